Source: an optimization exercise on an open RTL-to-GDS flow (aim: small area, a short achievable clock period and few clock cycles). Production flows keep margins and buffers that such runs may drop. Where RTL was checked, it was by simulation tests only, not by an equivalence proof against the original. Runs are listed by start time; runs that overlapped did not see each other's results, and the first one shown may already differ from the original design. Not every run is shown, and edits may drop behaviour that the tests do not exercise. Only the layout flow was run in runs 3 to 11; the RTL was not checked for function there. Power figures rest on the tool's default switching activity, not on a simulated workload.

File: flow/design.v
`timescale 1ns / 1ps
module filtering(
    output reg [7:0] out,
    output reg out_valid,
	 output reg [15:0] addr_edge,
	 output reg finished,
    output reg [15:0] addr_im,
    input  [7:0] dout_im,
    input start,
    input rst,
    input clk
    );
	reg [7:0] matrix [0:2][0:2];
	reg [1:0] row_matrix;
	reg [1:0] row_matrix1;
	reg [1:0] row_matrix2;
	reg [7:0] col1, col2;
	reg rd1, rd2;
	reg [7:0] row,col;
	reg start_flag;
	reg win_valid, ax_valid, abs_valid, a_valid;
	reg signed [10:0] Ax;
	reg signed [10:0] Ay;
	reg [9:0] abs_Ax;
	reg [9:0] abs_Ay;
	reg [10:0] A;
   always @(posedge clk) begin
     if ( rst ) begin
        start_flag<=0;
        addr_im<=0;
        finished<=0;
        rd1<=0;
        rd2<=0;
        win_valid<=0;
        ax_valid<=0;
        abs_valid<=0;
        a_valid<=0;
        out_valid<=0;
     end
     else begin
       if ( start && !start_flag ) begin
          start_flag<=1;
          finished<=0;
          row<=0;
          col<=0;
          row_matrix<=0;
          addr_edge<=16'hFFFF;
       end
       rd1<=0;
       if( start_flag==1 ) begin
	    row_matrix<=row_matrix+1;
		 row_matrix1<=row_matrix;
		 col1<=col;
		 rd1<=1;
		 addr_im<=224*(row+row_matrix)+col;
		 if( row_matrix==2 ) begin 
		     row_matrix<=0;
		     col<=col+1;
			  if ( col==223) begin 
		     row<=row+1;
			  col<=0;
			  if ( row==221 ) start_flag<=0;
		     end
		 end
       end
       rd2<=rd1;
       row_matrix2<=row_matrix1;
       col2<=col1;
       if ( rd2 ) begin
	    matrix[row_matrix2][2]<=dout_im;
		 matrix[row_matrix2][1]<=matrix[row_matrix2][2];
	    matrix[row_matrix2][0]<=matrix[row_matrix2][1];
       end
       win_valid<= rd2 && row_matrix2==2 && col2>=2;
       ax_valid<=win_valid;
	   if ( win_valid ) begin 
	      Ax<=matrix[0][0]+2*matrix[1][0]+matrix[2][0]-matrix[0][2]-2*matrix[1][2]-matrix[2][2];
         Ay<=matrix[0][0]+2*matrix[0][1]+matrix[0][2]-matrix[2][0]-2*matrix[2][1]-matrix[2][2];
       end
       abs_valid<=ax_valid;
       if ( ax_valid ) begin
         if ( Ax<0 )  abs_Ax<=-Ax;
         else 		abs_Ax<=Ax;	
         if ( Ay<0 )  abs_Ay<=-Ay;
         else 		abs_Ay<=Ay;	  
       end
       a_valid<=abs_valid;
       if ( abs_valid ) A<=abs_Ax+abs_Ay;
       out_valid<=a_valid;
       if ( a_valid ) begin
			if ( A>=200 ) out<=0;
			else out<=255;
			addr_edge<=addr_edge+1;
       end
       if ( out_valid && addr_edge==16'd49283 ) finished<=1;
     end
   end
endmodule
File: flow/run.sh
#!/bin/bash
# synth_recipe.tcl (not shown) runs the flow's synth.tcl, then flattens the netlist and writes it again
# the make line also repeats each setting of config.mk as NAME=value (left out here)
make -C /OpenROAD-flow-scripts/flow DESIGN_CONFIG=/design/flow/config.mk WORK_HOME=/design/flow/orfs CLKGATE_MAP_FILE= SYNTH_SCRIPT=/design/flow/synth_recipe.tcl finish
File: flow/config.mk
export PLATFORM = sky130hd
export DESIGN_NAME = filtering
export DESIGN_NICKNAME = filtering
export VERILOG_FILES = /design/flow/design.v
export SDC_FILE = /design/flow/constraint.sdc
export NUM_CORES = 4
export LEC_CHECK = 0
export CAP_MARGIN = 20
export CORE_MARGIN = 2
export CORE_UTILIZATION = 40
export SLEW_MARGIN = 20
File: flow/constraint.sdc
create_clock -name core_clock -period 4.5 [get_ports {clk}]
set_input_delay 0.9000 -clock core_clock [delete_from_list [all_inputs] [get_ports {clk}]]
set_output_delay 0.9000 -clock core_clock [all_outputs]
set_load 0.01 [all_outputs]
==> results.yml, run 1 <==
layout:
  diodes: 0
  area_delta_synth_final_pct: 11.70
  drive_gt1_share_pct: 11.34
  fin_nets: 1687
  final_core_util_pct: 45.11
sta:
  hold_viol: 0
  fmax_mhz: 245.9
  max_slew.worst_pin.slew_ns: 1.004
  setup_tns_ns: 0
  final_max_slew_viol_count: 0
  finalWorstSetupSlack_ns: 0.4330
  relSlewSlack_pct: 32.99
  fin_crit_ns: 4.067
  final-setup-viol-count: 0
  period_share_pct: 90.38
  grt_setup_unrepaired: "no"
  fin_skew_ns: 0.02535
detailed_routing:
  ant_nets: 0
  drt_iter0_markers: 933
  drt-pass1-iter-count: 7
  wl_mm: 40.12
  wl_per_cell_um: 19.10
  via_count: 11708
  drcViolationCount: 0
  viasPerCell: 5.575
worst_hold_path:
  min_from: "col1[6]"
  holdPathEnd: "col2[6]"
  min_path_type: "reg2reg"
  min_path_cells: 0
clock_network:
  htree_num_levels: 1
  cts_setup_buffers: 0
  cts.sinks: 256
  path_clk_slew_ns: 0.06
  clock_path_buffers: 3
  cts_buffers: 30
  ctsResizeCount: 0
  cts-root-buf: "clkbuf_16"
  tritoncts: "yes"
  hold_buffers: 0
  clock_latency_ns: 0.57
critical_path:
  start_kind: "flip-flop"
  end_kind: "flip-flop"
  cp_slowest_cell: "fa_1"
  rr_startpoint: "row[0]"
  rr_endpoint: "addr_im[14]"
  required_ns: 4.95
  r2r_slack_ns: 0.43
  crit_arrival_ns: 4.52
  crit_chain: "ha_1 > fa_1 > xor2_2 > fa_1 > ha_1 > inv_1 > fa_1 > nand2b_1 > a21oi_1 > xor2_1 > nand3_1 > or3_1 > a31o_2"
  slowest_delay_ns: 0.54
  worst-setup-path-type: "reg2reg"
  cp_max_fo: 6
  r2r_cells: 13
  cpMostUsedCell: "fa_1"
yosys:
  ys_seq_elements: 256
  netlist_instances: 1518
  synth_top_area_share_pct: 41.13
  ys_warn_count: 1
  async_reset_ff_share_pct: 0
  synth_top_cells_by_area: "edfxtp_1, fa_1, mux4_2"
  syn_avg_cell_area_um2: 11.11
  ys_seq_area_share_pct: 44.09
  syn_nets: 1668
  ys_types: 59
  synth-edff-count: 231
  synthFlopType: "edfxtp_1"
  yosysTopAreaCell: "edfxtp_1"
  synth_area_um2: 16870
power:
  max-vdd-ir-drop_mv: 0.2988
  powerDensity_nw_per_um2: 330.7
  leakagePower_nw: 7.215
placed_design:
  gp_congestion: 0.8560
  dpl_worst_slack_ns: 0.3243
  port-buffer-count: 52
  hpwl_mm: 29.07
floorplan:
  std_cell_rows: 75
  io_pins: 53
  start_util_pct: 40.39
  core_area_um2: 41760
  die_area_um2: 43820
  die_h_um: 209.3
  die_x_um: 209.3
global_route:
  grt_pass1_vias: 11734
  grt_use_total_pct: 18.66
  overflow: 0
  antenna_found_initial: 0
  grt_pass1_wl_mm: 64.78
  grt_max_degree: 48
run_status:
  status: "no timing/DRC/antenna violations"
run:
  maxCapViolations: 0
==> per-stage QoR <==
step | area, um^2 | total power [mW] | hold WS, ns | cells
3_5_place_dp | 17830 | 3.805 | 0.4045 | 2043
5_1_grt | 18840 | 6.508 | 0.4233 | 2100
2_1_floorplan | 16870 | 3.551 | 0.4003 | 1518
3_3_place_gp | 17830 | 3.794 | 0.4030 | 2043
6_report | 18840 | 6.229 | 0.4159 | 2100
4_1_cts | 18820 | 6.277 | 0.4153 | 2099
==> layout by cell type (no fill, tap or decap), types with 4 or more instances in the layout <==
cell,Yosys,layout
or3_1,7,7
and3_1,5,5
a22o_1,9,9
a21oi_1,91,91
fa_1,70,70
nand2_1,194,194
o21bai_1,6,6
xor2_1,27,26
dfxtp_1,25,25
clkinvlp_4,0,4
edfxtp_1,231,231
nor3_1,8,8
mux2_2,16,16
clkbuf_16,0,31
nand4_1,11,11
nand2b_1,12,12
mux4_2,55,55
bufinv_16,0,4
o21ai_0,117,117
clkinv_1,1,8
a21o_1,12,12
a211oi_1,9,9
nor2_1,112,112
nor2b_1,17,16
mux2i_1,43,43
ha_1,69,67
o221ai_1,14,14
clkbuf_1,52,6
nand3_1,30,30
a211oi_2,7,7
o31ai_1,9,9
buf_4,18,36
o21ai_1,14,14
clkdlybuf4s50_1,0,52
and4_1,4,4
clkinv_2,0,4
xnor2_1,48,48
inv_1,99,99
and2_1,4,4
a21oi_2,9,9
==> power by group <==
| group | switching (mW) | internal (mW) | total [mW] |
|---|---|---|---|
| logic | 0.604 | 0.459 | 1.06 |
| registers | 0.0476 | 2.65 | 2.70 |
| clock network | 0.985 | 1.48 | 2.47 |
| total | 1.64 | 4.59 | 6.23 |
==> layout make-up <==
type                            instances  area, um^2
Clock buffer                           37       798.3
Sequential cell                       256        7437
Clock inverter                         19       196.4
Inverter                              100       375.4
Fill cell                            3783       22920
Tap cell                              539       674.4
Timing Repair Buffer                   90       822.0
Multi-Input combinational cell       1059        8536
==> per-layer routing <==
| layer | up-vias | GRT usage, % | part of all wire (%) |
|---|---|---|---|
| li1 | 5479 | - | - |
| met4 | 0 | 6.453 | 2.8 |
| met3 | 79 | 2.289 | 5.9 |
| met2 | 386 | 31.24 | 48 |
| met5 | - | 0 | 0 |
| met1 | 5764 | 25.21 | 43 |
==> worst max path at each step <==
stage	from	endpoint	slack, ns	cells after the start
6_report	row[0]	addr_im[14]	0.43	13
5_1_grt	row[1]	addr_im[15]	0.02	14
4_1_cts	row[0]	addr_im[15]	0.28	13
3_5_place_dp	row[0]	addr_im[15]	0.32	13
3_3_place_gp	row[0]	addr_im[14]	0.43	12
2_1_floorplan	row[0]	addr_im[14]	0.69	13
==> kinds of logic after synthesis <==
group,count (synthesis),share of synthesized area (%)
buffers and inverters,203,5.386
AOI/OAI and AO/OA,315,11.31
DFF,256,44.09
and+or+nand+nor,415,10.76
xor gates and xnor gates,75,3.895
adders and majority gates,139,13.43
muxes,115,11.12
==> registers in the layout, indices dropped and copies added, names as in the netlist, 2 cells and up <==
signal	flops
addr_im	16
row	8
Ay	11
abs_Ay	10
col	8
abs_Ax	10
col1	7
row_matrix2	2
col2	7
addr_edge	16
matrix	128
row_matrix1	2
row_matrix	2
Ax	11
A	8
==> Yosys cell counts, drive strengths merged (2+ instances only) <==
master / number
o21a: 2
o221ai: 15
nor4: 2
xor2: 27
inv: 99
a21boi: 2
o21bai: 6
and3: 5
a21oi: 100
nor3: 8
nor2b: 17
a31o: 2
mux2i: 43
nor2: 112
or3: 7
and4: 4
o31ai: 10
buf: 51
clkbuf: 52
nand2: 194
and2: 4
nand3: 30
nand4: 11
a22o: 9
dfxtp: 25
o41ai: 3
fa: 70
a211oi: 16
mux2: 16
ha: 69
nor4b: 3
mux4: 56
nor3b: 2
nand2b: 12
a21o: 12
o21ai: 131
o211ai: 2
xnor2: 48
edfxtp: 231
==> critical path: cells and delay by family, from the launching register on <==
kind	cells	cell delay, ns
flip-flops	1	0.46
buffers and inverters	1	0.05
AND/OR/NAND/NOR	3	0.69
AO/OA/AOI/OAI	2	0.38
XOR/XNOR	2	0.57
adder cells (fa/ha/maj)	5	1.81
Testbench counts, summed over its fixed seeds: cycles 1,790,304.
==> run 2, diff against run 1 <==
==> flow/design.v (replaced) <==
`timescale 1ns / 1ps
module filtering(
    output reg [7:0] out,
    output reg out_valid,
    output reg [15:0] addr_edge,
    output reg finished,
    output reg [15:0] addr_im,
    input  [7:0] dout_im,
    input start,
    input rst,
    input clk
    );
   localparam M = 8;
   reg [7:0] px [0:2*M];
   integer i;
   reg       active;       
   reg       run;          
   reg [2:0] j;            
   reg [7:0] x;            
   reg f1v, f1j, f1x, f1l;
   reg f2v, f2j, f2x, f2l;
   reg [8:0] up1, vp1;     
   reg [9:0] up2, vp2;     
   wire [7:0] pa = px[2*M];
   wire [7:0] pb = px[M];
   wire [7:0] pc = px[0];
   wire [8:0] l  = pa + pb;           
   wire [8:0] r  = pb + pc;           
   wire [7:0] npc = ~pc;
   wire [8:0] eo = pa + npc;          
   wire [10:0] u = up2 + {2'b00, ~r};    
   wire [10:0] v = vp2 + l;              
   wire edge_hit = (u >= 11'd866) || (u <= 11'd666) || (v >= 11'd866) || (v <= 11'd666);
   always @(posedge clk) begin
      px[0] <= dout_im;
      for (i = 1; i <= 2*M; i = i + 1) px[i] <= px[i-1];
      up1 <= l;
      up2 <= up1 + eo;
      vp1 <= r;
      vp2 <= eo + {1'b0, ~vp1};
   end
   always @(posedge clk) begin
      if (rst) begin
         active <= 0;
         run <= 0;
         f1v <= 0; f2v <= 0;
         f1l <= 0; f2l <= 0;
         out_valid <= 0;
         finished <= 0;
      end else begin
         if (start && !active) begin
            active <= 1;
            run <= 1;
            finished <= 0;
            addr_im <= 0;
            j <= 0;
            x <= 0;
            addr_edge <= 16'hFFFF;
         end else if (run) begin
            j <= j + 1;
            if (j == 7) begin
               if (x == 223) begin
                  x <= 0;
                  addr_im <= addr_im - 16'd447;
               end else begin
                  x <= x + 1;
                  addr_im <= addr_im - 16'd1567;
               end
            end else
               addr_im <= addr_im + 16'd224;
            if (addr_im == 16'd50175) run <= 0;
         end
         f1v <= run && j >= 2 && x >= 2;
         f1j <= j == 2;
         f1x <= x == 2;
         f1l <= run && addr_im == 16'd50175;
         f2v <= f1v; f2j <= f1j; f2x <= f1x; f2l <= f1l;
         out_valid <= f2v;
         out <= edge_hit ? 8'd0 : 8'd255;
         if (f2v)
            addr_edge <= addr_edge + (f2j ? (f2x ? 16'd1 : -16'd1109) : 16'd222);
         if (f2l) begin
            finished <= 1;
            active <= 0;
         end
      end
   end
endmodule
==> results.yml, run 2 <==
power:
  intPower_mw: 4.328
  powerDensity_nw_per_um2: 549.4
  power_frac_seq_pct: 40.0
  p_sw_share_pct: 28.76
  p_clk_share_pct: 33.4
  leakagePower_nw: 4.588
  max-vdd-ir-drop_mv: 0.3443
  power_switching_mw: 1.747
  comb_power_share_pct: 26.6
detailed_routing:
  drt-pass1-iter-count: 4
  wl_per_cell_um: 12.94
  viasPerCell: 4.746
  via_count: 5895
  ant_nets: 0
  drt_iter0_markers: 197
  drcViolationCount: 0
  wl_mm: 16.07
sta:
  period_share_pct: 85.50
  final-setup-viol-count: 0
  setup_tns_ns: 0
  relSlewSlack_pct: 45.66
  grt_setup_unrepaired: "no"
  final_max_slew_viol_count: 0
  fin_crit_ns: 3.847
  hold_viol: 0
  fin_skew_ns: 0.007477
  fmax_mhz: 259.9
  max_slew.worst_pin.slew_ns: 0.8151
critical_path:
  start_kind: "flip-flop"
  path_buf_inv: 1
  required_ns: 4.80
  crit_start: "px[8][0]"
  crit_family: "compound AO/OA/AOI/OAI gates"
  end_kind: "flip-flop"
  crit_chain: "ha_1 > inv_1 > fa_1 > nor2b_1 > o21ai_0 > a21boi_0 > o21ai_0 > a21boi_0 > o21ai_0 > nor2b_1 > ha_1 > or3_1 > a32oi_1 > mux2i_1 > a2111oi_2"
  slowest_delay_ns: 0.41
  cpMostUsedCell: "o21ai_0"
  worst-setup-path-type: "reg2reg"
  cp_max_fo: 5
  rr_startpoint: "px[8][0]"
  crit_arrival_ns: 4.15
  cp_slowest_cell: "or3_1"
yosys:
  ys_top_cells_by_count: "dfxtp_1, ha_1, inv_1, nor2_1, nand2_1"
  netlist_instances: 846
  synth_area_um2: 9364
  async_reset_ff_share_pct: 0
  ys_types: 60
  ys_seq_area_share_pct: 54.30
  ys_seq_elements: 230
  ys_warn_count: 2
  yosysTopAreaCell: "dfxtp_1"
  syn_nets: 951
  syn_avg_cell_area_um2: 11.07
  synthFlopType: "dfxtp_1"
  synth_top_cells_by_area: "dfxtp_1, edfxtp_1, ha_1"
  synth_top_area_share_pct: 38.91
  synth-edff-count: 48
  post-synth-top-count-cell: "dfxtp_1"
layout:
  top_regs: "px x136, addr_edge x16, addr_im x16"
  largest_reg_flops: 136
  diodes: 0
  nFillCells: 2052
  final_cell_mix: "dfxtp_1, ha_1, inv_1"
  largest_register: "px"
  ff_latch_area_um2: 5085
  post-route-cell-area_um2: 11060
  drive_gt1_share_pct: 6.243
  layout_commonest_cell: "dfxtp_1"
  area_delta_synth_final_pct: 18.11
  multiInputGateArea_um2: 3949
  fin_cells: 1242
  fin_nets: 1018
placed_design:
  placed_cells: 1200
  place_area_um2: 10220
  gp_congestion: 0.7847
  port-buffer-count: 52
  hpwl_mm: 11.79
global_route:
  grt_pass1_vias: 5877
  grt_pass1_wl_mm: 27.59
  grt_max_degree: 23
  grt_use_total_pct: 13.81
  overflow: 0
  antenna_found_initial: 0
clock_network:
  cts_buffers: 24
  ctsResizeCount: 0
  hold_buffers: 0
  clock_latency_ns: 0.50
  clock_path_buffers: 3
  cts.sinks: 230
  cts_setup_buffers: 0
  htree_num_levels: 1
  tritoncts: "yes"
  cts-root-buf: "clkbuf_16"
  path_clk_slew_ns: 0.06
floorplan:
  core_area_um2: 22780
  io_pins: 53
  start_util_pct: 41.11
  die_x_um: 157.0
  die_h_um: 157.0
  die_area_um2: 24650
  std_cell_rows: 55
worst_hold_path:
  min_path_type: "reg2reg"
  min_from: "px[15][4]"
run_status:
  status: "no timing/DRC/antenna violations"
run:
  maxCapViolations: 0
==> run 2: cell count changes after synthesis, moves of 16 or more <==
cell      before  now
mux4_2        55    0
fa_1          70    8
ha_1          69   86
mux2i_1       43    5
clkbuf_1      52    6
a21oi_1       91   46
nor2_1       112   64
dfxtp_1       25  182
o21ai_0      117   34
buf_2         20    0
edfxtp_1     231   48
nand2_1      194   52
inv_1         99   67
mux2_2        16    0
==> run 2: per-layer routing <==
| metal | routed length [um] | GRT usage (%) | share of wire, % | up-vias |
|---|---|---|---|---|
| li1 | - | - | - | 3080 |
| met1 | 8154 | 19.20 | 51 | 2721 |
| met2 | 7082 | 22.20 | 44 | 81 |
| met3 | 655 | 2.450 | 4.1 | 13 |
| met4 | 179 | 3.713 | 1.1 | 0 |
| met5 | 0 | 0 | 0 | - |
==> run 2: final timing paths <==
kind,to,slack [ns],cells past startpoint
setup / recovery,out[6],0.65,15
hold / removal,px[16][4],0.32,0
setup reg to reg,out[6],0.65,15
hold reg to reg,px[16][4],0.32,0
==> run 2: logic make-up after synthesis <==
family | Yosys count | share of synthesized area [%]
AO/OA/AOI/OAI | 156 | 11.10
XOR/XNOR | 73 | 6.828
AND/OR/NAND/NOR | 207 | 10.50
adder cells (fa/ha/maj) | 94 | 13.20
multiplexers | 5 | 0.5345
flip-flops | 230 | 54.30
buffers and inverters | 81 | 3.527
==> run 2: cell type report <==
cell class,instances,area share (%)
Clock buffer,35,6.732
Clock inverter,7,0.8598
Inverter,67,2.274
Multi-Input combinational cell,535,35.71
Sequential cell,230,45.98
Tap cell,313,3.541
Timing Repair Buffer,55,4.910
==> run 2: power groups by stage <==
stage               combinational [mW]  sequential (mW)  clock [mW]
floorplan                         1.28             2.45           0
global placement                  1.59             2.47           0
detailed placement                1.61             2.48           0
CTS                               1.62             2.43        2.08
global route                      1.85             2.46        2.18
finish                            1.62             2.43        2.03
==> run 2: per-stage QoR <==
stage          power (mW)  setup slack, ns  hold slack [ns]  util [%]
6_report            6.076           0.6525           0.3234     48.55
5_1_grt             6.481           0.2828           0.3268     48.55
4_1_cts             6.142           0.6440           0.3233     48.55
3_5_place_dp        4.089           0.6615           0.3121     44.87
3_3_place_gp        4.060           0.7228           0.3098     44.87
2_1_floorplan       3.728            1.067           0.3096         -
Testbench counts for the RTL of run 2, summed over its fixed seeds: cycles 795,684.
==> run 3, diff against run 2 <==
==> flow/design.v (replaced) <==
`timescale 1ns / 1ps
module filtering(
    output reg [7:0] out,
    output reg out_valid,
    output reg [15:0] addr_edge,
    output reg finished,
    output reg [15:0] addr_im,
    input  [7:0] dout_im,
    input start,
    input rst,
    input clk
    );
   localparam M = 8;
   reg [7:0] px [0:2*M];
   integer i;
   wire [7:0] pa = px[2*M];
   wire [7:0] pb = px[M];
   wire [7:0] pc = px[0];
   wire [7:0] npc = ~pc;
   reg [8:0] lr, rr, er;      
   reg [8:0] lr1, rr1;        
   reg [9:0] xs, ys;          
   reg [10:0] us, vs;         
   wire [8:0] nrr1 = ~rr1;
   wire [8:0] nrr  = ~rr;
   always @(posedge clk) begin
      px[0] <= dout_im;
      for (i = 1; i <= 2*M; i = i + 1) px[i] <= px[i-1];
      lr  <= pa + pb;
      rr  <= pb + pc;
      er  <= pa + npc;
      lr1 <= lr;
      rr1 <= rr;
      xs  <= lr1 + er;
      ys  <= er + nrr1;
      us  <= xs + nrr;
      vs  <= ys + lr;
   end
   wire edge_hit = (us >= 11'd866) || (us <= 11'd666) || (vs >= 11'd866) || (vs <= 11'd666);
   reg       pend;           
   reg       run;
   reg [2:0] j;
   reg [7:0] x;
   reg       j7;             
   reg       xe;             
   reg       s0;             
   reg       fv, fj, fx, fl;  
   wire [15:0] de = fj ? (fx ? 16'd1 : -16'd1109) : 16'd222;
   wire [8:0]  ae_lo  = {1'b0, addr_edge[7:0]} + {1'b0, de[7:0]};
   wire [7:0]  ae_hi0 = addr_edge[15:8] + de[15:8];
   wire [7:0]  ae_hi1 = addr_edge[15:8] + de[15:8] + 8'd1;
   always @(posedge clk) begin
      if (rst) begin
         pend <= 0;
         run <= 0;
         fv <= 0;
         fl <= 0;
         out_valid <= 0;
         finished <= 0;
      end else begin
         pend <= start && !run && !pend;
         if (start && !run && !pend) finished <= 0;
         if (pend) run <= 1;
         fv <= run && ((j >= 5 && x >= 2) || (j <= 2 && (x >= 3 || (x == 0 && !s0))));
         fl <= run && addr_im == 16'd50176;
         out_valid <= fv;
         if (fl) begin
            finished <= 1;
            run <= 0;
         end
      end
   end
   always @(posedge clk) begin
      if (pend) begin
         addr_im <= 0;
         j <= 0;
         j7 <= 0;
         x <= 0;
         xe <= 0;
         s0 <= 1;
         addr_edge <= 16'hFFFF;
      end else begin
         if (run) begin
            j <= j + 1;
            j7 <= j == 6;
            xe <= x == 223;
            if (j7) begin
               x <= x + 1;
               if (xe) begin
                  x <= 0;
                  s0 <= 0;
                  addr_im <= addr_im - 16'd447;
               end else
                  addr_im <= addr_im - 16'd1567;
            end else
               addr_im <= addr_im + 16'd224;
         end
         if (fv)
            addr_edge <= {ae_lo[8] ? ae_hi1 : ae_hi0, ae_lo[7:0]};
      end
      fj <= j == 5;
      fx <= x == 2;
      out <= edge_hit ? 8'd0 : 8'd255;
   end
endmodule
==> results.yml, run 3 <==
run_status:
  status: "no timing/DRC/antenna violations"
critical_path:
  slowest_delay_ns: 0.47
  path_buf_inv: 1
  cpMostUsedCell: "ha_1"
  r2r_cells: 11
  cp_max_fo: 11
  required_ns: 4.89
  crit_cells: 11
  crit_arrival_ns: 3.58
  cp_slowest_cell: "or4_4"
  crit_chain: "nand2b_4 > clkinv_2 > ha_1 > ha_1 > and2_1 > a221oi_1 > nand3_1 > or4_4 > a211o_1 > a311oi_1 > a41oi_1"
  worst-setup-path-type: "reg2reg"
  crit_family: "simple AND/OR/NAND/NOR gates"
  end_kind: "flip-flop"
  start_kind: "flip-flop"
yosys:
  async_reset_ff_share_pct: 0
  ys_warn_count: 2
  syn_nets: 1095
  netlist_instances: 991
  ys_seq_elements: 278
  synth-edff-count: 0
  post-synth-top-count-cell: "dfxtp_1"
  ys_seq_area_share_pct: 53.47
  ys_types: 67
  synth_area_um2: 10410
  synthFlopType: "dfxtp_1"
  syn_avg_cell_area_um2: 10.50
  synth_top_area_share_pct: 53.47
  ys_top_cells_by_count: "dfxtp_1, ha_1, inv_1, a21oi_1, nor2_1"
  yosysTopAreaCell: "dfxtp_1"
  synth_top_cells_by_area: "dfxtp_1, ha_1, a21oi_1"
layout:
  largest_register: "px"
  drive_gt1_share_pct: 5.784
  largest_reg_flops: 136
  diodes: 0
  final_core_util_pct: 47.27
  fin_nets: 1155
  top_regs: "px x136, addr_edge x16, addr_im x16"
  layout_commonest_cell: "dfxtp_1"
  area_delta_synth_final_pct: 17.36
  final_cell_mix: "dfxtp_1, ha_1, inv_1"
floorplan:
  die_area_um2: 27330
  std_cell_rows: 59
  die_x_um: 165.3
  die_h_um: 165.3
  io_pins: 53
  core_area_um2: 25840
  start_util_pct: 40.28
sta:
  fin_skew_ns: 0.01200
  grt_setup_unrepaired: "no"
  relSlewSlack_pct: 57.41
  setup_tns_ns: 0
  final-setup-viol-count: 0
  fmax_mhz: 313.0
  fin_crit_ns: 3.195
  final_max_slew_viol_count: 0
  period_share_pct: 71.00
  max_slew.worst_pin.slew_ns: 0.6380
  hold_viol: 0
global_route:
  grt_pass1_wl_mm: 29.66
  grt_max_degree: 31
  grt_use_total_pct: 13.09
  antenna_found_initial: 0
  grt_pass1_vias: 6478
  overflow: 0
clock_network:
  path_clk_slew_ns: 0.07
  clock_latency_ns: 0.55
  hold_buffers: 0
  cts.sinks: 278
  cts_setup_buffers: 0
  cts_buffers: 29
  cts-root-buf: "clkbuf_16"
  clock_path_buffers: 3
  ctsResizeCount: 0
  tritoncts: "yes"
  htree_num_levels: 1
detailed_routing:
  drt-pass1-iter-count: 4
  viasPerCell: 4.814
  drt_iter0_markers: 323
  ant_nets: 0
  drcViolationCount: 0
  via_count: 6774
  wl_mm: 17.50
  wl_per_cell_um: 12.44
worst_hold_path:
  min_path_cells: 0
  min_path_type: "reg2reg"
placed_design:
  port-buffer-count: 52
  gp_congestion: 0.7982
  hpwl_mm: 12.39
power:
  finalPower_mw: 7.028
  leakagePower_nw: 5.298
  powerDensity_nw_per_um2: 575.4
  max-vdd-ir-drop_mv: 0.3878
run:
  maxCapViolations: 0
run 3: logic make-up after synthesis:
logic type                 count (synthesis)  synth area share, %
AOI/OAI and AO/OA                        203                11.90
xor gates and xnor gates                  74                6.227
adders and majority gates                 93                11.76
buffers and inverters                    104                4.532
DFF                                      278                53.47
muxes                                     11                1.058
and+or+nand+nor                          228                11.05
run 3: worst paths after layout:
| check | from | end | slack, ns |
|---|---|---|---|
| max | fx | addr_edge[13] | 1.31 |
| max reg2reg | fx | addr_edge[13] | 1.31 |
| min reg2reg | px[9][0] | px[10][0] | 0.32 |
| min | px[9][0] | px[10][0] | 0.32 |
run 3: metal layers:
layer / vias to the layer above / wire length (um) / track usage, %
met4: 0 / 336 / 3.683
met1: 3137 / 8579 / 18.12
met5: - / 0 / 0
met2: 111 / 7808 / 21.14
met3: 30 / 780 / 2.173
li1: 3496 / - / -
run 3: final cells by class:
class | instances | area, um^2
fillers | 2401 | 13620
flip-flops and latches | 278 | 5565
clock buffers | 38 | 799.5
well taps | 335 | 419.2
repair buffers | 54 | 535.5
clock inverters | 14 | 226.5
multi-input cells | 609 | 4370
inverters | 79 | 297.8
run 3: where the power goes:
part	internal, mW	total [mW]	switching, mW
combinational	0.711	1.46	0.753
sequential	2.84	3.05	0.212
clock	1.55	2.51	0.968
total	5.10	7.03	1.93
run 3: through the flow:
step	std cells	cell area [um^2]	worst slack, ns	hold WS, ns
CTS	1407	12210	1.329	0.3232
global route	1407	12210	1.040	0.3279
detailed placement	1355	11190	1.359	0.3121
finish	1407	12210	1.305	0.3233
global placement	1355	11190	1.434	0.3102
floorplan	991	10410	1.683	0.3096
==> run 4, diff against run 3 <==
--- a/flow/config.mk
+++ b/flow/config.mk
@@ -8,4 +8,5 @@
 export CAP_MARGIN = 20
 export CORE_MARGIN = 2
 export CORE_UTILIZATION = 40
+export SETUP_SLACK_MARGIN = 2.3
 export SLEW_MARGIN = 20
==> results.yml, run 4 <==
sta:
  period_share_pct: 61.55
  fin_crit_ns: 2.770
  final-setup-viol-count: 0
  setup_tns_ns: 0
  relSlewSlack_pct: 60.35
  final_max_slew_viol_count: 0
  fin_skew_ns: 0.01833
  grt_setup_unrepaired: "yes"
  hold_viol: 0
  fmax_mhz: 361.1
  finalWorstSetupSlack_ns: 1.730
  max_slew.worst_pin.slew_ns: 0.5940
detailed_routing:
  via_count: 6839
  drcViolationCount: 0
  ant_nets: 0
  drt-pass1-iter-count: 4
  wl_mm: 18.19
  wl_per_cell_um: 12.66
  viasPerCell: 4.759
  drt_iter0_markers: 227
yosys:
  ys_seq_area_share_pct: 53.47
  synth-edff-count: 0
  ys_seq_elements: 278
  synth_top_area_share_pct: 53.47
  synth_area_um2: 10410
  ys_top_cells_by_count: "dfxtp_1, ha_1, inv_1, a21oi_1, nor2_1"
  syn_nets: 1095
  ys_warn_count: 2
  ys_types: 67
  synth_top_cells_by_area: "dfxtp_1, ha_1, a21oi_1"
  yosysTopAreaCell: "dfxtp_1"
  async_reset_ff_share_pct: 0
  syn_avg_cell_area_um2: 10.50
  netlist_instances: 991
  synthFlopType: "dfxtp_1"
  post-synth-top-count-cell: "dfxtp_1"
critical_path:
  end_kind: "flip-flop"
  worst-setup-path-type: "reg2reg"
  required_ns: 4.88
  start_kind: "flip-flop"
  cp_max_fo: 5
  crit_arrival_ns: 3.15
floorplan:
  die_x_um: 165.3
  start_util_pct: 40.28
  io_pins: 53
  die_h_um: 165.3
  die_area_um2: 27330
  std_cell_rows: 59
  core_area_um2: 25840
placed_design:
  gp_congestion: 0.8490
  place_area_um2: 11290
  dpl_worst_slack_ns: 1.661
  port-buffer-count: 52
  hpwl_mm: 12.48
global_route:
  grt_max_degree: 32
  grt_pass1_wl_mm: 30.26
  overflow: 0
  grt_pass1_vias: 6480
  antenna_found_initial: 0
  grt_use_total_pct: 13.43
clock_network:
  cts_buffers: 29
  tritoncts: "yes"
  path_clk_slew_ns: 0.06
  htree_num_levels: 1
  clock_latency_ns: 0.55
  hold_buffers: 0
  cts.sinks: 278
  cts-root-buf: "clkbuf_16"
  clock_path_buffers: 3
layout:
  largest_reg_flops: 136
  nFillCells: 2380
  multiInputGateArea_um2: 4627
  area_delta_synth_final_pct: 22.30
  post-route-cell-area_um2: 12730
  fin_nets: 1183
  layout_commonest_cell: "dfxtp_1"
  final_cell_mix: "dfxtp_1, ha_1, inv_1"
  largest_register: "px"
  drive_gt1_share_pct: 14.97
  top_regs: "px x136, addr_edge x16, addr_im x16"
  diodes: 0
  ff_latch_area_um2: 5624
power:
  powerDensity_nw_per_um2: 561.3
  max-vdd-ir-drop_mv: 0.3235
  leakagePower_nw: 5.628
  finalPower_mw: 7.145
run:
  maxCapViolations: 0
worst_hold_path:
  min_path_type: "reg2reg"
run_status:
  status: "no timing/DRC/antenna violations"
## run 4: layout make-up
class | count | share of cell area [%]
Multi-Input combinational cell | 609 | 36.35
Timing Repair Buffer | 82 | 5.583
Tap cell | 335 | 3.293
Clock buffer | 40 | 6.822
Inverter | 79 | 2.369
Clock inverter | 14 | 1.396
Sequential cell | 278 | 44.19
## run 4: per-stage QoR
step / cells / util, % / hold WS, ns
2_1_floorplan: 991 / - / 0.3096
3_3_place_gp: 1355 / 43.71 / 0.3103
3_5_place_dp: 1355 / 43.71 / 0.3121
4_1_cts: 1431 / 48.64 / 0.3179
5_1_grt: 1437 / 49.26 / 0.3245
6_report: 1437 / 49.26 / 0.3190
## run 4: report_power, final
group | switching (mW) | leakage, nW | internal (mW) | total (mW)
Combinational | 0.820 | 2.77 | 0.762 | 1.58
Sequential | 0.210 | 2.33 | 2.84 | 3.05
Clock | 0.976 | 0.524 | 1.53 | 2.51
Total | 2.01 | 5.63 | 5.14 | 7.14
## run 4: critical path, stage by stage, from the launching register on
cell	delay, ns
dfxtp_2	0.32
nand2b_4	0.17
buf_6	0.14
xnor2_4	0.14
ha_4	0.16
nor2_1	0.06
a221oi_4	0.32
nand3_2	0.15
or4_4	0.58
a211o_1	0.27
a311oi_1	0.23
a41oi_1	0.07
## run 4: kinds of logic (layout without fill, tap and decap cells)
| family | count (synthesis) | after routing | synth area share (%) |
|---|---|---|---|
| AO/OA/AOI/OAI | 203 | 203 | 11.90 |
| XOR/XNOR | 74 | 74 | 6.227 |
| adder cells (fa/ha/maj) | 93 | 93 | 11.76 |
| buffers and inverters | 104 | 215 | 4.532 |
| flip-flops | 278 | 278 | 53.47 |
| multiplexers | 11 | 11 | 1.058 |
| AND/OR/NAND/NOR | 228 | 228 | 11.05 |
## run 4: worst paths after layout
| check | cells past startpoint | slack, ns | startpoint | end |
|---|---|---|---|---|
| max | 11 | 1.73 | fx | addr_edge[13] |
| min | 0 | 0.32 | px[11][1] | px[12][1] |
| min reg2reg | 0 | 0.32 | px[11][1] | px[12][1] |
| max reg2reg | 11 | 1.73 | fx | addr_edge[13] |
## run 4: layer usage
layer / global-route usage (%) / up-vias / wire length (um)
met3: 2.647 / 44 / 743
li1: - / 3557 / -
met5: 0 / - / 0
met1: 17.96 / 3119 / 8766
met4: 3.879 / 0 / 470
met2: 22.10 / 119 / 8209
## run 4: timing repair
action                                  in CTS  in global routing
cloned                                       0                  0
buffers inserted                            22                  6
endpoints found under the setup margin      59                 37
endpoints found under the hold margin        0                  0
pin swaps                                   15                 23
resized for setup                           85                 37
==> run 5, diff against run 4 <==
--- a/flow/design.v
+++ b/flow/design.v
@@ -44,11 +44,12 @@
    reg       j7;             
    reg       xe;             
    reg       s0;             
-   reg       fv, fj, fx, fl;  
-   wire [15:0] de = fj ? (fx ? 16'd1 : -16'd1109) : 16'd222;
-   wire [8:0]  ae_lo  = {1'b0, addr_edge[7:0]} + {1'b0, de[7:0]};
-   wire [7:0]  ae_hi0 = addr_edge[15:8] + de[15:8];
-   wire [7:0]  ae_hi1 = addr_edge[15:8] + de[15:8] + 8'd1;
+   reg       fv, fl;         
+   reg       fj1, fj2, fs;   
+   wire [7:0] klo = fv ? 8'd222 : (fj1 ? (fs ? 8'd35 : 8'd205) : 8'd0);
+   wire [8:0] ae_lo = {1'b0, addr_edge[7:0]} + {1'b0, klo};
+   wire [7:0] ae_hi_inc = addr_edge[15:8] + 8'd1;
+   wire [7:0] ae_hi_jmp = addr_edge[15:8] + (fs ? 8'd255 : 8'd250);
    always @(posedge clk) begin
       if (rst) begin
          pend <= 0;
@@ -95,11 +96,15 @@
             end else
                addr_im <= addr_im + 16'd224;
          end
-         if (fv)
-            addr_edge <= {ae_lo[8] ? ae_hi1 : ae_hi0, ae_lo[7:0]};
+         addr_edge[7:0] <= ae_lo[7:0];
+         if (fj2)
+            addr_edge[15:8] <= ae_hi_jmp;
+         else if (ae_lo[8])
+            addr_edge[15:8] <= ae_hi_inc;
       end
-      fj <= j == 5;
-      fx <= x == 2;
+      fj1 <= run && j == 3 && x >= 2;
+      fj2 <= run && j == 4 && x >= 2;
+      fs <= x == 2;
       out <= edge_hit ? 8'd0 : 8'd255;
    end
 endmodule
==> results.yml, run 5 <==
run_status:
  status: "no timing/DRC/antenna violations"
layout:
  drive_gt1_share_pct: 10.99
  final_core_util_pct: 49.01
  top_regs: "px x136, addr_edge x16, addr_im x16"
  area_delta_synth_final_pct: 20.00
  diodes: 0
  final_cell_mix: "dfxtp_1, ha_1, nor2_1"
  largest_register: "px"
  layout_commonest_cell: "dfxtp_1"
  fin_nets: 1138
  post-route-cell-area_um2: 12340
  fin_cells: 1376
  largest_reg_flops: 136
critical_path:
  crit_chain: "inv_2 > a21o_4 > ha_1 > a211oi_2 > o211ai_1 > nand2_2 > buf_6 > nor4_2 > or3_1"
  required_ns: 4.92
  crit_cells: 9
  rr_startpoint: "fs"
  r2r_cells: 9
  r2r_slack_ns: 2.31
  start_kind: "flip-flop"
  crit_family: "compound AO/OA/AOI/OAI gates"
  endpoint: "addr_edge[15]"
  crit_start: "fs"
  cp_slowest_cell: "dfxtp_2"
  path_buf_inv: 2
  end_kind: "flip-flop"
  rr_endpoint: "addr_edge[15]"
  slowest_delay_ns: 0.34
  crit_arrival_ns: 2.61
  cp_max_fo: 5
  worst-setup-path-type: "reg2reg"
detailed_routing:
  via_count: 6679
  ant_nets: 0
  top_layer_used: "met4"
  wl_mm: 18.17
  wl_per_cell_um: 13.21
  met3_length_um: 659
  drcViolationCount: 0
  wl_met2_mm: 8.254
  viasPerCell: 4.854
  drt_iter0_markers: 318
  drt-pass1-iter-count: 4
  met1_length_mm: 8.822
sta:
  relSlewSlack_pct: 37.15
  period_share_pct: 48.76
  max_slew.worst_pin.slew_ns: 0.9356
  fin_skew_ns: 0.01029
  setup_tns_ns: 0
  hold_ws_ns: 0.3206
  final-setup-viol-count: 0
  grt_setup_unrepaired: "yes"
  fmax_mhz: 455.7
  fin_crit_ns: 2.194
  final_max_slew_viol_count: 0
  hold_viol: 0
power:
  leakagePower_nw: 5.340
  powerDensity_nw_per_um2: 615.3
  max-vdd-ir-drop_mv: 0.3325
yosys:
  ys_types: 68
  synth-edff-count: 0
  yosysTopAreaCell: "dfxtp_1"
  ys_seq_area_share_pct: 54.31
  synth_top_cells_by_area: "dfxtp_1, ha_1, xnor2_1"
  syn_avg_cell_area_um2: 10.85
  post-synth-top-count-cell: "dfxtp_1"
  async_reset_ff_share_pct: 0
  syn_nets: 1059
  synth_top_area_share_pct: 54.31
  ys_top_cells_by_count: "dfxtp_1, ha_1, nor2_1, inv_1, a21oi_1"
  netlist_instances: 948
  synthFlopType: "dfxtp_1"
  synth_area_um2: 10280
  ys_seq_elements: 279
  ys_warn_count: 2
placed_design:
  port-buffer-count: 52
  place_area_um2: 11140
  hpwl_mm: 12.65
  placed_cells: 1313
  gp_congestion: 0.8694
floorplan:
  die_x_um: 164.4
  start_util_pct: 40.84
  std_cell_rows: 58
  die_h_um: 164.4
  core_area_um2: 25180
  io_pins: 53
  die_area_um2: 27010
clock_network:
  path_clk_slew_ns: 0.06
  cts_buffers: 27
  tritoncts: "yes"
  htree_num_levels: 1
  cts-root-buf: "clkbuf_16"
  clock_latency_ns: 0.54
  clock_path_buffers: 3
  cts.sinks: 279
global_route:
  grt_max_degree: 42
  overflow: 0
  grt_use_total_pct: 13.53
  grt_pass1_vias: 6463
  antenna_found_initial: 0
  grt_pass1_wl_mm: 29.90
worst_hold_path:
  min_path_type: "reg2reg"
run:
  maxCapViolations: 0
==> run 5: changes by cell type after synthesis, moves of 5 or more <==
cell	delta
nand2_1	-28
a21oi_1	-13
xor2_1	-11
ha_1	+6
a211oi_1	+12
nor4_1	+9
o21bai_1	+5
mux2i_1	-8
nand2b_1	+5
nand3_1	-9
a21o_1	+8
inv_1	-12
o21ai_0	-11
==> run 5: logic make-up after synthesis <==
logic type               synth area share [%]
adder cells (fa/ha/maj)                 12.82
buffers and inverters                   3.443
AND/OR/NAND/NOR                         10.10
XOR/XNOR                                5.706
AO/OA/AOI/OAI                           13.22
flip-flops                              54.31
multiplexers                           0.4015
==> run 5: repair_timing <==
| item | in CTS | in global routing |
|---|---|---|
| setup buffers | 7 | 8 |
| pin swaps | 5 | 12 |
| setup endpoints to repair | 52 | 18 |
| hold buffers | 0 | 0 |
| resized for setup | 72 | 33 |
| gates cloned | 0 | 0 |
==> run 5: final cells by class <==
type | count | area (um^2)
Timing Repair Buffer | 69 | 635.6
Clock inverter | 9 | 165.2
Clock buffer | 39 | 750.7
Multi-Input combinational cell | 583 | 4502
Sequential cell | 279 | 5624
Fill cell | 2252 | 12840
Tap cell | 330 | 412.9
Inverter | 67 | 251.5
==> run 5: per-stage QoR <==
stage	setup WS, ns	power, mW
6_report	2.306	7.593
2_1_floorplan	2.292	4.666
3_5_place_dp	1.959	5.208
5_1_grt	2.207	8.088
3_3_place_gp	2.034	5.190
4_1_cts	2.037	7.586
==> run 5: routing by layer <==
layer	vias to the layer above	track usage [%]
li1	3462	-
met1	3097	17.81
met2	88	22.40
met3	32	2.247
met4	0	4.864
met5	-	0
==> run 5: worst min-delay path by stage <==
| stage | to | cells past startpoint | slack (ns) | start |
|---|---|---|---|---|
| after CTS | px[12][6] | 0 | 0.32 | px[11][6] |
| after global placement | px[6][7] | 0 | 0.31 | px[5][7] |
| final | px[12][6] | 0 | 0.32 | px[11][6] |
| after global routing | px[5][6] | 0 | 0.33 | px[4][6] |
| after detailed placement | px[11][4] | 0 | 0.31 | px[10][4] |
| after floorplan | px[10][0] | 0 | 0.31 | px[9][0] |
==> run 5: power breakdown <==
| part | switching [mW] | total (mW) | leakage (nW) | internal [mW] |
|---|---|---|---|---|
| sequential | 0.263 | 3.18 | 2.35 | 2.92 |
| clock | 0.914 | 2.31 | 0.439 | 1.39 |
| combinational | 1.09 | 2.11 | 2.55 | 1.01 |
==> run 6, diff against run 5 <==
--- a/flow/config.mk
+++ b/flow/config.mk
@@ -8,5 +8,7 @@
 export CAP_MARGIN = 20
 export CORE_MARGIN = 2
 export CORE_UTILIZATION = 40
+export CTS_BUF_LIST = sky130_fd_sc_hd__clkbuf_4 sky130_fd_sc_hd__clkbuf_8
+export CTS_CLUSTER_SIZE = 30
 export SETUP_SLACK_MARGIN = 2.3
 export SLEW_MARGIN = 20
==> results.yml, run 6 <==
sta:
  fmax_mhz: 458.2
  grt_setup_unrepaired: "yes"
  final-setup-viol-count: 0
  hold_viol: 0
  fin_skew_ns: 0.03462
  fin_crit_ns: 2.183
  max_slew.worst_pin.slew_ns: 0.9526
  setup_tns_ns: 0
  period_share_pct: 48.50
  relSlewSlack_pct: 36.00
  final_max_slew_viol_count: 0
global_route:
  grt_pass1_vias: 6528
  grt_max_degree: 42
  overflow: 0
  grt_pass1_wl_mm: 30.22
  antenna_found_initial: 0
  grt_use_total_pct: 13.75
floorplan:
  die_area_um2: 27010
  die_h_um: 164.4
  die_x_um: 164.4
  core_area_um2: 25180
  start_util_pct: 40.84
  std_cell_rows: 58
  io_pins: 53
detailed_routing:
  wl_mm: 18.24
  drt-pass1-iter-count: 4
  wl_per_cell_um: 13.05
  ant_nets: 0
  via_count: 6725
  viasPerCell: 4.814
  drcViolationCount: 0
  drt_iter0_markers: 303
yosys:
  async_reset_ff_share_pct: 0
  synth_fa_ha_area_share_pct: 12.82
  synth_top_family_by_area: "compound AO/OA/AOI/OAI gates"
  muxShareOfSynthArea_pct: 0.4015
  yosysTopAreaCell: "dfxtp_1"
  ys_seq_area_share_pct: 54.31
  synth-edff-count: 0
  synthFlopType: "dfxtp_1"
  post-synth-top-count-cell: "dfxtp_1"
  yosys.area_share.simple_pct: 10.10
  netlist_instances: 948
  synth_compound_area_share_pct: 13.22
  syn_avg_cell_area_um2: 10.85
  ys_types: 68
  synth_area_um2: 10280
  synth_xor_area_share_pct: 5.706
  synth_top_cells_by_area: "dfxtp_1, ha_1, xnor2_1"
  syn_nets: 1059
  ys_top_cells_by_count: "dfxtp_1, ha_1, nor2_1, inv_1, a21oi_1"
  ys_warn_count: 2
  synth_top_area_share_pct: 54.31
  ys_seq_elements: 279
power:
  powerDensity_nw_per_um2: 606.3
  leakagePower_nw: 5.354
  max-vdd-ir-drop_mv: 0.3450
  finalPower_mw: 7.435
clock_network:
  hold_buffers: 0
  cts-root-buf: "clkbuf_8"
  path_clk_slew_ns: 0.06
  clock_latency_ns: 0.56
  clock_path_buffers: 3
  htree_num_levels: 2
  tritoncts: "yes"
  cts_buffers: 44
  cts.sinks: 279
placed_design:
  port-buffer-count: 52
  hpwl_mm: 12.65
  gp_congestion: 0.8694
  placed_cells: 1313
layout:
  top_regs: "px x136, addr_edge x16, addr_im x16"
  fin_cells: 1397
  nFillCells: 2260
  layout_commonest_cell: "dfxtp_1"
  fin_nets: 1149
  diodes: 0
  area_delta_synth_final_pct: 19.23
  drive_gt1_share_pct: 13.59
  largest_register: "px"
  final_cell_mix: "dfxtp_1, ha_1, nor2_1"
  largest_reg_flops: 136
worst_hold_path:
  min_path_type: "reg2reg"
  min_from: "px[11][1]"
critical_path:
  start_kind: "flip-flop"
  worst-setup-path-type: "reg2reg"
  required_ns: 4.91
  end_kind: "flip-flop"
  cp_max_fo: 6
  cp_slowest_cell: "dfxtp_2"
  crit_chain: "nor2b_4 > ha_4 > fa_2 > a211oi_2 > o211ai_1 > nand2_2 > buf_4 > nor4_1 > or3_1"
  rr_startpoint: "fv"
  slowest_delay_ns: 0.41
  crit_arrival_ns: 2.59
  crit_start: "fv"
run:
  maxCapViolations: 0
run_status:
  status: "no timing/DRC/antenna violations"
==> run 6: cell count changes in the layout (fill, tap and decap cells not counted), sizes merged <==
cell	change
clkbuf	+23
clkinv	+8
buf	-6
bufinv	-2
clkinvlp	-2
==> run 6: worst max-delay path, delay by kind of cell (launching register included) <==
kind                       cells  cell delay, ns
DFF                            1            0.41
AOI/OAI and AO/OA              2            0.43
and+or+nand+nor                4            0.56
buffers and inverters          1            0.13
adders and majority gates      2            0.54
==> run 6: cell type report <==
cell class | count | area (um^2) | area share [%]
tap | 330 | 412.9 | 3.367
multi-input combinational | 583 | 4492 | 36.63
sequential | 279 | 5623 | 45.85
inverter | 67 | 251.5 | 2.051
clock buffer | 62 | 784.5 | 6.397
timing repair buffer | 63 | 566.8 | 4.622
clock inverter | 13 | 132.6 | 1.082
==> run 6: metrics by stage <==
stage	area (um^2)	worst slack (ns)	hold WS [ns]	util (%)
after global routing	12260	2.230	0.3173	48.70
after detailed placement	11140	1.959	0.3121	44.23
after CTS	12130	2.066	0.3070	48.16
final	12260	2.317	0.3031	48.70
after floorplan	10290	2.292	0.3096	-
after global placement	11140	2.034	0.3097	44.23
==> run 6: final timing paths <==
path                   end  slack [ns]  depth (start not counted)
max reg2reg  addr_edge[15]        2.32                          9
min              px[12][1]        0.30                          0
min reg2reg      px[12][1]        0.30                          0
max          addr_edge[15]        2.32                          9
==> run 6: cell families (layout without fill, tap and decap cells) <==
group / Yosys count / after routing
mux: 4 / 4
xor+xnor: 67 / 67
simple gates: 205 / 205
flops: 279 / 279
compound gates: 207 / 207
buf+inv: 86 / 205
fa+ha+maj: 100 / 100
==> run 6: power by group <==
part	switching [mW]	internal (mW)	leakage [nW]	total, mW
registers	0.261	2.92	2.35	3.18
clock network	0.941	1.25	0.494	2.19
logic	1.08	0.988	2.51	2.07
total	2.28	5.15	5.35	7.43
==> run 6: timing repair <==
| item | CTS | global route |
|---|---|---|
| gates cloned | 0 | 0 |
| gates resized for setup | 68 | 31 |
| buffers inserted | 6 | 3 |
| endpoints found under the hold margin | 0 | 0 |
| pin swaps | 3 | 7 |
| endpoints found under the setup margin | 52 | 24 |
==> run 6: per-layer routing <==
layer / track usage (%) / vias up / share of wire, %
met5: 0 / - / 0
met4: 4.944 / 0 / 2.5
met3: 3.131 / 37 / 3.9
met2: 22.48 / 116 / 45
met1: 17.80 / 3092 / 49
li1: - / 3480 / -
==> run 7, diff against run 6 <==
--- a/flow/config.mk
+++ b/flow/config.mk
@@ -8,7 +8,5 @@
 export CAP_MARGIN = 20
 export CORE_MARGIN = 2
 export CORE_UTILIZATION = 40
-export CTS_BUF_LIST = sky130_fd_sc_hd__clkbuf_4 sky130_fd_sc_hd__clkbuf_8
-export CTS_CLUSTER_SIZE = 30
-export SETUP_SLACK_MARGIN = 2.3
+export SETUP_SLACK_MARGIN = 2.6
 export SLEW_MARGIN = 20
==> results.yml, run 7 <==
run_status:
  status: "no timing/DRC/antenna violations"
yosys:
  ys_types: 68
  syn_avg_cell_area_um2: 10.85
  ys_top_cells_by_count: "dfxtp_1, ha_1, nor2_1, inv_1, a21oi_1"
  post-synth-top-count-cell: "dfxtp_1"
  ys_warn_count: 2
  ys_seq_area_share_pct: 54.31
  synth_area_um2: 10280
  yosysTopAreaCell: "dfxtp_1"
  synth_top_area_share_pct: 54.31
  synthFlopType: "dfxtp_1"
  syn_nets: 1059
  synth_top_cells_by_area: "dfxtp_1, ha_1, xnor2_1"
  netlist_instances: 948
  synth-edff-count: 0
  async_reset_ff_share_pct: 0
  ys_seq_elements: 279
layout:
  area_delta_synth_final_pct: 30.44
  layout_commonest_cell: "dfxtp_1"
  diodes: 0
  post-route-cell-area_um2: 13420
  final_core_util_pct: 53.27
  largest_register: "px"
  drive_gt1_share_pct: 27.11
  top_regs: "px x136, addr_edge x16, addr_im x16"
  final_cell_mix: "dfxtp_1, ha_1, nor2_1"
  largest_reg_flops: 136
  fin_nets: 1180
detailed_routing:
  viasPerCell: 4.870
  via_count: 6925
  drt_iter0_markers: 315
  wl_per_cell_um: 13.92
  drcViolationCount: 0
  ant_nets: 0
  drt-pass1-iter-count: 4
  wl_mm: 19.79
global_route:
  antenna_found_initial: 0
  overflow: 0
  grt_use_total_pct: 14.31
  grt_pass1_vias: 6754
  grt_pass1_wl_mm: 31.63
  grt_max_degree: 42
sta:
  final_max_slew_viol_count: 0
  final-setup-viol-count: 0
  relSlewSlack_pct: 44.90
  fin_crit_ns: 2.089
  finalWorstSetupSlack_ns: 2.411
  grt_setup_unrepaired: "yes"
  hold_viol: 0
  period_share_pct: 46.42
  fin_skew_ns: 0.008584
  setup_tns_ns: 0
  fmax_mhz: 478.7
  max_slew.worst_pin.slew_ns: 0.8265
floorplan:
  std_cell_rows: 58
  core_area_um2: 25180
  die_x_um: 164.4
  io_pins: 53
  start_util_pct: 40.84
  die_h_um: 164.4
  die_area_um2: 27010
critical_path:
  required_ns: 4.94
  cp_slowest_cell: "fa_2"
  cp_max_fo: 4
  start_kind: "flip-flop"
  crit_chain: "nor2b_4 > ha_4 > fa_2 > a211oi_4 > o211ai_1 > nand2_2 > buf_4 > nor2_1 > a211o_1"
  crit_arrival_ns: 2.53
  worst-setup-path-type: "reg2reg"
  slowest_delay_ns: 0.42
  end_kind: "flip-flop"
clock_network:
  path_clk_slew_ns: 0.06
  cts_buffers: 29
  cts.sinks: 279
  cts-root-buf: "clkbuf_16"
  tritoncts: "yes"
  hold_buffers: 0
  htree_num_levels: 1
  clock_path_buffers: 3
  clock_latency_ns: 0.55
worst_hold_path:
  min_path_type: "reg2reg"
run:
  maxCapViolations: 0
power:
  max-vdd-ir-drop_mv: 0.3626
  leakagePower_nw: 5.705
  powerDensity_nw_per_um2: 634.0
placed_design:
  dpl_worst_slack_ns: 2.010
  hpwl_mm: 12.90
  port-buffer-count: 52
  gp_congestion: 0.7997
  place_area_um2: 11230
## run 7: cell types whose count changed in the layout (fill, tap and decap cells not counted), moves of 11 or more
| cell | change |
|---|---|
| clkbuf_8 | -49 |
| buf_6 | +47 |
| dlygate4sd2_1 | -41 |
| buf_4 | +39 |
| clkbuf_16 | +29 |
| dfxtp_1 | -26 |
| dfxtp_4 | +19 |
| ha_1 | -12 |
| clkbuf_4 | -11 |
## run 7: logic make-up after synthesis
logic type / count (synthesis) / synth area share, %
compound gates: 207 / 13.22
fa+ha+maj: 100 / 12.82
xor+xnor: 67 / 5.706
flops: 279 / 54.31
simple gates: 205 / 10.10
mux: 4 / 0.4015
buf+inv: 86 / 3.443
## run 7: power breakdown
group          total (mW)  internal, mW  switching, mW
Combinational        2.56          1.30           1.26
Sequential           3.20          2.93          0.266
Clock                2.75          1.75           1.00
Total                8.51          5.98           2.53
## run 7: worst max-delay path: cells and delay by family, from the launching register on
family | cells | cell delay, ns
AO/OA/AOI/OAI | 3 | 0.59
adder cells (fa/ha/maj) | 2 | 0.58
flip-flops | 1 | 0.33
AND/OR/NAND/NOR | 3 | 0.33
buffers and inverters | 1 | 0.15
## run 7: cell type report
cell class | count | area, um^2
Tap cell | 330 | 412.9
Clock buffer | 32 | 757.0
Sequential cell | 279 | 5703
Inverter | 67 | 256.5
Clock inverter | 22 | 375.4
Timing Repair Buffer | 109 | 1033
Multi-Input combinational cell | 583 | 4877
Fill cell | 2152 | 11770
## run 7: metrics by stage
step | std cells | power (mW) | hold slack, ns
floorplan | 948 | 4.722 | 0.3096
global placement | 1311 | 5.249 | 0.3096
detailed placement | 1311 | 5.277 | 0.3121
CTS | 1406 | 8.313 | 0.3243
global route | 1422 | 9.025 | 0.3273
finish | 1422 | 8.505 | 0.3223
## run 7: path summary, 6_finish.rpt
path,start,cells past startpoint,to,slack [ns]
max,fj1,9,addr_edge[13],2.41
min reg2reg,px[4][7],0,px[5][7],0.32
min,px[4][7],0,px[5][7],0.32
max reg2reg,fj1,9,addr_edge[13],2.41
## run 7: timing repair
item                                    4_1_cts  5_1_grt
endpoints found under the setup margin       87       77
pin swaps                                    32       52
cloned                                        0        0
buffers inserted                             41       16
resized for setup                           297       85
## run 7: metal layers
metal	track usage [%]	part of all wire, %
met3	2.652	4.4
met4	4.226	1.9
met5	0	0
met1	18.90	47
met2	23.83	46
==> run 8, diff against run 7 <==
--- a/flow/design.v
+++ b/flow/design.v
@@ -20,7 +20,6 @@
    reg [8:0] lr, rr, er;      
    reg [8:0] lr1, rr1;        
    reg [9:0] xs, ys;          
-   reg [10:0] us, vs;         
    wire [8:0] nrr1 = ~rr1;
    wire [8:0] nrr  = ~rr;
    always @(posedge clk) begin
@@ -33,9 +32,9 @@
       rr1 <= rr;
       xs  <= lr1 + er;
       ys  <= er + nrr1;
-      us  <= xs + nrr;
-      vs  <= ys + lr;
    end
+   wire [10:0] us = xs + nrr;   
+   wire [10:0] vs = ys + lr;    
    wire edge_hit = (us >= 11'd866) || (us <= 11'd666) || (vs >= 11'd866) || (vs <= 11'd666);
    reg       pend;           
    reg       run;
@@ -62,8 +61,8 @@
          pend <= start && !run && !pend;
          if (start && !run && !pend) finished <= 0;
          if (pend) run <= 1;
-         fv <= run && ((j >= 5 && x >= 2) || (j <= 2 && (x >= 3 || (x == 0 && !s0))));
-         fl <= run && addr_im == 16'd50176;
+         fv <= run && ((j >= 4 && x >= 2) || (j <= 1 && (x >= 3 || (x == 0 && !s0))));
+         fl <= run && j == 1 && addr_im == 16'd49952;
          out_valid <= fv;
          if (fl) begin
             finished <= 1;
@@ -102,8 +101,8 @@
          else if (ae_lo[8])
             addr_edge[15:8] <= ae_hi_inc;
       end
-      fj1 <= run && j == 3 && x >= 2;
-      fj2 <= run && j == 4 && x >= 2;
+      fj1 <= run && j == 2 && x >= 2;
+      fj2 <= run && j == 3 && x >= 2;
       fs <= x == 2;
       out <= edge_hit ? 8'd0 : 8'd255;
    end
--- a/flow/config.mk
+++ b/flow/config.mk
@@ -8,5 +8,5 @@
 export CAP_MARGIN = 20
 export CORE_MARGIN = 2
 export CORE_UTILIZATION = 40
-export SETUP_SLACK_MARGIN = 2.6
+export SETUP_SLACK_MARGIN = 2.3
 export SLEW_MARGIN = 20
==> results.yml, run 8 <==
clock_network:
  cts_buffers: 26
  clock_path_buffers: 3
  cts.sinks: 257
  htree_num_levels: 1
  tritoncts: "yes"
  clock_latency_ns: 0.52
  cts-root-buf: "clkbuf_16"
  path_clk_slew_ns: 0.06
layout:
  area_delta_synth_final_pct: 22.00
  top_regs: "px x136, addr_edge x16, addr_im x16"
  largest_register: "px"
  largest_reg_flops: 136
  drive_gt1_share_pct: 12.61
  final_cell_mix: "dfxtp_1, ha_1, inv_1"
  fin_nets: 1089
  post-route-cell-area_um2: 11730
  layout_commonest_cell: "dfxtp_1"
  diodes: 0
floorplan:
  die_area_um2: 25290
  die_h_um: 159.0
  std_cell_rows: 56
  die_x_um: 159.0
  start_util_pct: 40.83
  io_pins: 53
  core_area_um2: 23540
run:
  maxCapViolations: 0
critical_path:
  crit_chain: "inv_2 > ha_4 > fa_2 > a211oi_2 > nor2_1 > xor2_1 > or4b_1 > a31oi_1 > mux2i_1 > nor4_2"
  start_kind: "flip-flop"
  crit_arrival_ns: 2.79
  worst-setup-path-type: "reg2reg"
  required_ns: 4.92
  end_kind: "flip-flop"
  cp_slowest_cell: "or4b_1"
  cp_max_fo: 3
  slowest_delay_ns: 0.52
sta:
  finalWorstSetupSlack_ns: 2.133
  max_slew.worst_pin.slew_ns: 0.5215
  hold_ws_ns: 0.3223
  grt_setup_unrepaired: "yes"
  period_share_pct: 52.60
  relSlewSlack_pct: 65.23
  setup_tns_ns: 0
  final-setup-viol-count: 0
  fmax_mhz: 422.5
  final_max_slew_viol_count: 0
  fin_crit_ns: 2.367
  hold_viol: 0
  fin_skew_ns: 0.01259
yosys:
  ys_seq_area_share_pct: 53.53
  post-synth-top-count-cell: "dfxtp_1"
  synth_top_area_share_pct: 53.53
  syn_avg_cell_area_um2: 10.68
  synth_area_um2: 9612
  synth-edff-count: 0
  ys_top_cells_by_count: "dfxtp_1, ha_1, inv_1, nor2_1, nand2_1"
  syn_nets: 1010
  ys_warn_count: 2
  ys_seq_elements: 257
  yosysTopAreaCell: "dfxtp_1"
  synth_top_cells_by_area: "dfxtp_1, ha_1, xnor2_1"
  synthFlopType: "dfxtp_1"
  ys_types: 59
  async_reset_ff_share_pct: 0
  netlist_instances: 900
run_status:
  status: "no timing/DRC/antenna violations"
detailed_routing:
  wl_mm: 16.64
  met3_length_um: 615
  via_count: 6136
  drcViolationCount: 0
  top_layer_used: "met4"
  met1_length_mm: 8.283
  viasPerCell: 4.656
  drt_iter0_markers: 238
  ant_nets: 0
  drt-pass1-iter-count: 4
  wl_met2_mm: 7.426
  wl_per_cell_um: 12.62
global_route:
  antenna_found_initial: 0
  grt_pass1_wl_mm: 27.60
  overflow: 0
  grt_max_degree: 27
  grt_pass1_vias: 5883
  grt_use_total_pct: 12.91
placed_design:
  hpwl_mm: 11.69
  place_area_um2: 10480
  dpl_worst_slack_ns: 1.889
  gp_congestion: 0.8121
  port-buffer-count: 52
power:
  max-vdd-ir-drop_mv: 0.2982
  p_clk_share_pct: 31.4
  powerDensity_nw_per_um2: 639.5
  intPower_mw: 5.233
  p_sw_share_pct: 30.22
  power_switching_mw: 2.266
  power_frac_seq_pct: 37.6
  comb_power_share_pct: 31.0
  leakagePower_nw: 5.217
worst_hold_path:
  min_path_type: "reg2reg"
-- run 8: cell types whose count changed after synthesis, sizes merged, moves of 6 or more --
cell    previous run  this run
dfxtp            279       257
xor2              25        31
nand4             11         4
nor2              68        58
a211oi            14         8
nor4              13         7
nand2             34        56
-- run 8: worst paths after layout --
kind / from / endpoint / slack, ns / cells past startpoint
max: rr[0] / out[6] / 2.13 / 10
min: px[10][7] / px[11][7] / 0.32 / 0
max reg2reg: rr[0] / out[6] / 2.13 / 10
min reg2reg: px[10][7] / px[11][7] / 0.32 / 0
-- run 8: timing repair --
item,in CTS,in global routing
resized for setup,77,25
setup buffers,7,8
setup endpoints to repair,52,13
pin swaps,17,15
hold buffers,0,0
-- run 8: through the flow --
step	power (mW)	utilization, %	std cells
global placement	5.060	44.53	1255
CTS	7.435	49.06	1310
global route	7.989	49.81	1318
floorplan	4.527	-	900
detailed placement	5.078	44.53	1255
finish	7.499	49.81	1318
-- run 8: cell type report --
class,instances,area (um^2)
flip-flops and latches,257,5174
inverters,72,270.3
repair buffers,69,610.6
clock buffers,36,779.5
well taps,319,399.1
multi-input cells,553,4299
fillers,2195,11820
clock inverters,12,193.9
-- run 8: per-layer routing --
layer  up-vias  GRT usage, %
met4         0         3.760
met2        78         21.15
li1       3215             -
met3        25         2.318
met5         -             0
met1      2818         17.53
-- run 8: power by group through the flow --
stage               sequential, mW  clock [mW]  combinational (mW)
floorplan                     2.83           0                1.69
global placement              2.86           0                2.20
detailed placement            2.86           0                2.22
CTS                           2.82        2.42                2.20
global route                  2.86        2.52                2.61
finish                        2.82        2.36                2.32
-- run 8: logic make-up (layout without fill, tap and decap cells) --
| group | Yosys count | after routing | share of synthesized area, % |
|---|---|---|---|
| AND/OR/NAND/NOR | 197 | 197 | 9.763 |
| adder cells (fa/ha/maj) | 99 | 99 | 13.59 |
| multiplexers | 7 | 7 | 0.7290 |
| buffers and inverters | 90 | 189 | 3.801 |
| flip-flops | 257 | 257 | 53.53 |
| AO/OA/AOI/OAI | 178 | 178 | 12.03 |
| XOR/XNOR | 72 | 72 | 6.561 |
-- run 8: worst max-delay path, delay by kind of cell (launching register included) --
kind            cells  cell delay, ns
buf+inv             1            0.04
mux                 1            0.12
compound gates      2            0.42
flops               1            0.33
xor+xnor            1            0.16
fa+ha+maj           2            0.50
simple gates        3            0.72
==> run 9, diff against run 8 <==
--- a/flow/config.mk
+++ b/flow/config.mk
@@ -8,5 +8,7 @@
 export CAP_MARGIN = 20
 export CORE_MARGIN = 2
 export CORE_UTILIZATION = 40
+export CTS_CLUSTER_DIAMETER = 60
+export CTS_CLUSTER_SIZE = 40
 export SETUP_SLACK_MARGIN = 2.3
 export SLEW_MARGIN = 20
==> results.yml, run 9 <==
layout:
  layout_commonest_cell: "dfxtp_1"
  largest_reg_flops: 136
  final_core_util_pct: 48.43
  multiInputGateArea_um2: 4244
  nFillCells: 2234
  fin_cells: 1303
  ff_latch_area_um2: 5190
  drive_gt1_share_pct: 10.77
  largest_register: "px"
  final_cell_mix: "dfxtp_1, ha_1, inv_1"
  top_regs: "px x136, addr_edge x16, addr_im x16"
  area_delta_synth_final_pct: 18.61
  diodes: 0
  fin_nets: 1080
critical_path:
  worst-setup-path-type: "reg2reg"
  end_kind: "flip-flop"
  crit_family: "compound AO/OA/AOI/OAI gates"
  cp_slowest_cell: "or3_4"
  start_kind: "flip-flop"
  required_ns: 4.89
  cpMostUsedCell: "a21oi_2"
  cp_max_fo: 6
  slowest_delay_ns: 0.44
  path_buf_inv: 1
  crit_arrival_ns: 2.77
  crit_chain: "inv_2 > a21o_4 > ha_4 > a21o_1 > a21oi_2 > o21bai_4 > a21oi_2 > or3_4 > o31ai_2 > or3b_1"
yosys:
  netlist_instances: 900
  ys_seq_elements: 257
  synth_top_cells_by_area: "dfxtp_1, ha_1, xnor2_1"
  ys_seq_area_share_pct: 53.53
  syn_avg_cell_area_um2: 10.68
  synth_area_um2: 9612
  ys_types: 59
  syn_nets: 1010
  yosysTopAreaCell: "dfxtp_1"
  async_reset_ff_share_pct: 0
  synth_top_area_share_pct: 53.53
  synthFlopType: "dfxtp_1"
  synth-edff-count: 0
  ys_top_cells_by_count: "dfxtp_1, ha_1, inv_1, nor2_1, nand2_1"
  post-synth-top-count-cell: "dfxtp_1"
  ys_warn_count: 2
sta:
  final-setup-viol-count: 0
  max_slew.worst_pin.slew_ns: 0.5110
  relSlewSlack_pct: 65.89
  period_share_pct: 53.04
  final_max_slew_viol_count: 0
  fin_crit_ns: 2.387
  fin_skew_ns: 0.02738
  grt_setup_unrepaired: "yes"
  fmax_mhz: 419.0
  hold_viol: 0
  setup_tns_ns: 0
detailed_routing:
  via_count: 6067
  ant_nets: 0
  viasPerCell: 4.656
  wl_per_cell_um: 12.52
  wl_mm: 16.31
  drcViolationCount: 0
  drt-pass1-iter-count: 4
  drt_iter0_markers: 208
floorplan:
  std_cell_rows: 56
  die_x_um: 159.0
  core_area_um2: 23540
  die_h_um: 159.0
  die_area_um2: 25290
  io_pins: 53
  start_util_pct: 40.83
clock_network:
  htree_num_levels: 1
  cts-root-buf: "clkbuf_16"
  cts_buffers: 20
  path_clk_slew_ns: 0.07
  clock_latency_ns: 0.52
  cts.sinks: 257
  hold_buffers: 0
  tritoncts: "yes"
  clock_path_buffers: 3
power:
  max-vdd-ir-drop_mv: 0.2704
  finalPower_mw: 6.993
  powerDensity_nw_per_um2: 613.4
  leakagePower_nw: 5.068
global_route:
  grt_pass1_vias: 5797
  grt_pass1_wl_mm: 27.34
  overflow: 0
  grt_max_degree: 31
  grt_use_total_pct: 12.84
  antenna_found_initial: 0
worst_hold_path:
  min_path_type: "reg2reg"
placed_design:
  placed_cells: 1255
  hpwl_mm: 11.69
  port-buffer-count: 52
  gp_congestion: 0.8121
run_status:
  status: "no timing/DRC/antenna violations"
run:
  maxCapViolations: 0
## run 9: where the power goes
part           total, mW  internal (mW)  switching (mW)
Combinational       2.29           1.11            1.18
Sequential          2.81           2.61           0.205
Clock               1.89          0.943           0.947
Total               6.99           4.66            2.33
## run 9: worst paths after layout
path	startpoint	endpoint	slack [ns]	cells past startpoint
worst max-delay path	fs	addr_edge[15]	2.11	10
worst min register to register	px[13][6]	px[14][6]	0.32	0
worst max register to register	fs	addr_edge[15]	2.11	10
worst min-delay path	px[13][6]	px[14][6]	0.32	0
## run 9: metal layers
layer | vias to the layer above | global-route usage (%) | wire [um]
li1 | 3190 | - | -
met1 | 2780 | 17.39 | 8148
met2 | 77 | 21.15 | 7274
met3 | 20 | 2.084 | 611
met5 | - | 0 | 0
met4 | 0 | 3.926 | 274
## run 9: cell families after synthesis
| group | share of synthesized area [%] |
|---|---|
| muxes | 0.7290 |
| AOI/OAI and AO/OA | 12.03 |
| and+or+nand+nor | 9.763 |
| adders and majority gates | 13.59 |
| buffers and inverters | 3.801 |
| xor gates and xnor gates | 6.561 |
| DFF | 53.53 |
## run 9: stage by stage
step	area (um^2)	setup WS, ns	hold slack, ns
after detailed placement	10480	1.889	0.3121
final	11400	2.113	0.3151
after floorplan	9649	2.135	0.3096
after CTS	11240	2.083	0.3190
after global placement	10480	1.932	0.3096
after global routing	11400	1.970	0.3229
## run 9: final cells by class
class                           count  area share, %
Sequential cell                   257          45.52
Multi-Input combinational cell    553          37.23
Timing Repair Buffer               66          5.026
Clock buffer                       22          4.642
Tap cell                          319          3.501
Inverter                           72          2.371
Clock inverter                     14          1.712
## run 9: timing repair
action                     CTS  global route
pin swaps                    4            12
setup endpoints to repair   53            14
setup buffers                2            10
gates resized for setup     74            20
==> run 10, diff against run 9 <==
==> flow/design.v (replaced) <==
`timescale 1ns / 1ps
module filtering(
    output reg [7:0] out,
    output reg out_valid,
    output reg [15:0] addr_edge,
    output reg finished,
    output reg [15:0] addr_im,
    input  [7:0] dout_im,
    input start,
    input rst,
    input clk
    );
   localparam M = 8;
   reg [7:0] px [1:2*M];
   integer i;
   wire [7:0] pa = px[2*M];
   wire [7:0] pb = px[M];
   wire [7:0] pc = dout_im;
   wire [7:0] npc = ~pc;
   reg [8:0] lr, rr, er;      
   reg [8:0] lr1, rr1;        
   reg [9:0] xs, ys;          
   wire [8:0] nrr1 = ~rr1;
   wire [8:0] nrr  = ~rr;
   always @(posedge clk) begin
      px[1] <= dout_im;
      for (i = 2; i <= 2*M; i = i + 1) px[i] <= px[i-1];
      lr  <= pa + pb;
      rr  <= pb + pc;
      er  <= pa + npc;
      lr1 <= lr;
      rr1 <= rr;
      xs  <= lr1 + er;
      ys  <= er + nrr1;
   end
   wire [11:0] u_hi = xs + nrr + 12'd1182;    
   wire [11:0] u_lo = xs + nrr + 12'd1381;    
   wire [11:0] v_hi = ys + lr + 12'd1182;
   wire [11:0] v_lo = ys + lr + 12'd1381;
   wire edge_hit = u_hi[11] || !u_lo[11] || v_hi[11] || !v_lo[11];
   reg       pend;           
   reg       run;
   reg [2:0] j;
   reg [2:0] xh;
   wire [4:0] xl = addr_im[4:0];
   reg       j7;             
   reg       xe;             
   reg       s0;             
   reg       fv, fl;         
   wire x_ge2 = xh != 0 || xl >= 2;
   wire x_ge3 = xh != 0 || xl >= 3;
   wire x_0   = xh == 0 && xl == 0;
   wire x_2   = xh == 0 && xl == 2;
   reg       fj1, fj2, fs;   
   wire [7:0] klo = fv ? 8'd222 : (fj1 ? (fs ? 8'd35 : 8'd205) : 8'd0);
   wire [4:0] ae_n0  = {1'b0, addr_edge[3:0]} + {1'b0, klo[3:0]};
   wire [4:0] ae_n1a = {1'b0, addr_edge[7:4]} + {1'b0, klo[7:4]};
   wire [4:0] ae_n1b = {1'b0, addr_edge[7:4]} + {1'b0, klo[7:4]} + 5'd1;
   wire [8:0] ae_lo  = {ae_n0[4] ? ae_n1b : ae_n1a, ae_n0[3:0]};
   wire [7:0] ae_hi_inc = addr_edge[15:8] + 8'd1;
   wire [7:0] ae_hi_jmp = addr_edge[15:8] + (fs ? 8'd255 : 8'd250);
   always @(posedge clk) begin
      if (rst) begin
         pend <= 0;
         run <= 0;
         fv <= 0;
         fl <= 0;
         out_valid <= 0;
         finished <= 0;
      end else begin
         pend <= start && !run && !pend;
         if (start && !run && !pend) finished <= 0;
         if (pend) run <= 1;
         fv <= run && ((j >= 3 && x_ge2) || (j == 0 && (x_ge3 || (x_0 && !s0))));
         fl <= run && j == 0 && addr_im == 16'd49728;
         out_valid <= fv;
         if (fl) begin
            finished <= 1;
            run <= 0;
         end
      end
   end
   always @(posedge clk) begin
      if (pend) begin
         addr_im <= 0;
         j <= 0;
         j7 <= 0;
         xh <= 0;
         xe <= 0;
         s0 <= 1;
         addr_edge <= 16'hFFFF;
      end else begin
         if (run) begin
            j <= j + 1;
            j7 <= j == 6;
            xe <= xh == 6 && xl == 31;
            if (j7) begin
               if (xe)
                  addr_im <= addr_im - 16'd447;
               else
                  addr_im <= addr_im - 16'd1567;
            end else
               addr_im <= addr_im + 16'd224;
            if (j7) begin
               if (xe) begin
                  xh <= 0;
                  s0 <= 0;
               end else if (xl == 31)
                  xh <= xh + 1;
            end
         end
         addr_edge[7:0] <= ae_lo[7:0];
         if (fj2)
            addr_edge[15:8] <= ae_hi_jmp;
         else if (ae_lo[8])
            addr_edge[15:8] <= ae_hi_inc;
      end
      fj1 <= run && j == 1 && x_ge2;
      fj2 <= run && j == 2 && x_ge2;
      fs <= x_2;
      out <= edge_hit ? 8'd0 : 8'd255;
   end
endmodule
==> results.yml, run 10 <==
run_status:
  status: "no timing/DRC/antenna violations"
layout:
  area_delta_synth_final_pct: 20.23
  final_cell_mix: "dfxtp_1, ha_1, inv_1"
  final_core_util_pct: 49.16
  diodes: 0
  fin_cells: 1272
  largest_reg_flops: 128
  post-route-cell-area_um2: 11200
  drive_gt1_share_pct: 14.91
  layout_commonest_cell: "dfxtp_1"
  largest_register: "px"
  top_regs: "px x128, addr_edge x16, addr_im x16"
  fin_nets: 1062
  nFillCells: 2093
yosys:
  ys_top_cells_by_count: "dfxtp_1, ha_1, inv_1, a21oi_1, nor2_1"
  ys_seq_area_share_pct: 52.45
  syn_avg_cell_area_um2: 10.63
  post-synth-top-count-cell: "dfxtp_1"
  syn_nets: 991
  synth_top_cells_by_area: "dfxtp_1, ha_1, inv_1"
  synthFlopType: "dfxtp_1"
  ys_types: 60
  synth_area_um2: 9313
  ys_warn_count: 2
  synth_top_area_share_pct: 52.45
  netlist_instances: 876
  yosysTopAreaCell: "dfxtp_1"
  async_reset_ff_share_pct: 0
  synth-edff-count: 0
  ys_seq_elements: 244
sta:
  setup_tns_ns: 0
  final_max_slew_viol_count: 0
  final-setup-viol-count: 0
  grt_setup_unrepaired: "yes"
  period_share_pct: 53.85
  fin_skew_ns: 0.02642
  fin_crit_ns: 2.423
  max_slew.worst_pin.slew_ns: 0.7879
  finalWorstSetupSlack_ns: 2.077
  fmax_mhz: 412.6
  hold_ws_ns: 0.3162
  hold_viol: 0
  relSlewSlack_pct: 47.40
critical_path:
  cp_max_fo: 4
  crit_arrival_ns: 2.85
  worst-setup-path-type: "reg2reg"
  slowest_delay_ns: 0.56
  required_ns: 4.93
  cp_slowest_cell: "fa_2"
  end_kind: "flip-flop"
  crit_chain: "nor2b_4 > and2_4 > fa_2 > ha_4 > nand3_4 > or3_4 > a21oi_4 > mux2_4 > nand2_1"
  start_kind: "flip-flop"
placed_design:
  dpl_worst_slack_ns: 1.402
  gp_congestion: 0.7931
  port-buffer-count: 52
  place_area_um2: 10220
  hpwl_mm: 11.87
  placed_cells: 1225
clock_network:
  cts.sinks: 244
  cts_buffers: 18
  cts-root-buf: "clkbuf_16"
  tritoncts: "yes"
  htree_num_levels: 1
  clock_path_buffers: 3
  path_clk_slew_ns: 0.09
  clock_latency_ns: 0.50
  hold_buffers: 0
worst_hold_path:
  min_path_type: "reg2reg"
global_route:
  antenna_found_initial: 0
  grt_max_degree: 30
  overflow: 0
  grt_use_total_pct: 13.90
  grt_pass1_vias: 5730
  grt_pass1_wl_mm: 27.47
floorplan:
  start_util_pct: 40.88
  die_x_um: 156.6
  io_pins: 53
  die_h_um: 156.6
  std_cell_rows: 55
  die_area_um2: 24520
  core_area_um2: 22780
run:
  maxCapViolations: 0
power:
  powerDensity_nw_per_um2: 541.5
  leakagePower_nw: 4.959
  finalPower_mw: 6.064
  max-vdd-ir-drop_mv: 0.3816
detailed_routing:
  wl_mm: 16.41
  viasPerCell: 4.719
  drcViolationCount: 0
  drt-pass1-iter-count: 4
  drt_iter0_markers: 180
  wl_per_cell_um: 12.90
  via_count: 6003
  ant_nets: 0
## run 10: cell types whose count changed after synthesis, moves of 5 or more
cell,before,now
dfxtp_1,257,244
nand3_1,8,17
xnor2_1,41,32
inv_1,71,79
o21ai_1,12,4
nor2_1,58,52
nor4_1,6,0
o21a_1,8,2
o21ai_0,25,31
nand2_1,56,51
nor3_1,18,13
o2111ai_1,0,5
## run 10: power by group
group | internal (mW) | total, mW | switching (mW)
Combinational | 0.855 | 1.78 | 0.928
Clock | 0.816 | 1.68 | 0.862
Sequential | 2.43 | 2.60 | 0.174
Total | 4.10 | 6.06 | 1.96
## run 10: final timing paths
check / endpoint / from / slack (ns) / depth (start not counted)
worst min register to register: px[7][0] / px[6][0] / 0.32 / 0
worst max-delay path: addr_edge[9] / fj1 / 2.08 / 9
worst max register to register: addr_edge[9] / fj1 / 2.08 / 9
worst min-delay path: px[7][0] / px[6][0] / 0.32 / 0
## run 10: routing by layer
layer  routed length [um]  up-vias  track usage [%]  part of all wire [%]
met5                    0        -                0                     0
met4                  292        0            3.451                   1.8
met3                  516       21            2.326                   3.1
met2                 7472       75            22.87                    46
met1                 8130     2791            19.08                    50
li1                     -     3116                -                     -
## run 10: cells by family (layout without fill, tap and decap cells)
group           after synthesis  after routing  share of synthesized area, %
mux                           8              8                        0.8867
buf+inv                      97            180                         4.232
xor+xnor                     65             65                         6.194
compound gates              171            171                         11.69
flops                       244            244                         52.45
simple gates                187            187                         9.768
fa+ha+maj                   104            104                         14.78
## run 10: worst max-delay path: cells and delay by family (launching register included)
kind / cells / cell delay, ns
AO/OA/AOI/OAI: 1 / 0.21
AND/OR/NAND/NOR: 5 / 0.76
adder cells (fa/ha/maj): 2 / 0.71
flip-flops: 1 / 0.34
multiplexers: 1 / 0.32
## run 10: cell type report
| class | count | area, um^2 | share of cell area, % |
|---|---|---|---|
| sequential | 244 | 4938 | 44.11 |
| timing repair buffer | 69 | 593.1 | 5.297 |
| multi-input combinational | 535 | 4329 | 38.66 |
| clock inverter | 13 | 190.2 | 1.699 |
| inverter | 79 | 300.3 | 2.682 |
| clock buffer | 19 | 454.2 | 4.056 |
| tap | 313 | 391.6 | 3.498 |
## run 10: what timing repair did
| action | 4_1_cts | 5_1_grt |
|---|---|---|
| gates resized for setup | 111 | 29 |
| pin swaps | 23 | 21 |
| endpoints found under the setup margin | 68 | 25 |
| setup buffers | 10 | 5 |
==> run 11, diff against run 10 <==
--- a/flow/config.mk
+++ b/flow/config.mk
@@ -10,5 +10,5 @@
 export CORE_UTILIZATION = 40
 export CTS_CLUSTER_DIAMETER = 60
 export CTS_CLUSTER_SIZE = 40
-export SETUP_SLACK_MARGIN = 2.3
+export SETUP_SLACK_MARGIN = 2.45
 export SLEW_MARGIN = 20
==> results.yml, run 11 <==
critical_path:
  path_buf_inv: 0
  end_kind: "flip-flop"
  cp_max_fo: 5
  crit_chain: "nor2b_4 > and2_4 > ha_1 > a21o_1 > a21oi_2 > xor2_2 > or3_4 > a21oi_4 > mux2_4 > nand2_1"
  cp_slowest_cell: "or3_4"
  worst-setup-path-type: "reg2reg"
  start_kind: "flip-flop"
  crit_family: "simple AND/OR/NAND/NOR gates"
  required_ns: 4.94
  slowest_delay_ns: 0.39
  crit_arrival_ns: 2.87
detailed_routing:
  top_layer_used: "met4"
  drt-pass1-iter-count: 4
  via_count: 6068
  wl_per_cell_um: 12.99
  ant_nets: 0
  viasPerCell: 4.700
  met1_length_mm: 8.285
  drcViolationCount: 0
  wl_met2_mm: 7.625
  drt_iter0_markers: 247
  wl_mm: 16.77
  met3_length_um: 495
yosys:
  ys_seq_elements: 244
  synth_top_cells_by_area: "dfxtp_1, ha_1, inv_1"
  yosysTopAreaCell: "dfxtp_1"
  syn_nets: 991
  post-synth-top-count-cell: "dfxtp_1"
  synthFlopType: "dfxtp_1"
  synth_top_area_share_pct: 52.45
  ys_top_cells_by_count: "dfxtp_1, ha_1, inv_1, a21oi_1, nor2_1"
  netlist_instances: 876
  ys_seq_area_share_pct: 52.45
  ys_types: 60
  async_reset_ff_share_pct: 0
  synth-edff-count: 0
  ys_warn_count: 2
  syn_avg_cell_area_um2: 10.63
  synth_area_um2: 9313
floorplan:
  io_pins: 53
  std_cell_rows: 55
  core_area_um2: 22780
  start_util_pct: 40.88
  die_h_um: 156.6
  die_x_um: 156.6
  die_area_um2: 24520
clock_network:
  cts-root-buf: "clkbuf_16"
  tritoncts: "yes"
  clock_path_buffers: 3
  htree_num_levels: 1
  cts_buffers: 19
  cts.sinks: 244
  clock_latency_ns: 0.51
  hold_buffers: 0
  path_clk_slew_ns: 0.09
sta:
  fin_crit_ns: 2.430
  hold_ws_ns: 0.3222
  final_max_slew_viol_count: 0
  fmax_mhz: 411.4
  hold_viol: 0
  fin_skew_ns: 0.02248
  period_share_pct: 54.01
  grt_setup_unrepaired: "yes"
  final-setup-viol-count: 0
  setup_tns_ns: 0
  max_slew.worst_pin.slew_ns: 0.5132
  relSlewSlack_pct: 65.75
placed_design:
  gp_congestion: 0.7717
  hpwl_mm: 11.71
  port-buffer-count: 52
layout:
  diodes: 0
  layout_commonest_cell: "dfxtp_1"
  area_delta_synth_final_pct: 23.79
  top_regs: "px x128, addr_edge x16, addr_im x16"
  drive_gt1_share_pct: 22.80
  largest_register: "px"
  final_cell_mix: "dfxtp_1, ha_1, inv_1"
  nFillCells: 2046
  largest_reg_flops: 128
  fin_nets: 1080
power:
  max-vdd-ir-drop_mv: 0.2814
  leakagePower_nw: 5.016
  powerDensity_nw_per_um2: 539.6
global_route:
  grt_use_total_pct: 14.10
  grt_max_degree: 30
  overflow: 0
  grt_pass1_vias: 5770
  grt_pass1_wl_mm: 28.04
  antenna_found_initial: 0
worst_hold_path:
  min_path_type: "reg2reg"
run_status:
  status: "no timing/DRC/antenna violations"
run:
  maxCapViolations: 0
-- run 11: changes by cell type in the layout (fill, tap and decap cells not counted), moves of 9 or more --
| cell | change |
|---|---|
| dfxtp_1 | -12 |
| clkdlybuf4s15_1 | +9 |
| dlygate4sd2_1 | -36 |
| clkdlybuf4s15_2 | +15 |
| clkbuf_2 | +10 |
| dfxtp_4 | +11 |
| buf_4 | +16 |
-- run 11: cell families after synthesis --
family          synth area share [%]
xor+xnor                       6.194
simple gates                   9.768
buf+inv                        4.232
mux                           0.8867
flops                          52.45
compound gates                 11.69
fa+ha+maj                      14.78
-- run 11: per-stage QoR --
step                      instance area (um^2)  power [mW]  setup slack (ns)  utilization [%]  cells
final                                    11530       6.221             2.070            50.61   1291
after global routing                     11530       6.644             1.957            50.61   1291
after CTS                                11320       6.203             2.075            49.71   1281
after detailed placement                 10290       4.341             1.349            45.17   1225
after global placement                   10290       4.314             1.362            45.17   1225
after floorplan                           9463       3.953             2.138                -    876
-- run 11: per-layer routing --
metal / up-vias / global-route usage (%)
met5: - / 0
met4: 0 / 4.325
met3: 29 / 2.022
met2: 76 / 22.68
met1: 2817 / 19.67
li1: 3146 / -
-- run 11: repair_timing --
item | 4_1_cts | 5_1_grt
setup endpoints to repair | 73 | 60
setup buffers | 22 | 10
cloned | 0 | 0
gates resized for setup | 181 | 72
pin swaps | 23 | 41
-- run 11: layout make-up --
cell class              count  area, um^2  share of cell area (%)
flip-flops and latches    244        4981                   43.21
clock inverters            12       158.9                   1.378
repair buffers             86       730.7                   6.338
inverters                  79       310.3                   2.692
clock buffers              22       506.7                   4.395
well taps                 313       391.6                   3.397
multi-input cells         535        4449                   38.59
-- run 11: worst paths after layout --
kind	startpoint	to	slack (ns)	cells past startpoint
worst min register to register	px[3][0]	px[4][0]	0.32	0
worst max-delay path	fv	addr_edge[9]	2.07	10
worst max register to register	fv	addr_edge[9]	2.07	10
worst min-delay path	px[3][0]	px[4][0]	0.32	0
-- run 11: power by group --
part	switching, mW	total [mW]	internal, mW
combinational	0.975	1.90	0.922
clock	0.868	1.75	0.878
sequential	0.151	2.58	2.43
total	1.99	6.22	4.23
==> run 12, diff against run 11 <==
--- a/flow/design.v
+++ b/flow/design.v
@@ -52,11 +52,10 @@
    wire x_0   = xh == 0 && xl == 0;
    wire x_2   = xh == 0 && xl == 2;
    reg       fj1, fj2, fs;   
-   wire [7:0] klo = fv ? 8'd222 : (fj1 ? (fs ? 8'd35 : 8'd205) : 8'd0);
-   wire [4:0] ae_n0  = {1'b0, addr_edge[3:0]} + {1'b0, klo[3:0]};
-   wire [4:0] ae_n1a = {1'b0, addr_edge[7:4]} + {1'b0, klo[7:4]};
-   wire [4:0] ae_n1b = {1'b0, addr_edge[7:4]} + {1'b0, klo[7:4]} + 5'd1;
-   wire [8:0] ae_lo  = {ae_n0[4] ? ae_n1b : ae_n1a, ae_n0[3:0]};
+   wire [8:0] ae_222 = {1'b0, addr_edge[7:0]} + 9'd222;
+   wire [8:0] ae_35  = {1'b0, addr_edge[7:0]} + 9'd35;
+   wire [8:0] ae_205 = {1'b0, addr_edge[7:0]} + 9'd205;
+   wire [8:0] ae_lo  = fv ? ae_222 : (fj1 ? (fs ? ae_35 : ae_205) : {1'b0, addr_edge[7:0]});
    wire [7:0] ae_hi_inc = addr_edge[15:8] + 8'd1;
    wire [7:0] ae_hi_jmp = addr_edge[15:8] + (fs ? 8'd255 : 8'd250);
    always @(posedge clk) begin
--- a/flow/config.mk
+++ b/flow/config.mk
@@ -10,5 +10,5 @@
 export CORE_UTILIZATION = 40
 export CTS_CLUSTER_DIAMETER = 60
 export CTS_CLUSTER_SIZE = 40
-export SETUP_SLACK_MARGIN = 2.45
+export SETUP_SLACK_MARGIN = 2.3
 export SLEW_MARGIN = 20
==> results.yml, run 12 <==
run_status:
  status: "no timing/DRC/antenna violations"
power:
  max-vdd-ir-drop_mv: 0.2944
  comb_power_share_pct: 29.9
  intPower_mw: 4.268
  p_sw_share_pct: 32.70
  finalPower_mw: 6.341
  power_frac_seq_pct: 40.7
  power_switching_mw: 2.073
  leakagePower_nw: 5.070
  powerDensity_nw_per_um2: 544.2
  p_clk_share_pct: 29.3
global_route:
  grt_pass1_vias: 6218
  overflow: 0
  grt_use_total_pct: 14.15
  grt_pass1_wl_mm: 28.70
  grt_max_degree: 37
  antenna_found_initial: 0
detailed_routing:
  drcViolationCount: 0
  via_count: 6303
  viasPerCell: 4.764
  drt_iter0_markers: 251
  wl_per_cell_um: 13.02
  ant_nets: 0
  drt-pass1-iter-count: 4
  wl_mm: 17.22
placed_design:
  gp_congestion: 0.8268
  port-buffer-count: 52
  place_area_um2: 10430
  hpwl_mm: 12.17
  dpl_worst_slack_ns: 1.340
yosys:
  async_reset_ff_share_pct: 0
  ys_seq_elements: 244
  netlist_instances: 909
  ys_top_cells_by_count: "dfxtp_1, ha_1, inv_1, a21oi_1, nand2_1"
  post-synth-top-count-cell: "dfxtp_1"
  ys_types: 68
  synth_area_um2: 9508
  synthFlopType: "dfxtp_1"
  synth_top_cells_by_area: "dfxtp_1, ha_1, xnor2_1"
  ys_warn_count: 2
  synth_top_area_share_pct: 51.38
  syn_nets: 1021
  syn_avg_cell_area_um2: 10.46
  yosysTopAreaCell: "dfxtp_1"
  synth-edff-count: 0
  ys_seq_area_share_pct: 51.38
clock_network:
  path_clk_slew_ns: 0.12
  cts.sinks: 244
  clock_latency_ns: 0.51
  clock_path_buffers: 3
  htree_num_levels: 1
  cts_buffers: 19
  tritoncts: "yes"
  cts-root-buf: "clkbuf_16"
sta:
  relSlewSlack_pct: 55.39
  final_max_slew_viol_count: 0
  fmax_mhz: 427.6
  final-setup-viol-count: 0
  fin_crit_ns: 2.339
  period_share_pct: 51.97
  grt_setup_unrepaired: "yes"
  setup_tns_ns: 0
  max_slew.worst_pin.slew_ns: 0.6682
  fin_skew_ns: 0.03392
  hold_viol: 0
  finalWorstSetupSlack_ns: 2.162
layout:
  layout_commonest_cell: "dfxtp_1"
  final_cell_mix: "dfxtp_1, ha_1, inv_1"
  fin_nets: 1104
  largest_register: "px"
  top_regs: "px x128, addr_edge x16, addr_im x16"
  diodes: 0
  post-route-cell-area_um2: 11650
  drive_gt1_share_pct: 16.43
  area_delta_synth_final_pct: 22.56
  largest_reg_flops: 128
critical_path:
  start_kind: "flip-flop"
  cp_max_fo: 4
  crit_arrival_ns: 2.76
  r2r_slack_ns: 2.16
  required_ns: 4.93
  worst-setup-path-type: "reg2reg"
  r2r_cells: 11
  end_kind: "flip-flop"
  rr_startpoint: "rr[0]"
  rr_endpoint: "out[6]"
worst_hold_path:
  holdPathEnd: "px[5][5]"
  min_from: "px[4][5]"
  min_path_cells: 0
  min_path_type: "reg2reg"
floorplan:
  die_h_um: 158.2
  start_util_pct: 40.63
  die_x_um: 158.2
  die_area_um2: 25020
  io_pins: 53
  core_area_um2: 23400
  std_cell_rows: 56
run:
  maxCapViolations: 0
run 12: cell count changes after synthesis, sizes merged, moves of 4 or more:
cell,delta
inv,+6
xor2,-5
nor3,+4
xnor2,+5
nor2,-5
o21ai,+11
nand2b,+5
a221oi,+4
run 12: layer usage:
layer | wire [um] | part of all wire, % | up-vias | track usage, %
met3 | 616 | 3.6 | 22 | 2.245
met1 | 8221 | 48 | 2936 | 18.70
met2 | 8081 | 47 | 72 | 23.85
met5 | 0 | 0 | - | 0
met4 | 300 | 1.7 | 0 | 4.247
li1 | - | - | 3273 | -
run 12: power groups by stage:
stage	Sequential [mW]	Combinational, mW	Clock (mW)
2_1_floorplan	2.58	1.34	0
3_3_place_gp	2.62	1.65	0
3_5_place_dp	2.63	1.67	0
4_1_cts	2.58	1.76	1.91
5_1_grt	2.62	2.14	2.00
6_report	2.58	1.90	1.86
run 12: worst max-delay path by stage:
stage,from,to,slack [ns],depth (start not counted)
after CTS,rr[0],out[6],2.15,11
after global routing,rr[4],out[6],2.01,9
after detailed placement,dout_im[0],er[8],1.34,11
after floorplan,dout_im[0],er[8],2.17,10
final,rr[0],out[6],2.16,11
after global placement,dout_im[0],er[8],1.37,11
run 12: stage by stage:
step	hold slack [ns]	util, %	instances
2_1_floorplan	0.3096	-	909
3_3_place_gp	0.3098	44.55	1260
3_5_place_dp	0.3121	44.55	1260
4_1_cts	0.2995	48.64	1308
5_1_grt	0.3043	49.79	1323
6_report	0.2989	49.79	1323
run 12: layout make-up:
class                           instances  area (um^2)
Tap cell                              319        399.1
Clock buffer                           21        503.0
Timing Repair Buffer                   84        709.4
Sequential cell                       244         4942
Fill cell                            2186        11750
Inverter                               85        345.3
Clock inverter                         12        252.7
Multi-Input combinational cell        558         4501
run 12: cell families (layout without fill, tap and decap cells):
family / after synthesis / after routing / synth area share (%)
buffers and inverters: 107 / 202 / 4.830
multiplexers: 8 / 8 / 0.8554
flip-flops: 244 / 244 / 51.38
AND/OR/NAND/NOR: 192 / 192 / 9.857
adder cells (fa/ha/maj): 101 / 101 / 14.00
XOR/XNOR: 65 / 65 / 5.988
AO/OA/AOI/OAI: 192 / 192 / 13.09
run 12: repair_timing:
action                     4_1_cts  5_1_grt
gates cloned                     0        0
setup buffers                   15       15
hold endpoints to repair         0        0
setup endpoints to repair       67       23
gates resized for setup        102       46
hold buffers                     0        0
pin swaps                       11       24
run 12: critical path, stage by stage (launching register included):
cell      delay, ns
dfxtp_2        0.33
inv_2          0.06
ha_4           0.12
inv_2          0.03
fa_2           0.36
nand2b_4       0.18
a21o_1         0.17
a311oi_2       0.29
nor2_1         0.07
a21o_1         0.16
mux2_4         0.27
nor4_2         0.23
Testbench counts for the RTL of run 12, summed over its fixed seeds: cycles 795,696.
==> run 13, diff against run 12 <==
--- a/flow/config.mk
+++ b/flow/config.mk
@@ -7,7 +7,7 @@
 export LEC_CHECK = 0
 export CAP_MARGIN = 20
 export CORE_MARGIN = 2
-export CORE_UTILIZATION = 40
+export CORE_UTILIZATION = 60
 export CTS_CLUSTER_DIAMETER = 60
 export CTS_CLUSTER_SIZE = 40
 export SETUP_SLACK_MARGIN = 2.3
==> results.yml, run 13 <==
yosys:
  synthFlopType: "dfxtp_1"
  syn_avg_cell_area_um2: 10.46
  synth_top_cells_by_area: "dfxtp_1, ha_1, xnor2_1"
  ys_seq_elements: 244
  ys_warn_count: 2
  ys_top_cells_by_count: "dfxtp_1, ha_1, inv_1, a21oi_1, nand2_1"
  synth_top_area_share_pct: 51.38
  post-synth-top-count-cell: "dfxtp_1"
  syn_nets: 1021
  yosysTopAreaCell: "dfxtp_1"
  synth-edff-count: 0
  ys_types: 68
  netlist_instances: 909
  async_reset_ff_share_pct: 0
  ys_seq_area_share_pct: 51.38
  synth_area_um2: 9508
global_route:
  antenna_found_initial: 0
  grt_pass1_vias: 6451
  grt_max_degree: 37
  overflow: 0
  grt_pass1_wl_mm: 29.08
  grt_use_total_pct: 21.02
critical_path:
  rr_startpoint: "lr[0]"
  end_kind: "flip-flop"
  rr_endpoint: "out[6]"
  required_ns: 4.87
  r2r_slack_ns: 2.18
  worst-setup-path-type: "reg2reg"
  start_kind: "flip-flop"
  r2r_cells: 9
  cp_max_fo: 3
  crit_arrival_ns: 2.69
sta:
  relSlewSlack_pct: 58.02
  final_max_slew_viol_count: 0
  fmax_mhz: 430.4
  setup_tns_ns: 0
  period_share_pct: 51.63
  grt_setup_unrepaired: "yes"
  hold_ws_ns: 0.3234
  fin_crit_ns: 2.323
  max_slew.worst_pin.slew_ns: 0.6289
  finalWorstSetupSlack_ns: 2.177
  hold_viol: 0
  final-setup-viol-count: 0
  fin_skew_ns: 0.02287
layout:
  post-route-cell-area_um2: 11370
  area_delta_synth_final_pct: 19.54
  layout_commonest_cell: "dfxtp_1"
  diodes: 0
  final_core_util_pct: 72.34
  largest_reg_flops: 128
  fin_cells: 1206
  top_regs: "px x128, addr_edge x16, addr_im x16"
  final_cell_mix: "dfxtp_1, inv_1, ha_1"
  drive_gt1_share_pct: 16.06
  largest_register: "px"
  fin_nets: 1094
worst_hold_path:
  holdPathEnd: "px[16][3]"
  min_path_type: "reg2reg"
  min_from: "px[15][3]"
  min_path_cells: 0
placed_design:
  gp_congestion: 0.8840
  dpl_worst_slack_ns: 1.309
  placed_cells: 1156
  port-buffer-count: 52
  hpwl_mm: 12.03
  place_area_um2: 10290
floorplan:
  io_pins: 53
  core_area_um2: 15710
  die_x_um: 129.9
  die_h_um: 129.9
  std_cell_rows: 46
  die_area_um2: 16870
  start_util_pct: 60.51
power:
  max-vdd-ir-drop_mv: 0.4730
  leakagePower_nw: 4.942
  finalPower_mw: 6.068
  powerDensity_nw_per_um2: 533.9
clock_network:
  clock_path_buffers: 3
  path_clk_slew_ns: 0.11
  clock_latency_ns: 0.49
  cts-root-buf: "clkbuf_16"
  cts.sinks: 244
  tritoncts: "yes"
  cts_buffers: 15
  htree_num_levels: 1
detailed_routing:
  ant_nets: 0
  drt_iter0_markers: 252
  viasPerCell: 5.311
  via_count: 6405
  wl_per_cell_um: 14.42
  wl_mm: 17.39
  drcViolationCount: 0
  drt-pass1-iter-count: 4
run_status:
  status: "no timing/DRC/antenna violations"
run:
  maxCapViolations: 0
==> run 13: cell counts after synthesis <==
Identical to the previous run, type by type.
==> run 13: cells by family (layout without fill, tap and decap cells) <==
group / count (synthesis) / after routing / share of synthesized area, %
adders and majority gates: 101 / 101 / 14.00
xor gates and xnor gates: 65 / 65 / 5.988
and+or+nand+nor: 192 / 192 / 9.857
DFF: 244 / 244 / 51.38
muxes: 8 / 8 / 0.8554
buffers and inverters: 107 / 188 / 4.830
AOI/OAI and AO/OA: 192 / 192 / 13.09
==> run 13: repair_timing <==
action                                  4_1_cts  5_1_grt
hold buffers                                  0        0
setup buffers                                16        9
pin swaps                                    18       32
gates resized for setup                     122       49
endpoints found under the setup margin       68       23
==> run 13: layout make-up <==
class	instances	area, um^2
multi-input combinational	558	4594
timing repair buffer	78	664.4
clock inverter	8	151.4
inverter	85	345.3
fill	1150	4347
sequential	244	4957
tap	216	270.3
clock buffer	17	382.9
==> run 13: how the worst max path moves through the flow <==
stage	cells after the start	slack [ns]	start	to
4_1_cts	11	2.17	rr[0]	out[6]
2_1_floorplan	10	2.17	dout_im[0]	er[8]
6_report	9	2.18	lr[0]	out[6]
3_3_place_gp	11	1.34	dout_im[0]	er[8]
3_5_place_dp	11	1.31	dout_im[0]	er[8]
5_1_grt	9	2.02	lr[0]	out[6]
==> run 13: routing by layer <==
metal | share of wire (%) | track usage, % | vias up
met5 | 0 | 0 | -
met4 | 2.3 | 6.768 | 0
met3 | 3.4 | 3.157 | 33
met2 | 49 | 36.74 | 108
met1 | 45 | 26.89 | 3023
li1 | - | - | 3241
==> run 13: where the power goes <==
group | total [mW] | internal (mW) | switching [mW]
Clock | 1.50 | 0.686 | 0.812
Combinational | 1.98 | 0.952 | 1.03
Sequential | 2.59 | 2.42 | 0.164
==> run 13: worst max-delay path: stages, from the launching register on <==
cell and delay [ns]:
dfxtp_1 0.33, ha_2 0.21, fa_2 0.38, a21oi_4 0.15, o2111ai_2 0.15, a21o_1 0.22
a21oi_2 0.17, xor2_1 0.21, mux2i_2 0.31, nor4_4 0.07
==> run 14, diff against run 13 <==
--- a/flow/design.v
+++ b/flow/design.v
@@ -33,11 +33,12 @@
       xs  <= lr1 + er;
       ys  <= er + nrr1;
    end
-   wire [11:0] u_hi = xs + nrr + 12'd1182;    
-   wire [11:0] u_lo = xs + nrr + 12'd1381;    
-   wire [11:0] v_hi = ys + lr + 12'd1182;
-   wire [11:0] v_lo = ys + lr + 12'd1381;
-   wire edge_hit = u_hi[11] || !u_lo[11] || v_hi[11] || !v_lo[11];
+   reg [10:0] us, vs;         
+   always @(posedge clk) begin
+      us <= xs + nrr;
+      vs <= ys + lr;
+   end
+   wire edge_hit = (us >= 11'd866) || (us <= 11'd666) || (vs >= 11'd866) || (vs <= 11'd666);
    reg       pend;           
    reg       run;
    reg [2:0] j;
@@ -70,8 +71,8 @@
          pend <= start && !run && !pend;
          if (start && !run && !pend) finished <= 0;
          if (pend) run <= 1;
-         fv <= run && ((j >= 3 && x_ge2) || (j == 0 && (x_ge3 || (x_0 && !s0))));
-         fl <= run && j == 0 && addr_im == 16'd49728;
+         fv <= run && ((j >= 4 && x_ge2) || (j <= 1 && (x_ge3 || (x_0 && !s0))));
+         fl <= run && j == 1 && addr_im == 16'd49952;
          out_valid <= fv;
          if (fl) begin
             finished <= 1;
@@ -114,8 +115,8 @@
          else if (ae_lo[8])
             addr_edge[15:8] <= ae_hi_inc;
       end
-      fj1 <= run && j == 1 && x_ge2;
-      fj2 <= run && j == 2 && x_ge2;
+      fj1 <= run && j == 2 && x_ge2;
+      fj2 <= run && j == 3 && x_ge2;
       fs <= x_2;
       out <= edge_hit ? 8'd0 : 8'd255;
    end
==> results.yml, run 14 <==
run_status:
  status: "no timing/DRC/antenna violations"
sta:
  grt_setup_unrepaired: "yes"
  max_slew.worst_pin.slew_ns: 0.7011
  setup_tns_ns: 0
  period_share_pct: 47.26
  fin_crit_ns: 2.127
  final_max_slew_viol_count: 0
  hold_viol: 0
  fmax_mhz: 470.2
  fin_skew_ns: 0.02520
  relSlewSlack_pct: 52.97
  final-setup-viol-count: 0
critical_path:
  worst-setup-path-type: "reg2reg"
  rr_startpoint: "fj2"
  start_kind: "flip-flop"
  required_ns: 4.88
  crit_start: "fj2"
  end_kind: "flip-flop"
  cp_max_fo: 6
  crit_arrival_ns: 2.51
layout:
  final_cell_mix: "dfxtp_1, ha_1, inv_1"
  ff_latch_area_um2: 5395
  multiInputGateArea_um2: 4536
  largest_reg_flops: 128
  largest_register: "px"
  nFillCells: 1176
  drive_gt1_share_pct: 10.21
  area_delta_synth_final_pct: 15.70
  diodes: 0
  top_regs: "px x128, addr_edge x16, addr_im x16"
  layout_commonest_cell: "dfxtp_1"
  post-route-cell-area_um2: 11700
  fin_nets: 1120
yosys:
  async_reset_ff_share_pct: 0
  yosysTopAreaCell: "dfxtp_1"
  ys_top_cells_by_count: "dfxtp_1, ha_1, inv_1, nor2_1, a21oi_1"
  synth-edff-count: 0
  synth_compound_area_share_pct: 14.42
  synth_top_cells_by_area: "dfxtp_1, ha_1, xnor2_1"
  ys_seq_elements: 266
  syn_nets: 1060
  synth_fa_ha_area_share_pct: 13.04
  synthFlopType: "dfxtp_1"
  post-synth-top-count-cell: "dfxtp_1"
  ys_types: 63
  synth_top_area_share_pct: 52.67
  synth_xor_area_share_pct: 5.371
  netlist_instances: 949
  ys_warn_count: 2
  ys_seq_area_share_pct: 52.67
  syn_avg_cell_area_um2: 10.65
  synth_area_um2: 10110
  yosys.area_share.simple_pct: 9.912
  synth_top_family_by_area: "compound AO/OA/AOI/OAI gates"
  muxShareOfSynthArea_pct: 0.8044
run:
  maxCapViolations: 0
worst_hold_path:
  min_path_type: "reg2reg"
  min_from: "px[14][2]"
global_route:
  grt_max_degree: 36
  antenna_found_initial: 0
  grt_pass1_wl_mm: 32.44
  grt_pass1_vias: 6836
  grt_use_total_pct: 22.01
  overflow: 0
clock_network:
  htree_num_levels: 1
  clock_latency_ns: 0.51
  clock_path_buffers: 3
  tritoncts: "yes"
  cts_buffers: 16
  path_clk_slew_ns: 0.11
  cts.sinks: 266
  cts-root-buf: "clkbuf_16"
power:
  p_clk_share_pct: 25.1
  leakagePower_nw: 5.136
  powerDensity_nw_per_um2: 598.9
  comb_power_share_pct: 30.8
  p_sw_share_pct: 33.30
  power_frac_seq_pct: 44.1
  intPower_mw: 4.673
  max-vdd-ir-drop_mv: 0.4567
  power_switching_mw: 2.333
placed_design:
  gp_congestion: 0.9071
  hpwl_mm: 13.94
  place_area_um2: 10820
  port-buffer-count: 52
detailed_routing:
  wl_per_cell_um: 15.57
  drt-pass1-iter-count: 4
  drt_iter0_markers: 327
  ant_nets: 0
  drcViolationCount: 0
  viasPerCell: 5.534
  wl_mm: 19.29
  via_count: 6857
floorplan:
  die_area_um2: 17910
  die_x_um: 133.8
  start_util_pct: 61.19
  io_pins: 53
  core_area_um2: 16520
  die_h_um: 133.8
  std_cell_rows: 47
==> run 14: what timing repair did <==
item                                    4_1_cts  5_1_grt
setup buffers                                 4        7
gates resized for setup                      96       22
hold buffers                                  0        0
endpoints found under the setup margin       61       21
pin swaps                                     4        7
==> run 14: final cells by class <==
type / count / area share (%)
Clock inverter: 11 / 2.118
Multi-Input combinational cell: 591 / 38.77
Timing Repair Buffer: 64 / 4.738
Inverter: 70 / 2.267
Clock buffer: 17 / 3.636
Tap cell: 220 / 2.353
Sequential cell: 266 / 46.12
==> run 14: cell families (layout without fill, tap and decap cells) <==
family | Yosys count | in the layout
AND/OR/NAND/NOR | 203 | 203
XOR/XNOR | 62 | 62
AO/OA/AOI/OAI | 218 | 218
adder cells (fa/ha/maj) | 100 | 100
multiplexers | 8 | 8
buffers and inverters | 92 | 162
flip-flops | 266 | 266
==> run 14: power groups by stage <==
stage	combinational [mW]	clock (mW)	sequential (mW)
detailed placement	2.10	0	3.14
global placement	2.02	0	3.12
global route	2.42	1.89	3.14
finish	2.16	1.76	3.09
CTS	2.11	1.80	3.10
floorplan	1.59	0	3.06
==> run 14: final timing paths <==
check | cells past startpoint | slack [ns] | to
hold reg to reg | 0 | 0.33 | px[15][2]
setup reg to reg | 7 | 2.37 | addr_edge[15]
hold / removal | 0 | 0.33 | px[15][2]
setup / recovery | 7 | 2.37 | addr_edge[15]
==> run 14: worst max-delay path: stages, from the launching register on <==
cell	delay, ns
dfxtp_4	0.39
and2_1	0.16
ha_1	0.39
o211ai_1	0.13
o21ai_1	0.26
a211oi_2	0.12
o31ai_1	0.18
or3b_1	0.36
==> run 14: layer usage <==
layer,vias to the layer above,global-route usage [%],routed length [um]
met2,131,40.57,9884
met3,43,2.910,628
met4,0,7.092,528
met5,-,0,0
li1,3434,-,-
met1,3249,26.56,8249
==> run 14: metrics by stage <==
stage	hold slack [ns]	worst slack [ns]	utilization, %	std cells	total power, mW
finish	0.3314	2.373	70.80	1239	7.006
global route	0.3363	2.211	70.80	1239	7.456
CTS	0.3325	2.107	70.12	1232	7.008
detailed placement	0.3121	1.437	65.45	1200	5.237
global placement	0.3105	1.587	65.45	1200	5.146
floorplan	0.3096	2.240	-	949	4.649
Testbench counts for the RTL of run 14, summed over its fixed seeds: cycles 795,708.
==> run 15, diff against run 14 <==
--- a/flow/config.mk
+++ b/flow/config.mk
@@ -10,5 +10,5 @@
 export CORE_UTILIZATION = 60
 export CTS_CLUSTER_DIAMETER = 60
 export CTS_CLUSTER_SIZE = 40
-export SETUP_SLACK_MARGIN = 2.3
+export SETUP_SLACK_MARGIN = 2.45
 export SLEW_MARGIN = 20
==> results.yml, run 15 <==
floorplan:
  io_pins: 53
  start_util_pct: 61.19
  die_h_um: 133.8
  std_cell_rows: 47
  die_area_um2: 17910
  core_area_um2: 16520
  die_x_um: 133.8
power:
  max-vdd-ir-drop_mv: 0.5497
  powerDensity_nw_per_um2: 577.4
  leakagePower_nw: 5.141
  finalPower_mw: 6.927
clock_network:
  cts.sinks: 266
  cts_buffers: 15
  tritoncts: "yes"
  clock_latency_ns: 0.51
  htree_num_levels: 1
  clock_path_buffers: 3
  path_clk_slew_ns: 0.12
  cts-root-buf: "clkbuf_16"
  hold_buffers: 0
layout:
  diodes: 0
  fin_nets: 1140
  ff_latch_area_um2: 5424
  top_regs: "px x128, addr_edge x16, addr_im x16"
  final_cell_mix: "dfxtp_1, ha_1, inv_1"
  final_core_util_pct: 72.61
  largest_register: "px"
  area_delta_synth_final_pct: 18.66
  multiInputGateArea_um2: 4767
  layout_commonest_cell: "dfxtp_1"
  nFillCells: 1140
  largest_reg_flops: 128
  drive_gt1_share_pct: 17.63
global_route:
  overflow: 0
  grt_pass1_wl_mm: 32.53
  grt_max_degree: 39
  grt_use_total_pct: 22.03
  grt_pass1_vias: 6882
  antenna_found_initial: 0
placed_design:
  hpwl_mm: 14.06
  gp_congestion: 0.9003
  dpl_worst_slack_ns: 1.349
  port-buffer-count: 52
yosys:
  ys_top_cells_by_count: "dfxtp_1, ha_1, inv_1, nor2_1, a21oi_1"
  ys_types: 63
  syn_avg_cell_area_um2: 10.65
  post-synth-top-count-cell: "dfxtp_1"
  async_reset_ff_share_pct: 0
  synth_top_area_share_pct: 52.67
  synth_area_um2: 10110
  ys_seq_elements: 266
  netlist_instances: 949
  yosysTopAreaCell: "dfxtp_1"
  ys_seq_area_share_pct: 52.67
  syn_nets: 1060
  synth-edff-count: 0
  synthFlopType: "dfxtp_1"
  ys_warn_count: 2
  synth_top_cells_by_area: "dfxtp_1, ha_1, xnor2_1"
run:
  maxCapViolations: 0
critical_path:
  end_kind: "flip-flop"
  worst-setup-path-type: "reg2reg"
  required_ns: 4.84
  crit_arrival_ns: 2.45
  r2r_cells: 7
  rr_startpoint: "addr_edge[5]"
  r2r_slack_ns: 2.39
  rr_endpoint: "addr_edge[15]"
  start_kind: "flip-flop"
  crit_start: "addr_edge[5]"
  cp_max_fo: 7
  endpoint: "addr_edge[15]"
detailed_routing:
  drt_iter0_markers: 354
  wl_mm: 19.74
  drt-pass1-iter-count: 5
  drcViolationCount: 0
  ant_nets: 0
  viasPerCell: 5.543
  wl_per_cell_um: 15.69
  via_count: 6973
sta:
  fin_skew_ns: 0.05391
  finalWorstSetupSlack_ns: 2.392
  hold_viol: 0
  fmax_mhz: 474.3
  setup_tns_ns: 0
  final_max_slew_viol_count: 0
  max_slew.worst_pin.slew_ns: 0.6334
  grt_setup_unrepaired: "yes"
  period_share_pct: 46.85
  relSlewSlack_pct: 57.51
  fin_crit_ns: 2.108
  final-setup-viol-count: 0
run_status:
  status: "no timing/DRC/antenna violations"
worst_hold_path:
  min_path_type: "reg2reg"
[run 15: cell counts after synthesis]
Identical to the previous run, type by type.
[run 15: worst min path at each step]
stage          startpoint        end  slack (ns)  cells past startpoint
5_1_grt          px[9][7]  px[10][7]        0.33                      0
2_1_floorplan    px[9][0]  px[10][0]        0.31                      0
3_5_place_dp    px[14][3]  px[15][3]        0.31                      0
4_1_cts          px[9][7]  px[10][7]        0.33                      0
3_3_place_gp     px[7][1]   px[8][1]        0.31                      0
6_report         px[9][7]  px[10][7]        0.33                      0
[run 15: report_power, final]
part,total (mW),switching (mW),internal (mW)
clock,1.50,0.815,0.685
combinational,2.33,1.19,1.14
sequential,3.10,0.294,2.81
total,6.93,2.30,4.63
[run 15: critical path, stage by stage, from the launching register on]
cell and delay [ns]:
dfxtp_4 0.38, ha_1 0.37, nand3_2 0.14, a211oi_2 0.30
nor4_4 0.08, buf_4 0.16, o31ai_1 0.21, or3b_1 0.35
[run 15: cell type report]
class | count | area share, %
Tap cell | 220 | 2.294
Sequential cell | 266 | 45.21
Multi-Input combinational cell | 591 | 39.73
Inverter | 70 | 2.388
Clock inverter | 10 | 1.085
Clock buffer | 16 | 3.243
Timing Repair Buffer | 85 | 6.049
[run 15: through the flow]
stage	hold WS (ns)	instance area, um^2	cells
3_5_place_dp	0.3121	10860	1201
5_1_grt	0.3339	12000	1258
3_3_place_gp	0.3099	10860	1201
2_1_floorplan	0.3096	10170	949
4_1_cts	0.3343	11640	1245
6_report	0.3298	12000	1258
[run 15: kinds of logic (layout without fill, tap and decap cells)]
group           count (synthesis)  count (layout)  share of synthesized area [%]
compound gates                218             218                          14.42
xor+xnor                       62              62                          5.371
fa+ha+maj                     100             100                          13.04
buf+inv                        92             181                          3.786
flops                         266             266                          52.67
mux                             8               8                         0.8044
simple gates                  203             203                          9.912
[run 15: layer usage]
metal / vias up / GRT usage [%] / share of wire (%)
met5: - / 0 / 0
met4: 0 / 6.856 / 2.6
met2: 145 / 39.40 / 50
met3: 38 / 2.834 / 3.0
li1: 3481 / - / -
met1: 3309 / 27.80 / 44
[run 15: repair_timing]
action,CTS,global route
resized for setup,126,111
endpoints found under the setup margin,73,59
pin swaps,10,33
endpoints found under the hold margin,0,0
buffers inserted,18,13
==> run 16, diff against run 15 <==
==> flow/flow/run.sh (new file) <==
#!/bin/bash
# The standard layout (standard.sh), with the port buffers that
# global placement inserts made from buf_2 cells instead of the
# resizer's default choice. Each tool's output goes to standard.log;
# ORFS keeps its per-step logs under orfs/logs.
set -euo pipefail
bash standard.sh BUFFER_PORTS_ARGS="-buffer_cell sky130_fd_sc_hd__buf_2" finish > standard.log 2>&1
==> flow/standard.sh (new file) <==
#!/bin/bash
# synth_recipe.tcl (not shown) runs the flow's synth.tcl, then flattens the netlist and writes it again
# the make line also repeats each setting of config.mk as NAME=value (left out here)
make -C /OpenROAD-flow-scripts/flow DESIGN_CONFIG=/design/flow/config.mk WORK_HOME=/design/flow/orfs CLKGATE_MAP_FILE= SYNTH_SCRIPT=/design/flow/synth_recipe.tcl "${@:-finish}"
--- a/flow/config.mk
+++ b/flow/config.mk
@@ -10,5 +10,5 @@
 export CORE_UTILIZATION = 60
 export CTS_CLUSTER_DIAMETER = 60
 export CTS_CLUSTER_SIZE = 40
-export SETUP_SLACK_MARGIN = 2.45
+export SETUP_SLACK_MARGIN = 2.3
 export SLEW_MARGIN = 20
removed: flow/run.sh
==> results.yml, run 16 <==
sta:
  final-setup-viol-count: 0
  hold_viol: 0
  fmax_mhz: 458.8
  grt_setup_unrepaired: "yes"
  fin_skew_ns: 0.01292
  period_share_pct: 48.43
  max_slew.worst_pin.slew_ns: 0.7019
  fin_crit_ns: 2.179
  setup_tns_ns: 0
  relSlewSlack_pct: 52.91
  final_max_slew_viol_count: 0
floorplan:
  die_h_um: 133.8
  start_util_pct: 61.19
  die_area_um2: 17910
  core_area_um2: 16520
  die_x_um: 133.8
  io_pins: 53
  std_cell_rows: 47
placed_design:
  gp_congestion: 0.9004
  hpwl_mm: 13.64
  placed_cells: 1201
  port-buffer-count: 52
critical_path:
  cp_slowest_cell: "dfxtp_4"
  start_kind: "flip-flop"
  cpMostUsedCell: "buf_4"
  cp_max_fo: 7
  worst-setup-path-type: "reg2reg"
  crit_chain: "buf_4 > ha_4 > nand3_2 > a211oi_4 > nor4_4 > buf_4 > o31ai_2 > or3b_1"
  crit_arrival_ns: 2.54
  end_kind: "flip-flop"
  required_ns: 4.86
  slowest_delay_ns: 0.39
detailed_routing:
  via_count: 6811
  viasPerCell: 5.511
  wl_mm: 18.73
  wl_per_cell_um: 15.15
  drt-pass1-iter-count: 4
  drt_iter0_markers: 316
  drcViolationCount: 0
  ant_nets: 0
yosys:
  syn_nets: 1060
  ys_top_cells_by_count: "dfxtp_1, ha_1, inv_1, nor2_1, a21oi_1"
  ys_seq_area_share_pct: 52.67
  ys_warn_count: 2
  post-synth-top-count-cell: "dfxtp_1"
  ys_seq_elements: 266
  synth-edff-count: 0
  synthFlopType: "dfxtp_1"
  synth_area_um2: 10110
  syn_avg_cell_area_um2: 10.65
  synth_top_area_share_pct: 52.67
  async_reset_ff_share_pct: 0
  synth_top_cells_by_area: "dfxtp_1, ha_1, xnor2_1"
  netlist_instances: 949
  yosysTopAreaCell: "dfxtp_1"
  ys_types: 63
worst_hold_path:
  min_path_type: "reg2reg"
clock_network:
  cts_buffers: 15
  clock_latency_ns: 0.49
  path_clk_slew_ns: 0.11
  htree_num_levels: 1
  clock_path_buffers: 3
  cts.sinks: 266
  tritoncts: "yes"
  cts-root-buf: "clkbuf_16"
layout:
  top_regs: "px x128, addr_edge x16, addr_im x16"
  fin_cells: 1236
  layout_commonest_cell: "dfxtp_1"
  drive_gt1_share_pct: 13.29
  largest_reg_flops: 128
  diodes: 0
  final_cell_mix: "dfxtp_1, ha_1, inv_1"
  largest_register: "px"
  area_delta_synth_final_pct: 12.62
  fin_nets: 1119
power:
  max-vdd-ir-drop_mv: 0.5109
  leakagePower_nw: 5.003
  power_switching_mw: 2.257
  intPower_mw: 4.510
  p_clk_share_pct: 22.7
  p_sw_share_pct: 33.35
  comb_power_share_pct: 31.7
  power_frac_seq_pct: 45.6
  powerDensity_nw_per_um2: 594.2
global_route:
  grt_max_degree: 35
  grt_pass1_vias: 6824
  antenna_found_initial: 0
  grt_use_total_pct: 21.13
  grt_pass1_wl_mm: 31.24
  overflow: 0
run_status:
  status: "no timing/DRC/antenna violations"
run:
  maxCapViolations: 0
[run 16: power by group through the flow]
stage | clock, mW | sequential (mW) | combinational, mW
floorplan | 0 | 3.06 | 1.59
global placement | 0 | 3.12 | 1.95
detailed placement | 0 | 3.13 | 2.00
CTS | 1.58 | 3.08 | 2.03
global route | 1.66 | 3.14 | 2.41
finish | 1.54 | 3.09 | 2.14
[run 16: final timing paths]
| path | end | depth (start not counted) | from | slack, ns |
|---|---|---|---|---|
| max reg2reg | addr_edge[15] | 8 | fs | 2.32 |
| min reg2reg | px[4][2] | 0 | px[3][2] | 0.33 |
| min | px[4][2] | 0 | px[3][2] | 0.33 |
| max | addr_edge[15] | 8 | fs | 2.32 |
[run 16: what timing repair did]
action                                  in CTS  in global routing
buffers inserted                             3                  7
pin swaps                                    2                  8
hold buffers                                 0                  0
endpoints found under the setup margin      10                 16
gates resized for setup                      8                 36
[run 16: critical path: cells and delay by family (launching register included)]
family,cells,cell delay [ns]
AOI/OAI and AO/OA,2,0.53
DFF,1,0.39
adders and majority gates,1,0.29
and+or+nand+nor,3,0.54
buffers and inverters,2,0.31
[run 16: area by class of cell]
class,count,area [um^2]
Sequential cell,266,5343
Fill cell,1268,5137
Multi-Input combinational cell,591,4611
Clock buffer,16,379.1
Timing Repair Buffer,64,350.3
Tap cell,220,275.3
Inverter,70,269.0
Clock inverter,9,160.2
[run 16: metal layers]
| layer | routed length, um | GRT usage [%] | up-vias |
|---|---|---|---|
| met5 | 0 | 0 | - |
| met4 | 529 | 6.383 | 0 |
| met3 | 653 | 2.494 | 36 |
| met2 | 9491 | 38.83 | 142 |
| met1 | 8052 | 25.98 | 3205 |
| li1 | - | - | 3428 |
[run 16: through the flow]
step                      area [um^2]  hold slack (ns)  setup WS (ns)  utilization, %  power, mW
after floorplan                 10130           0.3096          2.240               -      4.649
after global placement          10560           0.3111          2.022           63.92      5.062
after detailed placement        10560           0.3121          1.915           63.92      5.128
after CTS                       11150           0.3355          2.276           67.49      6.691
after global routing            11390           0.3385          2.241           68.91      7.204
final                           11390           0.3320          2.321           68.91      6.767
[run 16: kinds of logic (layout without fill, tap and decap cells)]
kind of cell             Yosys count  after routing  synth area share [%]
XOR/XNOR                          62             62                 5.371
AO/OA/AOI/OAI                    218            218                 14.42
adder cells (fa/ha/maj)          100            100                 13.04
buffers and inverters             92            159                 3.786
flip-flops                       266            266                 52.67
multiplexers                       8              8                0.8044
AND/OR/NAND/NOR                  203            203                 9.912
==> run 17, diff against run 16 <==
--- a/flow/config.mk
+++ b/flow/config.mk
@@ -7,7 +7,7 @@
 export LEC_CHECK = 0
 export CAP_MARGIN = 20
 export CORE_MARGIN = 2
-export CORE_UTILIZATION = 60
+export CORE_UTILIZATION = 75
 export CTS_CLUSTER_DIAMETER = 60
 export CTS_CLUSTER_SIZE = 40
 export SETUP_SLACK_MARGIN = 2.3
==> results.yml, run 17 <==
yosys:
  post-synth-top-count-cell: "dfxtp_1"
  async_reset_ff_share_pct: 0
  ys_top_cells_by_count: "dfxtp_1, ha_1, inv_1, nor2_1, a21oi_1"
  synth_area_um2: 10110
  yosysTopAreaCell: "dfxtp_1"
  synth_top_area_share_pct: 52.67
  synth-edff-count: 0
  syn_nets: 1060
  netlist_instances: 949
  synth_top_cells_by_area: "dfxtp_1, ha_1, xnor2_1"
  ys_seq_elements: 266
  ys_warn_count: 2
  syn_avg_cell_area_um2: 10.65
  ys_seq_area_share_pct: 52.67
  synthFlopType: "dfxtp_1"
  ys_types: 63
critical_path:
  crit_cells: 7
  path_buf_inv: 1
  r2r_cells: 7
  slowest_delay_ns: 0.41
  crit_family: "simple AND/OR/NAND/NOR gates"
  end_kind: "flip-flop"
  required_ns: 4.87
  r2r_slack_ns: 2.24
  cp_max_fo: 7
  worst-setup-path-type: "reg2reg"
  start_kind: "flip-flop"
  cp_slowest_cell: "dfxtp_1"
  crit_arrival_ns: 2.64
  crit_chain: "ha_1 > nand3_1 > a211oi_2 > nor4_4 > buf_4 > o31ai_2 > or3b_1"
clock_network:
  cts_buffers: 14
  clock_path_buffers: 3
  path_clk_slew_ns: 0.12
  cts.sinks: 266
  hold_buffers: 0
  htree_num_levels: 1
  tritoncts: "yes"
  clock_latency_ns: 0.50
  cts-root-buf: "clkbuf_16"
placed_design:
  hpwl_mm: 14.99
  place_area_um2: 10490
  dpl_worst_slack_ns: 1.910
  gp_congestion: 0.9674
  placed_cells: 1155
  port-buffer-count: 52
detailed_routing:
  viasPerCell: 6.188
  wl_per_cell_um: 19.38
  drt_iter0_markers: 640
  drcViolationCount: 0
  wl_mm: 22.96
  drt-pass1-iter-count: 6
  via_count: 7333
  ant_nets: 0
sta:
  max_slew.worst_pin.slew_ns: 1.018
  fin_skew_ns: 0.01988
  setup_tns_ns: 0
  final-setup-viol-count: 0
  fmax_mhz: 441.8
  period_share_pct: 50.30
  relSlewSlack_pct: 32.01
  fin_crit_ns: 2.264
  finalWorstSetupSlack_ns: 2.237
  final_max_slew_viol_count: 0
  hold_viol: 0
  grt_setup_unrepaired: "yes"
  hold_ws_ns: 0.3249
global_route:
  grt_util_met1_pct: 36.42
  overflow: 0
  use_met2_pct: 57.85
  grt_use_total_pct: 31.59
  antenna_found_initial: 0
  grt-busiest-layer: "met2"
  grt_max_degree: 34
  grt_pass1_vias: 7277
  grt_use_met3_pct: 4.135
  grt_pass1_wl_mm: 36.26
run_status:
  status: "no timing/DRC/antenna violations"
power:
  max-vdd-ir-drop_mv: 0.5313
  comb_power_share_pct: 32.5
  power_frac_seq_pct: 44.8
  p_clk_share_pct: 22.7
  powerDensity_nw_per_um2: 617.5
  intPower_mw: 4.563
  finalPower_mw: 6.944
  power_switching_mw: 2.381
  p_sw_share_pct: 34.29
  leakagePower_nw: 4.979
layout:
  final_cell_mix: "dfxtp_1, ha_1, inv_1"
  drive_gt1_share_pct: 12.59
  diodes: 0
  largest_register: "px"
  top_regs: "px x128, addr_edge x16, addr_im x16"
  layout_commonest_cell: "dfxtp_1"
  fin_cells: 1185
  area_delta_synth_final_pct: 11.22
  post-route-cell-area_um2: 11250
  largest_reg_flops: 128
  fin_nets: 1112
  final_core_util_pct: 85.26
floorplan:
  die_area_um2: 14430
  start_util_pct: 76.66
  io_pins: 53
  core_area_um2: 13190
  std_cell_rows: 42
  die_h_um: 120.1
  die_x_um: 120.1
worst_hold_path:
  min_path_type: "reg2reg"
  min_path_cells: 0
run:
  maxCapViolations: 0
[run 17: cell types whose count changed in the layout (fill, tap and decap cells not counted), moves of 3 or more]
cell     before  now
dfxtp_2       5    8
a21oi_2       6    3
buf_4        12    6
o21ai_0      36   33
dfxtp_1     258  255
o21ai_1       1    5
[run 17: logic make-up (layout without fill, tap and decap cells)]
group	after synthesis	after routing	share of synthesized area (%)
multiplexers	8	8	0.8044
XOR/XNOR	62	62	5.371
AO/OA/AOI/OAI	218	218	14.42
flip-flops	266	266	52.67
AND/OR/NAND/NOR	203	203	9.912
adder cells (fa/ha/maj)	100	100	13.04
buffers and inverters	92	152	3.786
[run 17: timing repair]
action                     4_1_cts  5_1_grt
setup endpoints to repair       19       20
pin swaps                        2        9
gates resized for setup         17       33
buffers inserted                 2        4
[run 17: area by class of cell]
class / instances / area, um^2
clock buffer: 18 / 406.6
clock inverter: 6 / 117.6
fill: 632 / 1944
inverter: 70 / 272.8
multi-input combinational: 591 / 4577
sequential: 266 / 5346
tap: 176 / 220.2
timing repair buffer: 58 / 305.3
[run 17: routing by layer]
layer / part of all wire [%] / up-vias
met4: 4.7 / 0
met5: 0 / -
li1: - / 3427
met1: 38 / 3483
met2: 51 / 331
met3: 5.6 / 92
[run 17: power groups by stage]
stage / logic [mW] / clock network [mW] / registers, mW
after floorplan: 1.59 / 0 / 3.06
after detailed placement: 2.03 / 0 / 3.14
after CTS: 2.12 / 1.58 / 3.09
after global placement: 1.91 / 0 / 3.12
after global routing: 2.46 / 1.65 / 3.15
final: 2.26 / 1.58 / 3.11
[run 17: worst register-to-register path, cell delays in order, from the launching register on]
cell and delay [ns]:
dfxtp_1 0.41, ha_1 0.39, nand3_1 0.15, a211oi_2 0.35, nor4_4 0.10, buf_4 0.17
o31ai_2 0.23, or3b_1 0.35
[run 17: path summary, 6_finish.rpt]
path,from,to
worst max-delay path,addr_edge[5],addr_edge[15]
worst min-delay path,px[7][6],px[8][6]
worst max register to register,addr_edge[5],addr_edge[15]
worst min register to register,px[7][6],px[8][6]
==> run 18, diff against run 17 <==
--- a/flow/config.mk
+++ b/flow/config.mk
@@ -5,9 +5,10 @@
 export SDC_FILE = /design/flow/constraint.sdc
 export NUM_CORES = 4
 export LEC_CHECK = 0
+export ABC_AREA = 1
 export CAP_MARGIN = 20
 export CORE_MARGIN = 2
-export CORE_UTILIZATION = 75
+export CORE_UTILIZATION = 60
 export CTS_CLUSTER_DIAMETER = 60
 export CTS_CLUSTER_SIZE = 40
 export SETUP_SLACK_MARGIN = 2.3
==> results.yml, run 18 <==
placed_design:
  port-buffer-count: 52
  gp_congestion: 0.9050
  hpwl_mm: 14.67
critical_path:
  worst-setup-path-type: "reg2out"
  cp_slowest_cell: "dfxtp_1"
  crit_cells: 1
  end_kind: "output port"
  cp_max_fo: 8
  crit_chain: "buf_2"
  r2r_cells: 7
  rr_endpoint: "xh[2]"
  crit_arrival_ns: 1.22
  start_kind: "flip-flop"
  required_ns: 3.60
  rr_startpoint: "run"
  crit_family: "flip-flops"
  slowest_delay_ns: 0.53
  r2r_slack_ns: 2.48
  path_buf_inv: 1
yosys:
  ys_types: 44
  synth-edff-count: 0
  ys_seq_elements: 266
  ys_seq_area_share_pct: 50.56
  syn_nets: 1272
  synth_area_um2: 10530
  synthFlopType: "dfxtp_1"
  netlist_instances: 1161
  ys_warn_count: 2
  yosysTopAreaCell: "dfxtp_1"
  synth_top_cells_by_area: "dfxtp_1, ha_1, nand2_1"
  synth_top_area_share_pct: 50.56
  post-synth-top-count-cell: "dfxtp_1"
  async_reset_ff_share_pct: 0
  ys_top_cells_by_count: "dfxtp_1, nand2_1, inv_1, a21oi_1, ha_1"
  syn_avg_cell_area_um2: 9.071
detailed_routing:
  ant_nets: 0
  drt_iter0_markers: 428
  drt-pass1-iter-count: 5
  viasPerCell: 5.141
  drcViolationCount: 0
  wl_per_cell_um: 13.46
  wl_mm: 19.53
  via_count: 7460
sta:
  hold_viol: 0
  hold_ws_ns: 0.3046
  max_slew.worst_pin.slew_ns: 0.6265
  fmax_mhz: 470.7
  final_max_slew_viol_count: 0
  setup_tns_ns: 0
  fin_crit_ns: 2.125
  relSlewSlack_pct: 58.17
  fin_skew_ns: 0.03901
  final-setup-viol-count: 0
  period_share_pct: 47.21
  grt_setup_unrepaired: "no"
worst_hold_path:
  holdPathEnd: "px[3][1]"
  min_from: "px[2][1]"
  min_path_type: "reg2reg"
  min_path_cells: 0
power:
  leakagePower_nw: 5.533
  finalPower_mw: 6.344
  max-vdd-ir-drop_mv: 0.4175
  powerDensity_nw_per_um2: 546.6
layout:
  drive_gt1_share_pct: 8.075
  diodes: 0
  nFillCells: 1452
  largest_reg_flops: 128
  largest_register: "px"
  layout_commonest_cell: "dfxtp_1"
  top_regs: "px x128, addr_edge x16, addr_im x16"
  fin_nets: 1328
  area_delta_synth_final_pct: 10.21
  final_cell_mix: "dfxtp_1, nand2_1, inv_1"
run:
  maxCapViolations: 0
clock_network:
  cts-root-buf: "clkbuf_16"
  tritoncts: "yes"
  hold_buffers: 0
  cts_buffers: 16
  clock_path_buffers: 3
  clock_latency_ns: 0.52
  path_clk_slew_ns: 0.12
  cts.sinks: 266
  htree_num_levels: 1
floorplan:
  start_util_pct: 61.10
  std_cell_rows: 48
  core_area_um2: 17240
  io_pins: 53
  die_area_um2: 18630
  die_x_um: 136.5
  die_h_um: 136.5
global_route:
  grt_pass1_wl_mm: 32.33
  overflow: 0
  grt_max_degree: 41
  grt_pass1_vias: 7038
  grt_use_total_pct: 21.59
  antenna_found_initial: 0
run_status:
  status: "no timing/DRC/antenna violations"
[run 18: kinds of logic (layout without fill, tap and decap cells)]
group | after synthesis | after routing | share of synthesized area [%]
AO/OA/AOI/OAI | 159 | 159 | 8.435
XOR/XNOR | 55 | 55 | 4.574
adder cells (fa/ha/maj) | 100 | 100 | 12.52
buffers and inverters | 154 | 219 | 5.964
flip-flops | 266 | 266 | 50.56
AND/OR/NAND/NOR | 427 | 427 | 17.94
[run 18: routing by layer]
metal	global-route usage [%]	share of wire [%]	routed length [um]
met4	5.324	2.0	386
met2	35.25	44	8627
met3	3.095	3.4	664
met5	0	0	0
met1	30.19	50	9850
[run 18: how the worst max path moves through the flow]
stage                       startpoint      endpoint  slack, ns
after floorplan             dout_im[0]         er[6]       2.34
after global placement      dout_im[0]         er[6]       2.06
after detailed placement    dout_im[0]         er[6]       2.07
after CTS                 addr_edge[4]  addr_edge[4]       2.36
after global routing               run         xh[2]       2.31
final                     addr_edge[4]  addr_edge[4]       2.38
[run 18: final cells by class]
cell class | count | area (um^2) | share of cell area [%]
clock buffers | 17 | 425.4 | 3.665
repair buffers | 53 | 267.8 | 2.307
multi-input cells | 741 | 4578 | 39.45
inverters | 139 | 524.3 | 4.517
clock inverters | 10 | 202.7 | 1.746
well taps | 225 | 281.5 | 2.426
flip-flops and latches | 266 | 5326 | 45.89
[run 18: power breakdown]
| group | leakage, nW | total (mW) | switching [mW] | internal (mW) |
|---|---|---|---|---|
| Combinational | 3.01 | 1.71 | 1.00 | 0.708 |
| Clock | 0.292 | 1.69 | 0.913 | 0.776 |
| Sequential | 2.23 | 2.95 | 0.206 | 2.74 |
| Total | 5.53 | 6.34 | 2.12 | 4.22 |
[run 18: what timing repair did]
action | 4_1_cts | 5_1_grt
setup endpoints to repair | 0 | 1
resized for setup | 0 | 1
setup buffers | 0 | 0
[run 18: per-stage QoR]
stage | std cells | cell area, um^2 | setup WS (ns) | utilization, %
5_1_grt | 1451 | 11610 | 2.309 | 67.33
3_3_place_gp | 1424 | 10980 | 2.058 | 63.68
2_1_floorplan | 1161 | 10530 | 2.342 | -
4_1_cts | 1451 | 11600 | 2.359 | 67.33
6_report | 1451 | 11610 | 2.375 | 67.33
3_5_place_dp | 1424 | 10980 | 2.067 | 63.68
==> run 19, diff against run 18 <==
--- a/flow/config.mk
+++ b/flow/config.mk
@@ -11,5 +11,5 @@
 export CORE_UTILIZATION = 60
 export CTS_CLUSTER_DIAMETER = 60
 export CTS_CLUSTER_SIZE = 40
-export SETUP_SLACK_MARGIN = 2.3
+export SETUP_SLACK_MARGIN = 2.45
 export SLEW_MARGIN = 20
==> results.yml, run 19 <==
yosys:
  synthFlopType: "dfxtp_1"
  yosysTopAreaCell: "dfxtp_1"
  ys_warn_count: 2
  synth_top_cells_by_area: "dfxtp_1, ha_1, nand2_1"
  ys_seq_area_share_pct: 50.56
  syn_nets: 1272
  ys_top_cells_by_count: "dfxtp_1, nand2_1, inv_1, a21oi_1, ha_1"
  synth_top_area_share_pct: 50.56
  ys_types: 44
  ys_seq_elements: 266
  async_reset_ff_share_pct: 0
  netlist_instances: 1161
  post-synth-top-count-cell: "dfxtp_1"
  synth-edff-count: 0
  syn_avg_cell_area_um2: 9.071
  synth_area_um2: 10530
critical_path:
  start_kind: "flip-flop"
  crit_family: "flip-flops"
  cp_max_fo: 5
  required_ns: 3.60
  end_kind: "output port"
  cp_slowest_cell: "dfxtp_1"
  path_buf_inv: 1
  crit_chain: "buf_2"
  worst-setup-path-type: "reg2out"
  slowest_delay_ns: 0.45
  crit_arrival_ns: 1.12
layout:
  area_delta_synth_final_pct: 11.32
  final_cell_mix: "dfxtp_1, nand2_1, inv_1"
  largest_register: "px"
  final_core_util_pct: 68.02
  layout_commonest_cell: "dfxtp_1"
  top_regs: "px x128, addr_edge x16, addr_im x16"
  diodes: 0
  fin_cells: 1453
  drive_gt1_share_pct: 10.42
  fin_nets: 1329
  post-route-cell-area_um2: 11720
  largest_reg_flops: 128
clock_network:
  path_clk_slew_ns: 0.12
  cts-root-buf: "clkbuf_16"
  clock_latency_ns: 0.52
  cts.sinks: 266
  hold_buffers: 0
  tritoncts: "yes"
  cts_buffers: 17
  cts_setup_buffers: 0
  htree_num_levels: 1
  clock_path_buffers: 3
power:
  finalPower_mw: 6.492
  leakagePower_nw: 5.566
  power_frac_seq_pct: 45.4
  power_switching_mw: 2.178
  comb_power_share_pct: 26.5
  intPower_mw: 4.315
  p_clk_share_pct: 28.1
  p_sw_share_pct: 33.54
  powerDensity_nw_per_um2: 553.8
  max-vdd-ir-drop_mv: 0.4867
placed_design:
  gp_congestion: 0.9182
  hpwl_mm: 14.48
  place_area_um2: 10990
  dpl_worst_slack_ns: 2.178
  placed_cells: 1424
  port-buffer-count: 52
detailed_routing:
  via_count: 7415
  drcViolationCount: 0
  wl_mm: 19.51
  wl_per_cell_um: 13.43
  drt-pass1-iter-count: 5
  drt_iter0_markers: 442
  ant_nets: 0
  viasPerCell: 5.103
sta:
  period_share_pct: 44.93
  final-setup-viol-count: 0
  fin_skew_ns: 0.04670
  relSlewSlack_pct: 59.35
  hold_viol: 0
  fin_crit_ns: 2.022
  grt_setup_unrepaired: "no"
  hold_ws_ns: 0.3035
  max_slew.worst_pin.slew_ns: 0.6089
  fmax_mhz: 494.6
  setup_tns_ns: 0
  finalWorstSetupSlack_ns: 2.478
  final_max_slew_viol_count: 0
floorplan:
  start_util_pct: 61.10
  core_area_um2: 17240
  die_h_um: 136.5
  die_area_um2: 18630
  std_cell_rows: 48
  io_pins: 53
  die_x_um: 136.5
global_route:
  antenna_found_initial: 0
  grt_pass1_wl_mm: 31.97
  grt_use_total_pct: 21.37
  grt_max_degree: 41
  overflow: 0
  grt_pass1_vias: 6950
worst_hold_path:
  min_path_type: "reg2reg"
run:
  maxCapViolations: 0
run_status:
  status: "no timing/DRC/antenna violations"
-- run 19: cell count changes in the layout (fill, tap and decap cells not counted), moves of 2 or more --
| cell | delta |
|---|---|
| dfxtp_1 | -18 |
| dfxtp_2 | +17 |
| clkinv_8 | -2 |
| fa_1 | -2 |
| fa_2 | +2 |
| ha_1 | -2 |
| ha_4 | +2 |
| inv_1 | -2 |
| inv_12 | +2 |
| inv_2 | +2 |
| o21ai_1 | -2 |
| o21ai_2 | +2 |
-- run 19: worst register-to-register path: stages (launching register included) --
cell and delay [ns]:
dfxtp_1 0.35, ha_1 0.26, inv_1 0.11, fa_1 0.42
o21ai_2 0.21, nand4_1 0.11, nand3_1 0.12, nand2_1 0.07
a21oi_1 0.15
-- run 19: power groups by stage --
stage                     clock network, mW  logic, mW  registers (mW)
after floorplan                           0       1.38            2.95
after global placement                    0       1.69            2.99
after detailed placement                  0       1.70            3.00
after CTS                              1.86       1.72            2.95
after global routing                   1.94       1.98            3.00
final                                  1.83       1.72            2.95
-- run 19: layer usage --
layer | routed length, um | global-route usage [%] | up-vias
met3 | 686 | 3.057 | 35
li1 | - | - | 3930
met1 | 9801 | 29.68 | 3321
met2 | 8532 | 34.83 | 129
met5 | 0 | 0 | -
met4 | 487 | 5.903 | 0
-- run 19: area by class of cell --
type | count | area [um^2]
Inverter | 139 | 524.3
Sequential cell | 266 | 5351
Tap cell | 225 | 281.5
Timing Repair Buffer | 53 | 267.8
Clock inverter | 12 | 255.2
Clock buffer | 17 | 425.4
Multi-Input combinational cell | 741 | 4618
Fill cell | 1415 | 5513
-- run 19: logic make-up (layout without fill, tap and decap cells) --
family / after synthesis / in the layout / synth area share [%]
xor+xnor: 55 / 55 / 4.574
buf+inv: 154 / 221 / 5.964
flops: 266 / 266 / 50.56
fa+ha+maj: 100 / 100 / 12.52
compound gates: 159 / 159 / 8.435
simple gates: 427 / 427 / 17.94
-- run 19: timing repair --
action | CTS | global route
hold endpoints to repair | 0 | 0
resized for setup | 12 | 14
endpoints found under the setup margin | 12 | 30
-- run 19: path summary, 6_finish.rpt --
check | cells after the start | slack (ns) | from | to
worst max register to register | 8 | 2.61 | lr[0] | vs[10]
worst min-delay path | 0 | 0.30 | px[3][1] | px[4][1]
worst min register to register | 0 | 0.30 | px[3][1] | px[4][1]
worst max-delay path | 1 | 2.48 | addr_edge[6] | addr_edge[6]
==> run 20, diff against run 19 <==
--- a/flow/config.mk
+++ b/flow/config.mk
@@ -11,5 +11,5 @@
 export CORE_UTILIZATION = 60
 export CTS_CLUSTER_DIAMETER = 60
 export CTS_CLUSTER_SIZE = 40
-export SETUP_SLACK_MARGIN = 2.45
+export SETUP_SLACK_MARGIN = 2.6
 export SLEW_MARGIN = 20
==> results.yml, run 20 <==
clock_network:
  hold_buffers: 0
  path_clk_slew_ns: 0.12
  cts.sinks: 266
  cts_buffers: 16
  clock_path_buffers: 3
  htree_num_levels: 1
  clock_latency_ns: 0.52
  tritoncts: "yes"
  cts-root-buf: "clkbuf_16"
sta:
  max_slew.worst_pin.slew_ns: 0.5035
  hold_ws_ns: 0.2997
  hold_viol: 0
  fin_skew_ns: 0.04243
  setup_tns_ns: 0
  grt_setup_unrepaired: "yes"
  relSlewSlack_pct: 66.39
  final_max_slew_viol_count: 0
  fin_crit_ns: 1.958
  final-setup-viol-count: 0
  fmax_mhz: 510.8
  period_share_pct: 43.50
yosys:
  synth_top_area_share_pct: 50.56
  ys_top_cells_by_count: "dfxtp_1, nand2_1, inv_1, a21oi_1, ha_1"
  yosysTopAreaCell: "dfxtp_1"
  netlist_instances: 1161
  synth-edff-count: 0
  synthFlopType: "dfxtp_1"
  ys_seq_elements: 266
  post-synth-top-count-cell: "dfxtp_1"
  ys_types: 44
  syn_nets: 1272
  async_reset_ff_share_pct: 0
  syn_avg_cell_area_um2: 9.071
  ys_seq_area_share_pct: 50.56
  synth_area_um2: 10530
  synth_top_cells_by_area: "dfxtp_1, ha_1, nand2_1"
  ys_warn_count: 2
layout:
  fin_nets: 1357
  final_cell_mix: "dfxtp_1, nand2_1, inv_1"
  diodes: 0
  final_core_util_pct: 70.92
  largest_reg_flops: 128
  nFillCells: 1371
  drive_gt1_share_pct: 15.05
  top_regs: "px x128, addr_edge x16, addr_im x16"
  area_delta_synth_final_pct: 16.07
  largest_register: "px"
  layout_commonest_cell: "dfxtp_1"
global_route:
  grt_util_met1_pct: 30.54
  grt_use_total_pct: 22.10
  use_met2_pct: 37.00
  antenna_found_initial: 0
  grt_pass1_vias: 7000
  grt-busiest-layer: "met2"
  grt_use_met3_pct: 2.871
  overflow: 0
  grt_pass1_wl_mm: 33.06
  grt_max_degree: 41
floorplan:
  io_pins: 53
  die_h_um: 136.5
  die_x_um: 136.5
  die_area_um2: 18630
  core_area_um2: 17240
  start_util_pct: 61.10
  std_cell_rows: 48
detailed_routing:
  wl_per_cell_um: 13.75
  ant_nets: 0
  via_count: 7631
  drcViolationCount: 0
  wl_mm: 20.36
  viasPerCell: 5.153
  drt_iter0_markers: 412
  drt-pass1-iter-count: 4
critical_path:
  path_buf_inv: 1
  crit_arrival_ns: 1.06
  required_ns: 3.60
  worst-setup-path-type: "reg2out"
  start_kind: "flip-flop"
  end_kind: "output port"
  crit_chain: "buf_6"
  cp_max_fo: 8
  cp_slowest_cell: "dfxtp_4"
  crit_family: "flip-flops"
  slowest_delay_ns: 0.43
run:
  maxCapViolations: 0
worst_hold_path:
  min_path_type: "reg2reg"
placed_design:
  gp_congestion: 0.8595
  port-buffer-count: 52
  hpwl_mm: 14.48
power:
  leakagePower_nw: 5.728
  powerDensity_nw_per_um2: 532.6
  max-vdd-ir-drop_mv: 0.4301
run_status:
  status: "no timing/DRC/antenna violations"
==> run 20: cell counts after synthesis <==
No cell type changed its count.
==> run 20: where the power goes <==
| group | leakage [nW] | internal (mW) | total, mW | switching (mW) |
|---|---|---|---|---|
| Sequential | 2.24 | 2.74 | 2.94 | 0.194 |
| Combinational | 3.18 | 0.791 | 1.85 | 1.06 |
| Clock | 0.305 | 0.812 | 1.73 | 0.916 |
==> run 20: cell type report <==
type,count,area (um^2),area share [%]
clock inverter,9,202.7,1.658
sequential,266,5438,44.48
inverter,139,526.8,4.309
multi-input combinational,742,4713,38.56
clock buffer,19,452.9,3.705
timing repair buffer,81,609.3,4.985
tap,225,281.5,2.303
==> run 20: path summary, 6_finish.rpt <==
kind	slack (ns)	depth (start not counted)	startpoint	end
setup / recovery	2.54	1	out[6]	out[2]
hold / removal	0.30	0	px[4][2]	px[5][2]
setup reg to reg	2.68	10	addr_edge[1]	addr_edge[12]
hold reg to reg	0.30	0	px[4][2]	px[5][2]
==> run 20: cells by family (layout without fill, tap and decap cells) <==
group                    Yosys count  in the layout  share of synthesized area [%]
AO/OA/AOI/OAI                    159            159                          8.435
flip-flops                       266            266                          50.56
AND/OR/NAND/NOR                  427            428                          17.94
XOR/XNOR                          55             55                          4.574
adder cells (fa/ha/maj)          100            100                          12.52
buffers and inverters            154            248                          5.964
==> run 20: repair_timing <==
item / in CTS / in global routing
resized for setup: 64 / 41
endpoints found under the setup margin: 50 / 49
gates cloned: 0 / 1
setup buffers: 20 / 8
==> run 20: routing by layer <==
layer | vias to the layer above | part of all wire [%]
li1 | 3981 | -
met1 | 3518 | 48
met2 | 110 | 47
met3 | 22 | 3.1
met4 | 0 | 1.4
met5 | - | 0
==> run 20: metrics by stage <==
step,power (mW),instance area [um^2],setup WS (ns),cells
final,6.511,12220,2.542,1481
after floorplan,4.326,10560,2.453,1161
after global routing,6.952,12220,2.493,1481
after detailed placement,4.711,11010,2.134,1424
after global placement,4.674,11010,2.179,1424
after CTS,6.503,11980,2.506,1472
==> run 21, diff against run 20 <==
--- a/flow/config.mk
+++ b/flow/config.mk
@@ -9,7 +9,5 @@
 export CAP_MARGIN = 20
 export CORE_MARGIN = 2
 export CORE_UTILIZATION = 60
-export CTS_CLUSTER_DIAMETER = 60
-export CTS_CLUSTER_SIZE = 40
-export SETUP_SLACK_MARGIN = 2.6
+export SETUP_SLACK_MARGIN = 2.5
 export SLEW_MARGIN = 20
==> results.yml, run 21 <==
power:
  leakagePower_nw: 5.709
  max-vdd-ir-drop_mv: 0.4195
  powerDensity_nw_per_um2: 579.4
placed_design:
  hpwl_mm: 14.48
  gp_congestion: 0.8595
  port-buffer-count: 52
yosys:
  ys_types: 44
  syn_nets: 1272
  ys_seq_elements: 266
  synth_top_cells_by_area: "dfxtp_1, ha_1, nand2_1"
  synth-edff-count: 0
  synth_top_area_share_pct: 50.56
  syn_avg_cell_area_um2: 9.071
  ys_seq_area_share_pct: 50.56
  async_reset_ff_share_pct: 0
  synthFlopType: "dfxtp_1"
  synth_area_um2: 10530
  ys_warn_count: 2
  post-synth-top-count-cell: "dfxtp_1"
  netlist_instances: 1161
  yosysTopAreaCell: "dfxtp_1"
  ys_top_cells_by_count: "dfxtp_1, nand2_1, inv_1, a21oi_1, ha_1"
floorplan:
  die_x_um: 136.5
  std_cell_rows: 48
  die_h_um: 136.5
  io_pins: 53
  die_area_um2: 18630
  core_area_um2: 17240
  start_util_pct: 61.10
sta:
  relSlewSlack_pct: 62.64
  period_share_pct: 44.05
  final_max_slew_viol_count: 0
  fin_skew_ns: 0.02328
  hold_viol: 0
  grt_setup_unrepaired: "yes"
  final-setup-viol-count: 0
  hold_ws_ns: 0.3245
  fin_crit_ns: 1.982
  max_slew.worst_pin.slew_ns: 0.5596
  fmax_mhz: 504.5
  setup_tns_ns: 0
clock_network:
  cts.sinks: 266
  clock_path_buffers: 3
  tritoncts: "yes"
  htree_num_levels: 1
  path_clk_slew_ns: 0.07
  clock_latency_ns: 0.54
  cts_buffers: 27
  cts-root-buf: "clkbuf_16"
  hold_buffers: 0
detailed_routing:
  wl_per_cell_um: 13.50
  ant_nets: 0
  drcViolationCount: 0
  viasPerCell: 5.108
  drt_iter0_markers: 356
  drt-pass1-iter-count: 5
  via_count: 7524
  wl_mm: 19.88
layout:
  area_delta_synth_final_pct: 14.63
  top_regs: "px x128, addr_edge x16, addr_im x16"
  layout_commonest_cell: "dfxtp_1"
  fin_nets: 1340
  largest_reg_flops: 128
  final_cell_mix: "dfxtp_1, nand2_1, inv_1"
  largest_register: "px"
  diodes: 0
  drive_gt1_share_pct: 13.14
global_route:
  grt_max_degree: 32
  overflow: 0
  antenna_found_initial: 0
  grt_pass1_vias: 6916
  grt_use_total_pct: 21.92
  grt_pass1_wl_mm: 32.73
critical_path:
  end_kind: "output port"
  crit_arrival_ns: 1.08
  crit_family: "flip-flops"
  cp_slowest_cell: "dfxtp_4"
  start_kind: "flip-flop"
  required_ns: 3.60
  slowest_delay_ns: 0.40
  worst-setup-path-type: "reg2out"
  crit_start: "addr_im[8]"
  rr_startpoint: "addr_im[0]"
  crit_chain: "buf_2"
  cp_max_fo: 7
  path_buf_inv: 1
worst_hold_path:
  min_from: "px[13][0]"
  min_path_type: "reg2reg"
run_status:
  status: "no timing/DRC/antenna violations"
run:
  maxCapViolations: 0
-- run 21: cell families (layout without fill, tap and decap cells) --
group | after synthesis | after routing | share of synthesized area, %
DFF | 266 | 266 | 50.56
AOI/OAI and AO/OA | 159 | 159 | 8.435
adders and majority gates | 100 | 100 | 12.52
buffers and inverters | 154 | 241 | 5.964
and+or+nand+nor | 427 | 427 | 17.94
xor gates and xnor gates | 55 | 55 | 4.574
-- run 21: final timing paths --
path                endpoint  slack [ns]  depth (start not counted)
setup / recovery  addr_im[8]        2.52                          1
hold / removal     px[14][0]        0.32                          0
setup reg to reg       xh[2]        2.67                         11
hold reg to reg    px[14][0]        0.32                          0
-- run 21: final cells by class --
| class | count | area, um^2 |
|---|---|---|
| fillers | 1393 | 5165 |
| inverters | 139 | 524.3 |
| clock inverters | 13 | 166.4 |
| multi-input cells | 741 | 4661 |
| clock buffers | 35 | 765.7 |
| well taps | 225 | 281.5 |
| repair buffers | 54 | 275.3 |
| flip-flops and latches | 266 | 5398 |
-- run 21: report_power, final --
part,internal [mW],switching (mW),leakage (nW)
Combinational,0.729,1.02,3.02
Clock,1.38,0.908,0.450
Sequential,2.75,0.210,2.24
Total,4.86,2.14,5.71
-- run 21: metal layers --
layer  up-vias  GRT usage (%)  wire, um  part of all wire (%)
li1       3963              -         -                     -
met1      3397          30.22      9705                    49
met3        37          3.318       673                   3.4
met2       127          36.36      9108                    46
met5         -              0         0                     0
met4         0          5.035       393                   2.0
-- run 21: what timing repair did --
item / 4_1_cts / 5_1_grt
setup endpoints to repair: 34 / 24
buffers inserted: 0 / 1
gates resized for setup: 30 / 24
hold endpoints to repair: 0 / 0
-- run 21: metrics by stage --
| step | std cells | power, mW | utilization [%] | setup WS [ns] | area [um^2] |
|---|---|---|---|---|---|
| 2_1_floorplan | 1161 | 4.326 | - | 2.453 | 10560 |
| 3_3_place_gp | 1424 | 4.674 | 63.87 | 2.179 | 11010 |
| 3_5_place_dp | 1424 | 4.711 | 63.87 | 2.134 | 11010 |
| 4_1_cts | 1472 | 7.023 | 69.53 | 2.475 | 11980 |
| 5_1_grt | 1473 | 7.440 | 70.03 | 2.482 | 12070 |
| 6_report | 1473 | 6.995 | 70.03 | 2.518 | 12070 |
==> run 22, diff against run 21 <==
--- a/flow/config.mk
+++ b/flow/config.mk
@@ -9,5 +9,7 @@
 export CAP_MARGIN = 20
 export CORE_MARGIN = 2
 export CORE_UTILIZATION = 60
+export CTS_CLUSTER_DIAMETER = 50
+export CTS_CLUSTER_SIZE = 30
 export SETUP_SLACK_MARGIN = 2.5
 export SLEW_MARGIN = 20
==> results.yml, run 22 <==
yosys:
  async_reset_ff_share_pct: 0
  ys_seq_elements: 266
  ys_types: 44
  ys_top_cells_by_count: "dfxtp_1, nand2_1, inv_1, a21oi_1, ha_1"
  synth_area_um2: 10530
  synth_top_cells_by_area: "dfxtp_1, ha_1, nand2_1"
  syn_avg_cell_area_um2: 9.071
  synth-edff-count: 0
  synthFlopType: "dfxtp_1"
  ys_seq_area_share_pct: 50.56
  post-synth-top-count-cell: "dfxtp_1"
  synth_top_area_share_pct: 50.56
  syn_nets: 1272
  ys_warn_count: 2
  yosysTopAreaCell: "dfxtp_1"
  netlist_instances: 1161
global_route:
  antenna_found_initial: 0
  overflow: 0
  grt_pass1_wl_mm: 32.89
  grt_max_degree: 32
  grt_use_total_pct: 22.02
  grt_pass1_vias: 6949
layout:
  nFillCells: 1405
  largest_reg_flops: 128
  top_regs: "px x128, addr_edge x16, addr_im x16"
  diodes: 0
  largest_register: "px"
  fin_nets: 1338
  ff_latch_area_um2: 5391
  final_cell_mix: "dfxtp_1, nand2_1, inv_1"
  multiInputGateArea_um2: 4651
  area_delta_synth_final_pct: 13.75
  layout_commonest_cell: "dfxtp_1"
  drive_gt1_share_pct: 12.86
sta:
  final-setup-viol-count: 0
  hold_viol: 0
  final_max_slew_viol_count: 0
  max_slew.worst_pin.slew_ns: 0.6640
  grt_setup_unrepaired: "yes"
  fin_crit_ns: 1.982
  period_share_pct: 44.04
  finalWorstSetupSlack_ns: 2.518
  fin_skew_ns: 0.02317
  fmax_mhz: 504.6
  relSlewSlack_pct: 55.67
  setup_tns_ns: 0
worst_hold_path:
  min_path_type: "reg2reg"
  min_from: "px[4][2]"
  min_path_cells: 0
placed_design:
  hpwl_mm: 14.48
  dpl_worst_slack_ns: 2.134
  port-buffer-count: 52
  gp_congestion: 0.8595
detailed_routing:
  drt-pass1-iter-count: 5
  wl_per_cell_um: 13.65
  drt_iter0_markers: 376
  via_count: 7549
  drcViolationCount: 0
  viasPerCell: 5.139
  wl_mm: 20.05
  ant_nets: 0
floorplan:
  std_cell_rows: 48
  die_x_um: 136.5
  io_pins: 53
  die_area_um2: 18630
  start_util_pct: 61.10
  die_h_um: 136.5
  core_area_um2: 17240
clock_network:
  hold_buffers: 0
  htree_num_levels: 1
  cts_buffers: 24
  clock_latency_ns: 0.54
  clock_path_buffers: 3
  cts.sinks: 266
  cts-root-buf: "clkbuf_16"
  tritoncts: "yes"
  path_clk_slew_ns: 0.08
critical_path:
  r2r_cells: 7
  worst-setup-path-type: "reg2out"
  start_kind: "flip-flop"
  cp_slowest_cell: "dfxtp_2"
  crit_arrival_ns: 1.08
  cp_max_fo: 5
  crit_family: "flip-flops"
  crit_chain: "buf_2"
  rr_startpoint: "run"
  end_kind: "output port"
  crit_cells: 1
  crit_start: "addr_im[6]"
  path_buf_inv: 1
  slowest_delay_ns: 0.40
  required_ns: 3.60
power:
  leakagePower_nw: 5.669
  max-vdd-ir-drop_mv: 0.3660
  powerDensity_nw_per_um2: 569.6
run_status:
  status: "no timing/DRC/antenna violations"
run:
  maxCapViolations: 0
run 22: cells by family after synthesis:
| family | count (synthesis) | synth area share (%) |
|---|---|---|
| AOI/OAI and AO/OA | 159 | 8.435 |
| xor gates and xnor gates | 55 | 4.574 |
| adders and majority gates | 100 | 12.52 |
| buffers and inverters | 154 | 5.964 |
| DFF | 266 | 50.56 |
| and+or+nand+nor | 427 | 17.94 |
run 22: timing repair:
action / CTS / global route
endpoints found under the setup margin: 33 / 28
hold endpoints to repair: 0 / 0
setup buffers: 0 / 2
resized for setup: 31 / 20
gates cloned: 0 / 0
run 22: stage by stage:
step           hold slack [ns]  cells  utilization, %  power (mW)  instance area (um^2)
6_report                0.3246   1469           69.50       6.823                 11980
5_1_grt                 0.3333   1469           69.50       7.262                 11980
3_3_place_gp            0.3096   1424           63.87       4.674                 11010
4_1_cts                 0.3295   1467           69.05       6.858                 11900
3_5_place_dp            0.3121   1424           63.87       4.711                 11010
2_1_floorplan           0.3096   1161               -       4.326                 10560
run 22: path summary, 6_finish.rpt:
path / end / slack (ns)
worst max-delay path: addr_im[6] / 2.52
worst min-delay path: px[5][2] / 0.32
worst max register to register: xh[2] / 2.62
worst min register to register: px[5][2] / 0.32
run 22: where the power goes:
part / switching (mW) / total [mW] / leakage, nW / internal (mW)
clock network: 0.988 / 2.12 / 0.412 / 1.14
logic: 1.02 / 1.74 / 3.02 / 0.722
registers: 0.213 / 2.96 / 2.24 / 2.75
run 22: final cells by class:
class,count,area share (%)
flip-flops and latches,266,45.01
multi-input cells,741,38.82
clock buffers,27,5.275
inverters,139,4.376
repair buffers,55,2.361
well taps,225,2.350
clock inverters,16,1.807
run 22: metal layers:
layer | up-vias | track usage (%) | share of wire, % | routed length (um)
li1 | 3964 | - | - | -
met1 | 3415 | 30.33 | 48 | 9676
met2 | 136 | 36.42 | 46 | 9204
met3 | 34 | 2.871 | 3.5 | 705
met4 | 0 | 6.076 | 2.3 | 465
met5 | - | 0 | 0 | 0
run 22: worst reg2reg max path: stages, from the launching register on:
cell and delay (ns):
dfxtp_1 0.75, nand2_2 0.35, inv_1 0.22, nand2_1 0.14, nand2_1 0.11, nand2_1 0.05, nor2_1 0.09, nor3_1 0.06
==> run 23, diff against run 22 <==
--- a/flow/config.mk
+++ b/flow/config.mk
@@ -9,7 +9,8 @@
 export CAP_MARGIN = 20
 export CORE_MARGIN = 2
 export CORE_UTILIZATION = 60
-export CTS_CLUSTER_DIAMETER = 50
-export CTS_CLUSTER_SIZE = 30
+export CTS_BUF_LIST = sky130_fd_sc_hd__clkbuf_8
+export CTS_CLUSTER_DIAMETER = 40
+export CTS_CLUSTER_SIZE = 20
 export SETUP_SLACK_MARGIN = 2.5
 export SLEW_MARGIN = 20
==> results.yml, run 23 <==
layout:
  largest_register: "px"
  fin_cells: 1490
  largest_reg_flops: 128
  final_cell_mix: "dfxtp_1, nand2_1, inv_1"
  diodes: 0
  top_regs: "px x128, addr_edge x16, addr_im x16"
  post-route-cell-area_um2: 11990
  drive_gt1_share_pct: 14.55
  layout_commonest_cell: "dfxtp_1"
  fin_nets: 1351
  area_delta_synth_final_pct: 13.83
yosys:
  synth_top_area_share_pct: 50.56
  netlist_instances: 1161
  ys_seq_elements: 266
  ys_seq_area_share_pct: 50.56
  ys_types: 44
  post-synth-top-count-cell: "dfxtp_1"
  synth_area_um2: 10530
  async_reset_ff_share_pct: 0
  ys_top_cells_by_count: "dfxtp_1, nand2_1, inv_1, a21oi_1, ha_1"
  syn_nets: 1272
  ys_warn_count: 2
  synthFlopType: "dfxtp_1"
  yosysTopAreaCell: "dfxtp_1"
  synth-edff-count: 0
  synth_top_cells_by_area: "dfxtp_1, ha_1, nand2_1"
  syn_avg_cell_area_um2: 9.071
global_route:
  grt_use_met3_pct: 4.251
  grt_util_met1_pct: 29.92
  overflow: 0
  antenna_found_initial: 0
  grt-busiest-layer: "met2"
  grt_pass1_vias: 6984
  grt_pass1_wl_mm: 32.56
  grt_use_total_pct: 21.91
  grt_max_degree: 32
  use_met2_pct: 35.25
critical_path:
  r2r_cells: 9
  slowest_delay_ns: 0.40
  rr_startpoint: "xe"
  required_ns: 3.60
  crit_family: "flip-flops"
  cp_max_fo: 7
  crit_chain: "buf_2"
  path_buf_inv: 1
  cp_slowest_cell: "dfxtp_4"
  start_kind: "flip-flop"
  endpoint: "addr_im[8]"
  worst-setup-path-type: "reg2out"
  r2r_slack_ns: 2.67
  crit_arrival_ns: 1.06
  crit_cells: 1
  rr_endpoint: "addr_im[14]"
  crit_start: "addr_im[8]"
  end_kind: "output port"
floorplan:
  io_pins: 53
  core_area_um2: 17240
  std_cell_rows: 48
  start_util_pct: 61.10
  die_x_um: 136.5
  die_h_um: 136.5
  die_area_um2: 18630
run:
  maxCapViolations: 0
sta:
  setup_tns_ns: 0
  fmax_mhz: 509.9
  fin_skew_ns: 0.04482
  period_share_pct: 43.58
  max_slew.worst_pin.slew_ns: 0.5590
  fin_crit_ns: 1.961
  hold_viol: 0
  final_max_slew_viol_count: 0
  final-setup-viol-count: 0
  grt_setup_unrepaired: "yes"
  relSlewSlack_pct: 62.68
placed_design:
  hpwl_mm: 14.48
  port-buffer-count: 52
  placed_cells: 1424
  gp_congestion: 0.8595
  place_area_um2: 11010
power:
  intPower_mw: 4.513
  power_switching_mw: 2.191
  p_clk_share_pct: 29.8
  comb_power_share_pct: 26.1
  finalPower_mw: 6.704
  power_frac_seq_pct: 44.1
  leakagePower_nw: 5.684
  powerDensity_nw_per_um2: 559.2
  p_sw_share_pct: 32.69
  max-vdd-ir-drop_mv: 0.3918
clock_network:
  tritoncts: "yes"
  cts.sinks: 266
  clock_path_buffers: 3
  clock_latency_ns: 0.55
  path_clk_slew_ns: 0.11
  cts_buffers: 34
  cts-root-buf: "clkbuf_8"
  htree_num_levels: 2
worst_hold_path:
  min_path_cells: 0
  min_path_type: "reg2reg"
  min_from: "px[4][2]"
detailed_routing:
  drcViolationCount: 0
  ant_nets: 0
  viasPerCell: 5.085
  via_count: 7577
  wl_mm: 19.70
  drt_iter0_markers: 350
  drt-pass1-iter-count: 5
  wl_per_cell_um: 13.22
run_status:
  status: "no timing/DRC/antenna violations"
[run 23: cell counts after synthesis]
Identical to the previous run, type by type.
[run 23: final cells by class]
| class | count | area [um^2] |
|---|---|---|
| Multi-Input combinational cell | 741 | 4663 |
| Timing Repair Buffer | 58 | 305.3 |
| Clock inverter | 22 | 274.0 |
| Inverter | 139 | 524.3 |
| Tap cell | 225 | 281.5 |
| Sequential cell | 266 | 5403 |
| Fill cell | 1402 | 5249 |
| Clock buffer | 39 | 536.8 |
[run 23: worst min path at each step]
stage / end
2_1_floorplan: px[10][0]
5_1_grt: px[5][2]
6_report: px[5][2]
4_1_cts: px[5][2]
3_3_place_gp: px[15][1]
3_5_place_dp: px[15][1]
[run 23: kinds of logic (layout without fill, tap and decap cells)]
group                    Yosys count  in the layout  synth area share (%)
AND/OR/NAND/NOR                  427            427                 17.94
buffers and inverters            154            258                 5.964
flip-flops                       266            266                 50.56
AO/OA/AOI/OAI                    159            159                 8.435
XOR/XNOR                          55             55                 4.574
adder cells (fa/ha/maj)          100            100                 12.52
[run 23: power by group through the flow]
stage	clock [mW]	sequential (mW)	combinational [mW]
6_report	2.00	2.96	1.75
5_1_grt	2.16	3.00	2.00
4_1_cts	2.06	2.96	1.72
3_3_place_gp	0	2.99	1.68
2_1_floorplan	0	2.95	1.38
3_5_place_dp	0	3.00	1.71
[run 23: per-layer routing]
metal | share of wire [%] | wire, um | vias up
li1 | - | - | 3986
met1 | 49 | 9630 | 3416
met2 | 45 | 8892 | 136
met3 | 4.0 | 783 | 39
met4 | 2.0 | 393 | 0
met5 | 0 | 0 | -
[run 23: through the flow]
stage          setup WS [ns]  hold WS, ns  utilization (%)
2_1_floorplan          2.453       0.3096                -
3_3_place_gp           2.179       0.3096            63.87
3_5_place_dp           2.134       0.3121            63.87
4_1_cts                2.455       0.3137            68.94
5_1_grt                2.498       0.3135            69.55
6_report               2.539       0.3009            69.55
[run 23: what timing repair did]
action,CTS,global route
cloned,0,0
endpoints found under the setup margin,34,31
setup buffers,1,4
hold buffers,0,0
resized for setup,35,22
==> run 24, diff against run 23 <==
--- a/flow/config.mk
+++ b/flow/config.mk
@@ -8,7 +8,7 @@
 export ABC_AREA = 1
 export CAP_MARGIN = 20
 export CORE_MARGIN = 2
-export CORE_UTILIZATION = 60
+export CORE_UTILIZATION = 70
 export CTS_BUF_LIST = sky130_fd_sc_hd__clkbuf_8
 export CTS_CLUSTER_DIAMETER = 40
 export CTS_CLUSTER_SIZE = 20
==> results.yml, run 24 <==
critical_path:
  start_kind: "flip-flop"
  crit_chain: "inv_1 > ha_1 > nand2_1 > nor2_1 > nand3_1 > nand3_1 > nand2_1 > a21oi_1 > nor2_1"
  slowest_delay_ns: 0.39
  worst-setup-path-type: "reg2reg"
  cp_slowest_cell: "dfxtp_2"
  end_kind: "flip-flop"
  rr_startpoint: "xe"
  crit_start: "xe"
  crit_arrival_ns: 2.45
  cp_max_fo: 5
  r2r_slack_ns: 2.52
  rr_endpoint: "addr_im[15]"
  required_ns: 4.97
  r2r_cells: 9
clock_network:
  clock_latency_ns: 0.57
  tritoncts: "yes"
  clock_path_buffers: 3
  htree_num_levels: 1
  path_clk_slew_ns: 0.11
  cts.sinks: 266
  cts-root-buf: "clkbuf_8"
  cts_buffers: 27
run_status:
  status: "no timing/DRC/antenna violations"
yosys:
  yosysTopAreaCell: "dfxtp_1"
  ys_seq_area_share_pct: 50.56
  ys_top_cells_by_count: "dfxtp_1, nand2_1, inv_1, a21oi_1, ha_1"
  synth-edff-count: 0
  syn_nets: 1272
  synth_xor_area_share_pct: 4.574
  ys_types: 44
  synth_top_family_by_area: "simple AND/OR/NAND/NOR gates"
  synth_area_um2: 10530
  muxShareOfSynthArea_pct: 0
  async_reset_ff_share_pct: 0
  synth_top_area_share_pct: 50.56
  netlist_instances: 1161
  synth_top_cells_by_area: "dfxtp_1, ha_1, nand2_1"
  ys_seq_elements: 266
  yosys.area_share.simple_pct: 17.94
  post-synth-top-count-cell: "dfxtp_1"
  syn_avg_cell_area_um2: 9.071
  synth_compound_area_share_pct: 8.435
  ys_warn_count: 2
  synth_fa_ha_area_share_pct: 12.52
  synthFlopType: "dfxtp_1"
worst_hold_path:
  min_path_type: "reg2reg"
  holdPathEnd: "px[2][3]"
  min_path_cells: 0
  min_from: "px[1][3]"
layout:
  diodes: 0
  fin_nets: 1370
  post-route-cell-area_um2: 12100
  top_regs: "px x128, addr_edge x16, addr_im x16"
  largest_reg_flops: 128
  final_cell_mix: "dfxtp_1, nand2_1, inv_1"
  layout_commonest_cell: "dfxtp_1"
  nFillCells: 874
  area_delta_synth_final_pct: 14.86
  largest_register: "px"
  drive_gt1_share_pct: 15.87
placed_design:
  port-buffer-count: 52
  place_area_um2: 10950
  gp_congestion: 0.9262
  hpwl_mm: 14.54
sta:
  grt_setup_unrepaired: "yes"
  max_slew.worst_pin.slew_ns: 0.7321
  fin_skew_ns: 0.04155
  relSlewSlack_pct: 50.93
  fmax_mhz: 505.2
  final_max_slew_viol_count: 0
  period_share_pct: 43.99
  final-setup-viol-count: 0
  hold_ws_ns: 0.3127
  hold_viol: 0
  setup_tns_ns: 0
  fin_crit_ns: 1.980
detailed_routing:
  wl_mm: 21.93
  via_count: 7980
  wl_per_cell_um: 14.99
  drcViolationCount: 0
  ant_nets: 0
  drt-pass1-iter-count: 5
  viasPerCell: 5.455
  drt_iter0_markers: 565
floorplan:
  die_h_um: 126.7
  core_area_um2: 14590
  die_x_um: 126.7
  die_area_um2: 16040
  start_util_pct: 72.19
  std_cell_rows: 44
  io_pins: 53
global_route:
  antenna_found_initial: 0
  grt_max_degree: 32
  grt_pass1_vias: 7518
  grt_use_total_pct: 26.59
  overflow: 0
  grt_pass1_wl_mm: 34.75
run:
  maxCapViolations: 0
power:
  leakagePower_nw: 5.767
  intPower_mw: 4.433
  powerDensity_nw_per_um2: 552.4
  power_frac_seq_pct: 43.9
  power_switching_mw: 2.250
  p_clk_share_pct: 28.8
  p_sw_share_pct: 33.67
  max-vdd-ir-drop_mv: 0.5306
  comb_power_share_pct: 27.3
run 24: cell counts after synthesis:
No cell type changed its count.
run 24: critical path, delay by kind of cell (launching register included):
family	cells	cell delay, ns
and+or+nand+nor	6	0.71
adders and majority gates	1	0.39
AOI/OAI and AO/OA	1	0.25
buffers and inverters	1	0.15
DFF	1	0.39
run 24: power groups by stage:
| stage | logic (mW) | registers, mW | clock network, mW |
|---|---|---|---|
| 4_1_cts | 1.79 | 2.93 | 1.96 |
| 5_1_grt | 2.07 | 2.97 | 2.05 |
| 6_report | 1.83 | 2.93 | 1.92 |
| 3_5_place_dp | 1.70 | 3.00 | 0 |
| 2_1_floorplan | 1.38 | 2.95 | 0 |
| 3_3_place_gp | 1.66 | 2.99 | 0 |
run 24: how the worst max path moves through the flow:
stage	endpoint	cells past startpoint
after floorplan	er[6]	9
after global placement	er[6]	10
after detailed placement	er[6]	10
after CTS	addr_edge[4]	1
after global routing	addr_im[15]	9
final	addr_im[15]	9
run 24: area by class of cell:
cell class | instances | area (um^2) | share of cell area [%]
Clock buffer | 29 | 399.1 | 3.300
Clock inverter | 20 | 339.1 | 2.803
Inverter | 139 | 528.0 | 4.365
Multi-Input combinational cell | 741 | 4644 | 38.39
Sequential cell | 266 | 5420 | 44.81
Tap cell | 184 | 230.2 | 1.903
Timing Repair Buffer | 83 | 530.5 | 4.386
Timing Repair inverter | 1 | 5.005 | 0.04137
run 24: layer usage:
metal  part of all wire, %  GRT usage [%]  wire length [um]
met4                   2.9          10.15               631
met5                     0              0                 0
met3                   5.7          3.922              1252
met1                    44          34.75              9569
met2                    48          44.92             10470
run 24: what timing repair did:
item / 4_1_cts / 5_1_grt
buffers inserted: 24 / 7
gates resized for setup: 56 / 16
hold buffers: 0 / 0
setup endpoints to repair: 46 / 35
gates cloned: 0 / 1
run 24: cells by family (layout without fill, tap and decap cells):
kind of cell | after synthesis | count (layout)
adder cells (fa/ha/maj) | 100 | 100
XOR/XNOR | 55 | 55
buffers and inverters | 154 | 272
flip-flops | 266 | 266
AO/OA/AOI/OAI | 159 | 159
AND/OR/NAND/NOR | 427 | 427
run 24: through the flow:
step | total power, mW | utilization (%) | cells | setup WS, ns
floorplan | 4.326 | - | 1161 | 2.453
global placement | 4.645 | 75.06 | 1382 | 2.195
detailed placement | 4.703 | 75.06 | 1382 | 2.158
CTS | 6.681 | 82.08 | 1455 | 2.451
global route | 7.090 | 82.92 | 1463 | 2.435
finish | 6.683 | 82.92 | 1463 | 2.520
==> run 25, diff against run 24 <==
--- a/flow/config.mk
+++ b/flow/config.mk
@@ -8,9 +8,9 @@
 export ABC_AREA = 1
 export CAP_MARGIN = 20
 export CORE_MARGIN = 2
-export CORE_UTILIZATION = 70
+export CORE_UTILIZATION = 60
 export CTS_BUF_LIST = sky130_fd_sc_hd__clkbuf_8
-export CTS_CLUSTER_DIAMETER = 40
-export CTS_CLUSTER_SIZE = 20
+export CTS_CLUSTER_DIAMETER = 50
+export CTS_CLUSTER_SIZE = 30
 export SETUP_SLACK_MARGIN = 2.5
 export SLEW_MARGIN = 20
==> results.yml, run 25 <==
run_status:
  status: "no timing/DRC/antenna violations"
layout:
  area_delta_synth_final_pct: 13.40
  largest_register: "px"
  multiInputGateArea_um2: 4633
  largest_reg_flops: 128
  diodes: 0
  drive_gt1_share_pct: 14.78
  layout_commonest_cell: "dfxtp_1"
  ff_latch_area_um2: 5424
  fin_nets: 1359
  final_cell_mix: "dfxtp_1, nand2_1, inv_1"
  top_regs: "px x128, addr_edge x16, addr_im x16"
  nFillCells: 1425
critical_path:
  crit_start: "addr_im[11]"
  crit_chain: "buf_6"
  required_ns: 3.60
  cp_slowest_cell: "dfxtp_4"
  path_buf_inv: 1
  slowest_delay_ns: 0.37
  start_kind: "flip-flop"
  crit_arrival_ns: 1.07
  cp_max_fo: 2
  rr_startpoint: "addr_im[0]"
  crit_family: "flip-flops"
  end_kind: "output port"
  crit_cells: 1
  worst-setup-path-type: "reg2out"
  rr_endpoint: "xh[2]"
  r2r_cells: 12
  r2r_slack_ns: 2.60
floorplan:
  core_area_um2: 17240
  start_util_pct: 61.10
  io_pins: 53
  die_x_um: 136.5
  die_area_um2: 18630
  std_cell_rows: 48
  die_h_um: 136.5
clock_network:
  htree_num_levels: 1
  clock_path_buffers: 3
  cts-root-buf: "clkbuf_8"
  clock_latency_ns: 0.58
  path_clk_slew_ns: 0.11
  cts.sinks: 266
  cts_buffers: 24
  tritoncts: "yes"
  hold_buffers: 0
yosys:
  ys_types: 44
  synth_top_cells_by_area: "dfxtp_1, ha_1, nand2_1"
  synth_area_um2: 10530
  ys_seq_area_share_pct: 50.56
  ys_top_cells_by_count: "dfxtp_1, nand2_1, inv_1, a21oi_1, ha_1"
  ys_warn_count: 2
  ys_seq_elements: 266
  synth_top_area_share_pct: 50.56
  syn_nets: 1272
  post-synth-top-count-cell: "dfxtp_1"
  yosysTopAreaCell: "dfxtp_1"
  syn_avg_cell_area_um2: 9.071
  async_reset_ff_share_pct: 0
  synthFlopType: "dfxtp_1"
  netlist_instances: 1161
  synth-edff-count: 0
global_route:
  overflow: 0
  grt_pass1_wl_mm: 32.95
  antenna_found_initial: 0
  grt_use_total_pct: 22.07
  grt_pass1_vias: 6992
  grt_max_degree: 32
sta:
  period_share_pct: 43.70
  setup_tns_ns: 0
  hold_ws_ns: 0.3295
  final_max_slew_viol_count: 0
  final-setup-viol-count: 0
  fin_skew_ns: 0.04365
  hold_viol: 0
  fin_crit_ns: 1.967
  max_slew.worst_pin.slew_ns: 0.5601
  relSlewSlack_pct: 62.61
  fmax_mhz: 508.5
  grt_setup_unrepaired: "yes"
worst_hold_path:
  holdPathEnd: "px[6][3]"
  min_path_type: "reg2reg"
  min_path_cells: 0
  min_from: "px[5][3]"
power:
  max-vdd-ir-drop_mv: 0.4390
  powerDensity_nw_per_um2: 528.5
  leakagePower_nw: 5.668
  finalPower_mw: 6.312
run:
  maxCapViolations: 0
detailed_routing:
  drt-pass1-iter-count: 5
  viasPerCell: 5.123
  via_count: 7633
  drt_iter0_markers: 417
  drcViolationCount: 0
  ant_nets: 0
  wl_per_cell_um: 13.53
  wl_mm: 20.17
placed_design:
  gp_congestion: 0.8595
  port-buffer-count: 52
  hpwl_mm: 14.48
## run 25: timing repair
item | CTS | global route
buffers inserted | 21 | 2
resized for setup | 58 | 19
pin swaps | 0 | 0
cloned | 0 | 0
setup endpoints to repair | 37 | 34
## run 25: worst max path at each step
stage              endpoint  slack [ns]
2_1_floorplan         er[6]        2.45
3_3_place_gp          er[6]        2.18
3_5_place_dp          er[6]        2.13
4_1_cts        addr_edge[4]        2.45
5_1_grt              out[6]        2.47
6_report        addr_im[11]        2.53
## run 25: power breakdown
group / switching [mW] / internal (mW) / total [mW]
combinational: 1.04 / 0.753 / 1.80
sequential: 0.188 / 2.74 / 2.93
clock: 0.916 / 0.669 / 1.58
## run 25: area by class of cell
class,instances,area share (%)
Clock buffer,26,2.996
Clock inverter,17,1.781
Inverter,139,4.390
Multi-Input combinational cell,741,38.80
Sequential cell,266,45.42
Tap cell,225,2.357
Timing Repair Buffer,76,4.264
## run 25: layer usage
metal | part of all wire (%) | global-route usage, % | vias up | wire, um
met3 | 3.9 | 2.722 | 44 | 779
met2 | 45 | 35.94 | 141 | 9093
li1 | - | - | 4002 | -
met1 | 48 | 30.54 | 3446 | 9743
met4 | 2.7 | 7.234 | 0 | 551
met5 | 0 | 0 | - | 0
## run 25: through the flow
step           util (%)  setup WS [ns]  instances  cell area (um^2)
2_1_floorplan         -          2.453       1161             10560
3_3_place_gp      63.87          2.179       1424             11010
3_5_place_dp      63.87          2.134       1424             11010
4_1_cts           68.90          2.451       1488             11880
5_1_grt           69.29          2.472       1490             11940
6_report          69.29          2.533       1490             11940
## run 25: cell families (layout without fill, tap and decap cells)
logic type,Yosys count,after routing,share of synthesized area [%]
xor gates and xnor gates,55,55,4.574
and+or+nand+nor,427,427,17.94
buffers and inverters,154,258,5.964
adders and majority gates,100,100,12.52
AOI/OAI and AO/OA,159,159,8.435
DFF,266,266,50.56
==> run 26, diff against run 25 <==
--- a/flow/config.mk
+++ b/flow/config.mk
@@ -12,5 +12,5 @@
 export CTS_BUF_LIST = sky130_fd_sc_hd__clkbuf_8
 export CTS_CLUSTER_DIAMETER = 50
 export CTS_CLUSTER_SIZE = 30
-export SETUP_SLACK_MARGIN = 2.5
+export SETUP_SLACK_MARGIN = 2.58
 export SLEW_MARGIN = 20
==> results.yml, run 26 <==
detailed_routing:
  wl_per_cell_um: 13.66
  wl_mm: 20.52
  via_count: 7738
  drcViolationCount: 0
  drt-pass1-iter-count: 6
  drt_iter0_markers: 406
  viasPerCell: 5.152
  ant_nets: 0
yosys:
  post-synth-top-count-cell: "dfxtp_1"
  muxShareOfSynthArea_pct: 0
  synth_fa_ha_area_share_pct: 12.52
  ys_types: 44
  netlist_instances: 1161
  synth_xor_area_share_pct: 4.574
  synthFlopType: "dfxtp_1"
  synth_top_family_by_area: "simple AND/OR/NAND/NOR gates"
  ys_seq_elements: 266
  syn_nets: 1272
  ys_top_cells_by_count: "dfxtp_1, nand2_1, inv_1, a21oi_1, ha_1"
  ys_seq_area_share_pct: 50.56
  async_reset_ff_share_pct: 0
  yosys.area_share.simple_pct: 17.94
  synth_area_um2: 10530
  synth_top_area_share_pct: 50.56
  ys_warn_count: 2
  synth_compound_area_share_pct: 8.435
  yosysTopAreaCell: "dfxtp_1"
  synth_top_cells_by_area: "dfxtp_1, ha_1, nand2_1"
  syn_avg_cell_area_um2: 9.071
  synth-edff-count: 0
layout:
  largest_register: "px"
  top_regs: "px x128, addr_edge x16, addr_im x16"
  area_delta_synth_final_pct: 16.22
  largest_reg_flops: 128
  final_cell_mix: "dfxtp_1, nand2_1, inv_1"
  drive_gt1_share_pct: 16.29
  fin_nets: 1371
  post-route-cell-area_um2: 12240
  layout_commonest_cell: "dfxtp_1"
  diodes: 0
critical_path:
  start_kind: "flip-flop"
  crit_arrival_ns: 1.07
  rr_startpoint: "addr_edge[0]"
  path_buf_inv: 1
  crit_start: "addr_im[11]"
  slowest_delay_ns: 0.37
  required_ns: 3.60
  end_kind: "output port"
  cp_max_fo: 2
  worst-setup-path-type: "reg2out"
  cp_slowest_cell: "dfxtp_4"
  crit_family: "flip-flops"
  crit_chain: "buf_6"
clock_network:
  cts.sinks: 266
  hold_buffers: 0
  cts-root-buf: "clkbuf_8"
  htree_num_levels: 1
  path_clk_slew_ns: 0.11
  cts_buffers: 24
  clock_latency_ns: 0.59
  clock_path_buffers: 3
  tritoncts: "yes"
floorplan:
  die_h_um: 136.5
  core_area_um2: 17240
  start_util_pct: 61.10
  die_x_um: 136.5
  io_pins: 53
  std_cell_rows: 48
  die_area_um2: 18630
power:
  powerDensity_nw_per_um2: 519.7
  leakagePower_nw: 5.778
  max-vdd-ir-drop_mv: 0.4390
placed_design:
  port-buffer-count: 52
  dpl_worst_slack_ns: 2.134
  gp_congestion: 0.8595
  place_area_um2: 11010
  hpwl_mm: 14.48
worst_hold_path:
  min_from: "px[5][3]"
  min_path_type: "reg2reg"
sta:
  setup_tns_ns: 0
  period_share_pct: 43.73
  max_slew.worst_pin.slew_ns: 0.5069
  fmax_mhz: 508.2
  fin_crit_ns: 1.968
  relSlewSlack_pct: 66.16
  finalWorstSetupSlack_ns: 2.532
  fin_skew_ns: 0.04364
  final-setup-viol-count: 0
  grt_setup_unrepaired: "yes"
  hold_viol: 0
  final_max_slew_viol_count: 0
run_status:
  status: "no timing/DRC/antenna violations"
global_route:
  grt_use_total_pct: 22.47
  overflow: 0
  grt_max_degree: 32
  grt_pass1_wl_mm: 33.53
  antenna_found_initial: 0
  grt_pass1_vias: 7147
run:
  maxCapViolations: 0
==> run 26: cell count changes in the layout (fill, tap and decap cells not counted), moves of 2 or more <==
cell and delta:
buf_2 -24, buf_4 +12, buf_6 +23, dfxtp_1 -4
dfxtp_2 +3, ha_1 -3, ha_4 +3, nand2_2 +2
==> run 26: cell type report <==
class	instances	area [um^2]
clock inverter	17	212.7
sequential	266	5431
inverter	139	526.8
clock buffer	26	357.8
tap	225	281.5
timing repair buffer	87	738.2
multi-input combinational	742	4691
fill	1373	4997
==> run 26: final timing paths <==
path / end / slack (ns) / cells past startpoint
worst max-delay path: addr_im[11] / 2.53 / 1
worst max register to register: addr_edge[12] / 2.65 / 10
worst min-delay path: px[6][3] / 0.33 / 0
worst min register to register: px[6][3] / 0.33 / 0
==> run 26: where the power goes <==
group	leakage (nW)	internal [mW]	switching [mW]	total, mW
clock	0.291	0.669	0.918	1.59
sequential	2.24	2.74	0.189	2.93
combinational	3.25	0.789	1.05	1.84
==> run 26: per-stage QoR <==
step / std cells / hold WS [ns] / utilization [%] / power (mW)
2_1_floorplan: 1161 / 0.3096 / - / 4.326
3_3_place_gp: 1424 / 0.3096 / 63.87 / 4.674
3_5_place_dp: 1424 / 0.3121 / 63.87 / 4.711
4_1_cts: 1499 / 0.3359 / 70.41 / 6.392
5_1_grt: 1502 / 0.3412 / 71.01 / 6.799
6_report: 1502 / 0.3292 / 71.01 / 6.361
==> run 26: kinds of logic after synthesis <==
family | after synthesis
AO/OA/AOI/OAI | 159
XOR/XNOR | 55
adder cells (fa/ha/maj) | 100
buffers and inverters | 154
flip-flops | 266
AND/OR/NAND/NOR | 427
==> run 26: layer usage <==
| metal | wire length (um) | part of all wire (%) | vias to the layer above | GRT usage (%) |
|---|---|---|---|---|
| li1 | - | - | 4030 | - |
| met1 | 9832 | 48 | 3508 | 30.67 |
| met2 | 9385 | 46 | 156 | 36.83 |
| met3 | 785 | 3.8 | 44 | 3.020 |
| met4 | 520 | 2.5 | 0 | 7.465 |
| met5 | 0 | 0 | - | 0 |
==> run 26: worst register-to-register path, delay by kind of cell (launching register included) <==
kind	cells	cell delay (ns)
adders and majority gates	1	0.46
buffers and inverters	1	0.14
DFF	1	0.36
and+or+nand+nor	8	0.78
==> run 26: what timing repair did <==
| action | CTS | global route |
|---|---|---|
| buffers inserted | 32 | 2 |
| pin swaps | 0 | 3 |
| resized for setup | 94 | 21 |
| cloned | 0 | 1 |
| setup endpoints to repair | 53 | 64 |
==> run 27, diff against run 26 <==
--- a/flow/design.v
+++ b/flow/design.v
@@ -33,12 +33,11 @@
       xs  <= lr1 + er;
       ys  <= er + nrr1;
    end
-   reg [10:0] us, vs;         
-   always @(posedge clk) begin
-      us <= xs + nrr;
-      vs <= ys + lr;
-   end
-   wire edge_hit = (us >= 11'd866) || (us <= 11'd666) || (vs >= 11'd866) || (vs <= 11'd666);
+   wire [11:0] u_hi = xs + nrr + 12'd1182;    
+   wire [11:0] u_lo = xs + nrr + 12'd1381;    
+   wire [11:0] v_hi = ys + lr + 12'd1182;
+   wire [11:0] v_lo = ys + lr + 12'd1381;
+   wire edge_hit = u_hi[11] || !u_lo[11] || v_hi[11] || !v_lo[11];
    reg       pend;           
    reg       run;
    reg [2:0] j;
@@ -71,8 +70,8 @@
          pend <= start && !run && !pend;
          if (start && !run && !pend) finished <= 0;
          if (pend) run <= 1;
-         fv <= run && ((j >= 4 && x_ge2) || (j <= 1 && (x_ge3 || (x_0 && !s0))));
-         fl <= run && j == 1 && addr_im == 16'd49952;
+         fv <= run && ((j >= 3 && x_ge2) || (j == 0 && (x_ge3 || (x_0 && !s0))));
+         fl <= run && j == 0 && addr_im == 16'd49728;
          out_valid <= fv;
          if (fl) begin
             finished <= 1;
@@ -115,8 +114,8 @@
          else if (ae_lo[8])
             addr_edge[15:8] <= ae_hi_inc;
       end
-      fj1 <= run && j == 2 && x_ge2;
-      fj2 <= run && j == 3 && x_ge2;
+      fj1 <= run && j == 1 && x_ge2;
+      fj2 <= run && j == 2 && x_ge2;
       fs <= x_2;
       out <= edge_hit ? 8'd0 : 8'd255;
    end
--- a/flow/config.mk
+++ b/flow/config.mk
@@ -10,7 +10,7 @@
 export CORE_MARGIN = 2
 export CORE_UTILIZATION = 60
 export CTS_BUF_LIST = sky130_fd_sc_hd__clkbuf_8
-export CTS_CLUSTER_DIAMETER = 50
-export CTS_CLUSTER_SIZE = 30
-export SETUP_SLACK_MARGIN = 2.58
+export CTS_CLUSTER_DIAMETER = 40
+export CTS_CLUSTER_SIZE = 20
+export SETUP_SLACK_MARGIN = 2.5
 export SLEW_MARGIN = 20
==> results.yml, run 27 <==
critical_path:
  r2r_slack_ns: 2.56
  crit_arrival_ns: 1.11
  rr_endpoint: "addr_im[15]"
  start_kind: "flip-flop"
  rr_startpoint: "addr_im[6]"
  cp_slowest_cell: "dfxtp_4"
  worst-setup-path-type: "reg2out"
  cp_max_fo: 8
  crit_chain: "buf_2"
  path_buf_inv: 1
  required_ns: 3.60
  crit_family: "flip-flops"
  r2r_cells: 13
  end_kind: "output port"
  slowest_delay_ns: 0.41
clock_network:
  clock_latency_ns: 0.56
  clock_path_buffers: 3
  cts.sinks: 244
  htree_num_levels: 1
  cts_buffers: 29
  hold_buffers: 0
  cts-root-buf: "clkbuf_8"
  path_clk_slew_ns: 0.09
  tritoncts: "yes"
layout:
  fin_nets: 1347
  area_delta_synth_final_pct: 19.34
  largest_register: "px"
  final_cell_mix: "dfxtp_1, nand2_1, inv_1"
  fin_cells: 1478
  diodes: 0
  post-route-cell-area_um2: 11980
  largest_reg_flops: 128
  drive_gt1_share_pct: 20.67
  layout_commonest_cell: "dfxtp_1"
  top_regs: "px x128, addr_edge x16, addr_im x16"
yosys:
  synth-edff-count: 0
  netlist_instances: 1133
  yosysTopAreaCell: "dfxtp_1"
  ys_top_cells_by_count: "dfxtp_1, nand2_1, inv_1, ha_1, a21oi_1"
  ys_warn_count: 2
  synth_top_area_share_pct: 48.66
  async_reset_ff_share_pct: 0
  syn_avg_cell_area_um2: 8.860
  ys_seq_elements: 244
  synth_area_um2: 10040
  ys_types: 44
  syn_nets: 1245
  ys_seq_area_share_pct: 48.66
  post-synth-top-count-cell: "dfxtp_1"
  synthFlopType: "dfxtp_1"
  synth_top_cells_by_area: "dfxtp_1, ha_1, nand2_1"
floorplan:
  core_area_um2: 16470
  die_x_um: 133.3
  start_util_pct: 60.97
  die_area_um2: 17780
  die_h_um: 133.3
  io_pins: 53
  std_cell_rows: 47
sta:
  fin_crit_ns: 2.014
  fin_skew_ns: 0.01707
  grt_setup_unrepaired: "yes"
  period_share_pct: 44.76
  setup_tns_ns: 0
  fmax_mhz: 496.5
  max_slew.worst_pin.slew_ns: 0.5361
  final-setup-viol-count: 0
  relSlewSlack_pct: 63.99
  hold_viol: 0
  final_max_slew_viol_count: 0
detailed_routing:
  viasPerCell: 5.095
  drt_iter0_markers: 401
  ant_nets: 0
  wl_per_cell_um: 13.35
  drcViolationCount: 0
  via_count: 7531
  wl_mm: 19.73
  drt-pass1-iter-count: 6
power:
  finalPower_mw: 6.609
  max-vdd-ir-drop_mv: 0.3795
  powerDensity_nw_per_um2: 551.7
  leakagePower_nw: 5.742
placed_design:
  gp_congestion: 0.8456
  place_area_um2: 10570
  placed_cells: 1392
  port-buffer-count: 52
  hpwl_mm: 14.30
global_route:
  grt_pass1_wl_mm: 32.35
  grt_max_degree: 20
  antenna_found_initial: 0
  grt_use_total_pct: 22.04
  grt_pass1_vias: 7011
  overflow: 0
worst_hold_path:
  holdPathEnd: "px[8][7]"
  min_path_type: "reg2reg"
  min_path_cells: 0
  min_from: "px[7][7]"
run:
  maxCapViolations: 0
run_status:
  status: "no timing/DRC/antenna violations"
## run 27: area by class of cell
type	count	area [um^2]
Timing Repair Buffer	84	590.6
Inverter	168	643.1
Clock inverter	25	344.1
Fill cell	1284	4486
Clock buffer	29	399.1
Multi-Input combinational cell	708	4743
Sequential cell	244	4985
Tap cell	220	275.3
## run 27: worst max path at each step
stage,start,to,slack (ns),cells after the start
after floorplan,dout_im[0],er[8],2.33,11
after global placement,dout_im[0],er[8],2.03,12
after detailed placement,dout_im[0],er[8],1.96,12
after CTS,fs,addr_edge[14],2.45,12
after global routing,fs,addr_edge[14],2.42,12
final,out[6],out[4],2.49,1
## run 27: per-stage QoR
step	util [%]	setup slack [ns]	hold WS [ns]
detailed placement	64.20	1.964	0.3121
CTS	70.35	2.451	0.3258
floorplan	-	2.327	0.3096
global placement	64.20	2.028	0.3095
finish	72.76	2.486	0.3211
global route	72.76	2.424	0.3216
## run 27: metal layers
| metal | share of wire, % | GRT usage, % | vias to the layer above |
|---|---|---|---|
| met1 | 48 | 30.73 | 3425 |
| met4 | 1.7 | 5.733 | 0 |
| li1 | - | - | 3940 |
| met3 | 4.4 | 3.349 | 31 |
| met2 | 45 | 36.11 | 135 |
| met5 | 0 | 0 | - |
## run 27: kinds of logic (layout without fill, tap and decap cells)
| family | after synthesis | count (layout) | synth area share (%) |
|---|---|---|---|
| AO/OA/AOI/OAI | 182 | 182 | 10.28 |
| AND/OR/NAND/NOR | 380 | 381 | 16.84 |
| buffers and inverters | 182 | 306 | 7.117 |
| XOR/XNOR | 44 | 44 | 3.839 |
| flip-flops | 244 | 244 | 48.66 |
| adder cells (fa/ha/maj) | 101 | 101 | 13.26 |
## run 27: where the power goes
part           internal, mW  switching [mW]
sequential             2.43           0.154
clock                 0.831           0.963
combinational         0.937            1.30
total                  4.19            2.41
## run 27: what timing repair did
| action | CTS | global route |
|---|---|---|
| setup buffers | 17 | 14 |
| endpoints found under the setup margin | 47 | 44 |
| gates resized for setup | 63 | 75 |
| pin swaps | 0 | 24 |
| cloned | 0 | 1 |
Testbench counts for the RTL of run 27, summed over its fixed seeds: cycles 795,696.
==> run 28, diff against run 27 <==
--- a/flow/config.mk
+++ b/flow/config.mk
@@ -9,8 +9,7 @@
 export CAP_MARGIN = 20
 export CORE_MARGIN = 2
 export CORE_UTILIZATION = 60
-export CTS_BUF_LIST = sky130_fd_sc_hd__clkbuf_8
-export CTS_CLUSTER_DIAMETER = 40
-export CTS_CLUSTER_SIZE = 20
+export CTS_CLUSTER_DIAMETER = 50
+export CTS_CLUSTER_SIZE = 30
 export SETUP_SLACK_MARGIN = 2.5
 export SLEW_MARGIN = 20
==> results.yml, run 28 <==
floorplan:
  die_x_um: 133.3
  die_area_um2: 17780
  start_util_pct: 60.97
  die_h_um: 133.3
  core_area_um2: 16470
  io_pins: 53
  std_cell_rows: 47
yosys:
  post-synth-top-count-cell: "dfxtp_1"
  netlist_instances: 1133
  syn_avg_cell_area_um2: 8.860
  ys_seq_elements: 244
  ys_top_cells_by_count: "dfxtp_1, nand2_1, inv_1, ha_1, a21oi_1"
  synthFlopType: "dfxtp_1"
  yosysTopAreaCell: "dfxtp_1"
  async_reset_ff_share_pct: 0
  ys_seq_area_share_pct: 48.66
  syn_nets: 1245
  synth_top_cells_by_area: "dfxtp_1, ha_1, nand2_1"
  synth-edff-count: 0
  synth_area_um2: 10040
  ys_warn_count: 2
  synth_top_area_share_pct: 48.66
  ys_types: 44
run:
  maxCapViolations: 0
sta:
  final-setup-viol-count: 0
  final_max_slew_viol_count: 0
  grt_setup_unrepaired: "yes"
  finalWorstSetupSlack_ns: 2.519
  setup_tns_ns: 0
  fmax_mhz: 504.8
  relSlewSlack_pct: 61.77
  period_share_pct: 44.02
  fin_crit_ns: 1.981
  max_slew.worst_pin.slew_ns: 0.5690
  fin_skew_ns: 0.02668
  hold_viol: 0
detailed_routing:
  drt_iter0_markers: 373
  wl_mm: 19.29
  via_count: 7396
  drcViolationCount: 0
  viasPerCell: 5.133
  ant_nets: 0
  wl_per_cell_um: 13.39
  drt-pass1-iter-count: 8
clock_network:
  clock_path_buffers: 3
  path_clk_slew_ns: 0.09
  clock_latency_ns: 0.52
  cts.sinks: 244
  cts_buffers: 21
  htree_num_levels: 1
  cts-root-buf: "clkbuf_16"
  tritoncts: "yes"
power:
  comb_power_share_pct: 31.5
  leakagePower_nw: 5.635
  powerDensity_nw_per_um2: 572.1
  power_switching_mw: 2.420
  intPower_mw: 4.260
  p_sw_share_pct: 36.22
  finalPower_mw: 6.680
  power_frac_seq_pct: 38.7
  max-vdd-ir-drop_mv: 0.4401
  p_clk_share_pct: 29.8
global_route:
  grt_max_degree: 31
  grt_use_total_pct: 21.57
  antenna_found_initial: 0
  grt_pass1_vias: 6841
  grt_pass1_wl_mm: 31.68
  overflow: 0
critical_path:
  crit_chain: "buf_2"
  crit_arrival_ns: 1.08
  worst-setup-path-type: "reg2out"
  required_ns: 3.60
  r2r_slack_ns: 2.57
  path_buf_inv: 1
  end_kind: "output port"
  cp_slowest_cell: "dfxtp_2"
  crit_family: "flip-flops"
  rr_startpoint: "rr[0]"
  start_kind: "flip-flop"
  rr_endpoint: "out[6]"
  slowest_delay_ns: 0.41
  cp_max_fo: 5
  r2r_cells: 15
worst_hold_path:
  min_path_type: "reg2reg"
  min_path_cells: 0
  holdPathEnd: "px[7][5]"
  min_from: "px[6][5]"
layout:
  largest_register: "px"
  drive_gt1_share_pct: 16.13
  largest_reg_flops: 128
  area_delta_synth_final_pct: 16.32
  layout_commonest_cell: "dfxtp_1"
  diodes: 0
  final_core_util_pct: 70.91
  fin_nets: 1318
  top_regs: "px x128, addr_edge x16, addr_im x16"
  final_cell_mix: "dfxtp_1, nand2_1, inv_1"
placed_design:
  gp_congestion: 0.8456
  hpwl_mm: 14.30
  dpl_worst_slack_ns: 1.964
  port-buffer-count: 52
run_status:
  status: "no timing/DRC/antenna violations"
==> run 28: cell counts after synthesis <==
No cell type changed its count.
==> run 28: metal layers <==
layer / wire, um / track usage (%)
met5: 0 / 0
met4: 293 / 5.142
met3: 778 / 2.816
met2: 8624 / 35.37
met1: 9592 / 30.56
==> run 28: cells by family (layout without fill, tap and decap cells) <==
group                      after synthesis  count (layout)  synth area share [%]
AOI/OAI and AO/OA                      182             182                 10.28
xor gates and xnor gates                44              44                 3.839
adders and majority gates              101             101                 13.26
buffers and inverters                  182             269                 7.117
DFF                                    244             244                 48.66
and+or+nand+nor                        380             381                 16.84
==> run 28: worst max-delay path by stage <==
stage | start | to | slack (ns) | cells after the start
after floorplan | dout_im[0] | er[8] | 2.33 | 11
after global placement | dout_im[0] | er[8] | 2.03 | 12
after detailed placement | dout_im[0] | er[8] | 1.96 | 12
after CTS | fs | addr_edge[14] | 2.45 | 12
after global routing | rr[1] | out[6] | 2.45 | 12
final | addr_edge[2] | addr_edge[2] | 2.52 | 1
==> run 28: final cells by class <==
class	instances	area, um^2
multi-input cells	708	4663
fillers	1327	4790
inverters	168	640.6
clock inverters	17	287.8
flip-flops and latches	244	4932
well taps	220	275.3
clock buffers	21	525.5
repair buffers	63	351.6
==> run 28: what timing repair did <==
action / 4_1_cts / 5_1_grt
resized for setup: 23 / 56
gates cloned: 0 / 1
setup endpoints to repair: 23 / 37
setup buffers: 0 / 10
hold buffers: 0 / 0
pin swaps: 0 / 18
==> run 28: power by group through the flow <==
stage | sequential [mW] | combinational, mW | clock, mW
after CTS | 2.58 | 1.97 | 2.04
final | 2.58 | 2.11 | 1.99
after detailed placement | 2.63 | 1.94 | 0
after floorplan | 2.58 | 1.58 | 0
after global routing | 2.62 | 2.42 | 2.13
after global placement | 2.62 | 1.91 | 0
==> run 28: per-stage QoR <==
| step | area [um^2] | hold WS (ns) | cells |
|---|---|---|---|
| floorplan | 10110 | 0.3096 | 1133 |
| global placement | 10570 | 0.3095 | 1392 |
| detailed placement | 10570 | 0.3121 | 1392 |
| CTS | 11410 | 0.3015 | 1430 |
| global route | 11680 | 0.3121 | 1441 |
| finish | 11680 | 0.3055 | 1441 |
==> run 28: worst register-to-register path, cell delays in order, from the launching register on <==
cell      delay (ns)
dfxtp_2         0.35
inv_2           0.05
ha_2            0.17
inv_2           0.04
fa_2            0.37
inv_2           0.09
nand3_2         0.07
nand3b_1        0.10
nand2_2         0.07
inv_2           0.05
nand3_2         0.06
nand3_2         0.08
nand2_1         0.06
nand2_1         0.07
nand2_1         0.06
nor3_2          0.15

## separate check: timing with driven ports
In the flow no input, the clock included, has a driving cell. The finished layouts below were timed again as built, in two steps.
Step 1, drivers: a clkbuf_16 drives clk and a buf_2 each remaining input, both assumed.
Step 2, shift: input delay + t, output delay - t, t = (earliest + latest rising clock arrival at the registers) / 2. This alone moves slack from input paths to output paths.
Three values: no drivers, after step 1, after step 2; two values: the first two.
| run | t, ns | setup WS [ns] | worst setup path after step 2 | clock arrival spread, ns | worst data-port slew with drivers (ns) |
|---|---|---|---|---|---|
| run 1 | 0.609 | 0.433 / 0.433 / 0.433 | register to register | 0.027 / 0.027 | 0.04 |
| run 2 | 0.542 | 0.653 / 0.653 / 0.653 | register to register | 0.007 / 0.007 | 0.04 |
| run 3 | 0.587 | 1.305 / 1.305 / 1.305 | register to register | 0.015 / 0.015 | 0.03 |
| run 4 | 0.592 | 1.730 / 1.730 / 1.730 | register to register | 0.019 / 0.018 | 0.03 |
| run 5 | 0.577 | 2.306 / 2.306 / 2.306 | register to register | 0.012 / 0.011 | 0.03 |
| run 6 | 0.579 | 2.317 / 2.317 / 2.317 | register to register | 0.036 / 0.036 | 0.03 |
| run 7 | 0.595 | 2.411 / 2.386 / 2.411 | register to register | 0.014 / 0.015 | 0.03 |
| run 8 | 0.556 | 2.133 / 2.133 / 2.133 | register to register | 0.016 / 0.016 | 0.03 |
| run 9 | 0.548 | 2.113 / 2.113 / 2.113 | register to register | 0.029 / 0.030 | 0.03 |
| run 10 | 0.537 | 2.077 / 2.077 / 1.833 | input to register | 0.032 / 0.032 | 0.07 |
| run 11 | 0.540 | 2.070 / 2.070 / 1.925 | input to register | 0.023 / 0.022 | 0.11 |
| run 12 | 0.539 | 2.161 / 2.161 / 1.805 | input to register | 0.038 / 0.038 | 0.07 |
| run 13 | 0.520 | 2.177 / 2.177 / 1.877 | input to register | 0.023 / 0.023 | 0.03 |
| run 14 | 0.542 | 2.373 / 2.339 / 1.956 | input to register | 0.027 / 0.028 | 0.04 |
| run 15 | 0.526 | 2.392 / 2.392 / 1.981 | input to register | 0.055 / 0.055 | 0.04 |
| run 16 | 0.526 | 2.321 / 2.316 / 1.962 | input to register | 0.018 / 0.018 | 0.03 |
| run 17 | 0.529 | 2.236 / 2.236 / 1.847 | input to register | 0.024 / 0.024 | 0.03 |
| run 18 | 0.546 | 2.375 / 2.330 / 2.069 | input to register | 0.040 / 0.039 | 0.03 |
| run 19 | 0.542 | 2.478 / 2.436 / 2.186 | input to register | 0.050 / 0.050 | 0.04 |
| run 20 | 0.544 | 2.542 / 2.498 / 2.142 | input to register | 0.048 / 0.048 | 0.03 |
| run 21 | 0.567 | 2.518 / 2.473 / 2.130 | input to register | 0.026 / 0.026 | 0.03 |
| run 22 | 0.574 | 2.518 / 2.471 / 2.114 | input to register | 0.026 / 0.025 | 0.03 |
| run 23 | 0.567 | 2.539 / 2.496 / 2.126 | input to register | 0.048 / 0.048 | 0.03 |
| run 24 | 0.593 | 2.520 / 2.488 / 2.107 | input to register | 0.043 / 0.042 | 0.03 |
| run 25 | 0.605 | 2.533 / 2.492 / 2.132 | input to register | 0.044 / 0.044 | 0.03 |
| run 26 | 0.607 | 2.532 / 2.490 / 2.134 | input to register | 0.044 / 0.044 | 0.03 |
| run 27 | 0.599 | 2.486 / 2.445 / 2.013 | input to register | 0.020 / 0.019 | 0.03 |
| run 28 | 0.553 | 2.519 / 2.475 / 2.062 | input to register | 0.029 / 0.029 | 0.03 |
After both steps setup and hold are still met in every run listed. For run 27, which loses most, drivers alone change the setup slack by -0.041 ns; drivers and shift together by -0.473 ns.
